Context: an optimization exercise on an open-source flow, tuned for a short achievable clock period and few clock cycles. The choices shown serve that exercise and are no tape-out recipe.
RTL that was checked went through simulation tests only; none was proved equivalent to the original.
The runs stand in the order in which they began. Some may have run side by side, so a run need not build on the results above it, and the first need not be the original design.
The series may have gaps, and a smaller design here may also do less where the tests do not look.
For runs 5 to 7 and 9, only the layout was checked, not whether the RTL still works.

`design/flow/design.v`:
```
module dflipflop(output reg [31:0] Q, input [31:0] D, input clk, ld);
    always @(posedge clk)
        if(ld)
            Q <= D;
endmodule
module dflipflop_4(output reg [3:0] Q, input [3:0] D, input clk, ld);
    always @(posedge clk)
        if(ld)
            Q <= D;
endmodule
module mux_2x1_32 (output reg [31:0] Y, input S, input [31:0] I0, I1);
    always @*
        if (S) Y <= I1;
        else Y <= I0;
endmodule
module mux_4x1_32 (output reg [31:0] Y, input [1:0]S, input [31:0] I0, I1, I2, I3);
    always @*
        case (S)
            2'b00: Y <= I0;
            2'b01: Y <= I1;
            2'b10: Y <= I2;
            2'b11: Y <= I3;
        endcase
endmodule
module mux_2x1_5 (output reg [4:0] Y, input S, input [4:0] I0, I1);
    always @*
        if (S) Y <= I1;
        else Y <= I0;
endmodule
module mux_4x1_4 (output reg [3:0] Y, input [1:0]S, input [3:0] I0, I1, I2, I3);
    always @*
        case (S)
            2'b00: Y <= I0;
            2'b01: Y <= I1;
            2'b10: Y <= I2;
            2'b11: Y <= I3;
        endcase
endmodule
module mux_5x1_4 (output reg [3:0] Y, input [2:0]S, input [3:0] I0, I1, I2, I3, I4);
    always @*
        case (S)
            3'b000: Y <= I0;
            3'b001: Y <= I1;
            3'b010: Y <= I2;
            3'b011: Y <= I3;
            3'b100: Y <= I4;
            default: Y <= 4'b0000;
        endcase
endmodule
module mux_16x1_32(Y, I0, I1, I2, I3, I4, I5, I6, I7, I8, I9, I10, I11, I12, I13, I14, I15, S);
    output reg [31:0] Y;
    input [31:0] I0, I1, I2, I3, I4, I5, I6, I7, I8, I9, I10, I11, I12, I13, I14, I15;
    input [3:0] S;
    always @*
    case (S)
        4'b0000: Y <= I0;
        4'b0001: Y <= I1;
        4'b0010: Y <= I2;
        4'b0011: Y <= I3;
        4'b0100: Y <= I4;
        4'b0101: Y <= I5;
        4'b0110: Y <= I6;
        4'b0111: Y <= I7;
        4'b1000: Y <= I8;
        4'b1001: Y <= I9;
        4'b1010: Y <= I10;
        4'b1011: Y <= I11;
        4'b1100: Y <= I12;
        4'b1101: Y <= I13;
        4'b1110: Y <= I14;
        4'b1111: Y <= I15;
    endcase
endmodule
module decoder_4to16 (output reg [15:0]E, input [3:0]D, input L);
    always @*
        if(!L) E <= 16'b0000000000000000;
        else
            case(D)
                4'b0000: E <= 16'b0000000000000001;
                4'b0001: E <= 16'b0000000000000010;
                4'b0010: E <= 16'b0000000000000100;
                4'b0011: E <= 16'b0000000000001000;
                4'b0100: E <= 16'b0000000000010000;
                4'b0101: E <= 16'b0000000000100000;
                4'b0110: E <= 16'b0000000001000000;
                4'b0111: E <= 16'b0000000010000000;
                4'b1000: E <= 16'b0000000100000000;
                4'b1001: E <= 16'b0000001000000000;
                4'b1010: E <= 16'b0000010000000000;
                4'b1011: E <= 16'b0000100000000000;
                4'b1100: E <= 16'b0001000000000000;
                4'b1101: E <= 16'b0010000000000000;
                4'b1110: E <= 16'b0100000000000000;
                4'b1111: E <= 16'b1000000000000000;
            endcase
endmodule
module register_file (output [31:0] OutA, OutB, input [31:0] IntA, input [3:0] SA, SB, Dec, input Clk, Ld);
    wire [31:0] Q0, Q1, Q2, Q3, Q4, Q5, Q6, Q7, Q8, Q9, Q10, Q11, Q12, Q13, Q14, Q15;
    wire [15:0] E;
    decoder_4to16 decoder (E, Dec, Ld);
    dflipflop R0 (Q0, IntA, Clk, E[0]);
    dflipflop R1 (Q1, IntA, Clk, E[1]);
    dflipflop R2 (Q2, IntA, Clk, E[2]);
    dflipflop R3 (Q3, IntA, Clk, E[3]);
    dflipflop R4 (Q4, IntA, Clk, E[4]);
    dflipflop R5 (Q5, IntA, Clk, E[5]);
    dflipflop R6 (Q6, IntA, Clk, E[6]);
    dflipflop R7 (Q7, IntA, Clk, E[7]);
    dflipflop R8 (Q8, IntA, Clk, E[8]);
    dflipflop R9 (Q9, IntA, Clk, E[9]);
    dflipflop R10 (Q10, IntA, Clk, E[10]);
    dflipflop R11 (Q11, IntA, Clk, E[11]);
    dflipflop R12 (Q12, IntA, Clk, E[12]);
    dflipflop R13 (Q13, IntA, Clk, E[13]);
    dflipflop R14 (Q14, IntA, Clk, E[14]);
    dflipflop R15 (Q15, IntA, Clk, E[15]);
    mux_16x1_32 muxA (OutA, Q0, Q1, Q2, Q3, Q4, Q5, Q6, Q7, Q8, Q9, Q10, Q11, Q12, Q13, Q14, Q15, SA);
    mux_16x1_32 muxB (OutB, Q0, Q1, Q2, Q3, Q4, Q5, Q6, Q7, Q8, Q9, Q10, Q11, Q12, Q13, Q14, Q15, SB);
endmodule
module alu (output reg [31:0] O, output reg [3:0] Flags, input [31:0] A, B, input [4:0] OP, input C_in, shifter_carry_out, V_in);
    always @* begin
        O = 32'b0;
        Flags = {1'b0, 1'b0, C_in, V_in};
        case(OP)
            5'b00000: begin                              
                      O = A & B;                         
                      Flags[3] = O[31];                  
                      Flags[2] = !O;                     
                      Flags[1] = shifter_carry_out;      
                    end
            5'b00001: begin                              
                      O = A ^ B;                         
                      Flags[3] = O[31];                  
                      Flags[2] = !O;                     
                      Flags[1] = shifter_carry_out;      
                    end
            5'b00010: begin                              
                      {Flags[1], O} = A - B;             
                      Flags[0] = (A[31] != B[31])        
                                  && (O[31] == B[31]);
                      Flags[3] = O[31];                  
                      Flags[2] = !O;                     
                    end
            5'b00011: begin                              
                      {Flags[1], O} = B - A;             
                      Flags[0] = (A[31] != B[31])        
                                  && (O[31] == A[31]);
                      Flags[3] = O[31];                  
                      Flags[2] = !O;                     
                    end
            5'b00100: begin                              
                      {Flags[1], O} = A + B;             
                      Flags[0] = (A[31] == B[31])        
                                && (A[31] != O[31]);
                      Flags[3] = O[31];                  
                      Flags[2] = !O;                     
                    end
            5'b00101: begin                              
                      {Flags[1], O} = A + B + C_in;      
                      Flags[0] = ((A[31] == B[31])       
                                && A[31] != O[31]);
                      Flags[3] = O[31];                  
                      Flags[2] = !O;                     
                    end
            5'b00110: begin                              
                      {Flags[1], O} = A - B - ~C_in;     
                      Flags[0] = (A[31] != B[31])        
                                  && (O[31] == B[31]);
                      Flags[3] = O[31];                  
                      Flags[2] = !O;                     
                    end
            5'b00111: begin                              
                      {Flags[1], O} = B - A - ~C_in;     
                      Flags[0] = (A[31] != B[31])        
                                  && (O[31] == A[31]);
                      Flags[3] = O[31];                  
                      Flags[2] = !O;                     
                    end
            5'b01000: begin                              
                      O = A & B;
                      Flags[3] = O[31];                  
                      Flags[2] = !O;                     
                      Flags[1] = shifter_carry_out;      
                    end
            5'b01001: begin                              
                      O = A ^ B;
                      Flags[3] = O[31];                  
                      Flags[2] = !O;                     
                      Flags[1] = shifter_carry_out;      
                    end
            5'b01010: begin                              
                      {Flags[1], O} = A - B;             
                      Flags[0] = (A[31] != B[31])        
                                  && (O[31] == B[31]);
                      Flags[3] = O[31];                  
                      Flags[2] = !O;                     
                    end
            5'b01011: begin                              
                      {Flags[1], O} = A + B;             
                      Flags[0] = (A[31] == B[31])        
                                && (A[31] != O[31]);
                      Flags[3] = O[31];                  
                      Flags[2] = !O;                     
                    end
            5'b01100: begin                              
                      O = A | B;                         
                      Flags[3] = O[31];                  
                      Flags[2] = !O;                     
                      Flags[1] = shifter_carry_out;      
                    end
            5'b01101: begin                              
                      O = B;                             
                      Flags[3] = O[31];                  
                      Flags[2] = !O;                     
                      Flags[1] = shifter_carry_out;      
                    end
            5'b01110: begin                              
                      O = A & ~B;                        
                      Flags[3] = O[31];                  
                      Flags[2] = !O;                     
                      Flags[1] = shifter_carry_out;      
                    end
            5'b01111: begin                              
                      O = ~B;                            
                      Flags[3] = O[31];                  
                      Flags[2] = !O;                     
                      Flags[1] = shifter_carry_out;      
                    end
            5'b10000: O = A;                             
            5'b10001: O = A + 3'b100;                    
            5'b10010: O = A + B + 3'b100;                
            5'b10011: O = A - B + 3'b100;                
            default: O = 32'b0;
        endcase
    end
endmodule
module condition_tester (output reg Cond, input [3:0] Code, input N, ZF, C, V);
    parameter EQ = 4'b0000;
    parameter NE = 4'b0001;
    parameter CS = 4'b0010;  
    parameter CC = 4'b0011;  
    parameter MI = 4'b0100;
    parameter PL = 4'b0101;
    parameter VS = 4'b0110;
    parameter VC = 4'b0111;
    parameter HI = 4'b1000;
    parameter LS = 4'b1001;
    parameter GE = 4'b1010;
    parameter LT = 4'b1011;
    parameter GT = 4'b1100;
    parameter LE = 4'b1101;
    parameter AL = 4'b1110;
    always @* begin
        case(Code)
            EQ:
                Cond <= ZF == 1;
            NE:
                Cond <= ZF == 0;
            CS:
                Cond <= C == 1;
            CC:
                Cond <= C == 0;
            MI:
                Cond <= N == 1;
            PL:
                Cond <= N == 0;
            VS:
                Cond <= V == 1;
            VC:
                Cond <= V == 0;
            HI:
                Cond <= (C == 1 && ZF == 0);
            LS:
                Cond <= (C == 0 && ZF == 1);
            GE:
                Cond <= N == V;
            LT:
                Cond <= N != V;
            GT:
                Cond <= (ZF == 0 && N == V);
            LE:  
                Cond <= (ZF == 1 || N != V);
            AL:	 
                Cond <= 1;
            default:
                Cond <= 0;
        endcase
    end
endmodule
module sign_extender (output reg [31:0] ext, input [31:0] unext, input size, en);
    parameter BYTE = 1'b0;
    parameter HALF = 1'b1;
    always @* begin
        if(en)
            case(size)
                BYTE: ext <= {{24{unext[7]}},unext[7:0]};
                HALF: ext <= {{16{unext[15]}},unext[15:0]};
            endcase
        else
            ext <= unext;
    end
endmodule
module shifter (output reg[31:0] OUT, output reg shifter_carry_out, input [31:0] IR, RM, input C_in);
    reg [31:0] temp;
    always @* begin
        temp = 32'b0;
        OUT = 32'b0;
        shifter_carry_out = C_in;
        if((IR[27:25] == 3'b001) || (IR[27:25] == 3'b000 && IR[4] == 1'b0))
            if(IR[25] == 1'b1)
                begin
                    {temp} = IR[7:0];
                    {OUT} = {temp, temp} >> (2 * IR[11:8]);
                    if(IR[11:8] == 4'b0000)  
                        shifter_carry_out = C_in;
                    else
                        shifter_carry_out = OUT[31];
                end
            else if(IR[25] == 1'b0 && IR[4] == 1'b0)
                case(IR[6:5])
                    2'b00:  if(IR[11:7] == 5'b00000)
                                begin
                                    {OUT} = RM;
                                    shifter_carry_out = C_in;
                                end
                            else
                                begin
                                    {OUT} = RM << IR[11:7];
                                    shifter_carry_out = RM[32-{IR[11:7]}];
                                end
                    2'b01:  if(IR[11:7] == 5'b00000)
                                begin
                                    {OUT} = 32'b0;
                                    shifter_carry_out = RM[31];
                                end
                            else
                                begin
                                    {OUT} = RM >> IR[11:7];
                                    shifter_carry_out = RM[{IR[11:7]}-1];
                                end
                    2'b10:  if(IR[11:7] == 5'b00000)
                                if(RM[31] == 1'b0)
                                    begin
                                        {OUT} = 32'b0;
                                        shifter_carry_out = RM[31];
                                    end
                                else
                                    begin
                                        {OUT} = 32'hFFFFFFFF;
                                        shifter_carry_out = RM[31];
                                    end
                            else
                                begin
                                    {OUT} = $signed(RM) >>> IR[11:7];
                                    shifter_carry_out = RM[{IR[11:7]}-1];
                                end
                    2'b11:  if(IR[11:7] == 5'b00000)  
                                begin
                                    {OUT} = (C_in << 31) | (RM >> 1);
                                    shifter_carry_out = RM[0];
                                end
                            else
                                begin
                                    {OUT} = {RM, RM} >> IR[11:7];
                                    shifter_carry_out = RM[{IR[11:7]}-1];
                                end
                endcase
        else if(IR[27:26] == 2'b01)
            if(IR[25] == 1'b0)
                {OUT} = IR[11:0];
            else
                {OUT} = RM;
        else if(IR[27:25] == 3'b000 && IR[4] == 1'b1)
            if(IR[22] == 1'b1)
                {OUT} = {IR[11:8], IR[3:0]};
            else
                {OUT} = RM;
        else if(IR[27:25] == 3'b101)
            {OUT} = {{8{IR[23]}},IR[23:0]} << 2;
    end
endmodule
module data_path(
    output [31:0] IR_OUT,
    output MOC,
    output Cond,
    input SE,
    input [1:0] size,
    input FR_ld,
    input RF_ld,
    input IR_ld,
    input MAR_ld,
    input MDR_ld,
    input R_W,
    input MOV,
    input MA_1, MA_0, MB_1, MB_0, MC_2, MC_1, MC_0, MD, ME,
    input [4:0] OP,
    input clk, clr,
    output [7:0] mem_addr,
    output [31:0] mem_wdata,
    input [31:0] mem_rdata,
    input mem_ack
    );
    parameter PC = 4'b1111;
    parameter LR = 4'b1110;
    parameter NPI_32 = 32'b00000000000000000000000000000000;  
    parameter ZERO = 32'b00000000000000000000000000000000;
    wire [3:0] mux_A_to_RF, mux_C_to_RF;
    wire [4:0] mux_D_to_ALU;
    wire [31:0] mux_B_to_ALU, mux_E_to_MDR;
    wire [31:0] current_IR, current_MAR, current_MDR;
    wire [3:0] current_flags;
    wire [31:0] shifter_to_mux_B;
    wire shifter_carry_out;
    wire [31:0] rf_PA_to_ALU, rf_PB_to_shifter;
    wire [31:0] mem_data_out_to_sign_extender;
    wire [3:0] alu_flags;
    wire [31:0] data_out;
    wire [31:0] alu_out;
    dflipflop IR (current_IR, data_out, clk, IR_ld);
    dflipflop MAR (current_MAR, alu_out, clk, MAR_ld);
    dflipflop MDR (current_MDR, mux_E_to_MDR, clk, MDR_ld);
    dflipflop_4 FR (current_flags, alu_flags, clk, FR_ld);
    mux_4x1_4 mux_A (mux_A_to_RF, {MA_1, MA_0}, current_IR[19:16], current_IR[15:12], PC, (current_IR[15:12] + 1'b1));  
    mux_5x1_4 mux_C (mux_C_to_RF, {MC_2, MC_1, MC_0}, current_IR[15:12], PC, current_IR[19:16], (current_IR[15:12] + 1'b1), LR);  
    mux_2x1_5 mux_D (mux_D_to_ALU, MD, {1'b0, current_IR[24:21]}, OP );
    mux_4x1_32 mux_B (mux_B_to_ALU, {MB_1, MB_0}, NPI_32, shifter_to_mux_B, current_MDR, ZERO);
    mux_2x1_32 mux_E (mux_E_to_MDR, ME, data_out, alu_out);
    alu mega_alu(alu_out, alu_flags, rf_PA_to_ALU, mux_B_to_ALU, mux_D_to_ALU, current_flags[1], shifter_carry_out, current_flags[0]);
    condition_tester cond_test(Cond, current_IR[31:28], current_flags[3], current_flags[2], current_flags[1], current_flags[0]);
    shifter mega_shifter (shifter_to_mux_B, shifter_carry_out, current_IR, rf_PB_to_shifter, current_flags[1]);
    assign mem_data_out_to_sign_extender = mem_rdata;
    assign MOC = mem_ack;
    assign mem_addr = current_MAR[7:0];
    assign mem_wdata = current_MDR;
    sign_extender sign_extend (data_out , mem_data_out_to_sign_extender, size[0], SE);
    register_file RF (rf_PA_to_ALU, rf_PB_to_shifter, alu_out, mux_A_to_RF, current_IR[3:0], mux_C_to_RF, clk, RF_ld);
    assign IR_OUT = current_IR;
endmodule
module next_state_decoder (
    output reg[5:0] NS,
    input [5:0] S,
    input [31:0] IR,
    input Cond, MOC
    );
    always @* begin
        case (S)
            6'b000000: NS <= 6'b000001;
            6'b000001: NS <= 6'b000010;
            6'b000010: NS <= 6'b000011;
            6'b000011:
                if (!MOC)
                    NS <= 6'b000011;
                else
                    NS <= 6'b000100;
            6'b000100:
                begin
                if (!Cond)
                    NS <= 6'b000001;
                else
                    begin
                        if ((IR[27:25] == 3'b001) || (IR[27:25] == 3'b000 && IR[4] == 1'b0))
                            if (IR[24:23] == 2'b10)
                                NS <= 6'b000101;        
                            else
                                if (IR[20] == 1'b1)
                                    NS <= 6'b000110;
                                else
                                    NS <= 6'b000111;
                        else if (IR[27:25] == 3'b101)
                            if(IR[24] == 1'b0)
                                NS <= 6'b001000;
                            else
                                NS <= 6'b001001;
                        else if(IR[27:26] == 2'b01)
                            if(IR[24] == 1'b0)
                                NS <= 6'b001010;
                            else
                                if(IR[23] == 1'b1)
                                  	NS <= 6'b001011;
                                else
                                  	NS <= 6'b001100;
                        else if(IR[27:25] == 3'b000 && IR[4] == 1'b1)
                            if(IR[24] == 1'b0)
                                NS <= 6'b011001;
                            else
                                if(IR[23] == 1'b1)
                                    NS <= 6'b011010;
                                else
                                    NS <= 6'b011011;
                        else
                            begin
                                                NS <= 6'b000001;
                            end
                    end
                end
            6'b000101: NS <= 6'b000001;
            6'b000110: NS <= 6'b000001;
            6'b000111: NS <= 6'b000001;
            6'b001000: NS <= 6'b000001;
            6'b001001: NS <= 6'b001000;
            6'b001010:
                if(IR[20] == 1'b1)
                    if(IR[22] == 1'b1)
                        NS <= 6'b001101;
                    else
                        NS <= 6'b001111;
                else
                    NS <= 6'b010010;
            6'b001011:
                if(IR[20] == 1'b1)
                    if(IR[22] == 1'b1)
                        NS <= 6'b001101;
                    else
                        NS <= 6'b001111;
                else
                    NS <= 6'b010010;
            6'b001100:
                if(IR[20] == 1'b1)
                    if(IR[22] == 1'b1)
                        NS <= 6'b001101;
                    else
                        NS <= 6'b001111;
                else
                    NS <= 6'b010010;
            6'b001101: NS <= 6'b001110;
            6'b001110:
                if(!MOC)
                    NS <= 6'b001110;
                else
                    NS <= 6'b010001;
            6'b001111: NS <= 6'b010000;
            6'b010000:
                if(!MOC)
                    NS <= 6'b010000;
                else
                    NS <= 6'b010001;
            6'b010001:
                if(IR[24] == 1'b1 && IR[21]==1'b0)
                    NS <= 6'b000001;
                else
                    if(IR[23] == 1'b1)
                        NS <= 6'b010111;
                    else
                        NS <= 6'b011000;
            6'b010010:
                if(IR[22] == 1'b1)
                    NS <= 6'b010011;
                else
                    NS <= 6'b010101;
            6'b010011: NS <= 6'b010100;
            6'b010100:
                if(!MOC)
                    NS <= 6'b010100;
                else
                    if(IR[24] == 1'b1 && IR[21]==1'b0)
                        NS <= 6'b000001;
                    else
                        if(IR[23] == 1'b1)
                            NS <= 6'b010111;
                        else
                            NS <= 6'b011000;
            6'b010101: NS <= 6'b010110;
            6'b010110:
                if(!MOC)
                    NS <= 6'b010110;
                else
                    if(IR[24] == 1'b1 && IR[21]==1'b0)
                        NS <= 6'b000001;
                    else
                        if(IR[23] == 1'b1)
                            NS <= 6'b010111;
                        else
                            NS <= 6'b011000;
            6'b010111: NS <= 6'b000001;
            6'b011000: NS <= 6'b000001;
            6'b011001:
                if (!(IR[5] == 1'b1 && IR[20] == 1'b0))
                    if (IR[20] == 1'b1)
                        if (IR[6] == 1'b1)
                            if (IR[5] == 1'b1)
                                NS <= 6'b011100;
                            else
                                NS <= 6'b011110;
                        else
                            NS <= 6'b100000;
                    else
                        NS <= 6'b100011;
                else
                    NS <= 6'b100110;
            6'b011010:
                if (!(IR[5] == 1'b1 && IR[20] == 1'b0))
                    if (IR[20] == 1'b1)
                        if (IR[6] == 1'b1)
                            if (IR[5] == 1'b1)
                                NS <= 6'b011100;
                            else
                                NS <= 6'b011110;
                        else
                            NS <= 6'b100000;
                    else
                        NS <= 6'b100011;
                else
                    NS <= 6'b100110;
            6'b011011:
                if (!(IR[5] == 1'b1 && IR[20] == 1'b0))
                    if (IR[20] == 1'b1)
                        if (IR[6] == 1'b1)
                            if (IR[5] == 1'b1)
                                NS <= 6'b011100;
                            else
                                NS <= 6'b011110;
                        else
                            NS <= 6'b100000;
                    else
                        NS <= 6'b100011;
                else
                    NS <= 6'b100110;
            6'b011100: NS <= 6'b011101;
            6'b011101:
                if(MOC)
                    NS <= 6'b100010;
                else
                    NS <= 6'b011101;
            6'b011110: NS <= 6'b011111;
            6'b011111:
                if(MOC)
                    NS <= 6'b100010;
                else
                    NS <= 6'b011111;
            6'b100000: NS <= 6'b100001;
            6'b100001:
                if(MOC)
                    NS <= 6'b100010;
                else
                    NS <= 6'b100001;
            6'b100010:
                if(IR[24] == 1'b1 && IR[21]==1'b0)
                    NS <= 6'b000001;
                    else
                    if(IR[23] == 1'b1)
                        NS <= 6'b010111;
                    else
                        NS <= 6'b011000;
            6'b100011: NS <= 6'b100100;
            6'b100100:
                if(MOC)
                    NS <= 6'b100101;
                else
                    NS <= 6'b100100;
            6'b100101:
                if(IR[24] == 1'b0)
                    NS <= 6'b101010;
                else
                    if(IR[23] == 1'b1)
                        NS <= 6'b101011;
                    else
                        NS <= 6'b101100;
            6'b100110:
                if(IR[6] == 1'b1)
                    NS <= 6'b100111;
                else
                    NS <= 6'b110010;
            6'b100111: NS <= 6'b101000;
            6'b101000:
                if(MOC)
                    NS <= 6'b101001;
                else
                    NS <= 6'b101000;
            6'b101001:
                if(IR[24] == 1'b0)
                    NS <= 6'b101010;
                else
                    if(IR[23] == 1'b1)
                        NS <= 6'b101011;
                    else
                        NS <= 6'b101100;
            6'b101010:
                if (!(IR[5] == 1'b1 && IR[20] == 1'b0))
                    NS <= 6'b101101;
                else
                    NS <= 6'b110000;
            6'b101011:
                if (!(IR[5] == 1'b1 && IR[20] == 1'b0))
                    NS <= 6'b101101;
                else
                    NS <= 6'b110000;
            6'b101100:
                if (!(IR[5] == 1'b1 && IR[20] == 1'b0))
                    NS <= 6'b101101;
                else
                    NS <= 6'b110000;
            6'b101101: NS <= 6'b101110;
            6'b101110:
                if(MOC)
                    NS <= 6'b101111;
                else
                    NS <= 6'b101110;
            6'b101111:
                if(IR[24] == 1'b1 && IR[21]==1'b0)
                    NS <= 6'b000001;
                else
                    if(IR[23] == 1'b1)
                        NS <= 6'b010111;
                    else
                        NS <= 6'b011000;
            6'b110000: NS <= 6'b110001;
            6'b110001:
                if(MOC)
                    if(IR[24] == 1'b1 && IR[21]==1'b0)
                        NS <= 6'b000001;
                    else
                        if(IR[23] == 1'b1)
                            NS <= 6'b010111;
                        else
                            NS <= 6'b011000;
                else
                    NS <= 6'b110001;
            6'b110010: NS <= 6'b110011;
            6'b110011:
                if(MOC)
                    if(IR[24] == 1'b1 && IR[21]==1'b0)
                        NS <= 6'b000001;
                    else
                        if(IR[23] == 1'b1)
                            NS <= 6'b010111;
                        else
                            NS <= 6'b011000;
                else
                    NS <= 6'b110011;
            default:
              begin
                NS <= 6'b000000;
              end
        endcase
    end
endmodule
module state_register (
    output reg[5:0] Q,
    input [5:0] D,
    input clk, clr
    );
    always @(posedge clk or negedge clr)
        if(clr == 1'b0)
            Q <= 6'b000000;
        else
            Q <= D;
endmodule
module control_signals_encoder (
    input [5:0] S,
    output reg SE,
    output reg[1:0] size,
    output reg FR_ld,
    output reg RF_ld,
    output reg IR,
    output reg MAR_ld,
    output reg MDR_ld,
    output reg R_W,
    output reg MOV,
    output reg MA_1, MA_0, MB_1, MB_0, MC_2, MC_1, MC_0, MD, ME,
    output reg[4:0] OP
    );
    always @* begin
        case (S)
            6'b000000:
            begin
                SE <= 0;
                size <= 2'b00;
                FR_ld <= 0;
                RF_ld <= 1;
                IR <= 0;
                MAR_ld <= 0;
                MDR_ld <= 0;
                R_W <= 0;
                MOV <= 0;
                MA_1 <= 0;
                MA_0 <= 0;
                MB_1 <= 1;
                MB_0 <= 1;
                MC_2 <= 0;
                MC_1 <= 0;
                MC_0 <= 1;
                MD <= 1;
                ME <= 0;
                OP <= 5'b01101;
            end
            6'b000001:
            begin
                SE <= 0;
                size <= 2'b00;
                FR_ld <= 0;
                RF_ld <= 0;
                IR <= 0;
                MAR_ld <= 1;
                MDR_ld <= 0;
                R_W <= 0;
                MOV <= 0;
                MA_1 <= 1;
                MA_0 <= 0;
                MB_1 <= 0;
                MB_0 <= 0;
                MC_2 <= 0;
                MC_1 <= 0;
                MC_0 <= 0;
                MD <= 1;
                ME <= 0;
                OP <= 5'b10000;
            end
            6'b000010:
            begin
                SE <= 0;
                size <= 2'b10;
                FR_ld <= 0;
                RF_ld <= 1;
                IR <= 0;
                MAR_ld <= 0;
                MDR_ld <= 0;
                R_W <= 1;
                MOV <= 1;
                MA_1 <= 1;
                MA_0 <= 0;
                MB_1 <= 0;
                MB_0 <= 0;
                MC_2 <= 0;
                MC_1 <= 0;
                MC_0 <= 1;
                MD <= 1;
                ME <= 0;
                OP <= 5'b10001;
            end
            6'b000011:
            begin
                SE <= 0;
                size <= 2'b10;
                FR_ld <= 0;
                RF_ld <= 0;
                IR <= 1;
                MAR_ld <= 0;
                MDR_ld <= 0;
                R_W <= 1;
                MOV <= 1;
                MA_1 <= 0;
                MA_0 <= 0;
                MB_1 <= 0;
                MB_0 <= 0;
                MC_2 <= 0;
                MC_1 <= 0;
                MC_0 <= 0;
                MD <= 0;
                ME <= 0;
                OP <= 5'b00000;
            end
            6'b000100:
            begin
                SE <= 0;
                size <= 2'b00;
                FR_ld <= 0;
                RF_ld <= 0;
                IR <= 0;
                MAR_ld <= 0;
                MDR_ld <= 0;
                R_W <= 0;
                MOV <= 0;
                MA_1 <= 0;
                MA_0 <= 0;
                MB_1 <= 0;
                MB_0 <= 0;
                MC_2 <= 0;
                MC_1 <= 0;
                MC_0 <= 0;
                MD <= 0;
                ME <= 0;
                OP <= 5'b00000;
            end
            6'b000101:
            begin
                SE <= 0;
                size <= 2'b01;
                FR_ld <= 1;
                RF_ld <= 0;
                IR <= 0;
                MAR_ld <= 0;
                MDR_ld <= 0;
                R_W <= 0;
                MOV <= 0;
                MA_1 <= 0;
                MA_0 <= 0;
                MB_1 <= 0;
                MB_0 <= 1;
                MC_2 <= 0;
                MC_1 <= 0;
                MC_0 <= 0;
                MD <= 0;
                ME <= 0;
                OP <= 5'b00000;
            end
            6'b000110:
            begin
                SE <= 0;
                size <= 2'b01;
                FR_ld <= 1;
                RF_ld <= 1;
                IR <= 0;
                MAR_ld <= 0;
                MDR_ld <= 0;
                R_W <= 0;
                MOV <= 0;
                MA_1 <= 0;
                MA_0 <= 0;
                MB_1 <= 0;
                MB_0 <= 1;
                MC_2 <= 0;
                MC_1 <= 0;
                MC_0 <= 0;
                MD <= 0;
                ME <= 0;
                OP <= 5'b00000;
            end
            6'b000111:
            begin
                SE <= 0;
                size <= 2'b01;
                FR_ld <= 0;
                RF_ld <= 1;
                IR <= 0;
                MAR_ld <= 0;
                MDR_ld <= 0;
                R_W <= 0;
                MOV <= 0;
                MA_1 <= 0;
                MA_0 <= 0;
                MB_1 <= 0;
                MB_0 <= 1;
                MC_2 <= 0;
                MC_1 <= 0;
                MC_0 <= 0;
                MD <= 0;
                ME <= 0;
                OP <= 5'b00000;
            end
            6'b001000:
            begin
                SE <= 0;
                size <= 2'b00;
                FR_ld <= 0;
                RF_ld <= 1;
                IR <= 0;
                MAR_ld <= 0;
                MDR_ld <= 0;
                R_W <= 0;
                MOV <= 0;
                MA_1 <= 1;
                MA_0 <= 0;
                MB_1 <= 0;
                MB_0 <= 1;
                MC_2 <= 0;
                MC_1 <= 0;
                MC_0 <= 1;
                MD <= 1;
                ME <= 0;
                OP <= 5'b00100;
            end
            6'b001001:
            begin
                SE <= 0;
                size <= 2'b00;
                FR_ld <= 0;
                RF_ld <= 1;
                IR <= 0;
                MAR_ld <= 0;
                MDR_ld <= 0;
                R_W <= 0;
                MOV <= 0;
                MA_1 <= 1;
                MA_0 <= 0;
                MB_1 <= 0;
                MB_0 <= 0;
                MC_2 <= 1;
                MC_1 <= 0;
                MC_0 <= 0;
                MD <= 1;
                ME <= 0;
                OP <= 5'b10000;
            end
            6'b001010:
            begin
                SE <= 0;
                size <= 2'b00;
                FR_ld <= 0;
                RF_ld <= 0;
                IR <= 0;
                MAR_ld <= 1;
                MDR_ld <= 0;
                R_W <= 0;
                MOV <= 0;
                MA_1 <= 0;
                MA_0 <= 0;
                MB_1 <= 0;
                MB_0 <= 0;
                MC_2 <= 0;
                MC_1 <= 0;
                MC_0 <= 0;
                MD <= 1;
                ME <= 0;
                OP <= 5'b10000;
            end
            6'b001011:
            begin
                SE <= 0;
                size <= 2'b00;
                FR_ld <= 0;
                RF_ld <= 0;
                IR <= 0;
                MAR_ld <= 1;
                MDR_ld <= 0;
                R_W <= 0;
                MOV <= 0;
                MA_1 <= 0;
                MA_0 <= 0;
                MB_1 <= 0;
                MB_0 <= 1;
                MC_2 <= 0;
                MC_1 <= 0;
                MC_0 <= 0;
                MD <= 1;
                ME <= 0;
                OP <= 5'b00100;
            end
            6'b001100:
            begin
                SE <= 0;
                size <= 2'b00;
                FR_ld <= 0;
                RF_ld <= 0;
                IR <= 0;
                MAR_ld <= 1;
                MDR_ld <= 0;
                R_W <= 0;
                MOV <= 0;
                MA_1 <= 0;
                MA_0 <= 0;
                MB_1 <= 0;
                MB_0 <= 1;
                MC_2 <= 0;
                MC_1 <= 0;
                MC_0 <= 0;
                MD <= 1;
                ME <= 0;
                OP <= 5'b00010;
            end
            6'b001101:
            begin
                SE <= 0;
                size <= 2'b00;
                FR_ld <= 0;
                RF_ld <= 0;
                IR <= 0;
                MAR_ld <= 0;
                MDR_ld <= 0;
                R_W <= 1;
                MOV <= 1;
                MA_1 <= 0;
                MA_0 <= 0;
                MB_1 <= 0;
                MB_0 <= 0;
                MC_2 <= 0;
                MC_1 <= 0;
                MC_0 <= 0;
                MD <= 0;
                ME <= 0;
                OP <= 5'b00000;
            end
            6'b001110:
            begin
                SE <= 0;
                size <= 2'b00;
                FR_ld <= 0;
                RF_ld <= 0;
                IR <= 0;
                MAR_ld <= 0;
                MDR_ld <= 1;
                R_W <= 1;
                MOV <= 1;
                MA_1 <= 0;
                MA_0 <= 0;
                MB_1 <= 0;
                MB_0 <= 0;
                MC_2 <= 0;
                MC_1 <= 0;
                MC_0 <= 0;
                MD <= 0;
                ME <= 0;
                OP <= 5'b00000;
            end
            6'b001111:
            begin
                SE <= 0;
                size <= 2'b10;
                FR_ld <= 0;
                RF_ld <= 0;
                IR <= 0;
                MAR_ld <= 0;
                MDR_ld <= 0;
                R_W <= 1;
                MOV <= 1;
                MA_1 <= 0;
                MA_0 <= 0;
                MB_1 <= 0;
                MB_0 <= 0;
                MC_2 <= 0;
                MC_1 <= 0;
                MC_0 <= 0;
                MD <= 0;
                ME <= 0;
                OP <= 5'b00000;
            end
            6'b010000:
            begin
                SE <= 0;
                size <= 2'b10;
                FR_ld <= 0;
                RF_ld <= 0;
                IR <= 0;
                MAR_ld <= 0;
                MDR_ld <= 1;
                R_W <= 1;
                MOV <= 1;
                MA_1 <= 0;
                MA_0 <= 0;
                MB_1 <= 0;
                MB_0 <= 0;
                MC_2 <= 0;
                MC_1 <= 0;
                MC_0 <= 0;
                MD <= 0;
                ME <= 0;
                OP <= 5'b00000;
            end
            6'b010001:
            begin
                SE <= 0;
                size <= 2'b00;
                FR_ld <= 0;
                RF_ld <= 1;
                IR <= 0;
                MAR_ld <= 0;
                MDR_ld <= 0;
                R_W <= 0;
                MOV <= 0;
                MA_1 <= 0;
                MA_0 <= 0;
                MB_1 <= 1;
                MB_0 <= 0;
                MC_2 <= 0;
                MC_1 <= 0;
                MC_0 <= 0;
                MD <= 1;
                ME <= 0;
                OP <= 5'b01101;
            end
            6'b010010:
            begin
                SE <= 0;
                size <= 2'b00;
                FR_ld <= 0;
                RF_ld <= 0;
                IR <= 0;
                MAR_ld <= 0;
                MDR_ld <= 1;
                R_W <= 0;
                MOV <= 0;
                MA_1 <= 0;
                MA_0 <= 1;
                MB_1 <= 0;
                MB_0 <= 0;
                MC_2 <= 0;
                MC_1 <= 0;
                MC_0 <= 0;
                MD <= 1;
                ME <= 1;
                OP <= 5'b10000;
            end
            6'b010011:
            begin
                SE <= 0;
                size <= 2'b00;
                FR_ld <= 0;
                RF_ld <= 0;
                IR <= 0;
                MAR_ld <= 0;
                MDR_ld <= 0;
                R_W <= 0;
                MOV <= 1;
                MA_1 <= 0;
                MA_0 <= 0;
                MB_1 <= 0;
                MB_0 <= 0;
                MC_2 <= 0;
                MC_1 <= 0;
                MC_0 <= 0;
                MD <= 0;
                ME <= 0;
                OP <= 5'b00000;
            end
            6'b010100:
            begin
                SE <= 0;
                size <= 2'b00;
                FR_ld <= 0;
                RF_ld <= 0;
                IR <= 0;
                MAR_ld <= 0;
                MDR_ld <= 0;
                R_W <= 0;
                MOV <= 1;
                MA_1 <= 0;
                MA_0 <= 0;
                MB_1 <= 0;
                MB_0 <= 0;
                MC_2 <= 0;
                MC_1 <= 0;
                MC_0 <= 0;
                MD <= 0;
                ME <= 0;
                OP <= 5'b00000;
            end
            6'b010101:
            begin
                SE <= 0;
                size <= 2'b10;
                FR_ld <= 0;
                RF_ld <= 0;
                IR <= 0;
                MAR_ld <= 0;
                MDR_ld <= 0;
                R_W <= 0;
                MOV <= 1;
                MA_1 <= 0;
                MA_0 <= 0;
                MB_1 <= 0;
                MB_0 <= 0;
                MC_2 <= 0;
                MC_1 <= 0;
                MC_0 <= 0;
                MD <= 0;
                ME <= 0;
                OP <= 5'b00000;
            end
            6'b010110:
            begin
                SE <= 0;
                size <= 2'b10;
                FR_ld <= 0;
                RF_ld <= 0;
                IR <= 0;
                MAR_ld <= 0;
                MDR_ld <= 0;
                R_W <= 0;
                MOV <= 1;
                MA_1 <= 0;
                MA_0 <= 0;
                MB_1 <= 0;
                MB_0 <= 0;
                MC_2 <= 0;
                MC_1 <= 0;
                MC_0 <= 0;
                MD <= 0;
                ME <= 0;
                OP <= 5'b00000;
            end
            6'b010111:
            begin
                SE <= 0;
                size <= 2'b00;
                FR_ld <= 0;
                RF_ld <= 1;
                IR <= 0;
                MAR_ld <= 0;
                MDR_ld <= 0;
                R_W <= 0;
                MOV <= 0;
                MA_1 <= 0;
                MA_0 <= 0;
                MB_1 <= 0;
                MB_0 <= 1;
                MC_2 <= 0;
                MC_1 <= 1;
                MC_0 <= 0;
                MD <= 1;
                ME <= 0;
                OP <= 5'b00100;
            end
            6'b011000:
            begin
                SE <= 0;
                size <= 2'b00;
                FR_ld <= 0;
                RF_ld <= 1;
                IR <= 0;
                MAR_ld <= 0;
                MDR_ld <= 0;
                R_W <= 0;
                MOV <= 0;
                MA_1 <= 0;
                MA_0 <= 0;
                MB_1 <= 0;
                MB_0 <= 1;
                MC_2 <= 0;
                MC_1 <= 1;
                MC_0 <= 0;
                MD <= 1;
                ME <= 0;
                OP <= 5'b00010;
            end
            6'b011001:
            begin
                SE <= 0;
                size <= 2'b00;
                FR_ld <= 0;
                RF_ld <= 0;
                IR <= 0;
                MAR_ld <= 1;
                MDR_ld <= 0;
                R_W <= 0;
                MOV <= 0;
                MA_1 <= 0;
                MA_0 <= 0;
                MB_1 <= 0;
                MB_0 <= 0;
                MC_2 <= 0;
                MC_1 <= 0;
                MC_0 <= 0;
                MD <= 1;
                ME <= 0;
                OP <= 5'b10000;
            end
            6'b011010:
            begin
                SE <= 0;
                size <= 2'b00;
                FR_ld <= 0;
                RF_ld <= 0;
                IR <= 0;
                MAR_ld <= 1;
                MDR_ld <= 0;
                R_W <= 0;
                MOV <= 0;
                MA_1 <= 0;
                MA_0 <= 0;
                MB_1 <= 0;
                MB_0 <= 1;
                MC_2 <= 0;
                MC_1 <= 0;
                MC_0 <= 0;
                MD <= 1;
                ME <= 0;
                OP <= 5'b00100;
            end
            6'b011011:
            begin
                SE <= 0;
                size <= 2'b00;
                FR_ld <= 0;
                RF_ld <= 0;
                IR <= 0;
                MAR_ld <= 1;
                MDR_ld <= 0;
                R_W <= 0;
                MOV <= 0;
                MA_1 <= 0;
                MA_0 <= 0;
                MB_1 <= 0;
                MB_0 <= 1;
                MC_2 <= 0;
                MC_1 <= 0;
                MC_0 <= 0;
                MD <= 1;
                ME <= 0;
                OP <= 5'b00010;
            end
            6'b011100:
            begin
                SE <= 0;
                size <= 2'b01;
                FR_ld <= 0;
                RF_ld <= 0;
                IR <= 0;
                MAR_ld <= 0;
                MDR_ld <= 0;
                R_W <= 1;
                MOV <= 1;
                MA_1 <= 0;
                MA_0 <= 0;
                MB_1 <= 0;
                MB_0 <= 0;
                MC_2 <= 0;
                MC_1 <= 0;
                MC_0 <= 0;
                MD <= 0;
                ME <= 0;
                OP <= 5'b00000;
            end
            6'b011101:
            begin
                SE <= 1;
                size <= 2'b01;
                FR_ld <= 0;
                RF_ld <= 0;
                IR <= 0;
                MAR_ld <= 0;
                MDR_ld <= 1;
                R_W <= 1;
                MOV <= 1;
                MA_1 <= 0;
                MA_0 <= 0;
                MB_1 <= 0;
                MB_0 <= 0;
                MC_2 <= 0;
                MC_1 <= 0;
                MC_0 <= 0;
                MD <= 0;
                ME <= 0;
                OP <= 5'b00000;
            end
            6'b011110:
            begin
                SE <= 0;
                size <= 2'b00;
                FR_ld <= 0;
                RF_ld <= 0;
                IR <= 0;
                MAR_ld <= 0;
                MDR_ld <= 0;
                R_W <= 1;
                MOV <= 1;
                MA_1 <= 0;
                MA_0 <= 0;
                MB_1 <= 0;
                MB_0 <= 0;
                MC_2 <= 0;
                MC_1 <= 0;
                MC_0 <= 0;
                MD <= 0;
                ME <= 0;
                OP <= 5'b00000;
            end
            6'b011111:
            begin
                SE <= 1;
                size <= 2'b00;
                FR_ld <= 0;
                RF_ld <= 0;
                IR <= 0;
                MAR_ld <= 0;
                MDR_ld <= 1;
                R_W <= 1;
                MOV <= 1;
                MA_1 <= 0;
                MA_0 <= 0;
                MB_1 <= 0;
                MB_0 <= 0;
                MC_2 <= 0;
                MC_1 <= 0;
                MC_0 <= 0;
                MD <= 0;
                ME <= 0;
                OP <= 5'b00000;
            end
            6'b100000:
            begin
                SE <= 0;
                size <= 2'b01;
                FR_ld <= 0;
                RF_ld <= 0;
                IR <= 0;
                MAR_ld <= 0;
                MDR_ld <= 0;
                R_W <= 1;
                MOV <= 1;
                MA_1 <= 0;
                MA_0 <= 0;
                MB_1 <= 0;
                MB_0 <= 0;
                MC_2 <= 0;
                MC_1 <= 0;
                MC_0 <= 0;
                MD <= 0;
                ME <= 0;
                OP <= 5'b00000;
            end
            6'b100001:
            begin
                SE <= 0;
                size <= 2'b01;
                FR_ld <= 0;
                RF_ld <= 0;
                IR <= 0;
                MAR_ld <= 0;
                MDR_ld <= 1;
                R_W <= 1;
                MOV <= 1;
                MA_1 <= 0;
                MA_0 <= 0;
                MB_1 <= 0;
                MB_0 <= 0;
                MC_2 <= 0;
                MC_1 <= 0;
                MC_0 <= 0;
                MD <= 0;
                ME <= 0;
                OP <= 5'b00000;
            end
            6'b100010:
            begin
                SE <= 0;
                size <= 2'b00;
                FR_ld <= 0;
                RF_ld <= 1;
                IR <= 0;
                MAR_ld <= 0;
                MDR_ld <= 0;
                R_W <= 0;
                MOV <= 0;
                MA_1 <= 0;
                MA_0 <= 0;
                MB_1 <= 1;
                MB_0 <= 0;
                MC_2 <= 0;
                MC_1 <= 0;
                MC_0 <= 0;
                MD <= 1;
                ME <= 0;
                OP <= 5'b01101;
            end
            6'b100011:
            begin
                SE <= 0;
                size <= 2'b10;
                FR_ld <= 0;
                RF_ld <= 0;
                IR <= 0;
                MAR_ld <= 0;
                MDR_ld <= 0;
                R_W <= 1;
                MOV <= 1;
                MA_1 <= 0;
                MA_0 <= 0;
                MB_1 <= 0;
                MB_0 <= 0;
                MC_2 <= 0;
                MC_1 <= 0;
                MC_0 <= 0;
                MD <= 0;
                ME <= 0;
                OP <= 5'b00000;
            end
            6'b100100:
            begin
                SE <= 0;
                size <= 2'b10;
                FR_ld <= 0;
                RF_ld <= 0;
                IR <= 0;
                MAR_ld <= 0;
                MDR_ld <= 1;
                R_W <= 1;
                MOV <= 1;
                MA_1 <= 0;
                MA_0 <= 0;
                MB_1 <= 0;
                MB_0 <= 0;
                MC_2 <= 0;
                MC_1 <= 0;
                MC_0 <= 0;
                MD <= 0;
                ME <= 0;
                OP <= 5'b00000;
            end
            6'b100101:
            begin
                SE <= 0;
                size <= 2'b00;
                FR_ld <= 0;
                RF_ld <= 1;
                IR <= 0;
                MAR_ld <= 0;
                MDR_ld <= 0;
                R_W <= 0;
                MOV <= 0;
                MA_1 <= 0;
                MA_0 <= 0;
                MB_1 <= 1;
                MB_0 <= 0;
                MC_2 <= 0;
                MC_1 <= 0;
                MC_0 <= 0;
                MD <= 1;
                ME <= 0;
                OP <= 5'b01101;
            end
            6'b100110:
            begin
                SE <= 0;
                size <= 2'b00;
                FR_ld <= 0;
                RF_ld <= 0;
                IR <= 0;
                MAR_ld <= 0;
                MDR_ld <= 1;
                R_W <= 0;
                MOV <= 0;
                MA_1 <= 0;
                MA_0 <= 1;
                MB_1 <= 0;
                MB_0 <= 0;
                MC_2 <= 0;
                MC_1 <= 0;
                MC_0 <= 0;
                MD <= 1;
                ME <= 1;
                OP <= 5'b10000;
            end
            6'b100111:
            begin
                SE <= 0;
                size <= 2'b10;
                FR_ld <= 0;
                RF_ld <= 0;
                IR <= 0;
                MAR_ld <= 0;
                MDR_ld <= 0;
                R_W <= 0;
                MOV <= 1;
                MA_1 <= 0;
                MA_0 <= 0;
                MB_1 <= 0;
                MB_0 <= 0;
                MC_2 <= 0;
                MC_1 <= 0;
                MC_0 <= 0;
                MD <= 0;
                ME <= 0;
                OP <= 5'b00000;
            end
            6'b101000:
            begin
                SE <= 0;
                size <= 2'b10;
                FR_ld <= 0;
                RF_ld <= 0;
                IR <= 0;
                MAR_ld <= 0;
                MDR_ld <= 0;
                R_W <= 0;
                MOV <= 1;
                MA_1 <= 0;
                MA_0 <= 0;
                MB_1 <= 0;
                MB_0 <= 0;
                MC_2 <= 0;
                MC_1 <= 0;
                MC_0 <= 0;
                MD <= 0;
                ME <= 0;
                OP <= 5'b00000;
            end
            6'b101001:
            begin
                SE <= 0;
                size <= 2'b00;
                FR_ld <= 0;
                RF_ld <= 0;
                IR <= 0;
                MAR_ld <= 0;
                MDR_ld <= 1;
                R_W <= 0;
                MOV <= 0;
                MA_1 <= 1;
                MA_0 <= 1;
                MB_1 <= 0;
                MB_0 <= 0;
                MC_2 <= 0;
                MC_1 <= 0;
                MC_0 <= 0;
                MD <= 1;
                ME <= 1;
                OP <= 5'b10000;
            end
            6'b101010:
            begin
                SE <= 0;
                size <= 2'b00;
                FR_ld <= 0;
                RF_ld <= 0;
                IR <= 0;
                MAR_ld <= 1;
                MDR_ld <= 0;
                R_W <= 0;
                MOV <= 0;
                MA_1 <= 0;
                MA_0 <= 0;
                MB_1 <= 0;
                MB_0 <= 0;
                MC_2 <= 0;
                MC_1 <= 0;
                MC_0 <= 0;
                MD <= 1;
                ME <= 0;
                OP <= 5'b10001;
            end
            6'b101011:
            begin
                SE <= 0;
                size <= 2'b00;
                FR_ld <= 0;
                RF_ld <= 0;
                IR <= 0;
                MAR_ld <= 1;
                MDR_ld <= 0;
                R_W <= 0;
                MOV <= 0;
                MA_1 <= 0;
                MA_0 <= 0;
                MB_1 <= 0;
                MB_0 <= 1;
                MC_1 <= 0;
                MC_2 <= 0;
                MC_0 <= 0;
                MD <= 1;
                ME <= 0;
                OP <= 5'b10010;
            end
            6'b101100:
            begin
                SE <= 0;
                size <= 2'b00;
                FR_ld <= 0;
                RF_ld <= 0;
                IR <= 0;
                MAR_ld <= 1;
                MDR_ld <= 0;
                R_W <= 0;
                MOV <= 0;
                MA_1 <= 0;
                MA_0 <= 0;
                MB_1 <= 0;
                MB_0 <= 1;
                MC_2 <= 0;
                MC_1 <= 0;
                MC_0 <= 0;
                MD <= 1;
                ME <= 0;
                OP <= 5'b10011;
            end
            6'b101101:
            begin
                SE <= 0;
                size <= 2'b10;
                FR_ld <= 0;
                RF_ld <= 0;
                IR <= 0;
                MAR_ld <= 0;
                MDR_ld <= 0;
                R_W <= 1;
                MOV <= 1;
                MA_1 <= 0;
                MA_0 <= 0;
                MB_1 <= 0;
                MB_0 <= 0;
                MC_2 <= 0;
                MC_1 <= 0;
                MC_0 <= 0;
                MD <= 0;
                ME <= 0;
                OP <= 5'b00000;
            end
            6'b101110:
            begin
                SE <= 0;
                size <= 2'b10;
                FR_ld <= 0;
                RF_ld <= 0;
                IR <= 0;
                MAR_ld <= 0;
                MDR_ld <= 1;
                R_W <= 1;
                MOV <= 1;
                MA_1 <= 0;
                MA_0 <= 0;
                MB_1 <= 0;
                MB_0 <= 0;
                MC_2 <= 0;
                MC_1 <= 0;
                MC_0 <= 0;
                MD <= 0;
                ME <= 0;
                OP <= 5'b00000;
            end
            6'b101111:
            begin
                SE <= 0;
                size <= 2'b00;
                FR_ld <= 0;
                RF_ld <= 1;
                IR <= 0;
                MAR_ld <= 0;
                MDR_ld <= 0;
                R_W <= 0;
                MOV <= 0;
                MA_1 <= 0;
                MA_0 <= 0;
                MB_1 <= 1;
                MB_0 <= 0;
                MC_2 <= 0;
                MC_1 <= 1;
                MC_0 <= 1;
                MD <= 1;
                ME <= 0;
                OP <= 5'b01101;
            end
            6'b110000:
            begin
                SE <= 0;
                size <= 2'b10;
                FR_ld <= 0;
                RF_ld <= 0;
                IR <= 0;
                MAR_ld <= 0;
                MDR_ld <= 0;
                R_W <= 0;
                MOV <= 1;
                MA_1 <= 0;
                MA_0 <= 0;
                MB_1 <= 1;
                MB_0 <= 0;
                MC_2 <= 0;
                MC_1 <= 0;
                MC_0 <= 0;
                MD <= 0;
                ME <= 0;
                OP <= 5'b00000;
            end
            6'b110001:
            begin
                SE <= 0;
                size <= 2'b10;
                FR_ld <= 0;
                RF_ld <= 0;
                IR <= 0;
                MAR_ld <= 0;
                MDR_ld <= 0;
                R_W <= 0;
                MOV <= 1;
                MA_1 <= 0;
                MA_0 <= 0;
                MB_1 <= 1;
                MB_0 <= 0;
                MC_2 <= 0;
                MC_1 <= 0;
                MC_0 <= 0;
                MD <= 0;
                ME <= 0;
                OP <= 5'b00000;
            end
            6'b110010:
            begin
                SE <= 0;
                size <= 2'b01;
                FR_ld <= 0;
                RF_ld <= 0;
                IR <= 0;
                MAR_ld <= 0;
                MDR_ld <= 0;
                R_W <= 0;
                MOV <= 1;
                MA_1 <= 0;
                MA_0 <= 0;
                MB_1 <= 1;
                MB_0 <= 0;
                MC_2 <= 0;
                MC_1 <= 0;
                MC_0 <= 0;
                MD <= 0;
                ME <= 0;
                OP <= 5'b00000;
            end
            6'b110011:
            begin
                SE <= 0;
                size <= 2'b01;
                FR_ld <= 0;
                RF_ld <= 0;
                IR <= 0;
                MAR_ld <= 0;
                MDR_ld <= 0;
                R_W <= 0;
                MOV <= 1;
                MA_1 <= 0;
                MA_0 <= 0;
                MB_1 <= 1;
                MB_0 <= 0;
                MC_2 <= 0;
                MC_1 <= 0;
                MC_0 <= 0;
                MD <= 0;
                ME <= 0;
                OP <= 5'b00000;
            end
            default:
            begin
                SE <= 0;
                size <= 2'b00;
                FR_ld <= 0;
                RF_ld <= 0;
                IR <= 0;
                MAR_ld <= 0;
                MDR_ld <= 0;
                R_W <= 0;
                MOV <= 0;
                MA_1 <= 0;
                MA_0 <= 0;
                MB_1 <= 0;
                MB_0 <= 0;
                MC_2 <= 0;
                MC_1 <= 0;
                MC_0 <= 0;
                MD <= 0;
                ME <= 0;
                OP <= 5'b00000;
            end
        endcase
    end
endmodule
module control_unit (
    input [31:0] IR,
    output SE,
    output [1:0] size,
    output FR_ld,
    output RF_ld,
    output IR_ld,
    output MAR_ld,
    output MDR_ld,
    output R_W,
    output MOV,
    input MOC,
    input ZF, N, C, V,  
    input COND,
    output MA_1, MA_0, MB_1, MB_0, MC_2, MC_1, MC_0, MD, ME,
    output [4:0] OP,
    input clk, clr
    );
    wire [5:0] current_state_w, next_state_w;
    next_state_decoder NSD (next_state_w, current_state_w, IR, COND, MOC);
    state_register SR (current_state_w, next_state_w, clk, clr);
    control_signals_encoder CSE (current_state_w, SE, size, FR_ld, RF_ld, IR_ld, MAR_ld, MDR_ld, R_W, MOV, MA_1, MA_0, MB_1, MB_0, MC_2, MC_1, MC_0, MD, ME, OP);
endmodule
module arm_cpu (
    input clk,
    input rst_n,
    output mem_req,
    output mem_rw,
    output [1:0] mem_size,
    output [7:0] mem_addr,
    output [31:0] mem_wdata,
    input [31:0] mem_rdata,
    input mem_ack
    );
    wire [31:0] IR;
    wire SE;
    wire [1:0] size;
    wire FR_ld;
    wire RF_ld;
    wire IR_ld;
    wire MAR_ld;
    wire MDR_ld;
    wire R_W;
    wire MOV;
    wire MOC;
    wire Cond;
    wire MA_1, MA_0, MB_1, MB_0, MC_2, MC_1, MC_0, MD, ME;
    wire [4:0] OP;
    control_unit CU (IR, SE, size, FR_ld, RF_ld, IR_ld, MAR_ld, MDR_ld, R_W, MOV, MOC, 1'b0, 1'b0, 1'b0, 1'b0, Cond, MA_1, MA_0, MB_1, MB_0, MC_2, MC_1, MC_0, MD, ME, OP, clk, rst_n);
    data_path DP (IR, MOC, Cond, SE, size, FR_ld, RF_ld, IR_ld, MAR_ld, MDR_ld, R_W, MOV, MA_1, MA_0, MB_1, MB_0, MC_2, MC_1, MC_0, MD, ME, OP, clk, rst_n,
                  mem_addr, mem_wdata, mem_rdata, mem_ack);
    assign mem_req = MOV;
    assign mem_rw = R_W;
    assign mem_size = size;
endmodule
```
`design/flow/run.sh`:
```
#!/bin/bash
# synth_recipe.tcl (not shown) runs the flow's synth.tcl, then flattens the netlist and writes it again
# the make line also repeats each setting of config.mk as NAME=value (left out here)
make -C /OpenROAD-flow-scripts/flow DESIGN_CONFIG=/design/flow/config.mk WORK_HOME=/design/flow/orfs CLKGATE_MAP_FILE= SYNTH_SCRIPT=/design/flow/synth_recipe.tcl finish
```
`design/flow/config.mk`:
```
export PLATFORM = sky130hd
export DESIGN_NAME = arm_cpu
export DESIGN_NICKNAME = arm_cpu
export VERILOG_FILES = /design/flow/design.v
export SDC_FILE = /design/flow/constraint.sdc
export NUM_CORES = 4
export LEC_CHECK = 0
export CAP_MARGIN = 40
export CORE_MARGIN = 2
export CORE_UTILIZATION = 25
export PLACE_DENSITY = 0.45
export SLEW_MARGIN = 30
```
`design/flow/constraint.sdc`:
```
create_clock -name core_clock -period 15.0 [get_ports {clk}]
set_input_delay 3.0000 -clock core_clock [delete_from_list [all_inputs] [get_ports {clk}]]
set_output_delay 3.0000 -clock core_clock [all_outputs]
set_load 0.01 [all_outputs]
```
==> impl_metrics.yaml, run 1 <==
synthesis:
  synth-simple-area-share: 0.188
  synthXorXnorAreaFrac: 0.0415
  synth-compound-area-share: 0.275
  synth_common_cells: "588 x edfxtp_1, 564 x nand2_1, 479 x nor2_1"
  async_reset_ff_frac: 0.0101
  yosys-top-cells-area: "edfxtp_1 32%, ha_1 4.2%, nand2_1 3.9%, a21oi_1 3.5%, nor2_1 3.3%"
  synthFlopType: "edfxtp_1"
  synth_top_area_cell: "edfxtp_1"
  yosysMostFrequentCell: "edfxtp_1"
  synth_top_family_by_area: "compound AO/OA/AOI/OAI gates"
  ys_ff_latch: 594
  yosysSeqAreaShare: 0.325
  synth_top_area_frac: 0.322
  netlist_instances: 6146
  syn-cell-area_sq_mm: 0.0548
  synthesis.nets: 6415
  synthMuxAreaShare: 0.0594
  synth.distinct_cells: 126
  synth_fa_ha_area_frac: 0.0606
  syn_area_per_cell_sq_um: 8.91
  yosysWarnings: 16
  synth-edff-count: 588
worst_setup_path:
  arrival_ps: 14740
  critical_path.max_fanout: 45
  crit_path_start_kind: "flop"
  cp.depth: 38
  timing.rr.start: "DP.IR.Q[3]"
  cp-end-kind: "flop"
  crit_buf_inv: 7
  r2r_slack_ps: 510
  crit_type: "flop to flop"
  rr_worst_depth: 38
  crit_top_cell: "buf_4"
  critPathTopFamily: "compound AO/OA/AOI/OAI gates"
  crit_slowest_cell: "a222oi_1"
  worstPathRequired_ps: 15250
  cp-endpoint: "DP.RF.R11.Q[31]"
  max_stage_delay_ps: 800
  timing.rr.end: "DP.RF.R11.Q[31]"
  startpoint: "DP.IR.Q[3]"
place:
  dpl.hpwl_um: 303000
  port-buffer-count: 78
  gp_congestion: 1.05
  dpl.cell_count: 9062
drt:
  drtIter0Drc: 10800
  drt-total-wl_um: 398000
  firstDrtPassIters: 7
  route.detailed.drc: 0
  vias_per_cell: 6.67
  dr_total_vias: 61400
  routedWlPerCell_um: 43.2
  antenna_left: 0
clock_tree:
  htree_levels: 3
  cts.repair.resized: 0
  postCtsHoldBufs: 0
  numCtsBuffers: 68
  ctsLongestPathBuffers: 3
  clock-root-buffer: "clkbuf_16"
  clk_latency_ps: 720
  postCtsSetupRepairBufs: 0
  clk_pin_slew_ps: 80
  cts_tree: "built"
  clock-sinks: 594
cells_and_area:
  final-instance-count-excl-fill: 9213
  area_growth_pct: 16.3
  num-fill-cells: 23100
  nets: 6563
  drive_gt1_frac: 0.142
timing:
  final-hold-violation-count: 0
  fmax_mhz: 69.0
  timing.final.crit_share: 0.966
  tightest_slew_ps: 1080
  tns_ps: 0
  max_slew_margin: 0.281
  period_needed_ps: 14490
  finalSetupViolations: 0
  rsz0062_at_grt: "false"
  skew_ps: 81.2
  slew_viol_final: 0
global_routing:
  antenna_found_initial: 27
  grt_usage: 0.343
  grt_pass1_vias: 56300
  grt_max_degree: 81
  grt_overflow: 0
  grt_pass1_wl_um: 526000
floorplan:
  die_area_sq_mm: 0.223
  initial_utilization: 0.252
  dieHeight_um: 472
  rows: 171
  core_area_sq_mm: 0.217
  io_pins: 79
  die_x_um: 472
job:
  cap_violations: 0
status:
  status: "complete, no violations"
min_path:
  hold_path_class: "flop to flop"
worst min path at each step:
stage	from	endpoint	slack [ps]	cells past startpoint
final	DP.IR.Q[24]	CU.SR.Q[0]	920	3
after global routing	DP.IR.Q[24]	CU.SR.Q[0]	930	3
after global placement	DP.IR.Q[21]	CU.SR.Q[4]	900	4
after CTS	DP.IR.Q[24]	CU.SR.Q[0]	900	3
after floorplan	DP.IR.Q[23]	CU.SR.Q[0]	590	2
after detailed placement	DP.IR.Q[21]	CU.SR.Q[4]	890	4
cells by family after synthesis:
kind of cell,count (synthesis)
buffers and inverters,659
adders and majority gates,237
DFF,594
xor gates and xnor gates,257
and+or+nand+nor,2064
muxes,243
AOI/OAI and AO/OA,2092
cell usage in the layout, fill, tap and decap left out, types with 53 or more instances in the layout:
master           instances
inv_1                  189
clkbuf_16               70
xor2_1                  55
buf_4                  391
nand2b_1                57
nor3_1                 131
a22oi_1                161
and3_1                  60
mux4_2                  60
nand2_1                561
a21oi_1                381
nand3_1                238
a21o_1                  65
nand4_1                 92
edfxtp_1               588
a221oi_1                97
clkdlybuf4s50_1         78
nor4_1                  78
a31oi_1                 94
nor2_1                 452
o22ai_1                101
mux2i_1                127
a22o_1                  73
o21ai_0                278
a211oi_1                68
o211ai_1                71
ha_1                   185
xnor2_1                200
mux2_2                  53
metrics by stage:
| step | instance area (sq um) | setup WS [ps] | hold WS (ps) | util |
|---|---|---|---|---|
| after floorplan | 54800 | 3520 | 591 | - |
| after global placement | 60700 | 1300 | 900 | 0.279 |
| after detailed placement | 61300 | 1300 | 886 | 0.282 |
| after CTS | 63600 | 1130 | 898 | 0.292 |
| after global routing | 63700 | 310 | 933 | 0.293 |
| final | 63700 | 515 | 920 | 0.293 |
worst register-to-register path, delay by kind of cell (launching register included):
kind,cells,cell delay [ps]
flip-flops,1,750
XOR/XNOR,2,630
buffers and inverters,7,2060
adder cells (fa/ha/maj),3,1270
AO/OA/AOI/OAI,23,8030
AND/OR/NAND/NOR,3,1310
per-layer routing:
layer / up-vias / track usage / part of all wire
li1: 24300 / - / -
met1: 31100 / 0.463 / 0.41
met2: 5004 / 0.488 / 0.40
met3: 991 / 0.0858 / 0.11
met4: 10 / 0.208 / 0.076
met5: - / 0 / 0.00017
layout make-up:
cell class / count / area, sq um / area share
Inverter: 217 / 815 / 0.0128
Sequential cell: 594 / 17800 / 0.279
Clock inverter: 43 / 504 / 0.00791
Timing Repair Buffer: 520 / 4320 / 0.0677
Tap cell: 2854 / 3570 / 0.0560
Multi-Input combinational cell: 4893 / 34900 / 0.547
Antenna cell: 12 / 30.0 / 0.000471
Clock buffer: 80 / 1790 / 0.0281
Testbench counts, summed over its fixed seeds: cycles 118,881.
Power of run 1 is left out: the tool's default activity adds up to more than one toggle a clock period on the data nets, which glitch-free logic cannot reach.
==> run 2: changes to the inputs <==
==> design/flow/design.v (replaced) <==
module alu_prep (
    output [32:0] X, Y,      
    output ci,
    output arith,            
    output vpre, vbit,       
    input [3:0] op,
    input [31:0] A, B,
    input C_in
    );
    wire add = (op == 4'b0100) || (op == 4'b0101) || (op == 4'b1011);    
    wire sub = (op == 4'b0010) || (op == 4'b0110) || (op == 4'b1010);    
    wire rev = (op == 4'b0011) || (op == 4'b0111);                       
    wire wc  = (op == 4'b0101) || (op == 4'b0110) || (op == 4'b0111);    
    wire [32:0] A2 = {1'b0, A} + 33'd2;
    wire [32:0] nA2 = {1'b1, ~A} + 33'd2;
    assign X = rev ? {1'b0, B} : ((op == 4'b0110) ? A2 : {1'b0, A});
    assign Y = add ? {1'b0, B} : (sub ? {1'b1, ~B} : ((op == 4'b0111) ? nA2 : {1'b1, ~A}));
    assign ci = wc ? C_in : (sub || rev);
    assign arith = add || sub || rev;
    assign vpre = add ? (A[31] == B[31]) : (A[31] != B[31]);
    assign vbit = add ? !A[31] : (sub ? B[31] : A[31]);
endmodule
module alu (
    output [31:0] O,
    output [3:0] Flags,      
    input [3:0] op,
    input [31:0] A, B,
    input [32:0] X, Y,
    input ci, arith, vpre, vbit,
    input shc, V_in
    );
    wire [32:0] s = X + Y + {32'd0, ci};
    wire [31:0] hs = X[31:0] ^ Y[31:0];
    wire [31:0] cz = {X[30:0] | Y[30:0], ci};
    wire z_arith = (hs == cz);
    reg [31:0] L;
    always @* begin
        case (op)
            4'b0000, 4'b1000: L = A & B;
            4'b0001, 4'b1001: L = A ^ B;
            4'b1100:          L = A | B;
            4'b1101:          L = B;
            4'b1110:          L = A & ~B;
            default:          L = ~B;
        endcase
    end
    assign O = arith ? s[31:0] : L;
    wire Zf = arith ? z_arith : (L == 32'd0);
    wire Vf = arith ? (vpre && (s[31] == vbit)) : V_in;
    wire Cf = arith ? s[32] : shc;
    assign Flags = {O[31], Zf, Cf, Vf};
endmodule
module shifter (output [31:0] OUT, output shifter_carry_out, input [31:0] IR, RM, input C_in);
    wire [3:0]  rot = IR[11:8];
    wire [63:0] imm_rr = {24'd0, IR[7:0], 24'd0, IR[7:0]} >> {rot, 1'b0};
    wire [31:0] imm_out = imm_rr[31:0];
    wire imm_c = (rot == 4'd0) ? C_in : imm_out[31];
    wire [4:0] amt = IR[11:7];
    wire [1:0] sh  = IR[6:5];
    wire [31:0] lsl = RM << amt;
    wire [31:0] lsr = RM >> amt;
    wire [31:0] asr = $signed(RM) >>> amt;
    wire [63:0] rr  = {RM, RM} >> amt;
    wire [32:0] lslc = {1'b0, RM} << amt;           
    wire [32:0] rsc  = {RM, 1'b0} >> amt;           
    reg  [31:0] reg_out;
    reg         reg_c;
    always @* begin
        case (sh)
            2'b00: begin reg_out = lsl; reg_c = (amt == 5'd0) ? C_in : lslc[32]; end
            2'b01: begin reg_out = (amt == 5'd0) ? 32'd0 : lsr; reg_c = (amt == 5'd0) ? RM[31] : rsc[0]; end
            2'b10: begin reg_out = (amt == 5'd0) ? {32{RM[31]}} : asr; reg_c = (amt == 5'd0) ? RM[31] : rsc[0]; end
            default: begin
                reg_out = (amt == 5'd0) ? {C_in, RM[31:1]} : rr[31:0];
                reg_c = (amt == 5'd0) ? RM[0] : rsc[0];
            end
        endcase
    end
    assign OUT = IR[25] ? imm_out : reg_out;
    assign shifter_carry_out = IR[25] ? imm_c : reg_c;
endmodule
module arm_cpu (
    input clk,
    input rst_n,
    output mem_req,
    output mem_rw,
    output [1:0] mem_size,
    output [7:0] mem_addr,
    output [31:0] mem_wdata,
    input [31:0] mem_rdata,
    input mem_ack
    );
    reg        req;
    reg        phF, phD1, phD2, phB;   
    reg        rw;
    reg [1:0]  sz;
    reg [7:0]  fa;           
    reg [31:0] r15v;         
    reg        fetched;      
    reg [31:0] ir;
    reg [7:0]  rn8;          
    reg [31:0] wd;           
    reg        fwdA, fwdD;   
    reg [31:0] wd2;          
    reg [7:0]  a2;           
    reg [31:0] ld_q;         
    reg        ld_w;         
    reg [3:0]  ld_dst_q;
    reg [3:0]  flg;          
    reg [31:0] rf [0:14];
    reg        x1_dp, x1_bl;
    reg        x2_we, x2_flg, x2_link;
    reg [3:0]  x2_rd, x2_op;
    reg [31:0] x2_A, x2_B;
    reg [32:0] x2_X, x2_Y;
    reg        x2_ci, x2_arith, x2_vpre, x2_vbit, x2_shc;
    reg [31:0] res_q;        
    wire ack = mem_ack && req;
    function [31:0] rdreg(input [3:0] n);
        rdreg = (n == 4'd15) ? r15v : rf[n];
    endfunction
    wire [31:0] alu_o;
    wire [3:0]  alu_f;
    alu ex_alu (alu_o, alu_f, x2_op, x2_A, x2_B, x2_X, x2_Y, x2_ci, x2_arith, x2_vpre, x2_vbit,
                x2_shc, flg[0]);
    wire [31:0] x2_res = x2_link ? x2_A : alu_o;
    wire [3:0] fl = x2_flg ? alu_f : flg;
    wire [31:0] fi = mem_rdata;
    wire N = fl[3], Z = fl[2], C = fl[1], V = fl[0];
    wire [15:0] cv = {1'b0, 1'b1, Z || (N != V), !Z && (N == V), N != V, N == V, !C && Z, C && !Z,
                      !V, V, !N, N, !C, C, !Z, Z};
    wire f_cond = cv[fi[31:28]];
    wire f_dp   = (fi[27:25] == 3'b001) || (fi[27:25] == 3'b000 && fi[4] == 1'b0);
    wire f_br   = (fi[27:25] == 3'b101);
    wire f_ls   = (fi[27:26] == 2'b01);
    wire f_misc = (fi[27:25] == 3'b000 && fi[4] == 1'b1);
    wire f_mem  = f_cond && (f_ls || f_misc);
    wire f_L = fi[20], f_S = fi[6], f_H = fi[5];
    wire       f_drw = f_ls ? f_L : !(f_H && !f_L);
    wire [1:0] f_dsz = f_ls ? (fi[22] ? 2'b00 : 2'b10)
                            : (f_L ? (f_S ? (f_H ? 2'b01 : 2'b00) : 2'b01)
                                   : (f_H ? (f_S ? 2'b10 : 2'b01) : 2'b10));
    wire i_ls   = (ir[27:26] == 2'b01);
    wire i_misc = !i_ls;                      
    wire i_L = ir[20], i_S = ir[6], i_H = ir[5];
    wire i_dbl  = i_misc && !i_L && (!i_H || i_S);
    wire i_sext = i_misc && i_L && i_S;
    wire [3:0] rd0 = ir[15:12];
    wire [3:0] rd1 = ir[15:12] + 4'd1;
    wire i_fwd  = i_dbl && rw && (ir[19:16] == rd0);
    wire [7:0]  rn8e = fwdA ? res_q[7:0] : rn8;
    wire [31:0] ldv = !i_sext ? mem_rdata
                    : (i_H ? {{16{mem_rdata[15]}}, mem_rdata[15:0]} : {{24{mem_rdata[7]}}, mem_rdata[7:0]});
    wire [31:0] x1_A = rdreg(ir[19:16]);
    wire [31:0] x1_M = rdreg(ir[3:0]);
    wire [31:0] sh_out;
    wire        sh_c;
    shifter ex_sh (sh_out, sh_c, ir, x1_M, flg[1]);
    wire [32:0] p_X, p_Y;
    wire        p_ci, p_arith, p_vpre, p_vbit;
    alu_prep ex_prep (p_X, p_Y, p_ci, p_arith, p_vpre, p_vbit, ir[24:21], x1_A, sh_out, flg[1]);
    wire dp_cmp = (ir[24:23] == 2'b10);
    assign mem_req   = req;
    assign mem_rw    = rw;
    assign mem_size  = sz;
    assign mem_addr  = phF ? fa : (phD1 ? rn8e : a2);
    assign mem_wdata = phD2 ? wd2 : (fwdD ? res_q : wd);
    always @(posedge clk or negedge rst_n) begin
        if (!rst_n) begin
            req <= 1'b0;
            phF <= 1'b1;
            phD1 <= 1'b0;
            phD2 <= 1'b0;
            phB <= 1'b0;
            rw <= 1'b1;
            sz <= 2'b10;
            fa <= 8'd0;
            r15v <= 32'd4;
            fetched <= 1'b0;
            x1_dp <= 1'b0;
            x1_bl <= 1'b0;
            x2_we <= 1'b0;
            x2_flg <= 1'b0;
            ld_w <= 1'b0;
        end else begin
            fetched <= ack && phF;
            x1_dp <= ack && phF && f_cond && f_dp;
            x1_bl <= ack && phF && f_cond && f_br && fi[24];
            x2_we <= (x1_dp && !dp_cmp) || x1_bl;
            x2_flg <= x1_dp && (dp_cmp || ir[20]);
            ld_w <= ack && (phD1 || phD2) && rw;
            if (fetched)
                r15v <= r15v + 32'd4;
            if (ack && phF)
                fa <= fa + 8'd4;
            req <= !(ack && phD1 && i_fwd);
            if (phB) begin
                phB <= 1'b0;
                phD2 <= 1'b1;
            end
            if (ack) begin
                if (phF && f_mem) begin
                    phF <= 1'b0;
                    phD1 <= 1'b1;
                    rw <= f_drw;
                    sz <= f_dsz;
                end
                if (phD1) begin
                    phD1 <= 1'b0;
                    if (i_dbl) begin
                        if (i_fwd) phB <= 1'b1;
                        else phD2 <= 1'b1;
                    end else begin
                        phF <= 1'b1;
                        rw <= 1'b1;
                        sz <= 2'b10;
                    end
                end
                if (phD2) begin
                    phD2 <= 1'b0;
                    phF <= 1'b1;
                    rw <= 1'b1;
                    sz <= 2'b10;
                end
            end
        end
    end
    integer k;
    always @(posedge clk) begin
        if (phF) begin
            ir   <= fi;
            rn8  <= rdreg(fi[19:16]);
            wd   <= rdreg(fi[15:12]);
            fwdA <= x2_we && (fi[19:16] == x2_rd);
            fwdD <= x2_we && (fi[15:12] == x2_rd);
        end
        if (fetched)
            wd2 <= rdreg(rd1);
        if (phD1)
            a2 <= rn8e + 8'd4;
        if (phB)
            a2 <= ld_q[7:0] + 8'd4;
        ld_q <= ldv;
        ld_dst_q <= phD2 ? rd1 : rd0;
        x2_rd    <= x1_bl ? 4'd14 : rd0;
        x2_link  <= x1_bl;
        x2_op    <= ir[24:21];
        x2_A     <= x1_bl ? r15v : x1_A;
        x2_B     <= sh_out;
        x2_shc   <= sh_c;
        x2_X     <= p_X;
        x2_Y     <= p_Y;
        x2_ci    <= p_ci;
        x2_arith <= p_arith;
        x2_vpre  <= p_vpre;
        x2_vbit  <= p_vbit;
        if (x2_we)
            res_q <= x2_res;
        if (x2_flg)
            flg <= alu_f;
        for (k = 0; k < 15; k = k + 1)
            if (ld_w && ld_dst_q == k)
                rf[k] <= ld_q;
            else if (x2_we && x2_rd == k)
                rf[k] <= x2_res;
    end
endmodule
==> run 2 against run 1 <==
Maximum frequency increased by 110%. Core utilization about the same. Non-clock buffer count increased by 5. Final area increased by 19%. Synthesized cell count increased by 26%. Routed wire length increased by 29%. Count of clock-buffer cells in the layout increased by 78. Cell count increased by 21%. Sequential cell count increased by 262. Critical path type unchanged. Critical endpoint is now x2_Y[12]. Highest routed layer unchanged.
==> impl_metrics.yaml, run 2 <==
worst_setup_path:
  arrival_ps: 7630
  critical_path.max_fanout: 54
  worstPathCellList: "buf_4 -> buf_4 -> buf_4 -> or3b_2 -> nor2_1 -> a211oi_2 -> a21oi_2 -> buf_4 -> o21ai_1 -> buf_4 -> nand2_1 -> nand2_1 -> nor3_1 -> a211o_1 -> nand3_1 -> mux2i_1 -> o31ai_1"
  critPathTopFamily: "simple AND/OR/NAND/NOR gates"
  max_stage_delay_ps: 660
  cp-end-kind: "flop"
  startpoint: "ir[2]"
  crit_top_cell: "buf_4"
  crit_slowest_cell: "buf_4"
  crit_buf_inv: 5
  timing.rr.start: "ir[2]"
  worstPathRequired_ps: 15660
  crit_path_start_kind: "flop"
  crit_type: "flop to flop"
min_path:
  hold_path_class: "flop to flop"
  min_from: "fa[7]"
place:
  gp_congestion: 1.09
  pre_cts_ws_ps: 8150
  port-buffer-count: 78
  dpl.hpwl_um: 361000
cells_and_area:
  area_growth_pct: 16.5
  multi_input_area_sq_mm: 0.0385
  num-fill-cells: 27500
  regMostFlops: "rf"
  nets: 7792
  drive_gt1_frac: 0.146
  final_util: 0.293
  largest_reg_flops: 480
  final_cell_mix: "1172 x nand2_1, 622 x edfxtp_1, 610 x nor2_1"
  biggestRegsByFlops: "rf (480), x2_X (33), x2_Y (33)"
  final_common_cell: "nand2_1"
  register_area_sq_mm: 0.0236
clock_tree:
  numCtsBuffers: 108
  clock-root-buffer: "clkbuf_16"
  htree_levels: 3
  cts_tree: "built"
  postCtsSetupRepairBufs: 0
  clk_pin_slew_ps: 70
  ctsLongestPathBuffers: 3
  clk_latency_ps: 840
  cts.repair.resized: 0
  postCtsHoldBufs: 0
  clock-sinks: 856
synthesis:
  synth-edff-count: 622
  yosysSeqAreaShare: 0.362
  syn-cell-area_sq_mm: 0.0653
  synth_top_area_frac: 0.286
  netlist_instances: 7739
  synth.distinct_cells: 126
  yosysWarnings: 4
  syn_area_per_cell_sq_um: 8.44
  synthFlopType: "edfxtp_1"
  async_reset_ff_frac: 0.0584
  synth_top_area_cell: "edfxtp_1"
  ys_ff_latch: 856
  synthesis.nets: 7884
  synth_common_cells: "1178 x nand2_1, 640 x nor2_1, 622 x edfxtp_1"
  yosys-top-cells-area: "edfxtp_1 29%, nand2_1 6.8%, dfxtp_1 5.6%, mux2i_1 4.0%, a21oi_1 3.9%"
  yosysMostFrequentCell: "nand2_1"
timing:
  rsz0062_at_grt: "false"
  skew_ps: 74.7
  tightest_slew_ps: 1040
  period_needed_ps: 6980
  max_slew_margin: 0.301
  setup_slack_ps: 8020
  finalSetupViolations: 0
  tns_ps: 0
  final-hold-violation-count: 0
  timing.final.crit_share: 0.465
  slew_viol_final: 0
  fmax_mhz: 143
  hold_slack_ps: 477
drt:
  drt-total-wl_um: 514000
  route.detailed.drc: 0
  vias_per_cell: 6.63
  antenna_left: 0
  routedWlPerCell_um: 45.9
  firstDrtPassIters: 9
  dr_total_vias: 74200
  drtIter0Drc: 14200
floorplan:
  io_pins: 79
  dieHeight_um: 515
  rows: 187
  core_area_sq_mm: 0.260
  initial_utilization: 0.252
  die_area_sq_mm: 0.265
  die_x_um: 515
job:
  cap_violations: 0
global_routing:
  antenna_found_initial: 68
  grt_max_degree: 111
  grt_pass1_vias: 67300
  grt_pass1_wl_um: 667000
  grt_usage: 0.373
  grt_overflow: 0
status:
  status: "complete, no violations"
## run 2: stage by stage
step           area, sq um  instances
2_1_floorplan        65300       7739
3_3_place_gp         70900      10900
3_5_place_dp         71800      10900
4_1_cts              75600      11100
5_1_grt              76000      11200
6_report             76100      11200
## run 2: routing by layer
| metal | GRT usage | vias up | share of wire |
|---|---|---|---|
| met5 | 0 | - | 0.00059 |
| met4 | 0.245 | 46 | 0.081 |
| met3 | 0.134 | 1682 | 0.13 |
| met2 | 0.526 | 6601 | 0.40 |
| met1 | 0.473 | 37000 | 0.39 |
| li1 | - | 28900 | - |
## run 2: area by class of cell
type / count / area share
multi-input combinational: 5915 / 0.507
clock inverter: 45 / 0.00834
sequential: 856 / 0.311
tap: 3402 / 0.0560
clock buffer: 158 / 0.0428
antenna: 46 / 0.00151
timing repair buffer: 525 / 0.0620
inverter: 241 / 0.0119
## run 2: logic make-up (layout without fill, tap and decap cells)
kind of cell	Yosys count	count (layout)	synth area share
AO/OA/AOI/OAI	2438	2438	0.256
XOR/XNOR	171	171	0.0229
adder cells (fa/ha/maj)	110	110	0.0213
buffers and inverters	968	969	0.0628
flip-flops	856	856	0.362
multiplexers	469	469	0.0815
other	0	46	0
AND/OR/NAND/NOR	2727	2727	0.194
## run 2: path summary, 6_finish.rpt
path | depth (start not counted) | endpoint | slack, ps
max | 17 | x2_Y[12] | 8020
min | 1 | fa[7] | 480
max reg2reg | 17 | x2_Y[12] | 8020
min reg2reg | 1 | fa[7] | 480
max in group asynchronous | 2 | r15v[2] | 12270
min in group asynchronous | 1 | x1_bl | 2100
Testbench counts for the RTL of run 2, summed over its fixed seeds: cycles 59,889.
Power of run 2 is not shown: the default activity estimate is doubtful for this run.
==> run 3: changes to the inputs <==
--- a/design/flow/design.v
+++ b/design/flow/design.v
@@ -95,12 +95,11 @@
     reg        rw;
     reg [1:0]  sz;
     reg [7:0]  fa;           
+    reg [7:0]  maddr;        
+    reg [31:0] wdo;          
     reg [31:0] r15v;         
     reg        fetched;      
     reg [31:0] ir;
-    reg [7:0]  rn8;          
-    reg [31:0] wd;           
-    reg        fwdA, fwdD;   
     reg [31:0] wd2;          
     reg [7:0]  a2;           
     reg [31:0] ld_q;         
@@ -114,10 +113,12 @@
     reg [31:0] x2_A, x2_B;
     reg [32:0] x2_X, x2_Y;
     reg        x2_ci, x2_arith, x2_vpre, x2_vbit, x2_shc;
-    reg [31:0] res_q;        
     wire ack = mem_ack && req;
     function [31:0] rdreg(input [3:0] n);
         rdreg = (n == 4'd15) ? r15v : rf[n];
+    endfunction
+    function [7:0] rdreg8(input [3:0] n);
+        rdreg8 = (n == 4'd15) ? r15v[7:0] : rf[n][7:0];
     endfunction
     wire [31:0] alu_o;
     wire [3:0]  alu_f;
@@ -148,7 +149,8 @@
     wire [3:0] rd0 = ir[15:12];
     wire [3:0] rd1 = ir[15:12] + 4'd1;
     wire i_fwd  = i_dbl && rw && (ir[19:16] == rd0);
-    wire [7:0]  rn8e = fwdA ? res_q[7:0] : rn8;
+    wire [7:0]  f_rn8 = (x2_we && fi[19:16] == x2_rd) ? x2_res[7:0] : rdreg8(fi[19:16]);
+    wire [31:0] f_rd  = (x2_we && fi[15:12] == x2_rd) ? x2_res : rdreg(fi[15:12]);
     wire [31:0] ldv = !i_sext ? mem_rdata
                     : (i_H ? {{16{mem_rdata[15]}}, mem_rdata[15:0]} : {{24{mem_rdata[7]}}, mem_rdata[7:0]});
     wire [31:0] x1_A = rdreg(ir[19:16]);
@@ -163,8 +165,8 @@
     assign mem_req   = req;
     assign mem_rw    = rw;
     assign mem_size  = sz;
-    assign mem_addr  = phF ? fa : (phD1 ? rn8e : a2);
-    assign mem_wdata = phD2 ? wd2 : (fwdD ? res_q : wd);
+    assign mem_addr  = maddr;
+    assign mem_wdata = wdo;
     always @(posedge clk or negedge rst_n) begin
         if (!rst_n) begin
             req <= 1'b0;
@@ -175,6 +177,7 @@
             rw <= 1'b1;
             sz <= 2'b10;
             fa <= 8'd0;
+            maddr <= 8'd0;
             r15v <= 32'd4;
             fetched <= 1'b0;
             x1_dp <= 1'b0;
@@ -193,30 +196,40 @@
                 r15v <= r15v + 32'd4;
             if (ack && phF)
                 fa <= fa + 8'd4;
+            if (phB)
+                maddr <= ld_q[7:0] + 8'd4;
             req <= !(ack && phD1 && i_fwd);
             if (phB) begin
                 phB <= 1'b0;
                 phD2 <= 1'b1;
             end
             if (ack) begin
-                if (phF && f_mem) begin
-                    phF <= 1'b0;
-                    phD1 <= 1'b1;
-                    rw <= f_drw;
-                    sz <= f_dsz;
+                if (phF) begin
+                    if (f_mem) begin
+                        phF <= 1'b0;
+                        phD1 <= 1'b1;
+                        rw <= f_drw;
+                        sz <= f_dsz;
+                        maddr <= f_rn8;
+                    end else begin
+                        maddr <= fa + 8'd4;
+                    end
                 end
                 if (phD1) begin
                     phD1 <= 1'b0;
                     if (i_dbl) begin
                         if (i_fwd) phB <= 1'b1;
                         else phD2 <= 1'b1;
+                        maddr <= a2;
                     end else begin
+                        maddr <= fa;
                         phF <= 1'b1;
                         rw <= 1'b1;
                         sz <= 2'b10;
                     end
                 end
                 if (phD2) begin
+                    maddr <= fa;
                     phD2 <= 1'b0;
                     phF <= 1'b1;
                     rw <= 1'b1;
@@ -228,18 +241,15 @@
     integer k;
     always @(posedge clk) begin
         if (phF) begin
-            ir   <= fi;
-            rn8  <= rdreg(fi[19:16]);
-            wd   <= rdreg(fi[15:12]);
-            fwdA <= x2_we && (fi[19:16] == x2_rd);
-            fwdD <= x2_we && (fi[15:12] == x2_rd);
+            ir  <= fi;
+            wdo <= f_rd;
         end
+        if (ack && phD1)
+            wdo <= wd2;
         if (fetched)
             wd2 <= rdreg(rd1);
         if (phD1)
-            a2 <= rn8e + 8'd4;
-        if (phB)
-            a2 <= ld_q[7:0] + 8'd4;
+            a2 <= maddr + 8'd4;
         ld_q <= ldv;
         ld_dst_q <= phD2 ? rd1 : rd0;
         x2_rd    <= x1_bl ? 4'd14 : rd0;
@@ -254,8 +264,6 @@
         x2_arith <= p_arith;
         x2_vpre  <= p_vpre;
         x2_vbit  <= p_vbit;
-        if (x2_we)
-            res_q <= x2_res;
         if (x2_flg)
             flg <= alu_f;
         for (k = 0; k < 15; k = k + 1)
==> design/flow/flow/run.sh (new file) <==
#!/bin/bash
# Standard layout (standard.sh, unchanged synthesis), with ORFS's
# repair_timing asked to keep a setup slack margin well beyond the clock
# constraint, so that it shortens paths the 15 ns constraint alone leaves alone.
export SETUP_SLACK_MARGIN=10.5
bash standard.sh > standard.log 2>&1
==> design/flow/standard.sh (new file) <==
#!/bin/bash
# synth_recipe.tcl (not shown) runs the flow's synth.tcl, then flattens the netlist and writes it again
# the make line also repeats each setting of config.mk as NAME=value (left out here)
make -C /OpenROAD-flow-scripts/flow DESIGN_CONFIG=/design/flow/config.mk WORK_HOME=/design/flow/orfs CLKGATE_MAP_FILE= SYNTH_SCRIPT=/design/flow/synth_recipe.tcl "${@:-finish}"
removed: design/flow/run.sh
==> run 3 against run 2 <==
Largest cell class unchanged. Clock skew shrank 0.77 ps. Critical endpoint is now mem_wdata[27]. Die area shrank 0.61%. Register-to-register slack gained 2200 ps. Sequential cell count down 34. Core utilization rose by 3.0 points. Critical path depth down 16. First-iteration DRC count grew 0.21%. Hold slack better by 37 ps. Maximum frequency rose by 46%. Setup slack improved by 2200 ps. Final area is 9.9% higher. Synthesized cell count rose by 1.9%.
==> impl_metrics.yaml, run 3 <==
synthesis:
  netlist_instances: 7885
  async_reset_ff_frac: 0.0706
  synth_top_area_cell: "edfxtp_1"
  yosysWarnings: 4
  synth_common_cells: "1251 x nand2_1, 580 x edfxtp_1, 555 x clkbuf_1"
  synth_top_area_frac: 0.268
  yosysMostFrequentCell: "nand2_1"
  yosysSeqAreaShare: 0.347
  syn_area_per_cell_sq_um: 8.23
  synthesis.nets: 8031
  yosys-top-cells-area: "edfxtp_1 27%, nand2_1 7.2%, dfxtp_1 5.7%, a21oi_1 4.1%, o21ai_0 3.8%"
  syn-cell-area_sq_mm: 0.0649
  synth-edff-count: 580
  ys_ff_latch: 822
  synth.distinct_cells: 117
  synthFlopType: "edfxtp_1"
timing:
  max_slew_margin: 0.294
  skew_ps: 73.9
  tightest_slew_ps: 1060
  timing.final.crit_share: 0.320
  finalSetupViolations: 0
  final-hold-violation-count: 0
  fmax_mhz: 209
  rsz0062_at_grt: "true"
  tns_ps: 0
  slew_viol_final: 0
  period_needed_ps: 4790
global_routing:
  grt_pass1_vias: 71500
  grt_max_degree: 91
  grt_pass1_wl_um: 684000
  antenna_found_initial: 45
  grt_overflow: 0
  grt_usage: 0.382
worst_setup_path:
  startpoint: "wdo[27]"
  crit_slowest_cell: "edfxtp_1"
  cp.depth: 1
  crit_path_start_kind: "flop"
  critPathTopFamily: "flip-flops"
  worstPathRequired_ps: 12000
  cp-endpoint: "mem_wdata[27]"
  cp-end-kind: "output pin"
  max_stage_delay_ps: 730
  arrival_ps: 1790
  worstPathCellList: "buf_6"
  crit_type: "flop to output pin"
  critical_path.max_fanout: 1
  r2r_slack_ps: 10250
  crit_buf_inv: 1
  rr_worst_depth: 14
  timing.rr.start: "ir[17]"
  timing.rr.end: "x2_Y[26]"
floorplan:
  die_x_um: 514
  dieHeight_um: 514
  rows: 187
  initial_utilization: 0.251
  io_pins: 79
  core_area_sq_mm: 0.259
  die_area_sq_mm: 0.264
cells_and_area:
  final_common_cell: "nand2_1"
  biggestRegsByFlops: "rf (480), x2_X (33), x2_Y (33)"
  nets: 8220
  num-fill-cells: 26800
  drive_gt1_frac: 0.234
  regMostFlops: "rf"
  largest_reg_flops: 480
  area_growth_pct: 28.8
  final_cell_mix: "1227 x nand2_1, 580 x edfxtp_1, 497 x buf_4"
  final_util: 0.323
drt:
  firstDrtPassIters: 13
  drt-total-wl_um: 530000
  dr_total_vias: 78700
  routedWlPerCell_um: 45.7
  drtIter0Drc: 14300
  antenna_left: 0
  vias_per_cell: 6.78
  route.detailed.drc: 0
job:
  cap_violations: 0
clock_tree:
  clk_pin_slew_ps: 70
  htree_levels: 3
  ctsLongestPathBuffers: 3
  postCtsHoldBufs: 0
  clk_latency_ps: 850
  cts_tree: "built"
  clock-sinks: 822
  numCtsBuffers: 106
  clock-root-buffer: "clkbuf_16"
min_path:
  min_from: "fa[7]"
  hold_path_class: "flop to flop"
place:
  gp_congestion: 1.13
  port-buffer-count: 78
  dpl.hpwl_um: 367000
status:
  status: "complete, no violations"
-- run 3: cell families after synthesis --
| logic type | count (synthesis) | synth area share |
|---|---|---|
| fa+ha+maj | 111 | 0.0216 |
| xor+xnor | 173 | 0.0233 |
| mux | 296 | 0.0555 |
| buf+inv | 980 | 0.0615 |
| compound gates | 2672 | 0.284 |
| flops | 822 | 0.347 |
| simple gates | 2831 | 0.206 |
-- run 3: layout make-up --
cell class	instances	area [sq um]	area share
multi-input combinational	6084	43300	0.517
sequential	822	22600	0.270
timing repair buffer	828	8990	0.108
tap	3402	4260	0.0509
clock buffer	148	2940	0.0352
inverter	232	882	0.0106
clock inverter	51	609	0.00729
antenna	34	85.1	0.00102
-- run 3: metrics by stage --
step / std cells / setup slack [ps] / instance area (sq um) / hold slack, ps
final: 11600 / 10210 / 83600 / 514
after CTS: 11400 / 10260 / 79700 / 517
after global placement: 11000 / 7900 / 70500 / 493
after detailed placement: 11000 / 8140 / 71400 / 493
after global routing: 11600 / 10190 / 83500 / 543
after floorplan: 7885 / 10280 / 65400 / 346
-- run 3: worst min path at each step --
stage,endpoint,slack [ps],cells past startpoint
4_1_cts,fa[7],520,1
3_5_place_dp,a2[1],490,0
3_3_place_gp,a2[1],490,0
5_1_grt,fa[7],540,1
6_report,fa[7],510,1
2_1_floorplan,x2_op[1],350,0
-- run 3: what timing repair did --
action	CTS	global route
gates resized for setup	762	449
buffers inserted	139	150
pin swaps	82	164
gates cloned	29	16
setup endpoints to repair	194	154
-- run 3: metal layers --
| metal | global-route usage | vias up | wire length [um] |
|---|---|---|---|
| met3 | 0.143 | 2272 | 68900 |
| met5 | 0.00457 | - | 450 |
| met1 | 0.464 | 38800 | 196000 |
| li1 | - | 30300 | - |
| met2 | 0.536 | 7299 | 212000 |
| met4 | 0.304 | 36 | 52900 |
Testbench counts for the RTL of run 3, summed over its fixed seeds: cycles 59,889.
Power of run 3 is not shown: the default activity estimate is doubtful for this run.
==> run 4: changes to the inputs <==
--- a/design/flow/config.mk
+++ b/design/flow/config.mk
@@ -7,6 +7,6 @@
 export LEC_CHECK = 0
 export CAP_MARGIN = 40
 export CORE_MARGIN = 2
-export CORE_UTILIZATION = 25
-export PLACE_DENSITY = 0.45
+export CORE_UTILIZATION = 55
+export PLACE_DENSITY = 0.65
 export SLEW_MARGIN = 30
==> run 4 against run 3 <==
The run now fails in global routing (5_1_grt). Area after synthesis unchanged. Synthesized cell count unchanged.
==> impl_metrics.yaml, run 4 <==
status:
  stop_error: "[ERROR GRT-0232] Routing congestion too high. Check the congestion heatmap in the GUI."
  status: "stopped before the end"
  stop_stage: "global routing (5_1_grt)"
synthesis:
  syn-cell-area_sq_mm: 0.0649
  yosysWarnings: 4
  synth-edff-count: 580
  synthesis.nets: 8031
  netlist_instances: 7885
  yosys-top-cells-area: "edfxtp_1 27%, nand2_1 7.2%, dfxtp_1 5.7%, a21oi_1 4.1%, o21ai_0 3.8%"
  synth_top_area_cell: "edfxtp_1"
  synth.distinct_cells: 117
  synth_common_cells: "1251 x nand2_1, 580 x edfxtp_1, 555 x clkbuf_1"
  synth_top_area_frac: 0.268
  yosysSeqAreaShare: 0.347
  ys_ff_latch: 822
  syn_area_per_cell_sq_um: 8.23
  yosysMostFrequentCell: "nand2_1"
  synthFlopType: "edfxtp_1"
  async_reset_ff_frac: 0.0706
place:
  pre_cts_ws_ps: 8460
  gp_congestion: 1.28
  port-buffer-count: 78
  dpl.hpwl_um: 298000
  dpl_cell_area_sq_mm: 0.0684
floorplan:
  rows: 126
  dieHeight_um: 348
  io_pins: 79
  initial_utilization: 0.552
  die_x_um: 348
clock_tree:
  clock-sinks: 822
  numCtsBuffers: 93
  ctsLongestPathBuffers: 3
  clock-root-buffer: "clkbuf_16"
  htree_levels: 3
global_routing:
  grt_max_degree: 91
  grt_usage: 0.757
  grt_overflow: 4
[run 4: cell counts after synthesis]
No cell type changed its count.
[run 4: logic make-up after synthesis]
family | share of synthesized area
xor+xnor | 0.0233
flops | 0.347
compound gates | 0.284
mux | 0.0555
simple gates | 0.206
fa+ha+maj | 0.0216
buf+inv | 0.0615
[run 4: timing repair]
item,4_1_cts
gates cloned,29
setup buffers,96
hold buffers,0
resized for setup,639
pin swaps,63
endpoints found under the setup margin,216
[run 4: metal layers]
metal | global-route usage | GRT overflow
met3 | 0.588 | 0
met4 | 0.712 | 0
met5 | 0.356 | 2
met2 | 0.905 | 2
met1 | 0.794 | 0
[run 4: how the worst max path moves through the flow]
stage | end | cells after the start | slack, ps
4_1_cts | mem_wdata[27] | 1 | 10390
2_1_floorplan | sz[1] | 9 | 10280
3_3_place_gp | wdo[2] | 9 | 8480
3_5_place_dp | wdo[2] | 9 | 8460
[run 4: through the flow]
stage	hold slack [ps]	std cells
after floorplan	346	7885
after global placement	464	9076
after detailed placement	463	9116
after CTS	483	9414
==> run 5: changes to the inputs <==
--- a/design/flow/design.v
+++ b/design/flow/design.v
@@ -29,7 +29,29 @@
     input ci, arith, vpre, vbit,
     input shc, V_in
     );
-    wire [32:0] s = X + Y + {32'd0, ci};
+    wire [32:0] s;
+    wire [32:0] p0 = X ^ Y;
+    wire [32:0] g0 = X & Y;
+    wire [33:0] gl0 = {g0, ci}, pl0 = {p0, 1'b0};
+    wire [33:0] gl1, pl1, gl2, pl2, gl3, pl3, gl4, pl4, gl5, pl5, gl6, pl6;
+    genvar i;
+    generate
+        for (i = 0; i < 34; i = i + 1) begin : ks
+            if (i >= 1)  begin : l1 assign gl1[i] = gl0[i] | (pl0[i] & gl0[i-1]);  assign pl1[i] = pl0[i] & pl0[i-1];  end
+            else         begin : c1 assign gl1[i] = gl0[i]; assign pl1[i] = pl0[i]; end
+            if (i >= 2)  begin : l2 assign gl2[i] = gl1[i] | (pl1[i] & gl1[i-2]);  assign pl2[i] = pl1[i] & pl1[i-2];  end
+            else         begin : c2 assign gl2[i] = gl1[i]; assign pl2[i] = pl1[i]; end
+            if (i >= 4)  begin : l3 assign gl3[i] = gl2[i] | (pl2[i] & gl2[i-4]);  assign pl3[i] = pl2[i] & pl2[i-4];  end
+            else         begin : c3 assign gl3[i] = gl2[i]; assign pl3[i] = pl2[i]; end
+            if (i >= 8)  begin : l4 assign gl4[i] = gl3[i] | (pl3[i] & gl3[i-8]);  assign pl4[i] = pl3[i] & pl3[i-8];  end
+            else         begin : c4 assign gl4[i] = gl3[i]; assign pl4[i] = pl3[i]; end
+            if (i >= 16) begin : l5 assign gl5[i] = gl4[i] | (pl4[i] & gl4[i-16]); assign pl5[i] = pl4[i] & pl4[i-16]; end
+            else         begin : c5 assign gl5[i] = gl4[i]; assign pl5[i] = pl4[i]; end
+            if (i >= 32) begin : l6 assign gl6[i] = gl5[i] | (pl5[i] & gl5[i-32]); assign pl6[i] = pl5[i] & pl5[i-32]; end
+            else         begin : c6 assign gl6[i] = gl5[i]; assign pl6[i] = pl5[i]; end
+        end
+    endgenerate
+    assign s = p0 ^ gl6[32:0];
     wire [31:0] hs = X[31:0] ^ Y[31:0];
     wire [31:0] cz = {X[30:0] | Y[30:0], ci};
     wire z_arith = (hs == cz);
@@ -97,6 +119,7 @@
     reg [7:0]  fa;           
     reg [7:0]  maddr;        
     reg [31:0] wdo;          
+    reg [15:0] selA, selM;   
     reg [31:0] r15v;         
     reg        fetched;      
     reg [31:0] ir;
@@ -114,11 +137,16 @@
     reg [32:0] x2_X, x2_Y;
     reg        x2_ci, x2_arith, x2_vpre, x2_vbit, x2_shc;
     wire ack = mem_ack && req;
-    function [31:0] rdreg(input [3:0] n);
-        rdreg = (n == 4'd15) ? r15v : rf[n];
+    function [31:0] rdsel(input [15:0] sel);
+        integer q;
+        begin
+            rdsel = sel[15] ? r15v : 32'd0;
+            for (q = 0; q < 15; q = q + 1)
+                rdsel = rdsel | (sel[q] ? rf[q] : 32'd0);
+        end
     endfunction
-    function [7:0] rdreg8(input [3:0] n);
-        rdreg8 = (n == 4'd15) ? r15v[7:0] : rf[n][7:0];
+    function [15:0] onehot(input [3:0] n);
+        onehot = 16'd1 << n;
     endfunction
     wire [31:0] alu_o;
     wire [3:0]  alu_f;
@@ -149,12 +177,20 @@
     wire [3:0] rd0 = ir[15:12];
     wire [3:0] rd1 = ir[15:12] + 4'd1;
     wire i_fwd  = i_dbl && rw && (ir[19:16] == rd0);
-    wire [7:0]  f_rn8 = (x2_we && fi[19:16] == x2_rd) ? x2_res[7:0] : rdreg8(fi[19:16]);
-    wire [31:0] f_rd  = (x2_we && fi[15:12] == x2_rd) ? x2_res : rdreg(fi[15:12]);
+    wire [511:0] rff;
+    genvar g;
+    generate
+        for (g = 0; g < 15; g = g + 1) begin : fwd
+            assign rff[32*g +: 32] = (x2_we && x2_rd == g) ? x2_res : rf[g];
+        end
+    endgenerate
+    assign rff[511:480] = r15v;
+    wire [7:0]  f_rn8 = rff[32*fi[19:16] +: 8];
+    wire [31:0] f_rd  = rff[32*fi[15:12] +: 32];
     wire [31:0] ldv = !i_sext ? mem_rdata
                     : (i_H ? {{16{mem_rdata[15]}}, mem_rdata[15:0]} : {{24{mem_rdata[7]}}, mem_rdata[7:0]});
-    wire [31:0] x1_A = rdreg(ir[19:16]);
-    wire [31:0] x1_M = rdreg(ir[3:0]);
+    wire [31:0] x1_A = rdsel(selA);
+    wire [31:0] x1_M = rdsel(selM);
     wire [31:0] sh_out;
     wire        sh_c;
     shifter ex_sh (sh_out, sh_c, ir, x1_M, flg[1]);
@@ -174,10 +210,11 @@
             phD1 <= 1'b0;
             phD2 <= 1'b0;
             phB <= 1'b0;
-            rw <= 1'b1;
-            sz <= 2'b10;
+            rw <= 1'b0;          
+            sz <= 2'b00;
             fa <= 8'd0;
             maddr <= 8'd0;
+            wdo <= 32'd0;
             r15v <= 32'd4;
             fetched <= 1'b0;
             x1_dp <= 1'b0;
@@ -198,7 +235,15 @@
                 fa <= fa + 8'd4;
             if (phB)
                 maddr <= ld_q[7:0] + 8'd4;
+            if (phF)
+                wdo <= f_rd;
+            if (ack && phD1)
+                wdo <= wd2;
             req <= !(ack && phD1 && i_fwd);
+            if (!req && phF) begin
+                rw <= 1'b1;
+                sz <= 2'b10;
+            end
             if (phB) begin
                 phB <= 1'b0;
                 phD2 <= 1'b1;
@@ -241,13 +286,12 @@
     integer k;
     always @(posedge clk) begin
         if (phF) begin
-            ir  <= fi;
-            wdo <= f_rd;
-        end
-        if (ack && phD1)
-            wdo <= wd2;
+            ir   <= fi;
+            selA <= onehot(fi[19:16]);
+            selM <= onehot((f_ls || f_misc) ? fi[15:12] + 4'd1 : fi[3:0]);
+        end
         if (fetched)
-            wd2 <= rdreg(rd1);
+            wd2 <= x1_M;
         if (phD1)
             a2 <= maddr + 8'd4;
         ld_q <= ldv;
==> design/flow/flow/run.sh (replaced) <==
#!/bin/bash
# Standard layout (standard.sh, unchanged synthesis), with two changes
# to how the layout is made:
#  - ORFS's repair_timing is asked to keep a setup slack margin well beyond the
#    clock constraint, so that it shortens paths the 15 ns constraint alone
#    leaves alone;
#  - the port buffers are plain buffers (buf_8) instead of the delay buffers
#    buffer_ports picks by default.
export SETUP_SLACK_MARGIN=11
export BUFFER_PORTS_ARGS="-buffer_cell sky130_fd_sc_hd__buf_8"
bash standard.sh > standard.log 2>&1
--- a/design/flow/config.mk
+++ b/design/flow/config.mk
@@ -7,6 +7,6 @@
 export LEC_CHECK = 0
 export CAP_MARGIN = 40
 export CORE_MARGIN = 2
-export CORE_UTILIZATION = 55
-export PLACE_DENSITY = 0.65
+export CORE_UTILIZATION = 25
+export PLACE_DENSITY = 0.45
 export SLEW_MARGIN = 30
==> run 5 against run 4 <==
Now clean on timing, DRC and antenna. Area after synthesis shrank 8.8%. Synthesized cell count shrank 2.9%.
==> impl_metrics.yaml, run 5 <==
min_path:
  min_from: "ir[21]"
  hold_path_class: "flop to flop"
  min_to: "x2_op[0]"
  min_path_cells: 0
synthesis:
  synth-edff-count: 100
  yosysSeqAreaShare: 0.313
  synth_top_area_frac: 0.225
  async_reset_ff_frac: 0.105
  synth_top_area_cell: "dfxtp_1"
  yosysMostFrequentCell: "nor2_1"
  synthFlopType: "dfxtp_1"
  syn_area_per_cell_sq_um: 7.73
  yosys-top-cells-area: "dfxtp_1 22%, nor2_1 6.3%, nand2_1 6.0%, a21oi_1 5.8%, edfxtp_1 5.1%"
  netlist_instances: 7657
  synth_common_cells: "990 x nor2_1, 939 x nand2_1, 684 x a21oi_1"
  yosysWarnings: 4
  synth.distinct_cells: 110
  ys_ff_latch: 854
  synthesis.nets: 7800
  syn-cell-area_sq_mm: 0.0592
drt:
  firstDrtPassIters: 10
  vias_per_cell: 6.46
  routedWlPerCell_um: 38.8
  dr_total_vias: 71700
  antenna_left: 0
  drt-total-wl_um: 431000
  drtIter0Drc: 13600
  route.detailed.drc: 0
worst_setup_path:
  cp-end-kind: "flop"
  arrival_ps: 5310
  timing.rr.end: "maddr[6]"
  crit_path_start_kind: "flop"
  worstPathRequired_ps: 15730
  crit_type: "flop to flop"
  r2r_slack_ps: 10420
  timing.rr.start: "x2_we"
  rr_worst_depth: 12
  critical_path.max_fanout: 35
cells_and_area:
  largest_reg_flops: 480
  final_common_cell: "nor2_1"
  final_cell_mix: "901 x nor2_1, 876 x nand2_1, 653 x dfxtp_1"
  nets: 7985
  biggestRegsByFlops: "rf (480), x2_X (33), x2_Y (33)"
  area_growth_pct: 31.4
  drive_gt1_frac: 0.238
  regMostFlops: "rf"
floorplan:
  rows: 178
  core_area_sq_mm: 0.235
  initial_utilization: 0.251
  die_area_sq_mm: 0.241
  dieHeight_um: 491
  die_x_um: 491
  io_pins: 79
place:
  dpl.hpwl_um: 273000
  gp_congestion: 1.04
  port-buffer-count: 78
timing:
  tns_ps: 0
  skew_ps: 65.2
  tightest_slew_ps: 1140
  fmax_mhz: 218
  period_needed_ps: 4580
  rsz0062_at_grt: "true"
  finalSetupViolations: 0
  timing.final.crit_share: 0.305
  max_slew_margin: 0.237
  final-hold-violation-count: 0
  slew_viol_final: 0
clock_tree:
  clk_pin_slew_ps: 60
  postCtsHoldBufs: 0
  cts_tree: "built"
  ctsLongestPathBuffers: 3
  clk_latency_ps: 790
  numCtsBuffers: 102
  htree_levels: 3
  clock-sinks: 854
  clock-root-buffer: "clkbuf_16"
status:
  status: "complete, no violations"
global_routing:
  antenna_found_initial: 43
  grt_max_degree: 74
  grt_pass1_wl_um: 559000
  grt_usage: 0.333
  grt_pass1_vias: 63000
  grt_overflow: 0
job:
  cap_violations: 0
-- run 5: cell types whose count changed after synthesis, moves of 73 or more --
cell	previous run	this run
nand3b_1	81	8
o22ai_1	155	67
mux2i_1	160	277
nand2_1	1251	939
nor2_1	547	990
edfxtp_1	580	100
dfxtp_1	184	664
nand4_1	130	56
a21oi_1	538	684
-- run 5: timing repair --
action / CTS / global route
resized for setup: 632 / 490
pin swaps: 122 / 178
setup buffers: 212 / 147
cloned: 26 / 15
setup endpoints to repair: 255 / 173
-- run 5: stage by stage --
| stage | setup slack (ps) | cell area (sq um) | instances | hold slack, ps | utilization |
|---|---|---|---|---|---|
| final | 10420 | 77800 | 11100 | 443 | 0.330 |
| after global placement | 8690 | 64200 | 10400 | 443 | 0.273 |
| after detailed placement | 8770 | 64900 | 10500 | 430 | 0.276 |
| after CTS | 10480 | 73700 | 10900 | 429 | 0.313 |
| after floorplan | 10180 | 60100 | 7657 | 345 | - |
| after global routing | 10460 | 77700 | 11100 | 447 | 0.330 |
-- run 5: layout make-up --
| type | instances | area [sq um] |
|---|---|---|
| diodes | 22 | 55.1 |
| clock buffers | 135 | 2850 |
| clock inverters | 58 | 668 |
| fillers | 24500 | 158000 |
| inverters | 267 | 1120 |
| multi-input cells | 5842 | 40900 |
| flip-flops and latches | 854 | 18600 |
| well taps | 3150 | 3940 |
| repair buffers | 770 | 9550 |
| repair inverters | 5 | 76.3 |
-- run 5: logic make-up (layout without fill, tap and decap cells) --
kind of cell | Yosys count | in the layout | synth area share
AO/OA/AOI/OAI | 2530 | 2530 | 0.280
XOR/XNOR | 152 | 152 | 0.0225
adder cells (fa/ha/maj) | 108 | 108 | 0.0230
buffers and inverters | 964 | 1235 | 0.0647
flip-flops | 854 | 854 | 0.313
multiplexers | 462 | 462 | 0.102
other | 0 | 22 | 0
AND/OR/NAND/NOR | 2587 | 2590 | 0.194
-- run 5: per-layer routing --
layer  GRT usage  vias up  routed length [um]
met5      0.0149        -                 574
met4       0.231       36               39900
met2       0.451     6773              164000
li1            -    28400                   -
met1       0.419    34500              160000
met3       0.142     2010               66700
-- run 5: worst max-delay path, cell delays in order, from the launching register on --
cell and delay, ps:
dfrtp_1 690, nand2_1 290, nor2_1 460, nand3_2 680, buf_4 670, o211ai_1 290, o211ai_1 120, a21oi_1 210
nor3_1 80, o21ai_0 390, o41ai_4 280, mux2i_1 180, o21a_1 120
-- run 5: worst max-delay path by stage --
stage | cells past startpoint | end | slack (ps) | from
after floorplan | 11 | maddr[3] | 10180 | mem_rdata[29]
final | 12 | maddr[6] | 10420 | x2_we
after detailed placement | 11 | wdo[12] | 8770 | mem_rdata[13]
after global placement | 11 | wdo[12] | 8690 | mem_rdata[13]
after CTS | 1 | mem_wdata[8] | 10480 | wdo[8]
after global routing | 12 | maddr[5] | 10460 | mem_rdata[30]
Power of run 5 is not shown: the default activity estimate is doubtful for this run.
==> run 6: changes to the inputs <==
--- a/design/flow/design.v
+++ b/design/flow/design.v
@@ -113,13 +113,13 @@
     input mem_ack
     );
     reg        req;
-    reg        phF, phD1, phD2, phB;   
+    reg        phF, phD0, phD1, phD2, phB;   
     reg        rw;
     reg [1:0]  sz;
     reg [7:0]  fa;           
     reg [7:0]  maddr;        
     reg [31:0] wdo;          
-    reg [15:0] selA, selM;   
+    reg [15:0] selA, selM, selD;   
     reg [31:0] r15v;         
     reg        fetched;      
     reg [31:0] ir;
@@ -131,7 +131,7 @@
     reg [3:0]  flg;          
     reg [31:0] rf [0:14];
     reg        x1_dp, x1_bl;
-    reg        x2_we, x2_flg, x2_link;
+    reg        x2_we, x2_flg;
     reg [3:0]  x2_rd, x2_op;
     reg [31:0] x2_A, x2_B;
     reg [32:0] x2_X, x2_Y;
@@ -148,27 +148,29 @@
     function [15:0] onehot(input [3:0] n);
         onehot = 16'd1 << n;
     endfunction
-    wire [31:0] alu_o;
-    wire [3:0]  alu_f;
-    alu ex_alu (alu_o, alu_f, x2_op, x2_A, x2_B, x2_X, x2_Y, x2_ci, x2_arith, x2_vpre, x2_vbit,
-                x2_shc, flg[0]);
-    wire [31:0] x2_res = x2_link ? x2_A : alu_o;
-    wire [3:0] fl = x2_flg ? alu_f : flg;
-    wire [31:0] fi = mem_rdata;
-    wire N = fl[3], Z = fl[2], C = fl[1], V = fl[0];
+    wire N = flg[3], Z = flg[2], C = flg[1], V = flg[0];
     wire [15:0] cv = {1'b0, 1'b1, Z || (N != V), !Z && (N == V), N != V, N == V, !C && Z, C && !Z,
                       !V, V, !N, N, !C, C, !Z, Z};
-    wire f_cond = cv[fi[31:28]];
+    wire [31:0] fi = mem_rdata;
     wire f_dp   = (fi[27:25] == 3'b001) || (fi[27:25] == 3'b000 && fi[4] == 1'b0);
     wire f_br   = (fi[27:25] == 3'b101);
     wire f_ls   = (fi[27:26] == 2'b01);
     wire f_misc = (fi[27:25] == 3'b000 && fi[4] == 1'b1);
-    wire f_mem  = f_cond && (f_ls || f_misc);
-    wire f_L = fi[20], f_S = fi[6], f_H = fi[5];
-    wire       f_drw = f_ls ? f_L : !(f_H && !f_L);
-    wire [1:0] f_dsz = f_ls ? (fi[22] ? 2'b00 : 2'b10)
-                            : (f_L ? (f_S ? (f_H ? 2'b01 : 2'b00) : 2'b01)
-                                   : (f_H ? (f_S ? 2'b10 : 2'b01) : 2'b10));
+    wire f_lsm  = f_ls || f_misc;
+    wire x2_busy = x2_we || x2_flg;           
+    wire f_wait = f_lsm && x2_busy;
+    wire f_mem  = f_lsm && !x2_busy && cv[fi[31:28]];
+    function drw(input [31:0] w);
+        drw = (w[27:26] == 2'b01) ? w[20] : !(w[5] && !w[20]);
+    endfunction
+    function [1:0] dsz(input [31:0] w);
+        dsz = (w[27:26] == 2'b01) ? (w[22] ? 2'b00 : 2'b10)
+            : (w[20] ? (w[6] ? (w[5] ? 2'b01 : 2'b00) : 2'b01)
+                     : (w[5] ? (w[6] ? 2'b10 : 2'b01) : 2'b10));
+    endfunction
+    wire [7:0]  f_rn8 = (fi[19:16] == 4'd15) ? r15v[7:0] : rf[fi[19:16]][7:0];
+    wire [31:0] f_rd  = (fi[15:12] == 4'd15) ? r15v : rf[fi[15:12]];
+    wire i_cond = cv[ir[31:28]];
     wire i_ls   = (ir[27:26] == 2'b01);
     wire i_misc = !i_ls;                      
     wire i_L = ir[20], i_S = ir[6], i_H = ir[5];
@@ -177,16 +179,6 @@
     wire [3:0] rd0 = ir[15:12];
     wire [3:0] rd1 = ir[15:12] + 4'd1;
     wire i_fwd  = i_dbl && rw && (ir[19:16] == rd0);
-    wire [511:0] rff;
-    genvar g;
-    generate
-        for (g = 0; g < 15; g = g + 1) begin : fwd
-            assign rff[32*g +: 32] = (x2_we && x2_rd == g) ? x2_res : rf[g];
-        end
-    endgenerate
-    assign rff[511:480] = r15v;
-    wire [7:0]  f_rn8 = rff[32*fi[19:16] +: 8];
-    wire [31:0] f_rd  = rff[32*fi[15:12] +: 32];
     wire [31:0] ldv = !i_sext ? mem_rdata
                     : (i_H ? {{16{mem_rdata[15]}}, mem_rdata[15:0]} : {{24{mem_rdata[7]}}, mem_rdata[7:0]});
     wire [31:0] x1_A = rdsel(selA);
@@ -198,6 +190,15 @@
     wire        p_ci, p_arith, p_vpre, p_vbit;
     alu_prep ex_prep (p_X, p_Y, p_ci, p_arith, p_vpre, p_vbit, ir[24:21], x1_A, sh_out, flg[1]);
     wire dp_cmp = (ir[24:23] == 2'b10);
+    wire x1_ex  = x1_dp && i_cond;
+    wire x1_mov = (ir[24:21] == 4'b1101 || ir[24:21] == 4'b1111) && !ir[20];   
+    wire x1_wmov = x1_ex && x1_mov;
+    wire x1_wbl  = x1_bl && i_cond;
+    wire [31:0] x1_res = x1_bl ? r15v : (ir[22] ? ~sh_out : sh_out);
+    wire [31:0] alu_o;
+    wire [3:0]  alu_f;
+    alu ex_alu (alu_o, alu_f, x2_op, x2_A, x2_B, x2_X, x2_Y, x2_ci, x2_arith, x2_vpre, x2_vbit,
+                x2_shc, flg[0]);
     assign mem_req   = req;
     assign mem_rw    = rw;
     assign mem_size  = sz;
@@ -207,6 +208,7 @@
         if (!rst_n) begin
             req <= 1'b0;
             phF <= 1'b1;
+            phD0 <= 1'b0;
             phD1 <= 1'b0;
             phD2 <= 1'b0;
             phB <= 1'b0;
@@ -224,37 +226,52 @@
             ld_w <= 1'b0;
         end else begin
             fetched <= ack && phF;
-            x1_dp <= ack && phF && f_cond && f_dp;
-            x1_bl <= ack && phF && f_cond && f_br && fi[24];
-            x2_we <= (x1_dp && !dp_cmp) || x1_bl;
-            x2_flg <= x1_dp && (dp_cmp || ir[20]);
+            x1_dp <= ack && phF && f_dp;
+            x1_bl <= ack && phF && f_br && fi[24];
+            x2_we <= x1_ex && !dp_cmp && !x1_mov;
+            x2_flg <= x1_ex && (dp_cmp || ir[20]);
             ld_w <= ack && (phD1 || phD2) && rw;
             if (fetched)
                 r15v <= r15v + 32'd4;
             if (ack && phF)
                 fa <= fa + 8'd4;
-            if (phB)
-                maddr <= ld_q[7:0] + 8'd4;
-            if (phF)
-                wdo <= f_rd;
-            if (ack && phD1)
-                wdo <= wd2;
-            req <= !(ack && phD1 && i_fwd);
+            req <= !(ack && phD1 && i_fwd) && !(ack && phF && f_wait);
             if (!req && phF) begin
                 rw <= 1'b1;
                 sz <= 2'b10;
             end
             if (phB) begin
+                maddr <= ld_q[7:0] + 8'd4;
                 phB <= 1'b0;
                 phD2 <= 1'b1;
             end
+            if (phF)
+                wdo <= f_rd;
+            if (phD0) begin
+                phD0 <= 1'b0;
+                if (i_cond) begin
+                    phD1 <= 1'b1;
+                    rw <= drw(ir);
+                    sz <= dsz(ir);
+                    maddr <= x1_A[7:0];
+                    wdo <= rdsel(selD);
+                end else begin
+                    phF <= 1'b1;
+                    maddr <= fa;
+                end
+            end
+            if (ack && phD1)
+                wdo <= wd2;
             if (ack) begin
                 if (phF) begin
-                    if (f_mem) begin
+                    if (f_wait) begin
+                        phF <= 1'b0;
+                        phD0 <= 1'b1;
+                    end else if (f_mem) begin
                         phF <= 1'b0;
                         phD1 <= 1'b1;
-                        rw <= f_drw;
-                        sz <= f_dsz;
+                        rw <= drw(fi);
+                        sz <= dsz(fi);
                         maddr <= f_rn8;
                     end else begin
                         maddr <= fa + 8'd4;
@@ -288,7 +305,8 @@
         if (phF) begin
             ir   <= fi;
             selA <= onehot(fi[19:16]);
-            selM <= onehot((f_ls || f_misc) ? fi[15:12] + 4'd1 : fi[3:0]);
+            selM <= onehot(f_lsm ? fi[15:12] + 4'd1 : fi[3:0]);
+            selD <= onehot(fi[15:12]);
         end
         if (fetched)
             wd2 <= x1_M;
@@ -296,10 +314,9 @@
             a2 <= maddr + 8'd4;
         ld_q <= ldv;
         ld_dst_q <= phD2 ? rd1 : rd0;
-        x2_rd    <= x1_bl ? 4'd14 : rd0;
-        x2_link  <= x1_bl;
+        x2_rd    <= rd0;
         x2_op    <= ir[24:21];
-        x2_A     <= x1_bl ? r15v : x1_A;
+        x2_A     <= x1_A;
         x2_B     <= sh_out;
         x2_shc   <= sh_c;
         x2_X     <= p_X;
@@ -313,7 +330,11 @@
         for (k = 0; k < 15; k = k + 1)
             if (ld_w && ld_dst_q == k)
                 rf[k] <= ld_q;
+            else if (x1_wmov && rd0 == k)
+                rf[k] <= x1_res;
+            else if (x1_wbl && k == 14)
+                rf[k] <= x1_res;
             else if (x2_we && x2_rd == k)
-                rf[k] <= x2_res;
+                rf[k] <= alu_o;
     end
 endmodule
==> run 6 against run 5 <==
Still clean on timing, DRC and antenna. Setup slack worse by 330 ps. Core utilization is 3.3 points higher. Critical path depth is 4 higher. Sequential cell count is 20 higher. Count of clock-buffer cells in the layout is 8 higher. Routed wire length is 48% higher. Sequential share of layout area is 0.46 points higher. Final area is 27% higher. Hold slack better by 16 ps. Largest cell class unchanged.
==> impl_metrics.yaml, run 6 <==
global_routing:
  grt_overflow: 0
  met3_usage: 0.252
  grt_pass1_wl_um: 796000
  grt_use_met1: 0.497
  antenna_found_initial: 59
  use_met2: 0.568
  grt_usage: 0.431
  grt_pass1_vias: 78400
  grt_max_degree: 86
  grt_most_used_layer: "met2"
timing:
  fmax_mhz: 203
  final-hold-violation-count: 0
  tightest_slew_ps: 1310
  max_slew_margin: 0.127
  period_needed_ps: 4920
  timing.final.crit_share: 0.328
  finalSetupViolations: 0
  skew_ps: 54.6
  tns_ps: 0
  slew_viol_final: 0
  rsz0062_at_grt: "true"
place:
  port-buffer-count: 78
  gp_congestion: 1.08
  dpl.hpwl_um: 400000
cells_and_area:
  largest_reg_flops: 480
  nets: 8757
  biggestRegsByFlops: "rf (480), x2_X (33), x2_Y (33)"
  drive_gt1_frac: 0.350
  regMostFlops: "rf"
  final_common_cell: "nand2_1"
  area_growth_pct: 44.5
  final_cell_mix: "773 x nand2_1, 688 x buf_4, 604 x edfxtp_1"
synthesis:
  yosysSeqAreaShare: 0.352
  synth.distinct_cells: 117
  synth_top_area_cell: "edfxtp_1"
  netlist_instances: 7894
  synth_common_cells: "867 x nand2_1, 645 x nor2_1, 604 x edfxtp_1"
  syn_area_per_cell_sq_um: 8.64
  syn-cell-area_sq_mm: 0.0682
  synth-edff-count: 604
  synthesis.nets: 8046
  async_reset_ff_frac: 0.104
  synth_top_area_frac: 0.266
  ys_ff_latch: 874
  synthFlopType: "edfxtp_1"
  yosysWarnings: 4
  yosysMostFrequentCell: "nand2_1"
  yosys-top-cells-area: "edfxtp_1 27%, a22oi_1 5.7%, dfxtp_1 5.3%, nand2_1 4.8%, a221oi_1 3.9%"
floorplan:
  die_x_um: 526
  rows: 191
  dieHeight_um: 526
  initial_utilization: 0.252
  die_area_sq_mm: 0.277
  io_pins: 79
  core_area_sq_mm: 0.271
drt:
  routedWlPerCell_um: 51.6
  antenna_left: 0
  vias_per_cell: 7.23
  firstDrtPassIters: 22
  drt-total-wl_um: 637000
  dr_total_vias: 89200
  route.detailed.drc: 0
  drtIter0Drc: 18800
job:
  cap_violations: 0
worst_setup_path:
  critical_path.max_fanout: 8
  arrival_ps: 5480
  crit_type: "flop to flop"
  cp-end-kind: "flop"
  worstPathRequired_ps: 15560
  crit_path_start_kind: "flop"
clock_tree:
  clock-root-buffer: "clkbuf_16"
  clock-sinks: 874
  ctsLongestPathBuffers: 3
  postCtsHoldBufs: 0
  clk_latency_ps: 840
  numCtsBuffers: 111
  clk_pin_slew_ps: 60
  cts_tree: "built"
  htree_levels: 3
status:
  status: "complete, no violations"
min_path:
  hold_path_class: "flop to flop"
run 6: kinds of logic (layout without fill, tap and decap cells):
| logic type | count (synthesis) | count (layout) | synth area share |
|---|---|---|---|
| AO/OA/AOI/OAI | 3061 | 3061 | 0.321 |
| buffers and inverters | 1076 | 1879 | 0.0652 |
| adder cells (fa/ha/maj) | 117 | 117 | 0.0216 |
| multiplexers | 328 | 330 | 0.0632 |
| XOR/XNOR | 178 | 178 | 0.0232 |
| flip-flops | 874 | 874 | 0.352 |
| other | 0 | 56 | 0 |
| AND/OR/NAND/NOR | 2260 | 2264 | 0.154 |
run 6: worst paths after layout:
path	startpoint	to	slack, ps	cells after the start
min in group asynchronous	rst_n	wdo[26]	2170	1
worst max register to register	selM[2]	rf[9][12]	10080	16
max in group asynchronous	rst_n	x1_bl	11720	2
worst min-delay path	wd2[4]	wdo[4]	460	2
worst min register to register	wd2[4]	wdo[4]	460	2
worst max-delay path	selM[2]	rf[9][12]	10080	16
run 6: worst max-delay path: stages (launching register included):
cell and delay, ps:
edfxtp_1 380, buf_6 180, buf_16 190, buf_12 160
a22o_1 260, a221oi_4 230, buf_12 170, and3_4 190
buf_12 130, inv_8 30, mux4_2 480, mux4_2 660
or3_4 480, a211oi_4 290, buf_12 190, and4bb_4 270
a221o_1 320
run 6: layer usage:
layer | vias up | part of all wire
met4 | 50 | 0.10
met2 | 9645 | 0.38
met3 | 2969 | 0.17
met1 | 44200 | 0.35
met5 | - | 0.0027
li1 | 32300 | -
run 6: cell type report:
type | count | area (sq um)
Sequential cell | 874 | 24100
Clock buffer | 143 | 3080
Clock inverter | 68 | 737
Tap cell | 3570 | 4470
Antenna cell | 56 | 140
Fill cell | 27000 | 173000
Timing Repair Buffer | 1407 | 16800
Inverter | 261 | 1190
Multi-Input combinational cell | 5950 | 48100
run 6: per-stage QoR:
step / util / setup WS [ps] / instance area [sq um] / instances / hold WS (ps)
after detailed placement: 0.282 / 8860 / 76400 / 11200 / 454
after floorplan: - / 10220 / 69600 / 7894 / 346
final: 0.364 / 10080 / 98600 / 12300 / 459
after CTS: 0.342 / 10250 / 92800 / 12000 / 467
after global placement: 0.277 / 8230 / 75300 / 11200 / 444
after global routing: 0.363 / 10110 / 98500 / 12300 / 496
run 6: repair_timing:
action,CTS,global route
pin swaps,465,428
resized for setup,1581,675
gates cloned,55,14
endpoints found under the setup margin,1151,847
setup buffers,517,212
Power of run 6 is not shown: the default activity estimate is doubtful for this run.
==> run 7: changes to the inputs <==
--- a/design/flow/design.v
+++ b/design/flow/design.v
@@ -191,10 +191,11 @@
     alu_prep ex_prep (p_X, p_Y, p_ci, p_arith, p_vpre, p_vbit, ir[24:21], x1_A, sh_out, flg[1]);
     wire dp_cmp = (ir[24:23] == 2'b10);
     wire x1_ex  = x1_dp && i_cond;
-    wire x1_mov = (ir[24:21] == 4'b1101 || ir[24:21] == 4'b1111) && !ir[20];   
+    wire x1_mov = (ir[24:21] == 4'b1101 || ir[24:21] == 4'b1111) && !ir[20] && ir[25];
+    wire [63:0] x1_immr = {24'd0, ir[7:0], 24'd0, ir[7:0]} >> {ir[11:8], 1'b0};
     wire x1_wmov = x1_ex && x1_mov;
     wire x1_wbl  = x1_bl && i_cond;
-    wire [31:0] x1_res = x1_bl ? r15v : (ir[22] ? ~sh_out : sh_out);
+    wire [31:0] x1_res = x1_bl ? r15v : (ir[22] ? ~x1_immr[31:0] : x1_immr[31:0]);
     wire [31:0] alu_o;
     wire [3:0]  alu_f;
     alu ex_alu (alu_o, alu_f, x2_op, x2_A, x2_B, x2_X, x2_Y, x2_ci, x2_arith, x2_vpre, x2_vbit,
==> run 7 against run 6 <==
Still clean on timing, DRC and antenna. Synthesized cell count increased by 0.65%. Core utilization decreased by 2.1 points. First-iteration DRC count decreased by 16%. Setup slack improved by 180 ps. Area after synthesis decreased by 3.4%. Via count decreased by 7.2%. Sequential cell count unchanged. Final area decreased by 9.0%. Critical endpoint is now mem_wdata[16].
==> impl_metrics.yaml, run 7 <==
global_routing:
  grt_pass1_wl_um: 717000
  grt_pass1_vias: 73200
  grt_max_degree: 63
  antenna_found_initial: 69
  grt_overflow: 0
  grt_usage: 0.398
worst_setup_path:
  critical_path.max_fanout: 2
  crit_type: "flop to output pin"
  crit_path_start_kind: "flop"
  critPathTopFamily: "flip-flops"
  max_stage_delay_ps: 650
  arrival_ps: 1730
  cp-end-kind: "output pin"
  crit_buf_inv: 1
  crit_slowest_cell: "dfrtp_4"
  worstPathCellList: "buf_8"
  worstPathRequired_ps: 12000
synthesis:
  yosysWarnings: 4
  synthesis.nets: 8097
  syn_area_per_cell_sq_um: 8.29
  ys_ff_latch: 874
  synthFlopType: "edfxtp_1"
  yosysSeqAreaShare: 0.364
  synth.distinct_cells: 91
  synth_top_area_cell: "edfxtp_1"
  synth-edff-count: 604
  yosysMostFrequentCell: "nand2_1"
  syn-cell-area_sq_mm: 0.0659
  synth_top_area_frac: 0.275
  yosys-top-cells-area: "edfxtp_1 28%, nand2_1 6.2%, dfxtp_1 5.4%, a21oi_1 5.2%, a22oi_1 5.1%"
  netlist_instances: 7945
  async_reset_ff_frac: 0.104
  synth_common_cells: "1082 x nand2_1, 809 x nor2_1, 684 x a21oi_1"
timing:
  slew_viol_final: 0
  hold_slack_ps: 475
  rsz0062_at_grt: "true"
  finalSetupViolations: 0
  timing.final.crit_share: 0.315
  final-hold-violation-count: 0
  skew_ps: 114
  tns_ps: 0
  period_needed_ps: 4730
  fmax_mhz: 211
  max_slew_margin: 0.288
  setup_slack_ps: 10270
  tightest_slew_ps: 1070
drt:
  firstDrtPassIters: 13
  vias_per_cell: 6.88
  drtIter0Drc: 15900
  drt-total-wl_um: 564000
  dr_total_vias: 82800
  antenna_left: 0
  routedWlPerCell_um: 46.8
  route.detailed.drc: 0
cells_and_area:
  drive_gt1_frac: 0.269
  largest_reg_flops: 480
  biggestRegsByFlops: "rf (480), x2_X (33), x2_Y (33)"
  fin_area_sq_mm: 0.0898
  regMostFlops: "rf"
  area_growth_pct: 36.2
  final_cell_mix: "1002 x nand2_1, 740 x nor2_1, 626 x a21oi_1"
  num-fill-cells: 26700
  nets: 8515
  final_common_cell: "nand2_1"
place:
  gp_congestion: 1.06
  port-buffer-count: 78
  pre_cts_ws_ps: 9300
  dpl_cell_area_sq_mm: 0.0739
  dpl.hpwl_um: 354000
clock_tree:
  clk_pin_slew_ps: 70
  htree_levels: 3
  postCtsHoldBufs: 0
  ctsLongestPathBuffers: 3
  numCtsBuffers: 112
  clock-root-buffer: "clkbuf_16"
  clock-sinks: 874
  cts_tree: "built"
  clk_latency_ps: 870
min_path:
  hold_path_class: "flop to flop"
floorplan:
  die_area_sq_mm: 0.268
  die_x_um: 517
  rows: 188
  core_area_sq_mm: 0.262
  dieHeight_um: 517
  io_pins: 79
  initial_utilization: 0.251
status:
  status: "complete, no violations"
job:
  cap_violations: 0
## run 7: cell types whose count changed in the layout (fill, tap and decap cells not counted), sizes merged, moves of 67 or more
cell,previous run,this run
nand2,868,1084
nor2,645,811
a22oi,519,451
buf,1379,1051
a21oi,481,686
o21ai,433,549
nor3,145,78
## run 7: final cells by class
class,count,area (sq um),area share
diodes,66,165,0.00184
well taps,3515,4400,0.0490
inverters,261,1130,0.0126
multi-input cells,6037,42900,0.478
flip-flops and latches,874,24100,0.268
repair buffers,1077,13400,0.149
clock buffers,147,3090,0.0344
clock inverters,66,637,0.00710
## run 7: worst paths after layout
path	start	slack [ps]	endpoint	depth (start not counted)
hold reg to reg	wd2[11]	480	wdo[11]	2
max in group asynchronous	rst_n	11770	r15v[2]	3
hold / removal	wd2[11]	480	wdo[11]	2
min in group asynchronous	rst_n	2130	wdo[29]	1
setup / recovery	wdo[16]	10270	mem_wdata[16]	1
setup reg to reg	selM[0]	10480	x2_Y[22]	15
## run 7: kinds of logic (layout without fill, tap and decap cells)
| logic type | Yosys count | after routing | synth area share |
|---|---|---|---|
| adders and majority gates | 117 | 117 | 0.0223 |
| DFF | 874 | 874 | 0.364 |
| buffers and inverters | 1040 | 1551 | 0.0617 |
| muxes | 311 | 311 | 0.0574 |
| AOI/OAI and AO/OA | 2955 | 2955 | 0.306 |
| other | 0 | 66 | 0 |
| and+or+nand+nor | 2441 | 2447 | 0.161 |
| xor gates and xnor gates | 207 | 207 | 0.0275 |
## run 7: timing repair
action                                  4_1_cts  5_1_grt
buffers inserted                            338      163
cloned                                       32       16
pin swaps                                   250      255
endpoints found under the setup margin     1056      619
gates resized for setup                     857      459
## run 7: per-layer routing
metal,wire length (um),part of all wire,vias to the layer above,track usage
met5,1490,0.0026,-,0.0370
met4,61100,0.11,49,0.319
met3,88000,0.16,2914,0.211
met2,217000,0.38,8561,0.545
met1,196000,0.35,40300,0.455
li1,-,-,31000,-
## run 7: metrics by stage
step | cells | utilization
final | 12000 | 0.342
after global routing | 12000 | 0.342
after CTS | 11800 | 0.326
after detailed placement | 11200 | 0.282
after global placement | 11100 | 0.277
after floorplan | 7945 | -
Power of run 7 is not shown: the default activity estimate is doubtful for this run.
==> run 8: changes to the inputs <==
--- a/design/flow/design.v
+++ b/design/flow/design.v
@@ -113,13 +113,13 @@
     input mem_ack
     );
     reg        req;
-    reg        phF, phD0, phD1, phD2, phB;   
+    reg        phF, phD1, phD2, phB;   
     reg        rw;
     reg [1:0]  sz;
     reg [7:0]  fa;           
     reg [7:0]  maddr;        
     reg [31:0] wdo;          
-    reg [15:0] selA, selM, selD;   
+    reg [15:0] selA, selM;   
     reg [31:0] r15v;         
     reg        fetched;      
     reg [31:0] ir;
@@ -131,7 +131,7 @@
     reg [3:0]  flg;          
     reg [31:0] rf [0:14];
     reg        x1_dp, x1_bl;
-    reg        x2_we, x2_flg;
+    reg        x2_we, x2_flg, x2_link;
     reg [3:0]  x2_rd, x2_op;
     reg [31:0] x2_A, x2_B;
     reg [32:0] x2_X, x2_Y;
@@ -148,29 +148,27 @@
     function [15:0] onehot(input [3:0] n);
         onehot = 16'd1 << n;
     endfunction
-    wire N = flg[3], Z = flg[2], C = flg[1], V = flg[0];
+    wire [31:0] alu_o;
+    wire [3:0]  alu_f;
+    alu ex_alu (alu_o, alu_f, x2_op, x2_A, x2_B, x2_X, x2_Y, x2_ci, x2_arith, x2_vpre, x2_vbit,
+                x2_shc, flg[0]);
+    wire [31:0] x2_res = x2_link ? x2_A : alu_o;
+    wire [3:0] fl = x2_flg ? alu_f : flg;
+    wire [31:0] fi = mem_rdata;
+    wire N = fl[3], Z = fl[2], C = fl[1], V = fl[0];
     wire [15:0] cv = {1'b0, 1'b1, Z || (N != V), !Z && (N == V), N != V, N == V, !C && Z, C && !Z,
                       !V, V, !N, N, !C, C, !Z, Z};
-    wire [31:0] fi = mem_rdata;
+    wire f_cond = cv[fi[31:28]];
     wire f_dp   = (fi[27:25] == 3'b001) || (fi[27:25] == 3'b000 && fi[4] == 1'b0);
     wire f_br   = (fi[27:25] == 3'b101);
     wire f_ls   = (fi[27:26] == 2'b01);
     wire f_misc = (fi[27:25] == 3'b000 && fi[4] == 1'b1);
-    wire f_lsm  = f_ls || f_misc;
-    wire x2_busy = x2_we || x2_flg;           
-    wire f_wait = f_lsm && x2_busy;
-    wire f_mem  = f_lsm && !x2_busy && cv[fi[31:28]];
-    function drw(input [31:0] w);
-        drw = (w[27:26] == 2'b01) ? w[20] : !(w[5] && !w[20]);
-    endfunction
-    function [1:0] dsz(input [31:0] w);
-        dsz = (w[27:26] == 2'b01) ? (w[22] ? 2'b00 : 2'b10)
-            : (w[20] ? (w[6] ? (w[5] ? 2'b01 : 2'b00) : 2'b01)
-                     : (w[5] ? (w[6] ? 2'b10 : 2'b01) : 2'b10));
-    endfunction
-    wire [7:0]  f_rn8 = (fi[19:16] == 4'd15) ? r15v[7:0] : rf[fi[19:16]][7:0];
-    wire [31:0] f_rd  = (fi[15:12] == 4'd15) ? r15v : rf[fi[15:12]];
-    wire i_cond = cv[ir[31:28]];
+    wire f_mem  = f_cond && (f_ls || f_misc);
+    wire f_L = fi[20], f_S = fi[6], f_H = fi[5];
+    wire       f_drw = f_ls ? f_L : !(f_H && !f_L);
+    wire [1:0] f_dsz = f_ls ? (fi[22] ? 2'b00 : 2'b10)
+                            : (f_L ? (f_S ? (f_H ? 2'b01 : 2'b00) : 2'b01)
+                                   : (f_H ? (f_S ? 2'b10 : 2'b01) : 2'b10));
     wire i_ls   = (ir[27:26] == 2'b01);
     wire i_misc = !i_ls;                      
     wire i_L = ir[20], i_S = ir[6], i_H = ir[5];
@@ -179,6 +177,16 @@
     wire [3:0] rd0 = ir[15:12];
     wire [3:0] rd1 = ir[15:12] + 4'd1;
     wire i_fwd  = i_dbl && rw && (ir[19:16] == rd0);
+    wire [511:0] rff;
+    genvar g;
+    generate
+        for (g = 0; g < 15; g = g + 1) begin : fwd
+            assign rff[32*g +: 32] = (x2_we && x2_rd == g) ? x2_res : rf[g];
+        end
+    endgenerate
+    assign rff[511:480] = r15v;
+    wire [7:0]  f_rn8 = rff[32*fi[19:16] +: 8];
+    wire [31:0] f_rd  = rff[32*fi[15:12] +: 32];
     wire [31:0] ldv = !i_sext ? mem_rdata
                     : (i_H ? {{16{mem_rdata[15]}}, mem_rdata[15:0]} : {{24{mem_rdata[7]}}, mem_rdata[7:0]});
     wire [31:0] x1_A = rdsel(selA);
@@ -190,16 +198,6 @@
     wire        p_ci, p_arith, p_vpre, p_vbit;
     alu_prep ex_prep (p_X, p_Y, p_ci, p_arith, p_vpre, p_vbit, ir[24:21], x1_A, sh_out, flg[1]);
     wire dp_cmp = (ir[24:23] == 2'b10);
-    wire x1_ex  = x1_dp && i_cond;
-    wire x1_mov = (ir[24:21] == 4'b1101 || ir[24:21] == 4'b1111) && !ir[20] && ir[25];
-    wire [63:0] x1_immr = {24'd0, ir[7:0], 24'd0, ir[7:0]} >> {ir[11:8], 1'b0};
-    wire x1_wmov = x1_ex && x1_mov;
-    wire x1_wbl  = x1_bl && i_cond;
-    wire [31:0] x1_res = x1_bl ? r15v : (ir[22] ? ~x1_immr[31:0] : x1_immr[31:0]);
-    wire [31:0] alu_o;
-    wire [3:0]  alu_f;
-    alu ex_alu (alu_o, alu_f, x2_op, x2_A, x2_B, x2_X, x2_Y, x2_ci, x2_arith, x2_vpre, x2_vbit,
-                x2_shc, flg[0]);
     assign mem_req   = req;
     assign mem_rw    = rw;
     assign mem_size  = sz;
@@ -209,12 +207,11 @@
         if (!rst_n) begin
             req <= 1'b0;
             phF <= 1'b1;
-            phD0 <= 1'b0;
             phD1 <= 1'b0;
             phD2 <= 1'b0;
             phB <= 1'b0;
-            rw <= 1'b0;          
-            sz <= 2'b00;
+            rw <= 1'b1;
+            sz <= 2'b10;
             fa <= 8'd0;
             maddr <= 8'd0;
             wdo <= 32'd0;
@@ -227,52 +224,33 @@
             ld_w <= 1'b0;
         end else begin
             fetched <= ack && phF;
-            x1_dp <= ack && phF && f_dp;
-            x1_bl <= ack && phF && f_br && fi[24];
-            x2_we <= x1_ex && !dp_cmp && !x1_mov;
-            x2_flg <= x1_ex && (dp_cmp || ir[20]);
+            x1_dp <= ack && phF && f_cond && f_dp;
+            x1_bl <= ack && phF && f_cond && f_br && fi[24];
+            x2_we <= (x1_dp && !dp_cmp) || x1_bl;
+            x2_flg <= x1_dp && (dp_cmp || ir[20]);
             ld_w <= ack && (phD1 || phD2) && rw;
             if (fetched)
                 r15v <= r15v + 32'd4;
             if (ack && phF)
                 fa <= fa + 8'd4;
-            req <= !(ack && phD1 && i_fwd) && !(ack && phF && f_wait);
-            if (!req && phF) begin
-                rw <= 1'b1;
-                sz <= 2'b10;
-            end
-            if (phB) begin
+            if (phB)
                 maddr <= ld_q[7:0] + 8'd4;
-                phB <= 1'b0;
-                phD2 <= 1'b1;
-            end
             if (phF)
                 wdo <= f_rd;
-            if (phD0) begin
-                phD0 <= 1'b0;
-                if (i_cond) begin
-                    phD1 <= 1'b1;
-                    rw <= drw(ir);
-                    sz <= dsz(ir);
-                    maddr <= x1_A[7:0];
-                    wdo <= rdsel(selD);
-                end else begin
-                    phF <= 1'b1;
-                    maddr <= fa;
-                end
-            end
             if (ack && phD1)
                 wdo <= wd2;
+            req <= !(ack && phD1 && i_fwd);
+            if (phB) begin
+                phB <= 1'b0;
+                phD2 <= 1'b1;
+            end
             if (ack) begin
                 if (phF) begin
-                    if (f_wait) begin
-                        phF <= 1'b0;
-                        phD0 <= 1'b1;
-                    end else if (f_mem) begin
+                    if (f_mem) begin
                         phF <= 1'b0;
                         phD1 <= 1'b1;
-                        rw <= drw(fi);
-                        sz <= dsz(fi);
+                        rw <= f_drw;
+                        sz <= f_dsz;
                         maddr <= f_rn8;
                     end else begin
                         maddr <= fa + 8'd4;
@@ -306,8 +284,7 @@
         if (phF) begin
             ir   <= fi;
             selA <= onehot(fi[19:16]);
-            selM <= onehot(f_lsm ? fi[15:12] + 4'd1 : fi[3:0]);
-            selD <= onehot(fi[15:12]);
+            selM <= onehot((f_ls || f_misc) ? fi[15:12] + 4'd1 : fi[3:0]);
         end
         if (fetched)
             wd2 <= x1_M;
@@ -315,9 +292,10 @@
             a2 <= maddr + 8'd4;
         ld_q <= ldv;
         ld_dst_q <= phD2 ? rd1 : rd0;
-        x2_rd    <= rd0;
+        x2_rd    <= x1_bl ? 4'd14 : rd0;
+        x2_link  <= x1_bl;
         x2_op    <= ir[24:21];
-        x2_A     <= x1_A;
+        x2_A     <= x1_bl ? r15v : x1_A;
         x2_B     <= sh_out;
         x2_shc   <= sh_c;
         x2_X     <= p_X;
@@ -331,11 +309,7 @@
         for (k = 0; k < 15; k = k + 1)
             if (ld_w && ld_dst_q == k)
                 rf[k] <= ld_q;
-            else if (x1_wmov && rd0 == k)
-                rf[k] <= x1_res;
-            else if (x1_wbl && k == 14)
-                rf[k] <= x1_res;
             else if (x2_we && x2_rd == k)
-                rf[k] <= alu_o;
+                rf[k] <= x2_res;
     end
 endmodule
==> run 8 against run 7 <==
Still clean. Non-clock buffer count shrank 285. First-iteration DRC count shrank 17%. Sequential cell count shrank 20. Routed wire length shrank 26%. Die area shrank 9.7%. Count of clock-buffer cells in the layout grew 10. Final area shrank 14%. Area after synthesis shrank 9.8%. Sequential share of layout area shrank 2.8 points. Global-route usage shrank 7.8 points. Hold slack lost 18 ps. Core utilization shrank 1.5 points. Largest cell class unchanged.
==> impl_metrics.yaml, run 8 <==
synthesis:
  synth.distinct_cells: 121
  synth-simple-area-share: 0.187
  synthXorXnorAreaFrac: 0.0231
  synth_fa_ha_area_frac: 0.0229
  synthFlopType: "dfxtp_1"
  synth-compound-area-share: 0.272
  syn_area_per_cell_sq_um: 7.94
  yosysMostFrequentCell: "nand2_1"
  synth_top_area_cell: "dfxtp_1"
  netlist_instances: 7492
  ys_ff_latch: 854
  syn-cell-area_sq_mm: 0.0595
  yosysSeqAreaShare: 0.312
  synthesis.nets: 7635
  synth-edff-count: 100
  yosys-top-cells-area: "dfxtp_1 22%, nand2_1 6.0%, nor2_1 5.6%, a21oi_1 5.4%, mux4_2 5.3%"
  async_reset_ff_frac: 0.105
  synth_top_family_by_area: "compound AO/OA/AOI/OAI gates"
  synth_top_area_frac: 0.224
  synthMuxAreaShare: 0.117
  yosysWarnings: 4
  synth_common_cells: "954 x nand2_1, 883 x nor2_1, 664 x dfxtp_1"
min_path:
  min_from: "wd2[1]"
  hold_path_class: "flop to flop"
worst_setup_path:
  arrival_ps: 1610
  worstPathRequired_ps: 12000
  crit_path_start_kind: "flop"
  crit_type: "flop to output pin"
  crit_buf_inv: 1
  critPathTopFamily: "flip-flops"
  crit_slowest_cell: "dfrtp_4"
  max_stage_delay_ps: 600
  critical_path.max_fanout: 2
  cp-end-kind: "output pin"
  timing.rr.start: "x2_op[2]"
  worstPathCellList: "buf_8"
  r2r_slack_ps: 10630
  startpoint: "wdo[29]"
place:
  port-buffer-count: 78
  gp_congestion: 1.02
  dpl.hpwl_um: 260000
floorplan:
  die_x_um: 492
  core_area_sq_mm: 0.237
  dieHeight_um: 492
  rows: 179
  initial_utilization: 0.251
  io_pins: 79
  die_area_sq_mm: 0.242
clock_tree:
  htree_levels: 3
  clk_pin_slew_ps: 70
  clk_latency_ps: 810
  numCtsBuffers: 105
  postCtsHoldBufs: 0
  clock-sinks: 854
  cts_tree: "built"
  ctsLongestPathBuffers: 3
  clock-root-buffer: "clkbuf_16"
timing:
  final-hold-violation-count: 0
  slew_viol_final: 0
  tns_ps: 0
  rsz0062_at_grt: "true"
  skew_ps: 89.8
  period_needed_ps: 4610
  tightest_slew_ps: 1070
  max_slew_margin: 0.281
  finalSetupViolations: 0
  timing.final.crit_share: 0.307
  fmax_mhz: 217
drt:
  routedWlPerCell_um: 37.8
  antenna_left: 0
  maxUsedRoutingLayer: "met5"
  wl_met3_um: 62000
  route.detailed.drc: 0
  drt-total-wl_um: 416000
  wl_met2_um: 159000
  firstDrtPassIters: 12
  dr_total_vias: 70800
  vias_per_cell: 6.44
  drtIter0Drc: 13100
  wl_met1_um: 153000
global_routing:
  grt_overflow: 0
  antenna_found_initial: 42
  grt_pass1_wl_um: 543000
  grt_usage: 0.321
  grt_pass1_vias: 62500
  grt_max_degree: 72
job:
  cap_violations: 0
cells_and_area:
  largest_reg_flops: 480
  area_growth_pct: 30.5
  nets: 7849
  num-fill-cells: 24600
  biggestRegsByFlops: "rf (480), x2_X (33), x2_Y (33)"
  final_common_cell: "nand2_1"
  regMostFlops: "rf"
  final_cell_mix: "884 x nand2_1, 828 x nor2_1, 656 x dfxtp_1"
  drive_gt1_frac: 0.235
status:
  status: "complete, no violations"
[run 8: cell families after synthesis]
logic type / count (synthesis)
AOI/OAI and AO/OA: 2416
xor gates and xnor gates: 157
adders and majority gates: 108
buffers and inverters: 949
DFF: 854
muxes: 513
and+or+nand+nor: 2495
[run 8: layout make-up]
class,instances,area [sq um],area share
Multi-Input combinational cell,5695,40400,0.520
Sequential cell,854,18600,0.240
Timing Repair Buffer,792,9890,0.127
Tap cell,3167,3960,0.0511
Clock buffer,157,3040,0.0391
Inverter,251,1090,0.0141
Clock inverter,37,400,0.00516
Timing Repair inverter,7,118,0.00152
Antenna cell,33,82.6,0.00106
[run 8: timing repair]
action	in CTS	in global routing
setup endpoints to repair	250	170
pin swaps	78	192
buffers inserted	217	160
hold endpoints to repair	0	0
cloned	34	15
resized for setup	540	477
[run 8: worst reg2reg max path: cells and delay by family (launching register included)]
family | cells | cell delay [ps]
muxes | 2 | 660
AOI/OAI and AO/OA | 5 | 1120
and+or+nand+nor | 5 | 1490
DFF | 1 | 320
buffers and inverters | 3 | 780
[run 8: path summary, 6_finish.rpt]
kind | to | depth (start not counted)
hold reg to reg | wdo[1] | 2
hold / removal | wdo[1] | 2
setup / recovery | mem_wdata[29] | 1
max in group asynchronous | wdo[1] | 2
setup reg to reg | maddr[2] | 15
min in group asynchronous | wdo[11] | 1
[run 8: layer usage]
metal | vias up | global-route usage
met2 | 6649 | 0.436
met5 | - | 0.00516
met4 | 28 | 0.244
met3 | 2022 | 0.128
li1 | 28000 | -
met1 | 34100 | 0.401
[run 8: metrics by stage]
| stage | worst slack (ps) | cells | hold WS (ps) | utilization | area (sq um) |
|---|---|---|---|---|---|
| floorplan | 10000 | 7492 | 343 | - | 60400 |
| global placement | 8610 | 10300 | 424 | 0.271 | 64200 |
| detailed placement | 8890 | 10300 | 419 | 0.274 | 64900 |
| CTS | 10480 | 10800 | 454 | 0.310 | 73400 |
| global route | 10390 | 11000 | 464 | 0.327 | 77500 |
| finish | 10390 | 11000 | 457 | 0.327 | 77600 |
Testbench counts for the RTL of run 8, summed over its fixed seeds: cycles 59,889.
Power of run 8 is not shown: the default activity estimate is doubtful for this run.
==> run 9: changes to the inputs <==
==> design/flow/design.v: back to that of run 7 <==
--- a/design/flow/config.mk
+++ b/design/flow/config.mk
@@ -7,6 +7,6 @@
 export LEC_CHECK = 0
 export CAP_MARGIN = 40
 export CORE_MARGIN = 2
-export CORE_UTILIZATION = 25
-export PLACE_DENSITY = 0.45
+export CORE_UTILIZATION = 33
+export PLACE_DENSITY = 0.5
 export SLEW_MARGIN = 30
==> run 9 against run 8 <==
Setup slack worse by 37 ps. Count of clock-buffer cells in the layout down 13. Sequential share of layout area up 3.6 points. Final area up 12%. Sequential cell count up 20. Core utilization up 11 points. Still clean. Routed wire length up 30%.
==> impl_metrics.yaml, run 9 <==
drt:
  route.detailed.drc: 0
  firstDrtPassIters: 10
  dr_total_vias: 82900
  antenna_left: 0
  vias_per_cell: 7.42
  routedWlPerCell_um: 48.2
  drtIter0Drc: 16800
  drt-total-wl_um: 539000
clock_tree:
  clock-root-buffer: "clkbuf_16"
  clk_latency_ps: 860
  clock-sinks: 874
  ctsLongestPathBuffers: 3
  htree_levels: 3
  numCtsBuffers: 111
  clk_pin_slew_ps: 60
  cts_tree: "built"
min_path:
  min_from: "wd2[11]"
  hold_path_class: "flop to flop"
global_routing:
  grt_max_degree: 63
  grt_pass1_vias: 73300
  grt_overflow: 0
  grt_pass1_wl_um: 691000
  antenna_found_initial: 55
  grt_usage: 0.500
worst_setup_path:
  max_stage_delay_ps: 600
  timing.rr.start: "selM[10]"
  worstPathRequired_ps: 12000
  startpoint: "wdo[0]"
  critical_path.max_fanout: 2
  critPathTopFamily: "flip-flops"
  arrival_ps: 1640
  crit_slowest_cell: "dfrtp_4"
  crit_buf_inv: 1
  crit_path_start_kind: "flop"
  crit_type: "flop to output pin"
  cp-end-kind: "output pin"
  worstPathCellList: "buf_8"
timing:
  final-hold-violation-count: 0
  rsz0062_at_grt: "true"
  skew_ps: 84.8
  period_needed_ps: 4640
  hold_slack_ps: 473
  tightest_slew_ps: 978
  timing.final.crit_share: 0.310
  tns_ps: 0
  max_slew_margin: 0.346
  slew_viol_final: 0
  fmax_mhz: 215
  finalSetupViolations: 0
cells_and_area:
  biggestRegsByFlops: "rf (480), x2_X (33), x2_Y (33)"
  regMostFlops: "rf"
  nets: 8518
  final_common_cell: "nand2_1"
  num-fill-cells: 19300
  largest_reg_flops: 480
  drive_gt1_frac: 0.257
  fin_area_sq_mm: 0.0871
  final_cell_mix: "1017 x nand2_1, 753 x nor2_1, 646 x a21oi_1"
  area_growth_pct: 32.2
  final-instance-count-excl-fill: 11200
synthesis:
  synthesis.nets: 8097
  netlist_instances: 7945
  syn-cell-area_sq_mm: 0.0659
  yosys-top-cells-area: "edfxtp_1 28%, nand2_1 6.2%, dfxtp_1 5.4%, a21oi_1 5.2%, a22oi_1 5.1%"
  synthFlopType: "edfxtp_1"
  synth-edff-count: 604
  synth_common_cells: "1082 x nand2_1, 809 x nor2_1, 684 x a21oi_1"
  synth.distinct_cells: 91
  synth_top_area_cell: "edfxtp_1"
  async_reset_ff_frac: 0.104
  ys_ff_latch: 874
  synth_top_area_frac: 0.275
  syn_area_per_cell_sq_um: 8.29
  yosysSeqAreaShare: 0.364
  yosysWarnings: 4
  yosysMostFrequentCell: "nand2_1"
place:
  gp_congestion: 1.07
  dpl_cell_area_sq_mm: 0.0726
  dpl.cell_count: 10300
  port-buffer-count: 78
  dpl.hpwl_um: 337000
floorplan:
  core_area_sq_mm: 0.199
  io_pins: 79
  rows: 164
  initial_utilization: 0.331
  die_x_um: 451
  die_area_sq_mm: 0.203
  dieHeight_um: 451
status:
  status: "complete, no violations"
job:
  cap_violations: 0
[run 9: what timing repair did]
action,CTS,global route
resized for setup,676,432
setup endpoints to repair,1104,740
gates cloned,34,14
hold buffers,0,0
setup buffers,334,186
pin swaps,211,232
[run 9: per-layer routing]
metal / GRT usage / vias up / part of all wire
met1: 0.567 / 39800 / 0.34
met5: 0.0286 / - / 0.0021
li1: - / 31000 / -
met4: 0.452 / 44 / 0.12
met3: 0.265 / 3242 / 0.16
met2: 0.667 / 8880 / 0.38
[run 9: layout make-up]
class / count / area [sq um] / share of cell area
well taps: 2656 / 3320 / 0.0381
inverters: 261 / 1110 / 0.0127
multi-input cells: 6042 / 42200 / 0.484
flip-flops and latches: 874 / 24100 / 0.276
clock inverters: 64 / 618 / 0.00709
diodes: 59 / 148 / 0.00169
repair buffers: 1075 / 12600 / 0.144
repair inverters: 1 / 8.76 / 0.000101
clock buffers: 144 / 3070 / 0.0352
[run 9: worst paths after layout]
path	to	slack (ps)	cells after the start
max in group asynchronous	wdo[27]	11650	3
setup reg to reg	x2_Y[7]	10720	16
setup / recovery	mem_wdata[0]	10360	1
hold reg to reg	wdo[11]	470	2
hold / removal	wdo[11]	470	2
min in group asynchronous	maddr[3]	2120	1
[run 9: cells by family (layout without fill, tap and decap cells)]
family                   count (synthesis)  in the layout  synth area share
multiplexers                           311            311            0.0574
adder cells (fa/ha/maj)                117            117            0.0223
XOR/XNOR                               207            207            0.0275
other                                    0             59                 0
AND/OR/NAND/NOR                       2441           2452             0.161
AO/OA/AOI/OAI                         2955           2955             0.306
buffers and inverters                 1040           1545            0.0617
flip-flops                             874            874             0.364
[run 9: per-stage QoR]
step | setup slack (ps) | util
2_1_floorplan | 10320 | -
3_3_place_gp | 9150 | 0.358
3_5_place_dp | 9250 | 0.365
4_1_cts | 10380 | 0.417
5_1_grt | 10380 | 0.437
6_report | 10360 | 0.438
Power of run 9 is not shown: the default activity estimate is doubtful for this run.
==> run 10: changes to the inputs <==
--- a/design/flow/design.v
+++ b/design/flow/design.v
@@ -246,8 +246,6 @@
                 phB <= 1'b0;
                 phD2 <= 1'b1;
             end
-            if (phF)
-                wdo <= f_rd;
             if (phD0) begin
                 phD0 <= 1'b0;
                 if (i_cond) begin
@@ -261,44 +259,43 @@
                     maddr <= fa;
                 end
             end
-            if (ack && phD1)
+            if (ack && phD1) begin
                 wdo <= wd2;
-            if (ack) begin
-                if (phF) begin
-                    if (f_wait) begin
-                        phF <= 1'b0;
-                        phD0 <= 1'b1;
-                    end else if (f_mem) begin
-                        phF <= 1'b0;
-                        phD1 <= 1'b1;
-                        rw <= drw(fi);
-                        sz <= dsz(fi);
-                        maddr <= f_rn8;
-                    end else begin
-                        maddr <= fa + 8'd4;
-                    end
-                end
-                if (phD1) begin
-                    phD1 <= 1'b0;
-                    if (i_dbl) begin
-                        if (i_fwd) phB <= 1'b1;
-                        else phD2 <= 1'b1;
-                        maddr <= a2;
-                    end else begin
-                        maddr <= fa;
-                        phF <= 1'b1;
-                        rw <= 1'b1;
-                        sz <= 2'b10;
-                    end
-                end
-                if (phD2) begin
+                phD1 <= 1'b0;
+                if (i_dbl) begin
+                    if (i_fwd) phB <= 1'b1;
+                    else phD2 <= 1'b1;
+                    maddr <= a2;
+                end else begin
                     maddr <= fa;
-                    phD2 <= 1'b0;
                     phF <= 1'b1;
                     rw <= 1'b1;
                     sz <= 2'b10;
                 end
             end
+            if (ack && phD2) begin
+                maddr <= fa;
+                phD2 <= 1'b0;
+                phF <= 1'b1;
+                rw <= 1'b1;
+                sz <= 2'b10;
+            end
+            if (phF)
+                wdo <= f_rd;
+            if (ack && phF) begin
+                if (f_wait) begin
+                    phF <= 1'b0;
+                    phD0 <= 1'b1;
+                end else if (f_mem) begin
+                    phF <= 1'b0;
+                    phD1 <= 1'b1;
+                    rw <= drw(fi);
+                    sz <= dsz(fi);
+                    maddr <= f_rn8;
+                end else begin
+                    maddr <= fa + 8'd4;
+                end
+            end
         end
     end
     integer k;
--- a/design/flow/config.mk
+++ b/design/flow/config.mk
@@ -7,6 +7,6 @@
 export LEC_CHECK = 0
 export CAP_MARGIN = 40
 export CORE_MARGIN = 2
-export CORE_UTILIZATION = 33
-export PLACE_DENSITY = 0.5
+export CORE_UTILIZATION = 25
+export PLACE_DENSITY = 0.45
 export SLEW_MARGIN = 30
==> run 10 against run 9 <==
Global-route usage fell by 13 points. Hold slack improved by 74 ps. Core utilization fell by 10 points. Maximum frequency rose by 0.39%. Via count fell by 2.6%. Final area rose by 0.92%.
==> impl_metrics.yaml, run 10 <==
status:
  status: "complete, no violations"
synthesis:
  ys_ff_latch: 874
  synth-edff-count: 604
  synth_top_area_frac: 0.276
  yosysSeqAreaShare: 0.365
  syn_area_per_cell_sq_um: 8.37
  synth_common_cells: "885 x nand2_1, 824 x nor2_1, 775 x a21oi_1"
  synthFlopType: "edfxtp_1"
  synthesis.nets: 8016
  syn-cell-area_sq_mm: 0.0658
  async_reset_ff_frac: 0.104
  synth.distinct_cells: 105
  yosysWarnings: 4
  yosys-top-cells-area: "edfxtp_1 28%, a21oi_1 5.9%, a22oi_1 5.8%, dfxtp_1 5.4%, nand2_1 5.0%"
  synth_top_area_cell: "edfxtp_1"
  netlist_instances: 7865
  yosysMostFrequentCell: "nand2_1"
floorplan:
  core_area_sq_mm: 0.262
  dieHeight_um: 517
  io_pins: 79
  die_x_um: 517
  initial_utilization: 0.251
  rows: 188
  die_area_sq_mm: 0.267
clock_tree:
  clk_latency_ps: 840
  htree_levels: 3
  clk_pin_slew_ps: 60
  postCtsHoldBufs: 0
  numCtsBuffers: 109
  clock-root-buffer: "clkbuf_16"
  cts_tree: "built"
  clock-sinks: 874
  ctsLongestPathBuffers: 3
drt:
  drtIter0Drc: 17300
  routedWlPerCell_um: 44.0
  vias_per_cell: 6.78
  dr_total_vias: 80700
  firstDrtPassIters: 17
  drt-total-wl_um: 523000
  antenna_left: 0
  route.detailed.drc: 0
job:
  cap_violations: 0
cells_and_area:
  final_common_cell: "nand2_1"
  nets: 8386
  drive_gt1_frac: 0.253
  largest_reg_flops: 480
  area_growth_pct: 33.6
  regMostFlops: "rf"
  biggestRegsByFlops: "rf (480), x2_X (33), x2_Y (33)"
  final_cell_mix: "827 x nand2_1, 751 x nor2_1, 714 x a21oi_1"
  num-fill-cells: 26900
place:
  gp_congestion: 1.04
  dpl.hpwl_um: 325000
  port-buffer-count: 78
timing:
  timing.final.crit_share: 0.308
  max_slew_margin: 0.271
  fmax_mhz: 216
  skew_ps: 97.5
  tns_ps: 0
  tightest_slew_ps: 1070
  period_needed_ps: 4630
  slew_viol_final: 0
  finalSetupViolations: 0
  rsz0062_at_grt: "true"
  final-hold-violation-count: 0
global_routing:
  grt_pass1_vias: 71200
  grt_overflow: 0
  grt_pass1_wl_um: 673000
  grt_max_degree: 117
  antenna_found_initial: 50
  grt_usage: 0.371
worst_setup_path:
  crit_buf_inv: 1
  cp-end-kind: "output pin"
  arrival_ps: 1630
  crit_type: "flop to output pin"
  worstPathRequired_ps: 12000
  critical_path.max_fanout: 2
  crit_path_start_kind: "flop"
  crit_slowest_cell: "dfrtp_2"
  critPathTopFamily: "flip-flops"
  worstPathCellList: "buf_8"
  max_stage_delay_ps: 630
min_path:
  hold_path_class: "flop to flop"
run 10: cell count changes in the layout (fill, tap and decap cells not counted), sizes merged, moves of 36 or more:
| cell | change |
|---|---|
| a21oi | +90 |
| a221oi | -42 |
| a22o | -36 |
| a22oi | +66 |
| a31oi | -56 |
| mux2 | -55 |
| mux2i | +40 |
| nand2 | -196 |
| nor3 | +72 |
| o211ai | -61 |
| o21ai | +64 |
run 10: cell families after synthesis:
group	after synthesis	synth area share
simple gates	2372	0.161
buf+inv	1032	0.0654
flops	874	0.365
xor+xnor	200	0.0266
fa+ha+maj	116	0.0222
compound gates	2962	0.301
mux	309	0.0592
run 10: area by class of cell:
| cell class | instances | area [sq um] | area share |
|---|---|---|---|
| multi-input combinational | 5965 | 42000 | 0.478 |
| sequential | 874 | 24100 | 0.274 |
| timing repair buffer | 1037 | 12500 | 0.142 |
| tap | 3515 | 4400 | 0.0500 |
| clock buffer | 151 | 3030 | 0.0344 |
| inverter | 248 | 1030 | 0.0117 |
| clock inverter | 57 | 803 | 0.00913 |
| antenna | 51 | 128 | 0.00145 |
run 10: final timing paths:
kind,startpoint,slack [ps],cells past startpoint,endpoint
setup / recovery,wdo[18],10370,1,mem_wdata[18]
hold / removal,fa[7],550,1,fa[7]
setup reg to reg,selM[5],10510,17,x2_X[3]
hold reg to reg,fa[7],550,1,fa[7]
max in group asynchronous,rst_n,11740,3,wdo[27]
min in group asynchronous,rst_n,2110,1,fa[7]
run 10: through the flow:
stage | util | cell area (sq um) | setup WS [ps] | hold WS [ps] | cells
3_3_place_gp | 0.274 | 71800 | 9200 | 526 | 11000
3_5_place_dp | 0.278 | 73000 | 9270 | 532 | 11100
4_1_cts | 0.320 | 83900 | 10400 | 546 | 11600
5_1_grt | 0.335 | 87800 | 10420 | 566 | 11900
6_report | 0.336 | 87900 | 10370 | 547 | 11900
2_1_floorplan | - | 67000 | 10170 | 391 | 7865
run 10: metal layers:
| metal | vias to the layer above | global-route usage | routed length (um) | part of all wire |
|---|---|---|---|---|
| met4 | 44 | 0.281 | 53200 | 0.10 |
| met1 | 39100 | 0.439 | 184000 | 0.35 |
| met5 | - | 0.0346 | 1130 | 0.0022 |
| li1 | 30500 | - | - | - |
| met3 | 2704 | 0.199 | 86400 | 0.17 |
| met2 | 8364 | 0.495 | 198000 | 0.38 |
run 10: timing repair:
item | CTS | global route
gates cloned | 40 | 10
setup endpoints to repair | 1138 | 600
setup buffers | 321 | 177
resized for setup | 746 | 452
pin swaps | 185 | 228
hold endpoints to repair | 0 | 0
Testbench counts for the RTL of run 10, summed over its fixed seeds: cycles 59,889.
Power of run 10 is not shown: the default activity estimate is doubtful for this run.

## what the ideal ports hide
Ports are ideal in the flow. The routed layouts listed here were re-timed in OpenROAD. Step 1 assumes that a clkbuf_16 drives the clock port and a buf_2 every other input. Step 2 also shifts input and output timing later by t, the mid clock arrival at the registers, as if the neighbouring blocks saw the same clock. Slacks: no drivers / after step 1 / after step 2; pairs: no drivers / after step 1.
run | t, ns | slack for setup (ns) | worst setup path at the end | latest minus earliest clock arrival (ns)
run 1 | 0.750 | 0.515 / 0.515 / 0.515 | register to register | 0.081 / 0.081
run 2 | 0.903 | 8.024 / 8.024 / 8.024 | register to register | 0.086 / 0.086
run 3 | 0.920 | 10.207 / 10.097 / 9.542 | input to register | 0.084 / 0.084
run 5 | 0.853 | 10.418 / 10.399 / 9.709 | input to register | 0.070 / 0.069
run 6 | 0.904 | 10.084 / 10.084 / 9.424 | input to register | 0.055 / 0.054
run 7 | 0.919 | 10.268 / 10.163 / 9.659 | input to register | 0.114 / 0.114
run 8 | 0.864 | 10.393 / 10.297 / 9.565 | input to register | 0.090 / 0.090
run 9 | 0.920 | 10.357 / 10.256 / 9.702 | input to register | 0.091 / 0.091
run 10 | 0.892 | 10.375 / 10.275 / 9.637 | input to register | 0.098 / 0.098
After both steps setup and hold are still met in every run listed. The setup slack of run 8, which loses most, moves by -0.096 ns with the drivers and by -0.828 ns with both steps.
